Source: an optimization exercise on an open RTL-to-GDS flow (aim: small area). Production flows keep margins and buffers that such runs may drop. RTL that was checked went through simulation tests only; none was proved equivalent to the original. Order is by start time. A run may have started before the one above it ended, and the first run may already hold edits. Some runs may be left out. An edit can pass the tests and still lose a function that they never use. Function not checked in run 1: the RTL went through the layout flow alone.

==> config.mk <==
export PLATFORM = sky130hd
export DESIGN_NAME = filter_fsm
export DESIGN_NICKNAME = filter_fsm
export VERILOG_FILES = /design/flow/design.v
export SDC_FILE = /design/flow/constraint.sdc
export NUM_CORES = 4
export LEC_CHECK = 0
export CAP_MARGIN = 20
export CORE_MARGIN = 2
export CORE_UTILIZATION = 40
export SLEW_MARGIN = 20
export SYNTH_HIERARCHICAL = 1
==> constraint.sdc <==
create_clock -name core_clock -period 13.0 [get_ports {clk_i}]
set_input_delay 2.6000 -clock core_clock [delete_from_list [all_inputs] [get_ports {clk_i}]]
set_output_delay 2.6000 -clock core_clock [all_outputs]
set_load 0.01 [all_outputs]
==> design.v <==
module grayscale_conv (
  input  logic [2:0][2:0][7:0] pixel_i,
  input  logic [107:0]         k_i,
  output logic [7:0]           pixel_o
);
  wire p1;
  wire p2;
  wire p3;
  wire p4;
  wire p5;
  wire p6;
  wire p7;
  wire p8;
  wire p9;
  wire p10;
  wire p11;
  wire p12;
  wire p13;
  wire p14;
  wire p15;
  wire p16;
  wire p17;
  wire p18;
  wire p19;
  wire p20;
  wire p21;
  wire p22;
  wire p23;
  wire p24;
  wire p25;
  wire p26;
  wire p27;
  wire p28;
  wire p29;
  wire p30;
  wire p31;
  wire p32;
  wire p33;
  wire p34;
  wire p35;
  wire p36;
  wire p37;
  wire p38;
  wire p39;
  wire p40;
  wire p41;
  wire p42;
  wire p43;
  wire p44;
  wire p45;
  wire p46;
  wire p47;
  wire p48;
  wire p49;
  wire p50;
  wire p51;
  wire p52;
  wire p53;
  wire p54;
  wire p55;
  wire p56;
  wire p57;
  wire p58;
  wire p59;
  wire p60;
  wire p61;
  wire p62;
  wire p63;
  wire p64;
  wire p65;
  wire p66;
  wire p67;
  wire p68;
  wire p69;
  wire p70;
  wire p71;
  wire p72;
  wire p73;
  wire p74;
  wire p75;
  wire p76;
  wire p77;
  wire p78;
  wire p79;
  wire p80;
  wire p81;
  wire p82;
  wire p83;
  wire p84;
  wire p85;
  wire p86;
  wire p87;
  wire p88;
  wire p89;
  wire p90;
  wire p91;
  wire p92;
  wire p93;
  wire p94;
  wire p95;
  wire p96;
  wire p97;
  wire p98;
  wire p99;
  wire p100;
  wire p101;
  wire p102;
  wire p103;
  wire p104;
  wire p105;
  wire p106;
  wire p107;
  wire p108;
  wire p109;
  wire p110;
  wire p111;
  wire p112;
  wire p113;
  wire p114;
  wire p115;
  wire p116;
  wire p117;
  wire p118;
  wire p119;
  wire p120;
  wire p121;
  wire p122;
  wire p123;
  wire p124;
  wire p125;
  wire p126;
  wire p127;
  wire p128;
  wire p129;
  wire p130;
  wire p131;
  wire p132;
  wire p133;
  wire p134;
  wire p135;
  wire p136;
  wire p137;
  wire p138;
  wire p139;
  wire p140;
  wire p141;
  wire p142;
  wire p143;
  wire p144;
  wire p145;
  wire p146;
  wire p147;
  wire p148;
  wire p149;
  wire p150;
  wire p151;
  wire p152;
  wire p153;
  wire p154;
  wire p155;
  wire p156;
  wire p157;
  wire p158;
  wire p159;
  wire p160;
  wire p161;
  wire p162;
  wire p163;
  wire p164;
  wire p165;
  wire p166;
  wire p167;
  wire p168;
  wire p169;
  wire p170;
  wire p171;
  wire p172;
  wire p173;
  wire p174;
  wire p175;
  wire p176;
  wire p177;
  wire p178;
  wire p179;
  wire p180;
  wire p181;
  wire p182;
  wire p183;
  wire p184;
  wire p185;
  wire p186;
  wire p187;
  wire p188;
  wire p189;
  wire p190;
  wire p191;
  wire p192;
  wire p193;
  wire p194;
  wire p195;
  wire p196;
  wire p197;
  wire p198;
  wire p199;
  wire p200;
  wire p201;
  wire p202;
  wire p203;
  wire p204;
  wire p205;
  wire p206;
  wire p207;
  wire p208;
  wire p209;
  wire p210;
  wire p211;
  wire p212;
  wire p213;
  wire p214;
  wire p215;
  wire p216;
  wire p217;
  wire p218;
  wire p219;
  wire p220;
  wire p221;
  wire p222;
  wire p223;
  wire p224;
  wire p225;
  wire p226;
  wire p227;
  wire p228;
  wire p229;
  wire p230;
  wire p231;
  wire p232;
  wire p233;
  wire p234;
  wire p235;
  wire p236;
  wire p237;
  wire p238;
  wire p239;
  wire p240;
  wire p241;
  wire p242;
  wire p243;
  wire p244;
  wire p245;
  wire p246;
  wire p247;
  wire p248;
  wire p249;
  wire p250;
  wire p251;
  wire p252;
  wire p253;
  wire p254;
  wire p255;
  wire p256;
  wire p257;
  wire p258;
  wire p259;
  wire p260;
  wire p261;
  wire p262;
  wire p263;
  wire p264;
  wire p265;
  wire p266;
  wire p267;
  wire p268;
  wire p269;
  wire p270;
  wire p271;
  wire p272;
  wire p273;
  wire p274;
  wire p275;
  wire p276;
  wire p277;
  wire p278;
  wire p279;
  wire p280;
  wire p281;
  wire p282;
  wire p283;
  wire p284;
  wire p285;
  wire p286;
  wire p287;
  wire p288;
  wire p289;
  wire p290;
  wire p291;
  wire p292;
  wire p293;
  wire p294;
  wire p295;
  wire p296;
  wire p297;
  wire p298;
  wire p299;
  wire p300;
  wire p301;
  wire p302;
  wire p303;
  wire p304;
  wire p305;
  wire p306;
  wire p307;
  wire p308;
  wire p309;
  wire p310;
  wire p311;
  wire p312;
  wire p313;
  wire p314;
  wire p315;
  wire p316;
  wire p317;
  wire p318;
  wire p319;
  wire p320;
  wire p321;
  wire p322;
  wire p323;
  wire p324;
  wire p325;
  wire p326;
  wire p327;
  wire p328;
  wire p329;
  wire p330;
  wire p331;
  wire p332;
  wire p333;
  wire p334;
  wire p335;
  wire p336;
  wire p337;
  wire p338;
  wire p339;
  wire p340;
  wire p341;
  wire p342;
  wire p343;
  wire p344;
  wire p345;
  wire p346;
  wire p347;
  wire p348;
  wire p349;
  wire p350;
  wire p351;
  wire p352;
  wire p353;
  wire p354;
  wire p355;
  wire p356;
  wire p357;
  wire p358;
  wire p359;
  wire p360;
  wire p361;
  wire p362;
  wire p363;
  wire p364;
  wire p365;
  wire p366;
  wire p367;
  wire p368;
  wire p369;
  wire p370;
  wire p371;
  wire p372;
  wire p373;
  wire p374;
  wire p375;
  wire p376;
  wire p377;
  wire p378;
  wire p379;
  wire p380;
  wire p381;
  wire p382;
  wire p383;
  wire p384;
  wire p385;
  wire p386;
  wire p387;
  wire p388;
  wire p389;
  wire p390;
  wire p391;
  wire p392;
  wire p393;
  wire p394;
  wire p395;
  wire p396;
  wire p397;
  wire p398;
  wire p399;
  wire p400;
  wire p401;
  wire p402;
  wire p403;
  wire p404;
  wire p405;
  wire p406;
  wire p407;
  wire p408;
  wire p409;
  wire p410;
  wire p411;
  wire p412;
  wire p413;
  wire p414;
  wire p415;
  wire p416;
  wire p417;
  wire p418;
  wire p419;
  wire p420;
  wire p421;
  wire p422;
  wire p423;
  wire p424;
  wire p425;
  wire p426;
  wire p427;
  wire p428;
  wire p429;
  wire p430;
  wire p431;
  wire p432;
  wire p433;
  wire p434;
  wire p435;
  wire p436;
  wire p437;
  wire p438;
  wire p439;
  wire p440;
  wire p441;
  wire p442;
  wire p443;
  wire p444;
  wire p445;
  wire p446;
  wire p447;
  wire p448;
  wire p449;
  wire p450;
  wire p451;
  wire p452;
  wire p453;
  wire p454;
  wire p455;
  wire p456;
  wire p457;
  wire p458;
  wire p459;
  wire p460;
  wire p461;
  wire p462;
  wire p463;
  wire p464;
  wire p465;
  wire p466;
  wire p467;
  wire p468;
  wire p469;
  wire p470;
  wire p471;
  wire p472;
  wire p473;
  wire p474;
  wire p475;
  wire p476;
  wire p477;
  wire p478;
  wire p479;
  wire p480;
  wire p481;
  wire p482;
  wire p483;
  wire p484;
  wire p485;
  wire p486;
  wire p487;
  wire p488;
  wire p489;
  wire p490;
  wire p491;
  wire p492;
  wire p493;
  wire p494;
  wire p495;
  wire p496;
  wire p497;
  wire p498;
  wire p499;
  wire p500;
  wire p501;
  wire p502;
  wire p503;
  wire p504;
  wire p505;
  wire p506;
  wire p507;
  wire p508;
  wire p509;
  wire p510;
  wire p511;
  wire p512;
  wire p513;
  wire p514;
  wire p515;
  wire p516;
  wire p517;
  wire p518;
  wire p519;
  wire p520;
  wire p521;
  wire p522;
  wire p523;
  wire p524;
  wire p525;
  wire p526;
  wire p527;
  wire p528;
  wire p529;
  wire p530;
  wire p531;
  wire p532;
  wire p533;
  wire p534;
  wire p535;
  wire p536;
  wire p537;
  wire p538;
  wire p539;
  wire p540;
  wire p541;
  wire p542;
  wire p543;
  wire p544;
  wire p545;
  wire p546;
  wire p547;
  wire p548;
  wire p549;
  wire p550;
  wire p551;
  wire p552;
  wire p553;
  wire p554;
  wire p555;
  wire p556;
  wire p557;
  wire p558;
  wire p559;
  wire p560;
  wire p561;
  wire p562;
  wire p563;
  wire p564;
  wire p565;
  wire p566;
  wire p567;
  wire p568;
  wire p569;
  wire p570;
  wire p571;
  wire p572;
  wire p573;
  wire p574;
  wire p575;
  wire p576;
  wire p577;
  wire p578;
  wire p579;
  wire p580;
  wire p581;
  wire p582;
  wire p583;
  wire p584;
  wire p585;
  wire p586;
  wire p587;
  wire p588;
  wire p589;
  wire p590;
  wire p591;
  wire p592;
  wire p593;
  wire p594;
  wire p595;
  wire p596;
  wire p597;
  wire p598;
  wire p599;
  wire p600;
  wire p601;
  wire p602;
  wire p603;
  wire p604;
  wire p605;
  wire p606;
  wire p607;
  wire p608;
  wire p609;
  wire p610;
  wire p611;
  wire p612;
  wire p613;
  wire p614;
  wire p615;
  wire p616;
  wire p617;
  wire p618;
  wire p619;
  wire p620;
  wire p621;
  wire p622;
  wire p623;
  wire p624;
  wire p625;
  wire p626;
  wire p627;
  wire p628;
  wire p629;
  wire p630;
  wire p631;
  wire p632;
  wire p633;
  wire p634;
  wire p635;
  wire p636;
  wire p637;
  wire p638;
  wire p639;
  wire p640;
  wire p641;
  wire p642;
  wire p643;
  wire p644;
  wire p645;
  wire p646;
  wire p647;
  wire p648;
  wire p649;
  wire p650;
  wire p651;
  wire p652;
  wire p653;
  wire p654;
  wire p655;
  wire p656;
  wire p657;
  wire p658;
  wire p659;
  wire p660;
  wire p661;
  wire p662;
  wire p663;
  wire p664;
  wire p665;
  wire p666;
  wire p667;
  wire p668;
  wire p669;
  wire p670;
  wire p671;
  wire p672;
  wire p673;
  wire p674;
  wire p675;
  wire p676;
  wire p677;
  wire p678;
  wire p679;
  wire p680;
  wire p681;
  wire p682;
  wire p683;
  wire p684;
  wire p685;
  wire p686;
  wire p687;
  wire p688;
  wire p689;
  wire p690;
  wire p691;
  wire p692;
  wire p693;
  wire p694;
  wire p695;
  wire p696;
  wire p697;
  wire p698;
  wire p699;
  wire p700;
  wire p701;
  wire p702;
  wire p703;
  wire p704;
  wire p705;
  wire p706;
  wire p707;
  wire p708;
  wire p709;
  wire p710;
  wire p711;
  wire p712;
  wire p713;
  wire p714;
  wire p715;
  wire p716;
  wire p717;
  wire p718;
  wire p719;
  wire p720;
  wire p721;
  wire p722;
  wire p723;
  wire p724;
  wire p725;
  wire p726;
  wire p727;
  wire p728;
  wire p729;
  wire p730;
  wire p731;
  wire p732;
  wire p733;
  wire p734;
  wire p735;
  wire p736;
  wire p737;
  wire p738;
  wire p739;
  wire p740;
  wire p741;
  wire p742;
  wire p743;
  wire p744;
  wire p745;
  wire p746;
  wire p747;
  wire p748;
  wire p749;
  wire p750;
  wire p751;
  wire p752;
  wire p753;
  wire p754;
  wire p755;
  wire p756;
  wire p757;
  wire p758;
  wire p759;
  wire p760;
  wire p761;
  wire p762;
  wire p763;
  wire p764;
  wire p765;
  wire p766;
  wire p767;
  wire p768;
  wire p769;
  wire p770;
  wire p771;
  wire p772;
  wire p773;
  wire p774;
  wire p775;
  wire p776;
  wire p777;
  wire p778;
  wire p779;
  wire p780;
  wire p781;
  wire p782;
  wire p783;
  wire p784;
  wire p785;
  wire p786;
  wire p787;
  wire p788;
  wire p789;
  wire p790;
  wire p791;
  wire p792;
  wire p793;
  wire p794;
  wire p795;
  wire p796;
  wire p797;
  wire p798;
  wire p799;
  wire p800;
  wire p801;
  wire p802;
  wire p803;
  wire p804;
  wire p805;
  wire p806;
  wire p807;
  wire p808;
  wire p809;
  wire p810;
  wire p811;
  wire p812;
  wire p813;
  wire p814;
  wire p815;
  wire p816;
  wire p817;
  wire p818;
  wire p819;
  wire p820;
  wire p821;
  wire p822;
  wire p823;
  wire p824;
  wire p825;
  wire p826;
  wire p827;
  wire p828;
  wire p829;
  wire p830;
  wire p831;
  wire p832;
  wire p833;
  wire p834;
  wire p835;
  wire p836;
  wire p837;
  wire p838;
  wire p839;
  wire p840;
  wire p841;
  wire p842;
  wire p843;
  wire p844;
  wire p845;
  wire p846;
  wire p847;
  wire p848;
  wire p849;
  wire p850;
  wire p851;
  wire p852;
  wire p853;
  wire p854;
  wire p855;
  wire p856;
  wire p857;
  wire p858;
  wire p859;
  wire p860;
  wire p861;
  wire p862;
  wire p863;
  wire p864;
  wire s865;
  wire c866;
  wire s867;
  wire c868;
  wire s869;
  wire c870;
  wire s871;
  wire c872;
  wire s873;
  wire c874;
  wire s875;
  wire c876;
  wire s877;
  wire c878;
  wire s879;
  wire c880;
  wire s881;
  wire c882;
  wire s883;
  wire c884;
  wire s885;
  wire c886;
  wire s887;
  wire c888;
  wire s889;
  wire c890;
  wire s891;
  wire c892;
  wire s893;
  wire c894;
  wire s895;
  wire c896;
  wire s897;
  wire c898;
  wire s899;
  wire c900;
  wire s901;
  wire c902;
  wire s903;
  wire c904;
  wire s905;
  wire c906;
  wire s907;
  wire c908;
  wire s909;
  wire c910;
  wire s911;
  wire c912;
  wire s913;
  wire c914;
  wire s915;
  wire c916;
  wire s917;
  wire c918;
  wire s919;
  wire c920;
  wire s921;
  wire c922;
  wire s923;
  wire c924;
  wire s925;
  wire c926;
  wire s927;
  wire c928;
  wire s929;
  wire c930;
  wire s931;
  wire c932;
  wire s933;
  wire c934;
  wire s935;
  wire c936;
  wire s937;
  wire c938;
  wire s939;
  wire c940;
  wire s941;
  wire c942;
  wire s943;
  wire c944;
  wire s945;
  wire c946;
  wire s947;
  wire c948;
  wire s949;
  wire c950;
  wire s951;
  wire c952;
  wire s953;
  wire c954;
  wire s955;
  wire c956;
  wire s957;
  wire c958;
  wire s959;
  wire c960;
  wire s961;
  wire c962;
  wire s963;
  wire c964;
  wire s965;
  wire c966;
  wire s967;
  wire c968;
  wire s969;
  wire c970;
  wire s971;
  wire c972;
  wire s973;
  wire c974;
  wire s975;
  wire c976;
  wire s977;
  wire c978;
  wire s979;
  wire c980;
  wire s981;
  wire c982;
  wire s983;
  wire c984;
  wire s985;
  wire c986;
  wire s987;
  wire c988;
  wire s989;
  wire c990;
  wire s991;
  wire c992;
  wire s993;
  wire c994;
  wire s995;
  wire c996;
  wire s997;
  wire c998;
  wire s999;
  wire c1000;
  wire s1001;
  wire c1002;
  wire s1003;
  wire c1004;
  wire s1005;
  wire c1006;
  wire s1007;
  wire c1008;
  wire s1009;
  wire c1010;
  wire s1011;
  wire c1012;
  wire s1013;
  wire c1014;
  wire s1015;
  wire c1016;
  wire s1017;
  wire c1018;
  wire s1019;
  wire c1020;
  wire s1021;
  wire c1022;
  wire s1023;
  wire c1024;
  wire s1025;
  wire c1026;
  wire s1027;
  wire c1028;
  wire s1029;
  wire c1030;
  wire s1031;
  wire c1032;
  wire s1033;
  wire c1034;
  wire s1035;
  wire c1036;
  wire s1037;
  wire c1038;
  wire s1039;
  wire c1040;
  wire s1041;
  wire c1042;
  wire s1043;
  wire c1044;
  wire s1045;
  wire c1046;
  wire s1047;
  wire c1048;
  wire s1049;
  wire c1050;
  wire s1051;
  wire c1052;
  wire s1053;
  wire c1054;
  wire s1055;
  wire c1056;
  wire s1057;
  wire c1058;
  wire s1059;
  wire c1060;
  wire s1061;
  wire c1062;
  wire s1063;
  wire c1064;
  wire s1065;
  wire c1066;
  wire s1067;
  wire c1068;
  wire s1069;
  wire c1070;
  wire s1071;
  wire c1072;
  wire s1073;
  wire c1074;
  wire s1075;
  wire c1076;
  wire s1077;
  wire c1078;
  wire s1079;
  wire c1080;
  wire s1081;
  wire c1082;
  wire s1083;
  wire c1084;
  wire s1085;
  wire c1086;
  wire s1087;
  wire c1088;
  wire s1089;
  wire c1090;
  wire s1091;
  wire c1092;
  wire s1093;
  wire c1094;
  wire s1095;
  wire c1096;
  wire s1097;
  wire c1098;
  wire s1099;
  wire c1100;
  wire s1101;
  wire c1102;
  wire s1103;
  wire c1104;
  wire s1105;
  wire c1106;
  wire s1107;
  wire c1108;
  wire s1109;
  wire c1110;
  wire s1111;
  wire c1112;
  wire s1113;
  wire c1114;
  wire s1115;
  wire c1116;
  wire s1117;
  wire c1118;
  wire s1119;
  wire c1120;
  wire s1121;
  wire c1122;
  wire s1123;
  wire c1124;
  wire s1125;
  wire c1126;
  wire s1127;
  wire c1128;
  wire s1129;
  wire c1130;
  wire s1131;
  wire c1132;
  wire s1133;
  wire c1134;
  wire s1135;
  wire c1136;
  wire s1137;
  wire c1138;
  wire s1139;
  wire c1140;
  wire s1141;
  wire c1142;
  wire s1143;
  wire c1144;
  wire s1145;
  wire c1146;
  wire s1147;
  wire c1148;
  wire s1149;
  wire c1150;
  wire s1151;
  wire c1152;
  wire s1153;
  wire c1154;
  wire s1155;
  wire c1156;
  wire s1157;
  wire c1158;
  wire s1159;
  wire c1160;
  wire s1161;
  wire c1162;
  wire s1163;
  wire c1164;
  wire s1165;
  wire c1166;
  wire s1167;
  wire c1168;
  wire s1169;
  wire c1170;
  wire s1171;
  wire c1172;
  wire s1173;
  wire c1174;
  wire s1175;
  wire c1176;
  wire s1177;
  wire c1178;
  wire s1179;
  wire c1180;
  wire s1181;
  wire c1182;
  wire s1183;
  wire c1184;
  wire s1185;
  wire c1186;
  wire s1187;
  wire c1188;
  wire s1189;
  wire c1190;
  wire s1191;
  wire c1192;
  wire s1193;
  wire c1194;
  wire s1195;
  wire c1196;
  wire s1197;
  wire c1198;
  wire s1199;
  wire c1200;
  wire s1201;
  wire c1202;
  wire s1203;
  wire c1204;
  wire s1205;
  wire c1206;
  wire s1207;
  wire c1208;
  wire s1209;
  wire c1210;
  wire s1211;
  wire c1212;
  wire s1213;
  wire c1214;
  wire s1215;
  wire c1216;
  wire s1217;
  wire c1218;
  wire s1219;
  wire c1220;
  wire s1221;
  wire c1222;
  wire s1223;
  wire c1224;
  wire s1225;
  wire c1226;
  wire s1227;
  wire c1228;
  wire s1229;
  wire c1230;
  wire s1231;
  wire c1232;
  wire s1233;
  wire c1234;
  wire s1235;
  wire c1236;
  wire s1237;
  wire c1238;
  wire s1239;
  wire c1240;
  wire s1241;
  wire c1242;
  wire s1243;
  wire c1244;
  wire s1245;
  wire c1246;
  wire s1247;
  wire c1248;
  wire s1249;
  wire c1250;
  wire s1251;
  wire c1252;
  wire s1253;
  wire c1254;
  wire s1255;
  wire c1256;
  wire s1257;
  wire c1258;
  wire s1259;
  wire c1260;
  wire s1261;
  wire c1262;
  wire s1263;
  wire c1264;
  wire s1265;
  wire c1266;
  wire s1267;
  wire c1268;
  wire s1269;
  wire c1270;
  wire s1271;
  wire c1272;
  wire s1273;
  wire c1274;
  wire s1275;
  wire c1276;
  wire s1277;
  wire c1278;
  wire s1279;
  wire c1280;
  wire s1281;
  wire c1282;
  wire s1283;
  wire c1284;
  wire s1285;
  wire c1286;
  wire s1287;
  wire c1288;
  wire s1289;
  wire c1290;
  wire s1291;
  wire c1292;
  wire s1293;
  wire c1294;
  wire s1295;
  wire c1296;
  wire s1297;
  wire c1298;
  wire s1299;
  wire c1300;
  wire s1301;
  wire c1302;
  wire s1303;
  wire c1304;
  wire s1305;
  wire c1306;
  wire s1307;
  wire c1308;
  wire s1309;
  wire c1310;
  wire s1311;
  wire c1312;
  wire s1313;
  wire c1314;
  wire s1315;
  wire c1316;
  wire s1317;
  wire c1318;
  wire s1319;
  wire c1320;
  wire s1321;
  wire c1322;
  wire s1323;
  wire c1324;
  wire s1325;
  wire c1326;
  wire s1327;
  wire c1328;
  wire s1329;
  wire c1330;
  wire s1331;
  wire c1332;
  wire s1333;
  wire c1334;
  wire s1335;
  wire c1336;
  wire s1337;
  wire c1338;
  wire s1339;
  wire c1340;
  wire s1341;
  wire c1342;
  wire s1343;
  wire c1344;
  wire s1345;
  wire c1346;
  wire s1347;
  wire c1348;
  wire s1349;
  wire c1350;
  wire s1351;
  wire c1352;
  wire s1353;
  wire c1354;
  wire s1355;
  wire c1356;
  wire s1357;
  wire c1358;
  wire s1359;
  wire c1360;
  wire s1361;
  wire c1362;
  wire s1363;
  wire c1364;
  wire s1365;
  wire c1366;
  wire s1367;
  wire c1368;
  wire s1369;
  wire c1370;
  wire s1371;
  wire c1372;
  wire s1373;
  wire c1374;
  wire s1375;
  wire c1376;
  wire s1377;
  wire c1378;
  wire s1379;
  wire c1380;
  wire s1381;
  wire c1382;
  wire s1383;
  wire c1384;
  wire s1385;
  wire c1386;
  wire s1387;
  wire c1388;
  wire s1389;
  wire c1390;
  wire s1391;
  wire c1392;
  wire s1393;
  wire c1394;
  wire s1395;
  wire c1396;
  wire s1397;
  wire c1398;
  wire s1399;
  wire c1400;
  wire s1401;
  wire c1402;
  wire s1403;
  wire c1404;
  wire s1405;
  wire c1406;
  wire s1407;
  wire c1408;
  wire s1409;
  wire c1410;
  wire s1411;
  wire c1412;
  wire s1413;
  wire c1414;
  wire s1415;
  wire c1416;
  wire s1417;
  wire c1418;
  wire s1419;
  wire c1420;
  wire s1421;
  wire c1422;
  wire s1423;
  wire c1424;
  wire s1425;
  wire c1426;
  wire s1427;
  wire c1428;
  wire s1429;
  wire c1430;
  wire s1431;
  wire c1432;
  wire s1433;
  wire c1434;
  wire s1435;
  wire c1436;
  wire s1437;
  wire c1438;
  wire s1439;
  wire c1440;
  wire s1441;
  wire c1442;
  wire s1443;
  wire c1444;
  wire s1445;
  wire c1446;
  wire s1447;
  wire c1448;
  wire s1449;
  wire c1450;
  wire s1451;
  wire c1452;
  wire s1453;
  wire c1454;
  wire s1455;
  wire c1456;
  wire s1457;
  wire c1458;
  wire s1459;
  wire c1460;
  wire s1461;
  wire c1462;
  wire s1463;
  wire c1464;
  wire s1465;
  wire c1466;
  wire s1467;
  wire c1468;
  wire s1469;
  wire c1470;
  wire s1471;
  wire c1472;
  wire s1473;
  wire c1474;
  wire s1475;
  wire c1476;
  wire s1477;
  wire c1478;
  wire s1479;
  wire c1480;
  wire s1481;
  wire c1482;
  wire s1483;
  wire c1484;
  wire s1485;
  wire c1486;
  wire s1487;
  wire c1488;
  wire s1489;
  wire c1490;
  wire s1491;
  wire c1492;
  wire s1493;
  wire c1494;
  wire s1495;
  wire c1496;
  wire s1497;
  wire c1498;
  wire s1499;
  wire c1500;
  wire s1501;
  wire c1502;
  wire s1503;
  wire c1504;
  wire s1505;
  wire c1506;
  wire s1507;
  wire c1508;
  wire s1509;
  wire c1510;
  wire s1511;
  wire c1512;
  wire s1513;
  wire c1514;
  wire s1515;
  wire c1516;
  wire s1517;
  wire c1518;
  wire s1519;
  wire c1520;
  wire s1521;
  wire c1522;
  wire s1523;
  wire c1524;
  wire s1525;
  wire c1526;
  wire s1527;
  wire c1528;
  wire s1529;
  wire c1530;
  wire s1531;
  wire c1532;
  wire s1533;
  wire c1534;
  wire s1535;
  wire c1536;
  wire s1537;
  wire c1538;
  wire s1539;
  wire c1540;
  wire s1541;
  wire c1542;
  wire s1543;
  wire c1544;
  wire s1545;
  wire c1546;
  wire s1547;
  wire c1548;
  wire s1549;
  wire c1550;
  wire s1551;
  wire c1552;
  wire s1553;
  wire c1554;
  wire s1555;
  wire c1556;
  wire s1557;
  wire c1558;
  wire s1559;
  wire c1560;
  wire s1561;
  wire c1562;
  wire s1563;
  wire c1564;
  wire s1565;
  wire c1566;
  wire s1567;
  wire c1568;
  wire s1569;
  wire c1570;
  wire s1571;
  wire c1572;
  wire s1573;
  wire c1574;
  wire s1575;
  wire c1576;
  wire s1577;
  wire c1578;
  wire s1579;
  wire c1580;
  wire s1581;
  wire c1582;
  wire s1583;
  wire c1584;
  wire s1585;
  wire c1586;
  wire s1587;
  wire c1588;
  wire s1589;
  wire c1590;
  wire s1591;
  wire c1592;
  wire s1593;
  wire c1594;
  wire s1595;
  wire c1596;
  wire s1597;
  wire c1598;
  wire s1599;
  wire c1600;
  wire s1601;
  wire c1602;
  wire s1603;
  wire c1604;
  wire s1605;
  wire c1606;
  wire s1607;
  wire c1608;
  wire s1609;
  wire c1610;
  wire s1611;
  wire c1612;
  wire s1613;
  wire c1614;
  wire s1615;
  wire c1616;
  wire s1617;
  wire c1618;
  wire s1619;
  wire c1620;
  wire s1621;
  wire c1622;
  wire s1623;
  wire c1624;
  wire s1625;
  wire c1626;
  wire s1627;
  wire c1628;
  wire s1629;
  wire c1630;
  wire s1631;
  wire c1632;
  wire s1633;
  wire c1634;
  wire s1635;
  wire c1636;
  wire s1637;
  wire c1638;
  wire s1639;
  wire c1640;
  wire s1641;
  wire c1642;
  wire s1643;
  wire c1644;
  wire s1645;
  wire c1646;
  wire s1647;
  wire c1648;
  wire s1649;
  wire c1650;
  wire s1651;
  wire c1652;
  wire s1653;
  wire c1654;
  wire s1655;
  wire c1656;
  wire s1657;
  wire c1658;
  wire s1659;
  wire c1660;
  wire s1661;
  wire c1662;
  wire s1663;
  wire c1664;
  wire s1665;
  wire c1666;
  wire s1667;
  wire c1668;
  wire s1669;
  wire c1670;
  wire s1671;
  wire c1672;
  wire s1673;
  wire c1674;
  wire s1675;
  wire c1676;
  wire s1677;
  wire c1678;
  wire s1679;
  wire c1680;
  wire s1681;
  wire c1682;
  wire s1683;
  wire c1684;
  wire s1685;
  wire c1686;
  wire s1687;
  wire c1688;
  wire s1689;
  wire c1690;
  wire s1691;
  wire c1692;
  wire s1693;
  wire c1694;
  wire s1695;
  wire c1696;
  wire s1697;
  wire c1698;
  wire s1699;
  wire c1700;
  wire s1701;
  wire c1702;
  wire s1703;
  wire c1704;
  wire s1705;
  wire c1706;
  wire s1707;
  wire c1708;
  wire s1709;
  wire c1710;
  wire s1711;
  wire c1712;
  wire s1713;
  wire c1714;
  wire s1715;
  wire c1716;
  wire s1717;
  wire c1718;
  wire s1719;
  wire c1720;
  wire s1721;
  wire c1722;
  wire s1723;
  wire c1724;
  wire s1725;
  wire c1726;
  wire s1727;
  wire c1728;
  wire s1729;
  wire c1730;
  wire s1731;
  wire c1732;
  wire s1733;
  wire c1734;
  wire s1735;
  wire c1736;
  wire s1737;
  wire c1738;
  wire s1739;
  wire c1740;
  wire s1741;
  wire c1742;
  wire s1743;
  wire c1744;
  wire s1745;
  wire c1746;
  wire s1747;
  wire c1748;
  wire s1749;
  wire c1750;
  wire s1751;
  wire c1752;
  wire s1753;
  wire c1754;
  wire s1755;
  wire c1756;
  wire s1757;
  wire c1758;
  wire s1759;
  wire c1760;
  wire s1761;
  wire c1762;
  wire s1763;
  wire c1764;
  wire s1765;
  wire c1766;
  wire s1767;
  wire c1768;
  wire s1769;
  wire c1770;
  wire s1771;
  wire c1772;
  wire s1773;
  wire c1774;
  wire s1775;
  wire c1776;
  wire s1777;
  wire c1778;
  wire s1779;
  wire c1780;
  wire s1781;
  wire c1782;
  wire s1783;
  wire c1784;
  wire s1785;
  wire c1786;
  wire s1787;
  wire c1788;
  wire s1789;
  wire c1790;
  wire s1791;
  wire c1792;
  wire s1793;
  wire c1794;
  wire s1795;
  wire c1796;
  wire s1797;
  wire c1798;
  wire s1799;
  wire c1800;
  wire s1801;
  wire c1802;
  wire s1803;
  wire c1804;
  wire s1805;
  wire c1806;
  wire s1807;
  wire c1808;
  wire s1809;
  wire c1810;
  wire s1811;
  wire c1812;
  wire s1813;
  wire c1814;
  wire s1815;
  wire c1816;
  wire s1817;
  wire c1818;
  wire s1819;
  wire c1820;
  wire s1821;
  wire c1822;
  wire s1823;
  wire c1824;
  wire s1825;
  wire c1826;
  wire s1827;
  wire c1828;
  wire s1829;
  wire c1830;
  wire s1831;
  wire c1832;
  wire s1833;
  wire c1834;
  wire s1835;
  wire c1836;
  wire s1837;
  wire c1838;
  wire s1839;
  wire c1840;
  wire s1841;
  wire c1842;
  wire s1843;
  wire c1844;
  wire s1845;
  wire c1846;
  wire s1847;
  wire c1848;
  wire s1849;
  wire c1850;
  wire s1851;
  wire c1852;
  wire s1853;
  wire c1854;
  wire s1855;
  wire c1856;
  wire s1857;
  wire c1858;
  wire s1859;
  wire c1860;
  wire s1861;
  wire c1862;
  wire s1863;
  wire c1864;
  wire s1865;
  wire c1866;
  wire s1867;
  wire c1868;
  wire s1869;
  wire c1870;
  wire s1871;
  wire c1872;
  wire s1873;
  wire c1874;
  wire s1875;
  wire c1876;
  wire s1877;
  wire c1878;
  wire s1879;
  wire c1880;
  wire s1881;
  wire c1882;
  wire s1883;
  wire c1884;
  wire s1885;
  wire c1886;
  wire s1887;
  wire c1888;
  wire s1889;
  wire c1890;
  wire s1891;
  wire c1892;
  wire s1893;
  wire c1894;
  wire s1895;
  wire c1896;
  wire s1897;
  wire c1898;
  wire s1899;
  wire c1900;
  wire s1901;
  wire c1902;
  wire s1903;
  wire c1904;
  wire s1905;
  wire c1906;
  wire s1907;
  wire c1908;
  wire s1909;
  wire c1910;
  wire s1911;
  wire c1912;
  wire s1913;
  wire c1914;
  wire s1915;
  wire c1916;
  wire s1917;
  wire c1918;
  wire s1919;
  wire c1920;
  wire s1921;
  wire c1922;
  wire s1923;
  wire c1924;
  wire s1925;
  wire c1926;
  wire s1927;
  wire c1928;
  wire s1929;
  wire c1930;
  wire s1931;
  wire c1932;
  wire s1933;
  wire c1934;
  wire s1935;
  wire c1936;
  wire s1937;
  wire c1938;
  wire s1939;
  wire c1940;
  wire s1941;
  wire c1942;
  wire s1943;
  wire c1944;
  wire s1945;
  wire c1946;
  wire s1947;
  wire c1948;
  wire s1949;
  wire c1950;
  wire s1951;
  wire c1952;
  wire s1953;
  wire c1954;
  wire s1955;
  wire c1956;
  wire s1957;
  wire c1958;
  wire s1959;
  wire c1960;
  wire s1961;
  wire c1962;
  wire s1963;
  wire c1964;
  wire s1965;
  wire c1966;
  wire s1967;
  wire c1968;
  wire s1969;
  wire c1970;
  wire s1971;
  wire c1972;
  wire s1973;
  wire c1974;
  wire s1975;
  wire c1976;
  wire s1977;
  wire c1978;
  wire s1979;
  wire c1980;
  wire s1981;
  wire c1982;
  wire s1983;
  wire c1984;
  wire s1985;
  wire c1986;
  wire s1987;
  wire c1988;
  wire s1989;
  wire c1990;
  wire s1991;
  wire c1992;
  wire s1993;
  wire c1994;
  wire s1995;
  wire c1996;
  wire s1997;
  wire c1998;
  wire s1999;
  wire c2000;
  wire s2001;
  wire c2002;
  wire s2003;
  wire c2004;
  wire s2005;
  wire c2006;
  wire s2007;
  wire c2008;
  wire s2009;
  wire c2010;
  wire s2011;
  wire c2012;
  wire s2013;
  wire c2014;
  wire s2015;
  wire c2016;
  wire s2017;
  wire c2018;
  wire s2019;
  wire c2020;
  wire s2021;
  wire c2022;
  wire s2023;
  wire c2024;
  wire s2025;
  wire c2026;
  wire s2027;
  wire c2028;
  wire s2029;
  wire c2030;
  wire s2031;
  wire c2032;
  wire s2033;
  wire c2034;
  wire s2035;
  wire c2036;
  wire s2037;
  wire c2038;
  wire s2039;
  wire c2040;
  wire s2041;
  wire c2042;
  wire s2043;
  wire c2044;
  wire s2045;
  wire c2046;
  wire s2047;
  wire c2048;
  wire s2049;
  wire c2050;
  wire s2051;
  wire c2052;
  wire s2053;
  wire c2054;
  wire s2055;
  wire c2056;
  wire s2057;
  wire c2058;
  wire s2059;
  wire c2060;
  wire s2061;
  wire c2062;
  wire s2063;
  wire c2064;
  wire s2065;
  wire c2066;
  wire s2067;
  wire c2068;
  wire s2069;
  wire c2070;
  wire s2071;
  wire c2072;
  wire s2073;
  wire c2074;
  wire s2075;
  wire c2076;
  wire s2077;
  wire c2078;
  wire s2079;
  wire c2080;
  wire s2081;
  wire c2082;
  wire s2083;
  wire c2084;
  wire s2085;
  wire c2086;
  wire s2087;
  wire c2088;
  wire s2089;
  wire c2090;
  wire s2091;
  wire c2092;
  wire s2093;
  wire c2094;
  wire s2095;
  wire c2096;
  wire s2097;
  wire c2098;
  wire s2099;
  wire c2100;
  wire s2101;
  wire c2102;
  wire s2103;
  wire c2104;
  wire s2105;
  wire c2106;
  wire s2107;
  wire c2108;
  wire s2109;
  wire c2110;
  wire s2111;
  wire c2112;
  wire s2113;
  wire c2114;
  wire s2115;
  wire c2116;
  wire s2117;
  wire c2118;
  wire s2119;
  wire c2120;
  wire s2121;
  wire c2122;
  wire s2123;
  wire c2124;
  wire s2125;
  wire c2126;
  wire s2127;
  wire c2128;
  wire s2129;
  wire c2130;
  wire s2131;
  wire c2132;
  wire s2133;
  wire c2134;
  wire s2135;
  wire c2136;
  wire s2137;
  wire c2138;
  wire s2139;
  wire c2140;
  wire s2141;
  wire c2142;
  wire s2143;
  wire c2144;
  wire s2145;
  wire c2146;
  wire s2147;
  wire c2148;
  wire s2149;
  wire c2150;
  wire s2151;
  wire c2152;
  wire s2153;
  wire c2154;
  wire s2155;
  wire c2156;
  wire s2157;
  wire c2158;
  wire s2159;
  wire c2160;
  wire s2161;
  wire c2162;
  wire s2163;
  wire c2164;
  wire s2165;
  wire c2166;
  wire s2167;
  wire c2168;
  wire s2169;
  wire c2170;
  wire s2171;
  wire c2172;
  wire s2173;
  wire c2174;
  wire s2175;
  wire c2176;
  wire s2177;
  wire c2178;
  wire s2179;
  wire c2180;
  wire s2181;
  wire c2182;
  wire s2183;
  wire c2184;
  wire s2185;
  wire c2186;
  wire s2187;
  wire c2188;
  wire s2189;
  wire c2190;
  wire s2191;
  wire c2192;
  wire s2193;
  wire c2194;
  wire s2195;
  wire c2196;
  wire s2197;
  wire c2198;
  wire s2199;
  wire c2200;
  wire s2201;
  wire c2202;
  wire s2203;
  wire c2204;
  wire s2205;
  wire c2206;
  wire s2207;
  wire c2208;
  wire s2209;
  wire c2210;
  wire s2211;
  wire c2212;
  wire s2213;
  wire c2214;
  wire s2215;
  wire c2216;
  wire s2217;
  wire c2218;
  wire s2219;
  wire c2220;
  wire s2221;
  wire c2222;
  wire s2223;
  wire c2224;
  wire s2225;
  wire c2226;
  wire s2227;
  wire c2228;
  wire s2229;
  wire c2230;
  wire s2231;
  wire c2232;
  wire s2233;
  wire c2234;
  wire s2235;
  wire c2236;
  wire s2237;
  wire c2238;
  wire s2239;
  wire c2240;
  wire s2241;
  wire c2242;
  wire s2243;
  wire c2244;
  wire s2245;
  wire c2246;
  wire s2247;
  wire c2248;
  wire s2249;
  wire c2250;
  wire s2251;
  wire c2252;
  wire s2253;
  wire c2254;
  wire s2255;
  wire c2256;
  wire s2257;
  wire c2258;
  wire s2259;
  wire c2260;
  wire s2261;
  wire c2262;
  wire s2263;
  wire c2264;
  wire s2265;
  wire c2266;
  wire s2267;
  wire c2268;
  wire s2269;
  wire c2270;
  wire s2271;
  wire c2272;
  wire s2273;
  wire c2274;
  wire s2275;
  wire c2276;
  wire s2277;
  wire c2278;
  wire s2279;
  wire c2280;
  wire s2281;
  wire c2282;
  wire s2283;
  wire c2284;
  wire s2285;
  wire c2286;
  wire s2287;
  wire c2288;
  wire s2289;
  wire c2290;
  wire s2291;
  wire c2292;
  wire s2293;
  wire c2294;
  wire s2295;
  wire c2296;
  wire s2297;
  wire c2298;
  wire s2299;
  wire c2300;
  wire s2301;
  wire c2302;
  wire s2303;
  wire c2304;
  wire s2305;
  wire c2306;
  wire s2307;
  wire c2308;
  wire s2309;
  wire c2310;
  wire s2311;
  wire c2312;
  wire s2313;
  wire c2314;
  wire s2315;
  wire c2316;
  wire s2317;
  wire c2318;
  wire s2319;
  wire c2320;
  wire s2321;
  wire c2322;
  wire s2323;
  wire c2324;
  wire s2325;
  wire c2326;
  wire s2327;
  wire c2328;
  wire s2329;
  wire c2330;
  wire s2331;
  wire c2332;
  wire s2333;
  wire c2334;
  wire s2335;
  wire c2336;
  wire s2337;
  wire c2338;
  wire s2339;
  wire c2340;
  wire s2341;
  wire c2342;
  wire s2343;
  wire c2344;
  wire s2345;
  wire c2346;
  wire s2347;
  wire c2348;
  wire s2349;
  wire c2350;
  wire s2351;
  wire c2352;
  wire s2353;
  wire c2354;
  wire s2355;
  wire c2356;
  wire s2357;
  wire c2358;
  wire s2359;
  wire c2360;
  wire s2361;
  wire c2362;
  wire s2363;
  wire c2364;
  wire s2365;
  wire c2366;
  wire s2367;
  wire c2368;
  wire s2369;
  wire c2370;
  wire s2371;
  wire c2372;
  wire s2373;
  wire c2374;
  wire s2375;
  wire c2376;
  wire s2377;
  wire c2378;
  wire s2379;
  wire c2380;
  wire s2381;
  wire c2382;
  wire s2383;
  wire c2384;
  wire s2385;
  wire c2386;
  wire s2387;
  wire c2388;
  wire s2389;
  wire c2390;
  wire s2391;
  wire c2392;
  wire s2393;
  wire c2394;
  wire s2395;
  wire c2396;
  wire s2397;
  wire c2398;
  wire s2399;
  wire c2400;
  wire s2401;
  wire c2402;
  wire s2403;
  wire c2404;
  wire s2405;
  wire c2406;
  wire s2407;
  wire c2408;
  wire s2409;
  wire c2410;
  wire s2411;
  wire c2412;
  wire s2413;
  wire c2414;
  wire s2415;
  wire c2416;
  wire s2417;
  wire c2418;
  wire s2419;
  wire c2420;
  wire s2421;
  wire c2422;
  wire s2423;
  wire c2424;
  wire s2425;
  wire c2426;
  wire s2427;
  wire c2428;
  wire s2429;
  wire c2430;
  wire s2431;
  wire c2432;
  wire s2433;
  wire c2434;
  wire s2435;
  wire c2436;
  wire s2437;
  wire c2438;
  wire s2439;
  wire c2440;
  wire s2441;
  wire c2442;
  wire s2443;
  wire c2444;
  wire s2445;
  wire c2446;
  wire s2447;
  wire c2448;
  wire s2449;
  wire c2450;
  wire s2451;
  wire c2452;
  wire s2453;
  wire c2454;
  wire s2455;
  wire c2456;
  wire s2457;
  wire c2458;
  wire s2459;
  wire c2460;
  wire s2461;
  wire c2462;
  wire s2463;
  wire c2464;
  wire s2465;
  wire c2466;
  wire s2467;
  wire c2468;
  wire s2469;
  wire c2470;
  wire s2471;
  wire c2472;
  wire s2473;
  wire c2474;
  wire s2475;
  wire c2476;
  wire s2477;
  wire c2478;
  wire s2479;
  wire c2480;
  wire s2481;
  wire c2482;
  wire s2483;
  wire c2484;
  wire s2485;
  wire c2486;
  wire s2487;
  wire c2488;
  wire s2489;
  wire c2490;
  wire s2491;
  wire c2492;
  wire s2493;
  wire c2494;
  wire s2495;
  wire c2496;
  wire s2497;
  wire c2498;
  wire s2499;
  wire c2500;
  wire s2501;
  wire c2502;
  wire s2503;
  wire c2504;
  wire s2505;
  wire c2506;
  wire s2507;
  wire c2508;
  wire s2509;
  wire c2510;
  wire s2511;
  wire c2512;
  wire s2513;
  wire c2514;
  wire s2515;
  wire c2516;
  wire s2517;
  wire c2518;
  wire s2519;
  wire c2520;
  wire s2521;
  wire c2522;
  wire s2523;
  wire c2524;
  wire s2525;
  wire c2526;
  wire s2527;
  wire c2528;
  wire s2529;
  wire c2530;
  wire s2531;
  wire c2532;
  wire s2533;
  wire c2534;
  wire s2535;
  wire c2536;
  wire s2537;
  wire c2538;
  wire s2539;
  wire c2540;
  wire s2541;
  wire c2542;
  wire s2543;
  wire c2544;
  wire s2545;
  wire c2546;
  wire s2547;
  wire c2548;
  wire s2549;
  wire c2550;
  wire s2551;
  wire c2552;
  wire s2553;
  wire c2554;
  wire s2555;
  wire c2556;
  wire s2557;
  wire c2558;
  wire s2559;
  wire c2560;
  wire s2561;
  wire c2562;
  wire s2563;
  wire c2564;
  wire s2565;
  wire c2566;
  wire s2567;
  wire c2568;
  wire s2569;
  wire c2570;
  wire s2571;
  wire c2572;
  wire s2573;
  wire c2574;
  wire s2575;
  wire c2576;
  wire s2577;
  assign p1 = ~k_i[0] | ~pixel_i[0][0][0];
  assign p2 = ~k_i[0] | ~pixel_i[0][0][1];
  assign p3 = ~k_i[0] | ~pixel_i[0][0][2];
  assign p4 = ~k_i[0] | ~pixel_i[0][0][3];
  assign p5 = ~k_i[0] | ~pixel_i[0][0][4];
  assign p6 = ~k_i[0] | ~pixel_i[0][0][5];
  assign p7 = ~k_i[0] | ~pixel_i[0][0][6];
  assign p8 = ~k_i[0] | ~pixel_i[0][0][7];
  assign p9 = ~k_i[1] | ~pixel_i[0][0][0];
  assign p10 = ~k_i[1] | ~pixel_i[0][0][1];
  assign p11 = ~k_i[1] | ~pixel_i[0][0][2];
  assign p12 = ~k_i[1] | ~pixel_i[0][0][3];
  assign p13 = ~k_i[1] | ~pixel_i[0][0][4];
  assign p14 = ~k_i[1] | ~pixel_i[0][0][5];
  assign p15 = ~k_i[1] | ~pixel_i[0][0][6];
  assign p16 = ~k_i[1] | ~pixel_i[0][0][7];
  assign p17 = ~k_i[2] | ~pixel_i[0][0][0];
  assign p18 = ~k_i[2] | ~pixel_i[0][0][1];
  assign p19 = ~k_i[2] | ~pixel_i[0][0][2];
  assign p20 = ~k_i[2] | ~pixel_i[0][0][3];
  assign p21 = ~k_i[2] | ~pixel_i[0][0][4];
  assign p22 = ~k_i[2] | ~pixel_i[0][0][5];
  assign p23 = ~k_i[2] | ~pixel_i[0][0][6];
  assign p24 = ~k_i[2] | ~pixel_i[0][0][7];
  assign p25 = ~k_i[3] | ~pixel_i[0][0][0];
  assign p26 = ~k_i[3] | ~pixel_i[0][0][1];
  assign p27 = ~k_i[3] | ~pixel_i[0][0][2];
  assign p28 = ~k_i[3] | ~pixel_i[0][0][3];
  assign p29 = ~k_i[3] | ~pixel_i[0][0][4];
  assign p30 = ~k_i[3] | ~pixel_i[0][0][5];
  assign p31 = ~k_i[3] | ~pixel_i[0][0][6];
  assign p32 = ~k_i[3] | ~pixel_i[0][0][7];
  assign p33 = ~k_i[4] | ~pixel_i[0][0][0];
  assign p34 = ~k_i[4] | ~pixel_i[0][0][1];
  assign p35 = ~k_i[4] | ~pixel_i[0][0][2];
  assign p36 = ~k_i[4] | ~pixel_i[0][0][3];
  assign p37 = ~k_i[4] | ~pixel_i[0][0][4];
  assign p38 = ~k_i[4] | ~pixel_i[0][0][5];
  assign p39 = ~k_i[4] | ~pixel_i[0][0][6];
  assign p40 = ~k_i[4] | ~pixel_i[0][0][7];
  assign p41 = ~k_i[5] | ~pixel_i[0][0][0];
  assign p42 = ~k_i[5] | ~pixel_i[0][0][1];
  assign p43 = ~k_i[5] | ~pixel_i[0][0][2];
  assign p44 = ~k_i[5] | ~pixel_i[0][0][3];
  assign p45 = ~k_i[5] | ~pixel_i[0][0][4];
  assign p46 = ~k_i[5] | ~pixel_i[0][0][5];
  assign p47 = ~k_i[5] | ~pixel_i[0][0][6];
  assign p48 = ~k_i[5] | ~pixel_i[0][0][7];
  assign p49 = ~k_i[6] | ~pixel_i[0][0][0];
  assign p50 = ~k_i[6] | ~pixel_i[0][0][1];
  assign p51 = ~k_i[6] | ~pixel_i[0][0][2];
  assign p52 = ~k_i[6] | ~pixel_i[0][0][3];
  assign p53 = ~k_i[6] | ~pixel_i[0][0][4];
  assign p54 = ~k_i[6] | ~pixel_i[0][0][5];
  assign p55 = ~k_i[6] | ~pixel_i[0][0][6];
  assign p56 = ~k_i[6] | ~pixel_i[0][0][7];
  assign p57 = ~k_i[7] | ~pixel_i[0][0][0];
  assign p58 = ~k_i[7] | ~pixel_i[0][0][1];
  assign p59 = ~k_i[7] | ~pixel_i[0][0][2];
  assign p60 = ~k_i[7] | ~pixel_i[0][0][3];
  assign p61 = ~k_i[7] | ~pixel_i[0][0][4];
  assign p62 = ~k_i[7] | ~pixel_i[0][0][5];
  assign p63 = ~k_i[7] | ~pixel_i[0][0][6];
  assign p64 = ~k_i[7] | ~pixel_i[0][0][7];
  assign p65 = ~k_i[8] | ~pixel_i[0][0][0];
  assign p66 = ~k_i[8] | ~pixel_i[0][0][1];
  assign p67 = ~k_i[8] | ~pixel_i[0][0][2];
  assign p68 = ~k_i[8] | ~pixel_i[0][0][3];
  assign p69 = ~k_i[8] | ~pixel_i[0][0][4];
  assign p70 = ~k_i[8] | ~pixel_i[0][0][5];
  assign p71 = ~k_i[8] | ~pixel_i[0][0][6];
  assign p72 = ~k_i[8] | ~pixel_i[0][0][7];
  assign p73 = ~k_i[9] | ~pixel_i[0][0][0];
  assign p74 = ~k_i[9] | ~pixel_i[0][0][1];
  assign p75 = ~k_i[9] | ~pixel_i[0][0][2];
  assign p76 = ~k_i[9] | ~pixel_i[0][0][3];
  assign p77 = ~k_i[9] | ~pixel_i[0][0][4];
  assign p78 = ~k_i[9] | ~pixel_i[0][0][5];
  assign p79 = ~k_i[9] | ~pixel_i[0][0][6];
  assign p80 = ~k_i[9] | ~pixel_i[0][0][7];
  assign p81 = ~k_i[10] | ~pixel_i[0][0][0];
  assign p82 = ~k_i[10] | ~pixel_i[0][0][1];
  assign p83 = ~k_i[10] | ~pixel_i[0][0][2];
  assign p84 = ~k_i[10] | ~pixel_i[0][0][3];
  assign p85 = ~k_i[10] | ~pixel_i[0][0][4];
  assign p86 = ~k_i[10] | ~pixel_i[0][0][5];
  assign p87 = ~k_i[10] | ~pixel_i[0][0][6];
  assign p88 = ~k_i[10] | ~pixel_i[0][0][7];
  assign p89 = k_i[11] & pixel_i[0][0][0];
  assign p90 = k_i[11] & pixel_i[0][0][1];
  assign p91 = k_i[11] & pixel_i[0][0][2];
  assign p92 = k_i[11] & pixel_i[0][0][3];
  assign p93 = k_i[11] & pixel_i[0][0][4];
  assign p94 = k_i[11] & pixel_i[0][0][5];
  assign p95 = k_i[11] & pixel_i[0][0][6];
  assign p96 = k_i[11] & pixel_i[0][0][7];
  assign p97 = ~k_i[12] | ~pixel_i[0][1][0];
  assign p98 = ~k_i[12] | ~pixel_i[0][1][1];
  assign p99 = ~k_i[12] | ~pixel_i[0][1][2];
  assign p100 = ~k_i[12] | ~pixel_i[0][1][3];
  assign p101 = ~k_i[12] | ~pixel_i[0][1][4];
  assign p102 = ~k_i[12] | ~pixel_i[0][1][5];
  assign p103 = ~k_i[12] | ~pixel_i[0][1][6];
  assign p104 = ~k_i[12] | ~pixel_i[0][1][7];
  assign p105 = ~k_i[13] | ~pixel_i[0][1][0];
  assign p106 = ~k_i[13] | ~pixel_i[0][1][1];
  assign p107 = ~k_i[13] | ~pixel_i[0][1][2];
  assign p108 = ~k_i[13] | ~pixel_i[0][1][3];
  assign p109 = ~k_i[13] | ~pixel_i[0][1][4];
  assign p110 = ~k_i[13] | ~pixel_i[0][1][5];
  assign p111 = ~k_i[13] | ~pixel_i[0][1][6];
  assign p112 = ~k_i[13] | ~pixel_i[0][1][7];
  assign p113 = ~k_i[14] | ~pixel_i[0][1][0];
  assign p114 = ~k_i[14] | ~pixel_i[0][1][1];
  assign p115 = ~k_i[14] | ~pixel_i[0][1][2];
  assign p116 = ~k_i[14] | ~pixel_i[0][1][3];
  assign p117 = ~k_i[14] | ~pixel_i[0][1][4];
  assign p118 = ~k_i[14] | ~pixel_i[0][1][5];
  assign p119 = ~k_i[14] | ~pixel_i[0][1][6];
  assign p120 = ~k_i[14] | ~pixel_i[0][1][7];
  assign p121 = ~k_i[15] | ~pixel_i[0][1][0];
  assign p122 = ~k_i[15] | ~pixel_i[0][1][1];
  assign p123 = ~k_i[15] | ~pixel_i[0][1][2];
  assign p124 = ~k_i[15] | ~pixel_i[0][1][3];
  assign p125 = ~k_i[15] | ~pixel_i[0][1][4];
  assign p126 = ~k_i[15] | ~pixel_i[0][1][5];
  assign p127 = ~k_i[15] | ~pixel_i[0][1][6];
  assign p128 = ~k_i[15] | ~pixel_i[0][1][7];
  assign p129 = ~k_i[16] | ~pixel_i[0][1][0];
  assign p130 = ~k_i[16] | ~pixel_i[0][1][1];
  assign p131 = ~k_i[16] | ~pixel_i[0][1][2];
  assign p132 = ~k_i[16] | ~pixel_i[0][1][3];
  assign p133 = ~k_i[16] | ~pixel_i[0][1][4];
  assign p134 = ~k_i[16] | ~pixel_i[0][1][5];
  assign p135 = ~k_i[16] | ~pixel_i[0][1][6];
  assign p136 = ~k_i[16] | ~pixel_i[0][1][7];
  assign p137 = ~k_i[17] | ~pixel_i[0][1][0];
  assign p138 = ~k_i[17] | ~pixel_i[0][1][1];
  assign p139 = ~k_i[17] | ~pixel_i[0][1][2];
  assign p140 = ~k_i[17] | ~pixel_i[0][1][3];
  assign p141 = ~k_i[17] | ~pixel_i[0][1][4];
  assign p142 = ~k_i[17] | ~pixel_i[0][1][5];
  assign p143 = ~k_i[17] | ~pixel_i[0][1][6];
  assign p144 = ~k_i[17] | ~pixel_i[0][1][7];
  assign p145 = ~k_i[18] | ~pixel_i[0][1][0];
  assign p146 = ~k_i[18] | ~pixel_i[0][1][1];
  assign p147 = ~k_i[18] | ~pixel_i[0][1][2];
  assign p148 = ~k_i[18] | ~pixel_i[0][1][3];
  assign p149 = ~k_i[18] | ~pixel_i[0][1][4];
  assign p150 = ~k_i[18] | ~pixel_i[0][1][5];
  assign p151 = ~k_i[18] | ~pixel_i[0][1][6];
  assign p152 = ~k_i[18] | ~pixel_i[0][1][7];
  assign p153 = ~k_i[19] | ~pixel_i[0][1][0];
  assign p154 = ~k_i[19] | ~pixel_i[0][1][1];
  assign p155 = ~k_i[19] | ~pixel_i[0][1][2];
  assign p156 = ~k_i[19] | ~pixel_i[0][1][3];
  assign p157 = ~k_i[19] | ~pixel_i[0][1][4];
  assign p158 = ~k_i[19] | ~pixel_i[0][1][5];
  assign p159 = ~k_i[19] | ~pixel_i[0][1][6];
  assign p160 = ~k_i[19] | ~pixel_i[0][1][7];
  assign p161 = ~k_i[20] | ~pixel_i[0][1][0];
  assign p162 = ~k_i[20] | ~pixel_i[0][1][1];
  assign p163 = ~k_i[20] | ~pixel_i[0][1][2];
  assign p164 = ~k_i[20] | ~pixel_i[0][1][3];
  assign p165 = ~k_i[20] | ~pixel_i[0][1][4];
  assign p166 = ~k_i[20] | ~pixel_i[0][1][5];
  assign p167 = ~k_i[20] | ~pixel_i[0][1][6];
  assign p168 = ~k_i[20] | ~pixel_i[0][1][7];
  assign p169 = ~k_i[21] | ~pixel_i[0][1][0];
  assign p170 = ~k_i[21] | ~pixel_i[0][1][1];
  assign p171 = ~k_i[21] | ~pixel_i[0][1][2];
  assign p172 = ~k_i[21] | ~pixel_i[0][1][3];
  assign p173 = ~k_i[21] | ~pixel_i[0][1][4];
  assign p174 = ~k_i[21] | ~pixel_i[0][1][5];
  assign p175 = ~k_i[21] | ~pixel_i[0][1][6];
  assign p176 = ~k_i[21] | ~pixel_i[0][1][7];
  assign p177 = ~k_i[22] | ~pixel_i[0][1][0];
  assign p178 = ~k_i[22] | ~pixel_i[0][1][1];
  assign p179 = ~k_i[22] | ~pixel_i[0][1][2];
  assign p180 = ~k_i[22] | ~pixel_i[0][1][3];
  assign p181 = ~k_i[22] | ~pixel_i[0][1][4];
  assign p182 = ~k_i[22] | ~pixel_i[0][1][5];
  assign p183 = ~k_i[22] | ~pixel_i[0][1][6];
  assign p184 = ~k_i[22] | ~pixel_i[0][1][7];
  assign p185 = k_i[23] & pixel_i[0][1][0];
  assign p186 = k_i[23] & pixel_i[0][1][1];
  assign p187 = k_i[23] & pixel_i[0][1][2];
  assign p188 = k_i[23] & pixel_i[0][1][3];
  assign p189 = k_i[23] & pixel_i[0][1][4];
  assign p190 = k_i[23] & pixel_i[0][1][5];
  assign p191 = k_i[23] & pixel_i[0][1][6];
  assign p192 = k_i[23] & pixel_i[0][1][7];
  assign p193 = ~k_i[24] | ~pixel_i[0][2][0];
  assign p194 = ~k_i[24] | ~pixel_i[0][2][1];
  assign p195 = ~k_i[24] | ~pixel_i[0][2][2];
  assign p196 = ~k_i[24] | ~pixel_i[0][2][3];
  assign p197 = ~k_i[24] | ~pixel_i[0][2][4];
  assign p198 = ~k_i[24] | ~pixel_i[0][2][5];
  assign p199 = ~k_i[24] | ~pixel_i[0][2][6];
  assign p200 = ~k_i[24] | ~pixel_i[0][2][7];
  assign p201 = ~k_i[25] | ~pixel_i[0][2][0];
  assign p202 = ~k_i[25] | ~pixel_i[0][2][1];
  assign p203 = ~k_i[25] | ~pixel_i[0][2][2];
  assign p204 = ~k_i[25] | ~pixel_i[0][2][3];
  assign p205 = ~k_i[25] | ~pixel_i[0][2][4];
  assign p206 = ~k_i[25] | ~pixel_i[0][2][5];
  assign p207 = ~k_i[25] | ~pixel_i[0][2][6];
  assign p208 = ~k_i[25] | ~pixel_i[0][2][7];
  assign p209 = ~k_i[26] | ~pixel_i[0][2][0];
  assign p210 = ~k_i[26] | ~pixel_i[0][2][1];
  assign p211 = ~k_i[26] | ~pixel_i[0][2][2];
  assign p212 = ~k_i[26] | ~pixel_i[0][2][3];
  assign p213 = ~k_i[26] | ~pixel_i[0][2][4];
  assign p214 = ~k_i[26] | ~pixel_i[0][2][5];
  assign p215 = ~k_i[26] | ~pixel_i[0][2][6];
  assign p216 = ~k_i[26] | ~pixel_i[0][2][7];
  assign p217 = ~k_i[27] | ~pixel_i[0][2][0];
  assign p218 = ~k_i[27] | ~pixel_i[0][2][1];
  assign p219 = ~k_i[27] | ~pixel_i[0][2][2];
  assign p220 = ~k_i[27] | ~pixel_i[0][2][3];
  assign p221 = ~k_i[27] | ~pixel_i[0][2][4];
  assign p222 = ~k_i[27] | ~pixel_i[0][2][5];
  assign p223 = ~k_i[27] | ~pixel_i[0][2][6];
  assign p224 = ~k_i[27] | ~pixel_i[0][2][7];
  assign p225 = ~k_i[28] | ~pixel_i[0][2][0];
  assign p226 = ~k_i[28] | ~pixel_i[0][2][1];
  assign p227 = ~k_i[28] | ~pixel_i[0][2][2];
  assign p228 = ~k_i[28] | ~pixel_i[0][2][3];
  assign p229 = ~k_i[28] | ~pixel_i[0][2][4];
  assign p230 = ~k_i[28] | ~pixel_i[0][2][5];
  assign p231 = ~k_i[28] | ~pixel_i[0][2][6];
  assign p232 = ~k_i[28] | ~pixel_i[0][2][7];
  assign p233 = ~k_i[29] | ~pixel_i[0][2][0];
  assign p234 = ~k_i[29] | ~pixel_i[0][2][1];
  assign p235 = ~k_i[29] | ~pixel_i[0][2][2];
  assign p236 = ~k_i[29] | ~pixel_i[0][2][3];
  assign p237 = ~k_i[29] | ~pixel_i[0][2][4];
  assign p238 = ~k_i[29] | ~pixel_i[0][2][5];
  assign p239 = ~k_i[29] | ~pixel_i[0][2][6];
  assign p240 = ~k_i[29] | ~pixel_i[0][2][7];
  assign p241 = ~k_i[30] | ~pixel_i[0][2][0];
  assign p242 = ~k_i[30] | ~pixel_i[0][2][1];
  assign p243 = ~k_i[30] | ~pixel_i[0][2][2];
  assign p244 = ~k_i[30] | ~pixel_i[0][2][3];
  assign p245 = ~k_i[30] | ~pixel_i[0][2][4];
  assign p246 = ~k_i[30] | ~pixel_i[0][2][5];
  assign p247 = ~k_i[30] | ~pixel_i[0][2][6];
  assign p248 = ~k_i[30] | ~pixel_i[0][2][7];
  assign p249 = ~k_i[31] | ~pixel_i[0][2][0];
  assign p250 = ~k_i[31] | ~pixel_i[0][2][1];
  assign p251 = ~k_i[31] | ~pixel_i[0][2][2];
  assign p252 = ~k_i[31] | ~pixel_i[0][2][3];
  assign p253 = ~k_i[31] | ~pixel_i[0][2][4];
  assign p254 = ~k_i[31] | ~pixel_i[0][2][5];
  assign p255 = ~k_i[31] | ~pixel_i[0][2][6];
  assign p256 = ~k_i[31] | ~pixel_i[0][2][7];
  assign p257 = ~k_i[32] | ~pixel_i[0][2][0];
  assign p258 = ~k_i[32] | ~pixel_i[0][2][1];
  assign p259 = ~k_i[32] | ~pixel_i[0][2][2];
  assign p260 = ~k_i[32] | ~pixel_i[0][2][3];
  assign p261 = ~k_i[32] | ~pixel_i[0][2][4];
  assign p262 = ~k_i[32] | ~pixel_i[0][2][5];
  assign p263 = ~k_i[32] | ~pixel_i[0][2][6];
  assign p264 = ~k_i[32] | ~pixel_i[0][2][7];
  assign p265 = ~k_i[33] | ~pixel_i[0][2][0];
  assign p266 = ~k_i[33] | ~pixel_i[0][2][1];
  assign p267 = ~k_i[33] | ~pixel_i[0][2][2];
  assign p268 = ~k_i[33] | ~pixel_i[0][2][3];
  assign p269 = ~k_i[33] | ~pixel_i[0][2][4];
  assign p270 = ~k_i[33] | ~pixel_i[0][2][5];
  assign p271 = ~k_i[33] | ~pixel_i[0][2][6];
  assign p272 = ~k_i[33] | ~pixel_i[0][2][7];
  assign p273 = ~k_i[34] | ~pixel_i[0][2][0];
  assign p274 = ~k_i[34] | ~pixel_i[0][2][1];
  assign p275 = ~k_i[34] | ~pixel_i[0][2][2];
  assign p276 = ~k_i[34] | ~pixel_i[0][2][3];
  assign p277 = ~k_i[34] | ~pixel_i[0][2][4];
  assign p278 = ~k_i[34] | ~pixel_i[0][2][5];
  assign p279 = ~k_i[34] | ~pixel_i[0][2][6];
  assign p280 = ~k_i[34] | ~pixel_i[0][2][7];
  assign p281 = k_i[35] & pixel_i[0][2][0];
  assign p282 = k_i[35] & pixel_i[0][2][1];
  assign p283 = k_i[35] & pixel_i[0][2][2];
  assign p284 = k_i[35] & pixel_i[0][2][3];
  assign p285 = k_i[35] & pixel_i[0][2][4];
  assign p286 = k_i[35] & pixel_i[0][2][5];
  assign p287 = k_i[35] & pixel_i[0][2][6];
  assign p288 = k_i[35] & pixel_i[0][2][7];
  assign p289 = ~k_i[36] | ~pixel_i[1][0][0];
  assign p290 = ~k_i[36] | ~pixel_i[1][0][1];
  assign p291 = ~k_i[36] | ~pixel_i[1][0][2];
  assign p292 = ~k_i[36] | ~pixel_i[1][0][3];
  assign p293 = ~k_i[36] | ~pixel_i[1][0][4];
  assign p294 = ~k_i[36] | ~pixel_i[1][0][5];
  assign p295 = ~k_i[36] | ~pixel_i[1][0][6];
  assign p296 = ~k_i[36] | ~pixel_i[1][0][7];
  assign p297 = ~k_i[37] | ~pixel_i[1][0][0];
  assign p298 = ~k_i[37] | ~pixel_i[1][0][1];
  assign p299 = ~k_i[37] | ~pixel_i[1][0][2];
  assign p300 = ~k_i[37] | ~pixel_i[1][0][3];
  assign p301 = ~k_i[37] | ~pixel_i[1][0][4];
  assign p302 = ~k_i[37] | ~pixel_i[1][0][5];
  assign p303 = ~k_i[37] | ~pixel_i[1][0][6];
  assign p304 = ~k_i[37] | ~pixel_i[1][0][7];
  assign p305 = ~k_i[38] | ~pixel_i[1][0][0];
  assign p306 = ~k_i[38] | ~pixel_i[1][0][1];
  assign p307 = ~k_i[38] | ~pixel_i[1][0][2];
  assign p308 = ~k_i[38] | ~pixel_i[1][0][3];
  assign p309 = ~k_i[38] | ~pixel_i[1][0][4];
  assign p310 = ~k_i[38] | ~pixel_i[1][0][5];
  assign p311 = ~k_i[38] | ~pixel_i[1][0][6];
  assign p312 = ~k_i[38] | ~pixel_i[1][0][7];
  assign p313 = ~k_i[39] | ~pixel_i[1][0][0];
  assign p314 = ~k_i[39] | ~pixel_i[1][0][1];
  assign p315 = ~k_i[39] | ~pixel_i[1][0][2];
  assign p316 = ~k_i[39] | ~pixel_i[1][0][3];
  assign p317 = ~k_i[39] | ~pixel_i[1][0][4];
  assign p318 = ~k_i[39] | ~pixel_i[1][0][5];
  assign p319 = ~k_i[39] | ~pixel_i[1][0][6];
  assign p320 = ~k_i[39] | ~pixel_i[1][0][7];
  assign p321 = ~k_i[40] | ~pixel_i[1][0][0];
  assign p322 = ~k_i[40] | ~pixel_i[1][0][1];
  assign p323 = ~k_i[40] | ~pixel_i[1][0][2];
  assign p324 = ~k_i[40] | ~pixel_i[1][0][3];
  assign p325 = ~k_i[40] | ~pixel_i[1][0][4];
  assign p326 = ~k_i[40] | ~pixel_i[1][0][5];
  assign p327 = ~k_i[40] | ~pixel_i[1][0][6];
  assign p328 = ~k_i[40] | ~pixel_i[1][0][7];
  assign p329 = ~k_i[41] | ~pixel_i[1][0][0];
  assign p330 = ~k_i[41] | ~pixel_i[1][0][1];
  assign p331 = ~k_i[41] | ~pixel_i[1][0][2];
  assign p332 = ~k_i[41] | ~pixel_i[1][0][3];
  assign p333 = ~k_i[41] | ~pixel_i[1][0][4];
  assign p334 = ~k_i[41] | ~pixel_i[1][0][5];
  assign p335 = ~k_i[41] | ~pixel_i[1][0][6];
  assign p336 = ~k_i[41] | ~pixel_i[1][0][7];
  assign p337 = ~k_i[42] | ~pixel_i[1][0][0];
  assign p338 = ~k_i[42] | ~pixel_i[1][0][1];
  assign p339 = ~k_i[42] | ~pixel_i[1][0][2];
  assign p340 = ~k_i[42] | ~pixel_i[1][0][3];
  assign p341 = ~k_i[42] | ~pixel_i[1][0][4];
  assign p342 = ~k_i[42] | ~pixel_i[1][0][5];
  assign p343 = ~k_i[42] | ~pixel_i[1][0][6];
  assign p344 = ~k_i[42] | ~pixel_i[1][0][7];
  assign p345 = ~k_i[43] | ~pixel_i[1][0][0];
  assign p346 = ~k_i[43] | ~pixel_i[1][0][1];
  assign p347 = ~k_i[43] | ~pixel_i[1][0][2];
  assign p348 = ~k_i[43] | ~pixel_i[1][0][3];
  assign p349 = ~k_i[43] | ~pixel_i[1][0][4];
  assign p350 = ~k_i[43] | ~pixel_i[1][0][5];
  assign p351 = ~k_i[43] | ~pixel_i[1][0][6];
  assign p352 = ~k_i[43] | ~pixel_i[1][0][7];
  assign p353 = ~k_i[44] | ~pixel_i[1][0][0];
  assign p354 = ~k_i[44] | ~pixel_i[1][0][1];
  assign p355 = ~k_i[44] | ~pixel_i[1][0][2];
  assign p356 = ~k_i[44] | ~pixel_i[1][0][3];
  assign p357 = ~k_i[44] | ~pixel_i[1][0][4];
  assign p358 = ~k_i[44] | ~pixel_i[1][0][5];
  assign p359 = ~k_i[44] | ~pixel_i[1][0][6];
  assign p360 = ~k_i[44] | ~pixel_i[1][0][7];
  assign p361 = ~k_i[45] | ~pixel_i[1][0][0];
  assign p362 = ~k_i[45] | ~pixel_i[1][0][1];
  assign p363 = ~k_i[45] | ~pixel_i[1][0][2];
  assign p364 = ~k_i[45] | ~pixel_i[1][0][3];
  assign p365 = ~k_i[45] | ~pixel_i[1][0][4];
  assign p366 = ~k_i[45] | ~pixel_i[1][0][5];
  assign p367 = ~k_i[45] | ~pixel_i[1][0][6];
  assign p368 = ~k_i[45] | ~pixel_i[1][0][7];
  assign p369 = ~k_i[46] | ~pixel_i[1][0][0];
  assign p370 = ~k_i[46] | ~pixel_i[1][0][1];
  assign p371 = ~k_i[46] | ~pixel_i[1][0][2];
  assign p372 = ~k_i[46] | ~pixel_i[1][0][3];
  assign p373 = ~k_i[46] | ~pixel_i[1][0][4];
  assign p374 = ~k_i[46] | ~pixel_i[1][0][5];
  assign p375 = ~k_i[46] | ~pixel_i[1][0][6];
  assign p376 = ~k_i[46] | ~pixel_i[1][0][7];
  assign p377 = k_i[47] & pixel_i[1][0][0];
  assign p378 = k_i[47] & pixel_i[1][0][1];
  assign p379 = k_i[47] & pixel_i[1][0][2];
  assign p380 = k_i[47] & pixel_i[1][0][3];
  assign p381 = k_i[47] & pixel_i[1][0][4];
  assign p382 = k_i[47] & pixel_i[1][0][5];
  assign p383 = k_i[47] & pixel_i[1][0][6];
  assign p384 = k_i[47] & pixel_i[1][0][7];
  assign p385 = ~k_i[48] | ~pixel_i[1][1][0];
  assign p386 = ~k_i[48] | ~pixel_i[1][1][1];
  assign p387 = ~k_i[48] | ~pixel_i[1][1][2];
  assign p388 = ~k_i[48] | ~pixel_i[1][1][3];
  assign p389 = ~k_i[48] | ~pixel_i[1][1][4];
  assign p390 = ~k_i[48] | ~pixel_i[1][1][5];
  assign p391 = ~k_i[48] | ~pixel_i[1][1][6];
  assign p392 = ~k_i[48] | ~pixel_i[1][1][7];
  assign p393 = ~k_i[49] | ~pixel_i[1][1][0];
  assign p394 = ~k_i[49] | ~pixel_i[1][1][1];
  assign p395 = ~k_i[49] | ~pixel_i[1][1][2];
  assign p396 = ~k_i[49] | ~pixel_i[1][1][3];
  assign p397 = ~k_i[49] | ~pixel_i[1][1][4];
  assign p398 = ~k_i[49] | ~pixel_i[1][1][5];
  assign p399 = ~k_i[49] | ~pixel_i[1][1][6];
  assign p400 = ~k_i[49] | ~pixel_i[1][1][7];
  assign p401 = ~k_i[50] | ~pixel_i[1][1][0];
  assign p402 = ~k_i[50] | ~pixel_i[1][1][1];
  assign p403 = ~k_i[50] | ~pixel_i[1][1][2];
  assign p404 = ~k_i[50] | ~pixel_i[1][1][3];
  assign p405 = ~k_i[50] | ~pixel_i[1][1][4];
  assign p406 = ~k_i[50] | ~pixel_i[1][1][5];
  assign p407 = ~k_i[50] | ~pixel_i[1][1][6];
  assign p408 = ~k_i[50] | ~pixel_i[1][1][7];
  assign p409 = ~k_i[51] | ~pixel_i[1][1][0];
  assign p410 = ~k_i[51] | ~pixel_i[1][1][1];
  assign p411 = ~k_i[51] | ~pixel_i[1][1][2];
  assign p412 = ~k_i[51] | ~pixel_i[1][1][3];
  assign p413 = ~k_i[51] | ~pixel_i[1][1][4];
  assign p414 = ~k_i[51] | ~pixel_i[1][1][5];
  assign p415 = ~k_i[51] | ~pixel_i[1][1][6];
  assign p416 = ~k_i[51] | ~pixel_i[1][1][7];
  assign p417 = ~k_i[52] | ~pixel_i[1][1][0];
  assign p418 = ~k_i[52] | ~pixel_i[1][1][1];
  assign p419 = ~k_i[52] | ~pixel_i[1][1][2];
  assign p420 = ~k_i[52] | ~pixel_i[1][1][3];
  assign p421 = ~k_i[52] | ~pixel_i[1][1][4];
  assign p422 = ~k_i[52] | ~pixel_i[1][1][5];
  assign p423 = ~k_i[52] | ~pixel_i[1][1][6];
  assign p424 = ~k_i[52] | ~pixel_i[1][1][7];
  assign p425 = ~k_i[53] | ~pixel_i[1][1][0];
  assign p426 = ~k_i[53] | ~pixel_i[1][1][1];
  assign p427 = ~k_i[53] | ~pixel_i[1][1][2];
  assign p428 = ~k_i[53] | ~pixel_i[1][1][3];
  assign p429 = ~k_i[53] | ~pixel_i[1][1][4];
  assign p430 = ~k_i[53] | ~pixel_i[1][1][5];
  assign p431 = ~k_i[53] | ~pixel_i[1][1][6];
  assign p432 = ~k_i[53] | ~pixel_i[1][1][7];
  assign p433 = ~k_i[54] | ~pixel_i[1][1][0];
  assign p434 = ~k_i[54] | ~pixel_i[1][1][1];
  assign p435 = ~k_i[54] | ~pixel_i[1][1][2];
  assign p436 = ~k_i[54] | ~pixel_i[1][1][3];
  assign p437 = ~k_i[54] | ~pixel_i[1][1][4];
  assign p438 = ~k_i[54] | ~pixel_i[1][1][5];
  assign p439 = ~k_i[54] | ~pixel_i[1][1][6];
  assign p440 = ~k_i[54] | ~pixel_i[1][1][7];
  assign p441 = ~k_i[55] | ~pixel_i[1][1][0];
  assign p442 = ~k_i[55] | ~pixel_i[1][1][1];
  assign p443 = ~k_i[55] | ~pixel_i[1][1][2];
  assign p444 = ~k_i[55] | ~pixel_i[1][1][3];
  assign p445 = ~k_i[55] | ~pixel_i[1][1][4];
  assign p446 = ~k_i[55] | ~pixel_i[1][1][5];
  assign p447 = ~k_i[55] | ~pixel_i[1][1][6];
  assign p448 = ~k_i[55] | ~pixel_i[1][1][7];
  assign p449 = ~k_i[56] | ~pixel_i[1][1][0];
  assign p450 = ~k_i[56] | ~pixel_i[1][1][1];
  assign p451 = ~k_i[56] | ~pixel_i[1][1][2];
  assign p452 = ~k_i[56] | ~pixel_i[1][1][3];
  assign p453 = ~k_i[56] | ~pixel_i[1][1][4];
  assign p454 = ~k_i[56] | ~pixel_i[1][1][5];
  assign p455 = ~k_i[56] | ~pixel_i[1][1][6];
  assign p456 = ~k_i[56] | ~pixel_i[1][1][7];
  assign p457 = ~k_i[57] | ~pixel_i[1][1][0];
  assign p458 = ~k_i[57] | ~pixel_i[1][1][1];
  assign p459 = ~k_i[57] | ~pixel_i[1][1][2];
  assign p460 = ~k_i[57] | ~pixel_i[1][1][3];
  assign p461 = ~k_i[57] | ~pixel_i[1][1][4];
  assign p462 = ~k_i[57] | ~pixel_i[1][1][5];
  assign p463 = ~k_i[57] | ~pixel_i[1][1][6];
  assign p464 = ~k_i[57] | ~pixel_i[1][1][7];
  assign p465 = ~k_i[58] | ~pixel_i[1][1][0];
  assign p466 = ~k_i[58] | ~pixel_i[1][1][1];
  assign p467 = ~k_i[58] | ~pixel_i[1][1][2];
  assign p468 = ~k_i[58] | ~pixel_i[1][1][3];
  assign p469 = ~k_i[58] | ~pixel_i[1][1][4];
  assign p470 = ~k_i[58] | ~pixel_i[1][1][5];
  assign p471 = ~k_i[58] | ~pixel_i[1][1][6];
  assign p472 = ~k_i[58] | ~pixel_i[1][1][7];
  assign p473 = k_i[59] & pixel_i[1][1][0];
  assign p474 = k_i[59] & pixel_i[1][1][1];
  assign p475 = k_i[59] & pixel_i[1][1][2];
  assign p476 = k_i[59] & pixel_i[1][1][3];
  assign p477 = k_i[59] & pixel_i[1][1][4];
  assign p478 = k_i[59] & pixel_i[1][1][5];
  assign p479 = k_i[59] & pixel_i[1][1][6];
  assign p480 = k_i[59] & pixel_i[1][1][7];
  assign p481 = ~k_i[60] | ~pixel_i[1][2][0];
  assign p482 = ~k_i[60] | ~pixel_i[1][2][1];
  assign p483 = ~k_i[60] | ~pixel_i[1][2][2];
  assign p484 = ~k_i[60] | ~pixel_i[1][2][3];
  assign p485 = ~k_i[60] | ~pixel_i[1][2][4];
  assign p486 = ~k_i[60] | ~pixel_i[1][2][5];
  assign p487 = ~k_i[60] | ~pixel_i[1][2][6];
  assign p488 = ~k_i[60] | ~pixel_i[1][2][7];
  assign p489 = ~k_i[61] | ~pixel_i[1][2][0];
  assign p490 = ~k_i[61] | ~pixel_i[1][2][1];
  assign p491 = ~k_i[61] | ~pixel_i[1][2][2];
  assign p492 = ~k_i[61] | ~pixel_i[1][2][3];
  assign p493 = ~k_i[61] | ~pixel_i[1][2][4];
  assign p494 = ~k_i[61] | ~pixel_i[1][2][5];
  assign p495 = ~k_i[61] | ~pixel_i[1][2][6];
  assign p496 = ~k_i[61] | ~pixel_i[1][2][7];
  assign p497 = ~k_i[62] | ~pixel_i[1][2][0];
  assign p498 = ~k_i[62] | ~pixel_i[1][2][1];
  assign p499 = ~k_i[62] | ~pixel_i[1][2][2];
  assign p500 = ~k_i[62] | ~pixel_i[1][2][3];
  assign p501 = ~k_i[62] | ~pixel_i[1][2][4];
  assign p502 = ~k_i[62] | ~pixel_i[1][2][5];
  assign p503 = ~k_i[62] | ~pixel_i[1][2][6];
  assign p504 = ~k_i[62] | ~pixel_i[1][2][7];
  assign p505 = ~k_i[63] | ~pixel_i[1][2][0];
  assign p506 = ~k_i[63] | ~pixel_i[1][2][1];
  assign p507 = ~k_i[63] | ~pixel_i[1][2][2];
  assign p508 = ~k_i[63] | ~pixel_i[1][2][3];
  assign p509 = ~k_i[63] | ~pixel_i[1][2][4];
  assign p510 = ~k_i[63] | ~pixel_i[1][2][5];
  assign p511 = ~k_i[63] | ~pixel_i[1][2][6];
  assign p512 = ~k_i[63] | ~pixel_i[1][2][7];
  assign p513 = ~k_i[64] | ~pixel_i[1][2][0];
  assign p514 = ~k_i[64] | ~pixel_i[1][2][1];
  assign p515 = ~k_i[64] | ~pixel_i[1][2][2];
  assign p516 = ~k_i[64] | ~pixel_i[1][2][3];
  assign p517 = ~k_i[64] | ~pixel_i[1][2][4];
  assign p518 = ~k_i[64] | ~pixel_i[1][2][5];
  assign p519 = ~k_i[64] | ~pixel_i[1][2][6];
  assign p520 = ~k_i[64] | ~pixel_i[1][2][7];
  assign p521 = ~k_i[65] | ~pixel_i[1][2][0];
  assign p522 = ~k_i[65] | ~pixel_i[1][2][1];
  assign p523 = ~k_i[65] | ~pixel_i[1][2][2];
  assign p524 = ~k_i[65] | ~pixel_i[1][2][3];
  assign p525 = ~k_i[65] | ~pixel_i[1][2][4];
  assign p526 = ~k_i[65] | ~pixel_i[1][2][5];
  assign p527 = ~k_i[65] | ~pixel_i[1][2][6];
  assign p528 = ~k_i[65] | ~pixel_i[1][2][7];
  assign p529 = ~k_i[66] | ~pixel_i[1][2][0];
  assign p530 = ~k_i[66] | ~pixel_i[1][2][1];
  assign p531 = ~k_i[66] | ~pixel_i[1][2][2];
  assign p532 = ~k_i[66] | ~pixel_i[1][2][3];
  assign p533 = ~k_i[66] | ~pixel_i[1][2][4];
  assign p534 = ~k_i[66] | ~pixel_i[1][2][5];
  assign p535 = ~k_i[66] | ~pixel_i[1][2][6];
  assign p536 = ~k_i[66] | ~pixel_i[1][2][7];
  assign p537 = ~k_i[67] | ~pixel_i[1][2][0];
  assign p538 = ~k_i[67] | ~pixel_i[1][2][1];
  assign p539 = ~k_i[67] | ~pixel_i[1][2][2];
  assign p540 = ~k_i[67] | ~pixel_i[1][2][3];
  assign p541 = ~k_i[67] | ~pixel_i[1][2][4];
  assign p542 = ~k_i[67] | ~pixel_i[1][2][5];
  assign p543 = ~k_i[67] | ~pixel_i[1][2][6];
  assign p544 = ~k_i[67] | ~pixel_i[1][2][7];
  assign p545 = ~k_i[68] | ~pixel_i[1][2][0];
  assign p546 = ~k_i[68] | ~pixel_i[1][2][1];
  assign p547 = ~k_i[68] | ~pixel_i[1][2][2];
  assign p548 = ~k_i[68] | ~pixel_i[1][2][3];
  assign p549 = ~k_i[68] | ~pixel_i[1][2][4];
  assign p550 = ~k_i[68] | ~pixel_i[1][2][5];
  assign p551 = ~k_i[68] | ~pixel_i[1][2][6];
  assign p552 = ~k_i[68] | ~pixel_i[1][2][7];
  assign p553 = ~k_i[69] | ~pixel_i[1][2][0];
  assign p554 = ~k_i[69] | ~pixel_i[1][2][1];
  assign p555 = ~k_i[69] | ~pixel_i[1][2][2];
  assign p556 = ~k_i[69] | ~pixel_i[1][2][3];
  assign p557 = ~k_i[69] | ~pixel_i[1][2][4];
  assign p558 = ~k_i[69] | ~pixel_i[1][2][5];
  assign p559 = ~k_i[69] | ~pixel_i[1][2][6];
  assign p560 = ~k_i[69] | ~pixel_i[1][2][7];
  assign p561 = ~k_i[70] | ~pixel_i[1][2][0];
  assign p562 = ~k_i[70] | ~pixel_i[1][2][1];
  assign p563 = ~k_i[70] | ~pixel_i[1][2][2];
  assign p564 = ~k_i[70] | ~pixel_i[1][2][3];
  assign p565 = ~k_i[70] | ~pixel_i[1][2][4];
  assign p566 = ~k_i[70] | ~pixel_i[1][2][5];
  assign p567 = ~k_i[70] | ~pixel_i[1][2][6];
  assign p568 = ~k_i[70] | ~pixel_i[1][2][7];
  assign p569 = k_i[71] & pixel_i[1][2][0];
  assign p570 = k_i[71] & pixel_i[1][2][1];
  assign p571 = k_i[71] & pixel_i[1][2][2];
  assign p572 = k_i[71] & pixel_i[1][2][3];
  assign p573 = k_i[71] & pixel_i[1][2][4];
  assign p574 = k_i[71] & pixel_i[1][2][5];
  assign p575 = k_i[71] & pixel_i[1][2][6];
  assign p576 = k_i[71] & pixel_i[1][2][7];
  assign p577 = ~k_i[72] | ~pixel_i[2][0][0];
  assign p578 = ~k_i[72] | ~pixel_i[2][0][1];
  assign p579 = ~k_i[72] | ~pixel_i[2][0][2];
  assign p580 = ~k_i[72] | ~pixel_i[2][0][3];
  assign p581 = ~k_i[72] | ~pixel_i[2][0][4];
  assign p582 = ~k_i[72] | ~pixel_i[2][0][5];
  assign p583 = ~k_i[72] | ~pixel_i[2][0][6];
  assign p584 = ~k_i[72] | ~pixel_i[2][0][7];
  assign p585 = ~k_i[73] | ~pixel_i[2][0][0];
  assign p586 = ~k_i[73] | ~pixel_i[2][0][1];
  assign p587 = ~k_i[73] | ~pixel_i[2][0][2];
  assign p588 = ~k_i[73] | ~pixel_i[2][0][3];
  assign p589 = ~k_i[73] | ~pixel_i[2][0][4];
  assign p590 = ~k_i[73] | ~pixel_i[2][0][5];
  assign p591 = ~k_i[73] | ~pixel_i[2][0][6];
  assign p592 = ~k_i[73] | ~pixel_i[2][0][7];
  assign p593 = ~k_i[74] | ~pixel_i[2][0][0];
  assign p594 = ~k_i[74] | ~pixel_i[2][0][1];
  assign p595 = ~k_i[74] | ~pixel_i[2][0][2];
  assign p596 = ~k_i[74] | ~pixel_i[2][0][3];
  assign p597 = ~k_i[74] | ~pixel_i[2][0][4];
  assign p598 = ~k_i[74] | ~pixel_i[2][0][5];
  assign p599 = ~k_i[74] | ~pixel_i[2][0][6];
  assign p600 = ~k_i[74] | ~pixel_i[2][0][7];
  assign p601 = ~k_i[75] | ~pixel_i[2][0][0];
  assign p602 = ~k_i[75] | ~pixel_i[2][0][1];
  assign p603 = ~k_i[75] | ~pixel_i[2][0][2];
  assign p604 = ~k_i[75] | ~pixel_i[2][0][3];
  assign p605 = ~k_i[75] | ~pixel_i[2][0][4];
  assign p606 = ~k_i[75] | ~pixel_i[2][0][5];
  assign p607 = ~k_i[75] | ~pixel_i[2][0][6];
  assign p608 = ~k_i[75] | ~pixel_i[2][0][7];
  assign p609 = ~k_i[76] | ~pixel_i[2][0][0];
  assign p610 = ~k_i[76] | ~pixel_i[2][0][1];
  assign p611 = ~k_i[76] | ~pixel_i[2][0][2];
  assign p612 = ~k_i[76] | ~pixel_i[2][0][3];
  assign p613 = ~k_i[76] | ~pixel_i[2][0][4];
  assign p614 = ~k_i[76] | ~pixel_i[2][0][5];
  assign p615 = ~k_i[76] | ~pixel_i[2][0][6];
  assign p616 = ~k_i[76] | ~pixel_i[2][0][7];
  assign p617 = ~k_i[77] | ~pixel_i[2][0][0];
  assign p618 = ~k_i[77] | ~pixel_i[2][0][1];
  assign p619 = ~k_i[77] | ~pixel_i[2][0][2];
  assign p620 = ~k_i[77] | ~pixel_i[2][0][3];
  assign p621 = ~k_i[77] | ~pixel_i[2][0][4];
  assign p622 = ~k_i[77] | ~pixel_i[2][0][5];
  assign p623 = ~k_i[77] | ~pixel_i[2][0][6];
  assign p624 = ~k_i[77] | ~pixel_i[2][0][7];
  assign p625 = ~k_i[78] | ~pixel_i[2][0][0];
  assign p626 = ~k_i[78] | ~pixel_i[2][0][1];
  assign p627 = ~k_i[78] | ~pixel_i[2][0][2];
  assign p628 = ~k_i[78] | ~pixel_i[2][0][3];
  assign p629 = ~k_i[78] | ~pixel_i[2][0][4];
  assign p630 = ~k_i[78] | ~pixel_i[2][0][5];
  assign p631 = ~k_i[78] | ~pixel_i[2][0][6];
  assign p632 = ~k_i[78] | ~pixel_i[2][0][7];
  assign p633 = ~k_i[79] | ~pixel_i[2][0][0];
  assign p634 = ~k_i[79] | ~pixel_i[2][0][1];
  assign p635 = ~k_i[79] | ~pixel_i[2][0][2];
  assign p636 = ~k_i[79] | ~pixel_i[2][0][3];
  assign p637 = ~k_i[79] | ~pixel_i[2][0][4];
  assign p638 = ~k_i[79] | ~pixel_i[2][0][5];
  assign p639 = ~k_i[79] | ~pixel_i[2][0][6];
  assign p640 = ~k_i[79] | ~pixel_i[2][0][7];
  assign p641 = ~k_i[80] | ~pixel_i[2][0][0];
  assign p642 = ~k_i[80] | ~pixel_i[2][0][1];
  assign p643 = ~k_i[80] | ~pixel_i[2][0][2];
  assign p644 = ~k_i[80] | ~pixel_i[2][0][3];
  assign p645 = ~k_i[80] | ~pixel_i[2][0][4];
  assign p646 = ~k_i[80] | ~pixel_i[2][0][5];
  assign p647 = ~k_i[80] | ~pixel_i[2][0][6];
  assign p648 = ~k_i[80] | ~pixel_i[2][0][7];
  assign p649 = ~k_i[81] | ~pixel_i[2][0][0];
  assign p650 = ~k_i[81] | ~pixel_i[2][0][1];
  assign p651 = ~k_i[81] | ~pixel_i[2][0][2];
  assign p652 = ~k_i[81] | ~pixel_i[2][0][3];
  assign p653 = ~k_i[81] | ~pixel_i[2][0][4];
  assign p654 = ~k_i[81] | ~pixel_i[2][0][5];
  assign p655 = ~k_i[81] | ~pixel_i[2][0][6];
  assign p656 = ~k_i[81] | ~pixel_i[2][0][7];
  assign p657 = ~k_i[82] | ~pixel_i[2][0][0];
  assign p658 = ~k_i[82] | ~pixel_i[2][0][1];
  assign p659 = ~k_i[82] | ~pixel_i[2][0][2];
  assign p660 = ~k_i[82] | ~pixel_i[2][0][3];
  assign p661 = ~k_i[82] | ~pixel_i[2][0][4];
  assign p662 = ~k_i[82] | ~pixel_i[2][0][5];
  assign p663 = ~k_i[82] | ~pixel_i[2][0][6];
  assign p664 = ~k_i[82] | ~pixel_i[2][0][7];
  assign p665 = k_i[83] & pixel_i[2][0][0];
  assign p666 = k_i[83] & pixel_i[2][0][1];
  assign p667 = k_i[83] & pixel_i[2][0][2];
  assign p668 = k_i[83] & pixel_i[2][0][3];
  assign p669 = k_i[83] & pixel_i[2][0][4];
  assign p670 = k_i[83] & pixel_i[2][0][5];
  assign p671 = k_i[83] & pixel_i[2][0][6];
  assign p672 = k_i[83] & pixel_i[2][0][7];
  assign p673 = ~k_i[84] | ~pixel_i[2][1][0];
  assign p674 = ~k_i[84] | ~pixel_i[2][1][1];
  assign p675 = ~k_i[84] | ~pixel_i[2][1][2];
  assign p676 = ~k_i[84] | ~pixel_i[2][1][3];
  assign p677 = ~k_i[84] | ~pixel_i[2][1][4];
  assign p678 = ~k_i[84] | ~pixel_i[2][1][5];
  assign p679 = ~k_i[84] | ~pixel_i[2][1][6];
  assign p680 = ~k_i[84] | ~pixel_i[2][1][7];
  assign p681 = ~k_i[85] | ~pixel_i[2][1][0];
  assign p682 = ~k_i[85] | ~pixel_i[2][1][1];
  assign p683 = ~k_i[85] | ~pixel_i[2][1][2];
  assign p684 = ~k_i[85] | ~pixel_i[2][1][3];
  assign p685 = ~k_i[85] | ~pixel_i[2][1][4];
  assign p686 = ~k_i[85] | ~pixel_i[2][1][5];
  assign p687 = ~k_i[85] | ~pixel_i[2][1][6];
  assign p688 = ~k_i[85] | ~pixel_i[2][1][7];
  assign p689 = ~k_i[86] | ~pixel_i[2][1][0];
  assign p690 = ~k_i[86] | ~pixel_i[2][1][1];
  assign p691 = ~k_i[86] | ~pixel_i[2][1][2];
  assign p692 = ~k_i[86] | ~pixel_i[2][1][3];
  assign p693 = ~k_i[86] | ~pixel_i[2][1][4];
  assign p694 = ~k_i[86] | ~pixel_i[2][1][5];
  assign p695 = ~k_i[86] | ~pixel_i[2][1][6];
  assign p696 = ~k_i[86] | ~pixel_i[2][1][7];
  assign p697 = ~k_i[87] | ~pixel_i[2][1][0];
  assign p698 = ~k_i[87] | ~pixel_i[2][1][1];
  assign p699 = ~k_i[87] | ~pixel_i[2][1][2];
  assign p700 = ~k_i[87] | ~pixel_i[2][1][3];
  assign p701 = ~k_i[87] | ~pixel_i[2][1][4];
  assign p702 = ~k_i[87] | ~pixel_i[2][1][5];
  assign p703 = ~k_i[87] | ~pixel_i[2][1][6];
  assign p704 = ~k_i[87] | ~pixel_i[2][1][7];
  assign p705 = ~k_i[88] | ~pixel_i[2][1][0];
  assign p706 = ~k_i[88] | ~pixel_i[2][1][1];
  assign p707 = ~k_i[88] | ~pixel_i[2][1][2];
  assign p708 = ~k_i[88] | ~pixel_i[2][1][3];
  assign p709 = ~k_i[88] | ~pixel_i[2][1][4];
  assign p710 = ~k_i[88] | ~pixel_i[2][1][5];
  assign p711 = ~k_i[88] | ~pixel_i[2][1][6];
  assign p712 = ~k_i[88] | ~pixel_i[2][1][7];
  assign p713 = ~k_i[89] | ~pixel_i[2][1][0];
  assign p714 = ~k_i[89] | ~pixel_i[2][1][1];
  assign p715 = ~k_i[89] | ~pixel_i[2][1][2];
  assign p716 = ~k_i[89] | ~pixel_i[2][1][3];
  assign p717 = ~k_i[89] | ~pixel_i[2][1][4];
  assign p718 = ~k_i[89] | ~pixel_i[2][1][5];
  assign p719 = ~k_i[89] | ~pixel_i[2][1][6];
  assign p720 = ~k_i[89] | ~pixel_i[2][1][7];
  assign p721 = ~k_i[90] | ~pixel_i[2][1][0];
  assign p722 = ~k_i[90] | ~pixel_i[2][1][1];
  assign p723 = ~k_i[90] | ~pixel_i[2][1][2];
  assign p724 = ~k_i[90] | ~pixel_i[2][1][3];
  assign p725 = ~k_i[90] | ~pixel_i[2][1][4];
  assign p726 = ~k_i[90] | ~pixel_i[2][1][5];
  assign p727 = ~k_i[90] | ~pixel_i[2][1][6];
  assign p728 = ~k_i[90] | ~pixel_i[2][1][7];
  assign p729 = ~k_i[91] | ~pixel_i[2][1][0];
  assign p730 = ~k_i[91] | ~pixel_i[2][1][1];
  assign p731 = ~k_i[91] | ~pixel_i[2][1][2];
  assign p732 = ~k_i[91] | ~pixel_i[2][1][3];
  assign p733 = ~k_i[91] | ~pixel_i[2][1][4];
  assign p734 = ~k_i[91] | ~pixel_i[2][1][5];
  assign p735 = ~k_i[91] | ~pixel_i[2][1][6];
  assign p736 = ~k_i[91] | ~pixel_i[2][1][7];
  assign p737 = ~k_i[92] | ~pixel_i[2][1][0];
  assign p738 = ~k_i[92] | ~pixel_i[2][1][1];
  assign p739 = ~k_i[92] | ~pixel_i[2][1][2];
  assign p740 = ~k_i[92] | ~pixel_i[2][1][3];
  assign p741 = ~k_i[92] | ~pixel_i[2][1][4];
  assign p742 = ~k_i[92] | ~pixel_i[2][1][5];
  assign p743 = ~k_i[92] | ~pixel_i[2][1][6];
  assign p744 = ~k_i[92] | ~pixel_i[2][1][7];
  assign p745 = ~k_i[93] | ~pixel_i[2][1][0];
  assign p746 = ~k_i[93] | ~pixel_i[2][1][1];
  assign p747 = ~k_i[93] | ~pixel_i[2][1][2];
  assign p748 = ~k_i[93] | ~pixel_i[2][1][3];
  assign p749 = ~k_i[93] | ~pixel_i[2][1][4];
  assign p750 = ~k_i[93] | ~pixel_i[2][1][5];
  assign p751 = ~k_i[93] | ~pixel_i[2][1][6];
  assign p752 = ~k_i[93] | ~pixel_i[2][1][7];
  assign p753 = ~k_i[94] | ~pixel_i[2][1][0];
  assign p754 = ~k_i[94] | ~pixel_i[2][1][1];
  assign p755 = ~k_i[94] | ~pixel_i[2][1][2];
  assign p756 = ~k_i[94] | ~pixel_i[2][1][3];
  assign p757 = ~k_i[94] | ~pixel_i[2][1][4];
  assign p758 = ~k_i[94] | ~pixel_i[2][1][5];
  assign p759 = ~k_i[94] | ~pixel_i[2][1][6];
  assign p760 = ~k_i[94] | ~pixel_i[2][1][7];
  assign p761 = k_i[95] & pixel_i[2][1][0];
  assign p762 = k_i[95] & pixel_i[2][1][1];
  assign p763 = k_i[95] & pixel_i[2][1][2];
  assign p764 = k_i[95] & pixel_i[2][1][3];
  assign p765 = k_i[95] & pixel_i[2][1][4];
  assign p766 = k_i[95] & pixel_i[2][1][5];
  assign p767 = k_i[95] & pixel_i[2][1][6];
  assign p768 = k_i[95] & pixel_i[2][1][7];
  assign p769 = ~k_i[96] | ~pixel_i[2][2][0];
  assign p770 = ~k_i[96] | ~pixel_i[2][2][1];
  assign p771 = ~k_i[96] | ~pixel_i[2][2][2];
  assign p772 = ~k_i[96] | ~pixel_i[2][2][3];
  assign p773 = ~k_i[96] | ~pixel_i[2][2][4];
  assign p774 = ~k_i[96] | ~pixel_i[2][2][5];
  assign p775 = ~k_i[96] | ~pixel_i[2][2][6];
  assign p776 = ~k_i[96] | ~pixel_i[2][2][7];
  assign p777 = ~k_i[97] | ~pixel_i[2][2][0];
  assign p778 = ~k_i[97] | ~pixel_i[2][2][1];
  assign p779 = ~k_i[97] | ~pixel_i[2][2][2];
  assign p780 = ~k_i[97] | ~pixel_i[2][2][3];
  assign p781 = ~k_i[97] | ~pixel_i[2][2][4];
  assign p782 = ~k_i[97] | ~pixel_i[2][2][5];
  assign p783 = ~k_i[97] | ~pixel_i[2][2][6];
  assign p784 = ~k_i[97] | ~pixel_i[2][2][7];
  assign p785 = ~k_i[98] | ~pixel_i[2][2][0];
  assign p786 = ~k_i[98] | ~pixel_i[2][2][1];
  assign p787 = ~k_i[98] | ~pixel_i[2][2][2];
  assign p788 = ~k_i[98] | ~pixel_i[2][2][3];
  assign p789 = ~k_i[98] | ~pixel_i[2][2][4];
  assign p790 = ~k_i[98] | ~pixel_i[2][2][5];
  assign p791 = ~k_i[98] | ~pixel_i[2][2][6];
  assign p792 = ~k_i[98] | ~pixel_i[2][2][7];
  assign p793 = ~k_i[99] | ~pixel_i[2][2][0];
  assign p794 = ~k_i[99] | ~pixel_i[2][2][1];
  assign p795 = ~k_i[99] | ~pixel_i[2][2][2];
  assign p796 = ~k_i[99] | ~pixel_i[2][2][3];
  assign p797 = ~k_i[99] | ~pixel_i[2][2][4];
  assign p798 = ~k_i[99] | ~pixel_i[2][2][5];
  assign p799 = ~k_i[99] | ~pixel_i[2][2][6];
  assign p800 = ~k_i[99] | ~pixel_i[2][2][7];
  assign p801 = ~k_i[100] | ~pixel_i[2][2][0];
  assign p802 = ~k_i[100] | ~pixel_i[2][2][1];
  assign p803 = ~k_i[100] | ~pixel_i[2][2][2];
  assign p804 = ~k_i[100] | ~pixel_i[2][2][3];
  assign p805 = ~k_i[100] | ~pixel_i[2][2][4];
  assign p806 = ~k_i[100] | ~pixel_i[2][2][5];
  assign p807 = ~k_i[100] | ~pixel_i[2][2][6];
  assign p808 = ~k_i[100] | ~pixel_i[2][2][7];
  assign p809 = ~k_i[101] | ~pixel_i[2][2][0];
  assign p810 = ~k_i[101] | ~pixel_i[2][2][1];
  assign p811 = ~k_i[101] | ~pixel_i[2][2][2];
  assign p812 = ~k_i[101] | ~pixel_i[2][2][3];
  assign p813 = ~k_i[101] | ~pixel_i[2][2][4];
  assign p814 = ~k_i[101] | ~pixel_i[2][2][5];
  assign p815 = ~k_i[101] | ~pixel_i[2][2][6];
  assign p816 = ~k_i[101] | ~pixel_i[2][2][7];
  assign p817 = ~k_i[102] | ~pixel_i[2][2][0];
  assign p818 = ~k_i[102] | ~pixel_i[2][2][1];
  assign p819 = ~k_i[102] | ~pixel_i[2][2][2];
  assign p820 = ~k_i[102] | ~pixel_i[2][2][3];
  assign p821 = ~k_i[102] | ~pixel_i[2][2][4];
  assign p822 = ~k_i[102] | ~pixel_i[2][2][5];
  assign p823 = ~k_i[102] | ~pixel_i[2][2][6];
  assign p824 = ~k_i[102] | ~pixel_i[2][2][7];
  assign p825 = ~k_i[103] | ~pixel_i[2][2][0];
  assign p826 = ~k_i[103] | ~pixel_i[2][2][1];
  assign p827 = ~k_i[103] | ~pixel_i[2][2][2];
  assign p828 = ~k_i[103] | ~pixel_i[2][2][3];
  assign p829 = ~k_i[103] | ~pixel_i[2][2][4];
  assign p830 = ~k_i[103] | ~pixel_i[2][2][5];
  assign p831 = ~k_i[103] | ~pixel_i[2][2][6];
  assign p832 = ~k_i[103] | ~pixel_i[2][2][7];
  assign p833 = ~k_i[104] | ~pixel_i[2][2][0];
  assign p834 = ~k_i[104] | ~pixel_i[2][2][1];
  assign p835 = ~k_i[104] | ~pixel_i[2][2][2];
  assign p836 = ~k_i[104] | ~pixel_i[2][2][3];
  assign p837 = ~k_i[104] | ~pixel_i[2][2][4];
  assign p838 = ~k_i[104] | ~pixel_i[2][2][5];
  assign p839 = ~k_i[104] | ~pixel_i[2][2][6];
  assign p840 = ~k_i[104] | ~pixel_i[2][2][7];
  assign p841 = ~k_i[105] | ~pixel_i[2][2][0];
  assign p842 = ~k_i[105] | ~pixel_i[2][2][1];
  assign p843 = ~k_i[105] | ~pixel_i[2][2][2];
  assign p844 = ~k_i[105] | ~pixel_i[2][2][3];
  assign p845 = ~k_i[105] | ~pixel_i[2][2][4];
  assign p846 = ~k_i[105] | ~pixel_i[2][2][5];
  assign p847 = ~k_i[105] | ~pixel_i[2][2][6];
  assign p848 = ~k_i[105] | ~pixel_i[2][2][7];
  assign p849 = ~k_i[106] | ~pixel_i[2][2][0];
  assign p850 = ~k_i[106] | ~pixel_i[2][2][1];
  assign p851 = ~k_i[106] | ~pixel_i[2][2][2];
  assign p852 = ~k_i[106] | ~pixel_i[2][2][3];
  assign p853 = ~k_i[106] | ~pixel_i[2][2][4];
  assign p854 = ~k_i[106] | ~pixel_i[2][2][5];
  assign p855 = ~k_i[106] | ~pixel_i[2][2][6];
  assign p856 = ~k_i[106] | ~pixel_i[2][2][7];
  assign p857 = k_i[107] & pixel_i[2][2][0];
  assign p858 = k_i[107] & pixel_i[2][2][1];
  assign p859 = k_i[107] & pixel_i[2][2][2];
  assign p860 = k_i[107] & pixel_i[2][2][3];
  assign p861 = k_i[107] & pixel_i[2][2][4];
  assign p862 = k_i[107] & pixel_i[2][2][5];
  assign p863 = k_i[107] & pixel_i[2][2][6];
  assign p864 = k_i[107] & pixel_i[2][2][7];
  mac_fa u866 (.a(p1), .b(p193), .c(p289), .s(s865), .co(c866));
  mac_fa u868 (.a(p385), .b(p481), .c(p577), .s(s867), .co(c868));
  mac_fa u870 (.a(p673), .b(p769), .c(p97), .s(s869), .co(c870));
  mac_fa u872 (.a(s865), .b(s867), .c(s869), .s(s871), .co(c872));
  assign s873 = ~(p105 ^ p194);
  assign c874 = p105 | p194;
  mac_fa u876 (.a(p2), .b(p201), .c(p290), .s(s875), .co(c876));
  mac_fa u878 (.a(p297), .b(p386), .c(p393), .s(s877), .co(c878));
  mac_fa u880 (.a(p482), .b(p489), .c(p578), .s(s879), .co(c880));
  mac_fa u882 (.a(p585), .b(p674), .c(p681), .s(s881), .co(c882));
  mac_fa u884 (.a(p770), .b(p777), .c(p9), .s(s883), .co(c884));
  mac_fa u886 (.a(p98), .b(c866), .c(c868), .s(s885), .co(c886));
  mac_fa u888 (.a(c870), .b(s873), .c(s875), .s(s887), .co(c888));
  mac_fa u890 (.a(s877), .b(s879), .c(s881), .s(s889), .co(c890));
  mac_fa u892 (.a(s883), .b(c872), .c(s885), .s(s891), .co(c892));
  mac_fa u894 (.a(s887), .b(s889), .c(s891), .s(s893), .co(c894));
  assign s895 = ~(p10 ^ p106);
  assign c896 = p10 | p106;
  mac_fa u898 (.a(p113), .b(p17), .c(p195), .s(s897), .co(c898));
  mac_fa u900 (.a(p202), .b(p209), .c(p291), .s(s899), .co(c900));
  mac_fa u902 (.a(p298), .b(p3), .c(p305), .s(s901), .co(c902));
  mac_fa u904 (.a(p387), .b(p394), .c(p401), .s(s903), .co(c904));
  mac_fa u906 (.a(p483), .b(p490), .c(p497), .s(s905), .co(c906));
  mac_fa u908 (.a(p579), .b(p586), .c(p593), .s(s907), .co(c908));
  mac_fa u910 (.a(p675), .b(p682), .c(p689), .s(s909), .co(c910));
  mac_fa u912 (.a(p771), .b(p778), .c(p785), .s(s911), .co(c912));
  mac_fa u914 (.a(p99), .b(c874), .c(c876), .s(s913), .co(c914));
  mac_fa u916 (.a(c878), .b(c880), .c(c882), .s(s915), .co(c916));
  mac_fa u918 (.a(c884), .b(s895), .c(s897), .s(s917), .co(c918));
  mac_fa u920 (.a(s899), .b(s901), .c(s903), .s(s919), .co(c920));
  mac_fa u922 (.a(s905), .b(s907), .c(s909), .s(s921), .co(c922));
  mac_fa u924 (.a(s911), .b(c886), .c(c888), .s(s923), .co(c924));
  mac_fa u926 (.a(c890), .b(s913), .c(s915), .s(s925), .co(c926));
  mac_fa u928 (.a(s917), .b(s919), .c(s921), .s(s927), .co(c928));
  mac_fa u930 (.a(c892), .b(s923), .c(s925), .s(s929), .co(c930));
  mac_fa u932 (.a(s927), .b(c894), .c(s929), .s(s931), .co(c932));
  mac_fa u934 (.a(p100), .b(p107), .c(p11), .s(s933), .co(c934));
  mac_fa u936 (.a(p114), .b(p121), .c(p18), .s(s935), .co(c936));
  mac_fa u938 (.a(p196), .b(p203), .c(p210), .s(s937), .co(c938));
  mac_fa u940 (.a(p217), .b(p25), .c(p292), .s(s939), .co(c940));
  mac_fa u942 (.a(p299), .b(p306), .c(p313), .s(s941), .co(c942));
  mac_fa u944 (.a(p388), .b(p395), .c(p4), .s(s943), .co(c944));
  mac_fa u946 (.a(p402), .b(p409), .c(p484), .s(s945), .co(c946));
  mac_fa u948 (.a(p491), .b(p498), .c(p505), .s(s947), .co(c948));
  mac_fa u950 (.a(p580), .b(p587), .c(p594), .s(s949), .co(c950));
  mac_fa u952 (.a(p601), .b(p676), .c(p683), .s(s951), .co(c952));
  mac_fa u954 (.a(p690), .b(p697), .c(p772), .s(s953), .co(c954));
  mac_fa u956 (.a(p779), .b(p786), .c(p793), .s(s955), .co(c956));
  mac_fa u958 (.a(c896), .b(c898), .c(c900), .s(s957), .co(c958));
  mac_fa u960 (.a(c902), .b(c904), .c(c906), .s(s959), .co(c960));
  mac_fa u962 (.a(c908), .b(c910), .c(c912), .s(s961), .co(c962));
  mac_fa u964 (.a(s933), .b(s935), .c(s937), .s(s963), .co(c964));
  mac_fa u966 (.a(s939), .b(s941), .c(s943), .s(s965), .co(c966));
  mac_fa u968 (.a(s945), .b(s947), .c(s949), .s(s967), .co(c968));
  mac_fa u970 (.a(s951), .b(s953), .c(s955), .s(s969), .co(c970));
  mac_fa u972 (.a(c914), .b(c916), .c(c918), .s(s971), .co(c972));
  mac_fa u974 (.a(c920), .b(c922), .c(s957), .s(s973), .co(c974));
  mac_fa u976 (.a(s959), .b(s961), .c(s963), .s(s975), .co(c976));
  mac_fa u978 (.a(s965), .b(s967), .c(s969), .s(s977), .co(c978));
  mac_fa u980 (.a(c924), .b(c926), .c(s971), .s(s979), .co(c980));
  mac_fa u982 (.a(s973), .b(c928), .c(s975), .s(s981), .co(c982));
  mac_fa u984 (.a(s977), .b(c930), .c(s979), .s(s983), .co(c984));
  mac_fa u986 (.a(s981), .b(c932), .c(s983), .s(s985), .co(c986));
  assign s987 = ~(p101 ^ p108);
  assign c988 = p101 | p108;
  mac_fa u990 (.a(p115), .b(p12), .c(p122), .s(s989), .co(c990));
  mac_fa u992 (.a(p129), .b(p19), .c(p197), .s(s991), .co(c992));
  mac_fa u994 (.a(p204), .b(p211), .c(p218), .s(s993), .co(c994));
  mac_fa u996 (.a(p225), .b(p26), .c(p293), .s(s995), .co(c996));
  mac_fa u998 (.a(p300), .b(p307), .c(p314), .s(s997), .co(c998));
  mac_fa u1000 (.a(p321), .b(p33), .c(p389), .s(s999), .co(c1000));
  mac_fa u1002 (.a(p396), .b(p403), .c(p410), .s(s1001), .co(c1002));
  mac_fa u1004 (.a(p417), .b(p485), .c(p492), .s(s1003), .co(c1004));
  mac_fa u1006 (.a(p499), .b(p5), .c(p506), .s(s1005), .co(c1006));
  mac_fa u1008 (.a(p513), .b(p581), .c(p588), .s(s1007), .co(c1008));
  mac_fa u1010 (.a(p595), .b(p602), .c(p609), .s(s1009), .co(c1010));
  mac_fa u1012 (.a(p677), .b(p684), .c(p691), .s(s1011), .co(c1012));
  mac_fa u1014 (.a(p698), .b(p705), .c(p773), .s(s1013), .co(c1014));
  mac_fa u1016 (.a(p780), .b(p787), .c(p794), .s(s1015), .co(c1016));
  mac_fa u1018 (.a(p801), .b(c934), .c(c936), .s(s1017), .co(c1018));
  mac_fa u1020 (.a(c938), .b(c940), .c(c942), .s(s1019), .co(c1020));
  mac_fa u1022 (.a(c944), .b(c946), .c(c948), .s(s1021), .co(c1022));
  mac_fa u1024 (.a(c950), .b(c952), .c(c954), .s(s1023), .co(c1024));
  mac_fa u1026 (.a(c956), .b(s1001), .c(s1003), .s(s1025), .co(c1026));
  mac_fa u1028 (.a(s1005), .b(s1007), .c(s1009), .s(s1027), .co(c1028));
  mac_fa u1030 (.a(s1011), .b(s1013), .c(s1015), .s(s1029), .co(c1030));
  mac_fa u1032 (.a(s987), .b(s989), .c(s991), .s(s1031), .co(c1032));
  mac_fa u1034 (.a(s993), .b(s995), .c(s997), .s(s1033), .co(c1034));
  mac_fa u1036 (.a(s999), .b(c958), .c(c960), .s(s1035), .co(c1036));
  mac_fa u1038 (.a(c962), .b(c964), .c(c966), .s(s1037), .co(c1038));
  mac_fa u1040 (.a(c968), .b(c970), .c(s1017), .s(s1039), .co(c1040));
  mac_fa u1042 (.a(s1019), .b(s1021), .c(s1023), .s(s1041), .co(c1042));
  mac_fa u1044 (.a(s1025), .b(s1027), .c(s1029), .s(s1043), .co(c1044));
  mac_fa u1046 (.a(s1031), .b(s1033), .c(c972), .s(s1045), .co(c1046));
  mac_fa u1048 (.a(c974), .b(s1035), .c(s1037), .s(s1047), .co(c1048));
  mac_fa u1050 (.a(s1039), .b(s1041), .c(c976), .s(s1049), .co(c1050));
  mac_fa u1052 (.a(c978), .b(s1043), .c(c980), .s(s1051), .co(c1052));
  mac_fa u1054 (.a(s1045), .b(s1047), .c(c982), .s(s1053), .co(c1054));
  mac_fa u1056 (.a(s1049), .b(c984), .c(s1051), .s(s1055), .co(c1056));
  mac_fa u1058 (.a(s1053), .b(c986), .c(s1055), .s(s1057), .co(c1058));
  assign s1059 = ~(p102 ^ p109);
  assign c1060 = p102 | p109;
  mac_fa u1062 (.a(p116), .b(p123), .c(p13), .s(s1061), .co(c1062));
  mac_fa u1064 (.a(p130), .b(p137), .c(p198), .s(s1063), .co(c1064));
  mac_fa u1066 (.a(p20), .b(p205), .c(p212), .s(s1065), .co(c1066));
  mac_fa u1068 (.a(p219), .b(p226), .c(p233), .s(s1067), .co(c1068));
  mac_fa u1070 (.a(p27), .b(p294), .c(p301), .s(s1069), .co(c1070));
  mac_fa u1072 (.a(p308), .b(p315), .c(p322), .s(s1071), .co(c1072));
  mac_fa u1074 (.a(p329), .b(p34), .c(p390), .s(s1073), .co(c1074));
  mac_fa u1076 (.a(p397), .b(p404), .c(p41), .s(s1075), .co(c1076));
  mac_fa u1078 (.a(p411), .b(p418), .c(p425), .s(s1077), .co(c1078));
  mac_fa u1080 (.a(p486), .b(p493), .c(p500), .s(s1079), .co(c1080));
  mac_fa u1082 (.a(p507), .b(p514), .c(p521), .s(s1081), .co(c1082));
  mac_fa u1084 (.a(p582), .b(p589), .c(p596), .s(s1083), .co(c1084));
  mac_fa u1086 (.a(p6), .b(p603), .c(p610), .s(s1085), .co(c1086));
  mac_fa u1088 (.a(p617), .b(p678), .c(p685), .s(s1087), .co(c1088));
  mac_fa u1090 (.a(p692), .b(p699), .c(p706), .s(s1089), .co(c1090));
  mac_fa u1092 (.a(p713), .b(p774), .c(p781), .s(s1091), .co(c1092));
  mac_fa u1094 (.a(p788), .b(p795), .c(p802), .s(s1093), .co(c1094));
  mac_fa u1096 (.a(p809), .b(c1000), .c(c1002), .s(s1095), .co(c1096));
  mac_fa u1098 (.a(c1004), .b(c1006), .c(c1008), .s(s1097), .co(c1098));
  mac_fa u1100 (.a(c1010), .b(c1012), .c(c1014), .s(s1099), .co(c1100));
  mac_fa u1102 (.a(c1016), .b(c988), .c(c990), .s(s1101), .co(c1102));
  mac_fa u1104 (.a(c992), .b(c994), .c(c996), .s(s1103), .co(c1104));
  mac_fa u1106 (.a(c998), .b(s1059), .c(s1061), .s(s1105), .co(c1106));
  mac_fa u1108 (.a(s1063), .b(s1065), .c(s1067), .s(s1107), .co(c1108));
  mac_fa u1110 (.a(s1069), .b(s1071), .c(s1073), .s(s1109), .co(c1110));
  mac_fa u1112 (.a(s1075), .b(s1077), .c(s1079), .s(s1111), .co(c1112));
  mac_fa u1114 (.a(s1081), .b(s1083), .c(s1085), .s(s1113), .co(c1114));
  mac_fa u1116 (.a(s1087), .b(s1089), .c(s1091), .s(s1115), .co(c1116));
  mac_fa u1118 (.a(s1093), .b(c1018), .c(c1020), .s(s1117), .co(c1118));
  mac_fa u1120 (.a(c1022), .b(c1024), .c(c1026), .s(s1119), .co(c1120));
  mac_fa u1122 (.a(c1028), .b(c1030), .c(c1032), .s(s1121), .co(c1122));
  mac_fa u1124 (.a(c1034), .b(s1095), .c(s1097), .s(s1123), .co(c1124));
  mac_fa u1126 (.a(s1099), .b(s1101), .c(s1103), .s(s1125), .co(c1126));
  mac_fa u1128 (.a(s1105), .b(s1107), .c(s1109), .s(s1127), .co(c1128));
  mac_fa u1130 (.a(s1111), .b(s1113), .c(s1115), .s(s1129), .co(c1130));
  mac_fa u1132 (.a(c1036), .b(c1038), .c(c1040), .s(s1131), .co(c1132));
  mac_fa u1134 (.a(c1042), .b(s1117), .c(s1119), .s(s1133), .co(c1134));
  mac_fa u1136 (.a(s1121), .b(s1123), .c(s1125), .s(s1135), .co(c1136));
  mac_fa u1138 (.a(c1044), .b(s1127), .c(s1129), .s(s1137), .co(c1138));
  mac_fa u1140 (.a(c1046), .b(c1048), .c(s1131), .s(s1139), .co(c1140));
  mac_fa u1142 (.a(c1050), .b(s1133), .c(s1135), .s(s1141), .co(c1142));
  mac_fa u1144 (.a(s1137), .b(c1052), .c(s1139), .s(s1143), .co(c1144));
  mac_fa u1146 (.a(c1054), .b(s1141), .c(c1056), .s(s1145), .co(c1146));
  mac_fa u1148 (.a(s1143), .b(c1058), .c(s1145), .s(s1147), .co(c1148));
  assign s1149 = ~(p103 ^ p110);
  assign c1150 = p103 | p110;
  mac_fa u1152 (.a(p117), .b(p124), .c(p131), .s(s1151), .co(c1152));
  mac_fa u1154 (.a(p138), .b(p14), .c(p145), .s(s1153), .co(c1154));
  mac_fa u1156 (.a(p199), .b(p206), .c(p21), .s(s1155), .co(c1156));
  mac_fa u1158 (.a(p213), .b(p220), .c(p227), .s(s1157), .co(c1158));
  mac_fa u1160 (.a(p234), .b(p241), .c(p28), .s(s1159), .co(c1160));
  mac_fa u1162 (.a(p295), .b(p302), .c(p309), .s(s1161), .co(c1162));
  mac_fa u1164 (.a(p316), .b(p323), .c(p330), .s(s1163), .co(c1164));
  mac_fa u1166 (.a(p337), .b(p35), .c(p391), .s(s1165), .co(c1166));
  mac_fa u1168 (.a(p398), .b(p405), .c(p412), .s(s1167), .co(c1168));
  mac_fa u1170 (.a(p419), .b(p42), .c(p426), .s(s1169), .co(c1170));
  mac_fa u1172 (.a(p433), .b(p487), .c(p49), .s(s1171), .co(c1172));
  mac_fa u1174 (.a(p494), .b(p501), .c(p508), .s(s1173), .co(c1174));
  mac_fa u1176 (.a(p515), .b(p522), .c(p529), .s(s1175), .co(c1176));
  mac_fa u1178 (.a(p583), .b(p590), .c(p597), .s(s1177), .co(c1178));
  mac_fa u1180 (.a(p604), .b(p611), .c(p618), .s(s1179), .co(c1180));
  mac_fa u1182 (.a(p625), .b(p679), .c(p686), .s(s1181), .co(c1182));
  mac_fa u1184 (.a(p693), .b(p7), .c(p700), .s(s1183), .co(c1184));
  mac_fa u1186 (.a(p707), .b(p714), .c(p721), .s(s1185), .co(c1186));
  mac_fa u1188 (.a(p775), .b(p782), .c(p789), .s(s1187), .co(c1188));
  mac_fa u1190 (.a(p796), .b(p803), .c(p810), .s(s1189), .co(c1190));
  mac_fa u1192 (.a(p817), .b(c1060), .c(c1062), .s(s1191), .co(c1192));
  mac_fa u1194 (.a(c1064), .b(c1066), .c(c1068), .s(s1193), .co(c1194));
  mac_fa u1196 (.a(c1070), .b(c1072), .c(c1074), .s(s1195), .co(c1196));
  mac_fa u1198 (.a(c1076), .b(c1078), .c(c1080), .s(s1197), .co(c1198));
  mac_fa u1200 (.a(c1082), .b(c1084), .c(c1086), .s(s1199), .co(c1200));
  mac_fa u1202 (.a(c1088), .b(c1090), .c(c1092), .s(s1201), .co(c1202));
  mac_fa u1204 (.a(c1094), .b(s1149), .c(s1151), .s(s1203), .co(c1204));
  mac_fa u1206 (.a(s1153), .b(s1155), .c(s1157), .s(s1205), .co(c1206));
  mac_fa u1208 (.a(s1159), .b(s1161), .c(s1163), .s(s1207), .co(c1208));
  mac_fa u1210 (.a(s1165), .b(s1167), .c(s1169), .s(s1209), .co(c1210));
  mac_fa u1212 (.a(s1171), .b(s1173), .c(s1175), .s(s1211), .co(c1212));
  mac_fa u1214 (.a(s1177), .b(s1179), .c(s1181), .s(s1213), .co(c1214));
  mac_fa u1216 (.a(s1183), .b(s1185), .c(s1187), .s(s1215), .co(c1216));
  mac_fa u1218 (.a(s1189), .b(c1096), .c(c1098), .s(s1217), .co(c1218));
  mac_fa u1220 (.a(c1100), .b(c1102), .c(c1104), .s(s1219), .co(c1220));
  mac_fa u1222 (.a(c1106), .b(c1108), .c(c1110), .s(s1221), .co(c1222));
  mac_fa u1224 (.a(c1112), .b(c1114), .c(c1116), .s(s1223), .co(c1224));
  mac_fa u1226 (.a(s1191), .b(s1193), .c(s1195), .s(s1225), .co(c1226));
  mac_fa u1228 (.a(s1197), .b(s1199), .c(s1201), .s(s1227), .co(c1228));
  mac_fa u1230 (.a(s1203), .b(s1205), .c(s1207), .s(s1229), .co(c1230));
  mac_fa u1232 (.a(s1209), .b(s1211), .c(s1213), .s(s1231), .co(c1232));
  mac_fa u1234 (.a(s1215), .b(c1118), .c(c1120), .s(s1233), .co(c1234));
  mac_fa u1236 (.a(c1122), .b(c1124), .c(c1126), .s(s1235), .co(c1236));
  mac_fa u1238 (.a(s1217), .b(s1219), .c(s1221), .s(s1237), .co(c1238));
  mac_fa u1240 (.a(s1223), .b(s1225), .c(s1227), .s(s1239), .co(c1240));
  mac_fa u1242 (.a(c1128), .b(c1130), .c(s1229), .s(s1241), .co(c1242));
  mac_fa u1244 (.a(s1231), .b(c1132), .c(c1134), .s(s1243), .co(c1244));
  mac_fa u1246 (.a(c1136), .b(s1233), .c(s1235), .s(s1245), .co(c1246));
  mac_fa u1248 (.a(s1237), .b(s1239), .c(c1138), .s(s1247), .co(c1248));
  mac_fa u1250 (.a(s1241), .b(c1140), .c(c1142), .s(s1249), .co(c1250));
  mac_fa u1252 (.a(s1243), .b(s1245), .c(s1247), .s(s1251), .co(c1252));
  mac_fa u1254 (.a(c1144), .b(s1249), .c(s1251), .s(s1253), .co(c1254));
  mac_fa u1256 (.a(c1146), .b(s1253), .c(c1148), .s(s1255), .co(c1256));
  assign s1257 = ~(p104 ^ p111);
  assign c1258 = p104 | p111;
  mac_fa u1260 (.a(p118), .b(p125), .c(p132), .s(s1259), .co(c1260));
  mac_fa u1262 (.a(p139), .b(p146), .c(p15), .s(s1261), .co(c1262));
  mac_fa u1264 (.a(p153), .b(p200), .c(p207), .s(s1263), .co(c1264));
  mac_fa u1266 (.a(p214), .b(p22), .c(p221), .s(s1265), .co(c1266));
  mac_fa u1268 (.a(p228), .b(p235), .c(p242), .s(s1267), .co(c1268));
  mac_fa u1270 (.a(p249), .b(p29), .c(p296), .s(s1269), .co(c1270));
  mac_fa u1272 (.a(p303), .b(p310), .c(p317), .s(s1271), .co(c1272));
  mac_fa u1274 (.a(p324), .b(p331), .c(p338), .s(s1273), .co(c1274));
  mac_fa u1276 (.a(p345), .b(p36), .c(p392), .s(s1275), .co(c1276));
  mac_fa u1278 (.a(p399), .b(p406), .c(p413), .s(s1277), .co(c1278));
  mac_fa u1280 (.a(p420), .b(p427), .c(p43), .s(s1279), .co(c1280));
  mac_fa u1282 (.a(p434), .b(p441), .c(p488), .s(s1281), .co(c1282));
  mac_fa u1284 (.a(p495), .b(p50), .c(p502), .s(s1283), .co(c1284));
  mac_fa u1286 (.a(p509), .b(p516), .c(p523), .s(s1285), .co(c1286));
  mac_fa u1288 (.a(p530), .b(p537), .c(p57), .s(s1287), .co(c1288));
  mac_fa u1290 (.a(p584), .b(p591), .c(p598), .s(s1289), .co(c1290));
  mac_fa u1292 (.a(p605), .b(p612), .c(p619), .s(s1291), .co(c1292));
  mac_fa u1294 (.a(p626), .b(p633), .c(p680), .s(s1293), .co(c1294));
  mac_fa u1296 (.a(p687), .b(p694), .c(p701), .s(s1295), .co(c1296));
  mac_fa u1298 (.a(p708), .b(p715), .c(p722), .s(s1297), .co(c1298));
  mac_fa u1300 (.a(p729), .b(p776), .c(p783), .s(s1299), .co(c1300));
  mac_fa u1302 (.a(p790), .b(p797), .c(p8), .s(s1301), .co(c1302));
  mac_fa u1304 (.a(p804), .b(p811), .c(p818), .s(s1303), .co(c1304));
  mac_fa u1306 (.a(p825), .b(c1150), .c(c1152), .s(s1305), .co(c1306));
  mac_fa u1308 (.a(c1154), .b(c1156), .c(c1158), .s(s1307), .co(c1308));
  mac_fa u1310 (.a(c1160), .b(c1162), .c(c1164), .s(s1309), .co(c1310));
  mac_fa u1312 (.a(c1166), .b(c1168), .c(c1170), .s(s1311), .co(c1312));
  mac_fa u1314 (.a(c1172), .b(c1174), .c(c1176), .s(s1313), .co(c1314));
  mac_fa u1316 (.a(c1178), .b(c1180), .c(c1182), .s(s1315), .co(c1316));
  mac_fa u1318 (.a(c1184), .b(c1186), .c(c1188), .s(s1317), .co(c1318));
  mac_fa u1320 (.a(c1190), .b(s1257), .c(s1259), .s(s1319), .co(c1320));
  mac_fa u1322 (.a(s1261), .b(s1263), .c(s1265), .s(s1321), .co(c1322));
  mac_fa u1324 (.a(s1267), .b(s1269), .c(s1271), .s(s1323), .co(c1324));
  mac_fa u1326 (.a(s1273), .b(s1275), .c(s1277), .s(s1325), .co(c1326));
  mac_fa u1328 (.a(s1279), .b(s1281), .c(s1283), .s(s1327), .co(c1328));
  mac_fa u1330 (.a(s1285), .b(s1287), .c(s1289), .s(s1329), .co(c1330));
  mac_fa u1332 (.a(s1291), .b(s1293), .c(s1295), .s(s1331), .co(c1332));
  mac_fa u1334 (.a(s1297), .b(s1299), .c(s1301), .s(s1333), .co(c1334));
  mac_fa u1336 (.a(s1303), .b(c1192), .c(c1194), .s(s1335), .co(c1336));
  mac_fa u1338 (.a(c1196), .b(c1198), .c(c1200), .s(s1337), .co(c1338));
  mac_fa u1340 (.a(c1202), .b(c1204), .c(c1206), .s(s1339), .co(c1340));
  mac_fa u1342 (.a(c1208), .b(c1210), .c(c1212), .s(s1341), .co(c1342));
  mac_fa u1344 (.a(c1214), .b(c1216), .c(s1305), .s(s1343), .co(c1344));
  mac_fa u1346 (.a(s1307), .b(s1309), .c(s1311), .s(s1345), .co(c1346));
  mac_fa u1348 (.a(s1313), .b(s1315), .c(s1317), .s(s1347), .co(c1348));
  mac_fa u1350 (.a(s1319), .b(s1321), .c(s1323), .s(s1349), .co(c1350));
  mac_fa u1352 (.a(s1325), .b(s1327), .c(s1329), .s(s1351), .co(c1352));
  mac_fa u1354 (.a(s1331), .b(s1333), .c(c1218), .s(s1353), .co(c1354));
  mac_fa u1356 (.a(c1220), .b(c1222), .c(c1224), .s(s1355), .co(c1356));
  mac_fa u1358 (.a(c1226), .b(c1228), .c(s1335), .s(s1357), .co(c1358));
  mac_fa u1360 (.a(s1337), .b(s1339), .c(s1341), .s(s1359), .co(c1360));
  mac_fa u1362 (.a(s1343), .b(s1345), .c(s1347), .s(s1361), .co(c1362));
  mac_fa u1364 (.a(c1230), .b(c1232), .c(s1349), .s(s1363), .co(c1364));
  mac_fa u1366 (.a(s1351), .b(c1234), .c(c1236), .s(s1365), .co(c1366));
  mac_fa u1368 (.a(s1353), .b(c1238), .c(c1240), .s(s1367), .co(c1368));
  mac_fa u1370 (.a(s1355), .b(s1357), .c(s1359), .s(s1369), .co(c1370));
  mac_fa u1372 (.a(s1361), .b(c1242), .c(s1363), .s(s1371), .co(c1372));
  mac_fa u1374 (.a(c1244), .b(c1246), .c(s1365), .s(s1373), .co(c1374));
  mac_fa u1376 (.a(s1367), .b(c1248), .c(s1369), .s(s1375), .co(c1376));
  mac_fa u1378 (.a(s1371), .b(c1250), .c(s1373), .s(s1377), .co(c1378));
  mac_fa u1380 (.a(c1252), .b(s1375), .c(s1377), .s(s1379), .co(c1380));
  mac_fa u1382 (.a(c1254), .b(s1379), .c(c1256), .s(s1381), .co(c1382));
  mac_fa u1384 (.a(p112), .b(p119), .c(p126), .s(s1383), .co(c1384));
  mac_fa u1386 (.a(p133), .b(p140), .c(p147), .s(s1385), .co(c1386));
  mac_fa u1388 (.a(p154), .b(p16), .c(p161), .s(s1387), .co(c1388));
  mac_fa u1390 (.a(p208), .b(p215), .c(p222), .s(s1389), .co(c1390));
  mac_fa u1392 (.a(p229), .b(p23), .c(p236), .s(s1391), .co(c1392));
  mac_fa u1394 (.a(p243), .b(p250), .c(p257), .s(s1393), .co(c1394));
  mac_fa u1396 (.a(p30), .b(p304), .c(p311), .s(s1395), .co(c1396));
  mac_fa u1398 (.a(p318), .b(p325), .c(p332), .s(s1397), .co(c1398));
  mac_fa u1400 (.a(p339), .b(p346), .c(p353), .s(s1399), .co(c1400));
  mac_fa u1402 (.a(p37), .b(p400), .c(p407), .s(s1401), .co(c1402));
  mac_fa u1404 (.a(p414), .b(p421), .c(p428), .s(s1403), .co(c1404));
  mac_fa u1406 (.a(p435), .b(p44), .c(p442), .s(s1405), .co(c1406));
  mac_fa u1408 (.a(p449), .b(p496), .c(p503), .s(s1407), .co(c1408));
  mac_fa u1410 (.a(p51), .b(p510), .c(p517), .s(s1409), .co(c1410));
  mac_fa u1412 (.a(p524), .b(p531), .c(p538), .s(s1411), .co(c1412));
  mac_fa u1414 (.a(p545), .b(p58), .c(p592), .s(s1413), .co(c1414));
  mac_fa u1416 (.a(p599), .b(p606), .c(p613), .s(s1415), .co(c1416));
  mac_fa u1418 (.a(p620), .b(p627), .c(p634), .s(s1417), .co(c1418));
  mac_fa u1420 (.a(p641), .b(p65), .c(p688), .s(s1419), .co(c1420));
  mac_fa u1422 (.a(p695), .b(p702), .c(p709), .s(s1421), .co(c1422));
  mac_fa u1424 (.a(p716), .b(p723), .c(p730), .s(s1423), .co(c1424));
  mac_fa u1426 (.a(p737), .b(p784), .c(p791), .s(s1425), .co(c1426));
  mac_fa u1428 (.a(p798), .b(p805), .c(p812), .s(s1427), .co(c1428));
  mac_fa u1430 (.a(p819), .b(p826), .c(p833), .s(s1429), .co(c1430));
  mac_fa u1432 (.a(c1258), .b(c1260), .c(c1262), .s(s1431), .co(c1432));
  mac_fa u1434 (.a(c1264), .b(c1266), .c(c1268), .s(s1433), .co(c1434));
  mac_fa u1436 (.a(c1270), .b(c1272), .c(c1274), .s(s1435), .co(c1436));
  mac_fa u1438 (.a(c1276), .b(c1278), .c(c1280), .s(s1437), .co(c1438));
  mac_fa u1440 (.a(c1282), .b(c1284), .c(c1286), .s(s1439), .co(c1440));
  mac_fa u1442 (.a(c1288), .b(c1290), .c(c1292), .s(s1441), .co(c1442));
  mac_fa u1444 (.a(c1294), .b(c1296), .c(c1298), .s(s1443), .co(c1444));
  mac_fa u1446 (.a(c1300), .b(c1302), .c(c1304), .s(s1445), .co(c1446));
  mac_fa u1448 (.a(s1383), .b(s1385), .c(s1387), .s(s1447), .co(c1448));
  mac_fa u1450 (.a(s1389), .b(s1391), .c(s1393), .s(s1449), .co(c1450));
  mac_fa u1452 (.a(s1395), .b(s1397), .c(s1399), .s(s1451), .co(c1452));
  mac_fa u1454 (.a(s1401), .b(s1403), .c(s1405), .s(s1453), .co(c1454));
  mac_fa u1456 (.a(s1407), .b(s1409), .c(s1411), .s(s1455), .co(c1456));
  mac_fa u1458 (.a(s1413), .b(s1415), .c(s1417), .s(s1457), .co(c1458));
  mac_fa u1460 (.a(s1419), .b(s1421), .c(s1423), .s(s1459), .co(c1460));
  mac_fa u1462 (.a(s1425), .b(s1427), .c(s1429), .s(s1461), .co(c1462));
  mac_fa u1464 (.a(c1306), .b(c1308), .c(c1310), .s(s1463), .co(c1464));
  mac_fa u1466 (.a(c1312), .b(c1314), .c(c1316), .s(s1465), .co(c1466));
  mac_fa u1468 (.a(c1318), .b(c1320), .c(c1322), .s(s1467), .co(c1468));
  mac_fa u1470 (.a(c1324), .b(c1326), .c(c1328), .s(s1469), .co(c1470));
  mac_fa u1472 (.a(c1330), .b(c1332), .c(c1334), .s(s1471), .co(c1472));
  mac_fa u1474 (.a(s1431), .b(s1433), .c(s1435), .s(s1473), .co(c1474));
  mac_fa u1476 (.a(s1437), .b(s1439), .c(s1441), .s(s1475), .co(c1476));
  mac_fa u1478 (.a(s1443), .b(s1445), .c(s1447), .s(s1477), .co(c1478));
  mac_fa u1480 (.a(s1449), .b(s1451), .c(s1453), .s(s1479), .co(c1480));
  mac_fa u1482 (.a(s1455), .b(s1457), .c(s1459), .s(s1481), .co(c1482));
  mac_fa u1484 (.a(s1461), .b(c1336), .c(c1338), .s(s1483), .co(c1484));
  mac_fa u1486 (.a(c1340), .b(c1342), .c(c1344), .s(s1485), .co(c1486));
  mac_fa u1488 (.a(c1346), .b(c1348), .c(s1463), .s(s1487), .co(c1488));
  mac_fa u1490 (.a(s1465), .b(s1467), .c(s1469), .s(s1489), .co(c1490));
  mac_fa u1492 (.a(s1471), .b(s1473), .c(s1475), .s(s1491), .co(c1492));
  mac_fa u1494 (.a(c1350), .b(c1352), .c(s1477), .s(s1493), .co(c1494));
  mac_fa u1496 (.a(s1479), .b(s1481), .c(c1354), .s(s1495), .co(c1496));
  mac_fa u1498 (.a(c1356), .b(c1358), .c(s1483), .s(s1497), .co(c1498));
  mac_fa u1500 (.a(c1360), .b(c1362), .c(s1485), .s(s1499), .co(c1500));
  mac_fa u1502 (.a(s1487), .b(s1489), .c(s1491), .s(s1501), .co(c1502));
  mac_fa u1504 (.a(c1364), .b(s1493), .c(c1366), .s(s1503), .co(c1504));
  mac_fa u1506 (.a(s1495), .b(c1368), .c(s1497), .s(s1505), .co(c1506));
  mac_fa u1508 (.a(c1370), .b(s1499), .c(s1501), .s(s1507), .co(c1508));
  mac_fa u1510 (.a(c1372), .b(c1374), .c(s1503), .s(s1509), .co(c1510));
  mac_fa u1512 (.a(s1505), .b(c1376), .c(s1507), .s(s1511), .co(c1512));
  mac_fa u1514 (.a(c1378), .b(s1509), .c(s1511), .s(s1513), .co(c1514));
  mac_fa u1516 (.a(c1380), .b(s1513), .c(c1382), .s(s1515), .co(c1516));
  mac_fa u1518 (.a(p120), .b(p127), .c(p134), .s(s1517), .co(c1518));
  mac_fa u1520 (.a(p141), .b(p148), .c(p155), .s(s1519), .co(c1520));
  mac_fa u1522 (.a(p162), .b(p169), .c(p216), .s(s1521), .co(c1522));
  mac_fa u1524 (.a(p223), .b(p230), .c(p237), .s(s1523), .co(c1524));
  mac_fa u1526 (.a(p24), .b(p244), .c(p251), .s(s1525), .co(c1526));
  mac_fa u1528 (.a(p258), .b(p265), .c(p31), .s(s1527), .co(c1528));
  mac_fa u1530 (.a(p312), .b(p319), .c(p326), .s(s1529), .co(c1530));
  mac_fa u1532 (.a(p333), .b(p340), .c(p347), .s(s1531), .co(c1532));
  mac_fa u1534 (.a(p354), .b(p361), .c(p38), .s(s1533), .co(c1534));
  mac_fa u1536 (.a(p408), .b(p415), .c(p422), .s(s1535), .co(c1536));
  mac_fa u1538 (.a(p429), .b(p436), .c(p443), .s(s1537), .co(c1538));
  mac_fa u1540 (.a(p45), .b(p450), .c(p457), .s(s1539), .co(c1540));
  mac_fa u1542 (.a(p504), .b(p511), .c(p518), .s(s1541), .co(c1542));
  mac_fa u1544 (.a(p52), .b(p525), .c(p532), .s(s1543), .co(c1544));
  mac_fa u1546 (.a(p539), .b(p546), .c(p553), .s(s1545), .co(c1546));
  mac_fa u1548 (.a(p59), .b(p600), .c(p607), .s(s1547), .co(c1548));
  mac_fa u1550 (.a(p614), .b(p621), .c(p628), .s(s1549), .co(c1550));
  mac_fa u1552 (.a(p635), .b(p642), .c(p649), .s(s1551), .co(c1552));
  mac_fa u1554 (.a(p66), .b(p696), .c(p703), .s(s1553), .co(c1554));
  mac_fa u1556 (.a(p710), .b(p717), .c(p724), .s(s1555), .co(c1556));
  mac_fa u1558 (.a(p73), .b(p731), .c(p738), .s(s1557), .co(c1558));
  mac_fa u1560 (.a(p745), .b(p792), .c(p799), .s(s1559), .co(c1560));
  mac_fa u1562 (.a(p806), .b(p813), .c(p820), .s(s1561), .co(c1562));
  mac_fa u1564 (.a(p827), .b(p834), .c(p841), .s(s1563), .co(c1564));
  mac_fa u1566 (.a(c1384), .b(c1386), .c(c1388), .s(s1565), .co(c1566));
  mac_fa u1568 (.a(c1390), .b(c1392), .c(c1394), .s(s1567), .co(c1568));
  mac_fa u1570 (.a(c1396), .b(c1398), .c(c1400), .s(s1569), .co(c1570));
  mac_fa u1572 (.a(c1402), .b(c1404), .c(c1406), .s(s1571), .co(c1572));
  mac_fa u1574 (.a(c1408), .b(c1410), .c(c1412), .s(s1573), .co(c1574));
  mac_fa u1576 (.a(c1414), .b(c1416), .c(c1418), .s(s1575), .co(c1576));
  mac_fa u1578 (.a(c1420), .b(c1422), .c(c1424), .s(s1577), .co(c1578));
  mac_fa u1580 (.a(c1426), .b(c1428), .c(c1430), .s(s1579), .co(c1580));
  mac_fa u1582 (.a(s1517), .b(s1519), .c(s1521), .s(s1581), .co(c1582));
  mac_fa u1584 (.a(s1523), .b(s1525), .c(s1527), .s(s1583), .co(c1584));
  mac_fa u1586 (.a(s1529), .b(s1531), .c(s1533), .s(s1585), .co(c1586));
  mac_fa u1588 (.a(s1535), .b(s1537), .c(s1539), .s(s1587), .co(c1588));
  mac_fa u1590 (.a(s1541), .b(s1543), .c(s1545), .s(s1589), .co(c1590));
  mac_fa u1592 (.a(s1547), .b(s1549), .c(s1551), .s(s1591), .co(c1592));
  mac_fa u1594 (.a(s1553), .b(s1555), .c(s1557), .s(s1593), .co(c1594));
  mac_fa u1596 (.a(s1559), .b(s1561), .c(s1563), .s(s1595), .co(c1596));
  mac_fa u1598 (.a(c1432), .b(c1434), .c(c1436), .s(s1597), .co(c1598));
  mac_fa u1600 (.a(c1438), .b(c1440), .c(c1442), .s(s1599), .co(c1600));
  mac_fa u1602 (.a(c1444), .b(c1446), .c(c1448), .s(s1601), .co(c1602));
  mac_fa u1604 (.a(c1450), .b(c1452), .c(c1454), .s(s1603), .co(c1604));
  mac_fa u1606 (.a(c1456), .b(c1458), .c(c1460), .s(s1605), .co(c1606));
  mac_fa u1608 (.a(c1462), .b(s1565), .c(s1567), .s(s1607), .co(c1608));
  mac_fa u1610 (.a(s1569), .b(s1571), .c(s1573), .s(s1609), .co(c1610));
  mac_fa u1612 (.a(s1575), .b(s1577), .c(s1579), .s(s1611), .co(c1612));
  mac_fa u1614 (.a(s1581), .b(s1583), .c(s1585), .s(s1613), .co(c1614));
  mac_fa u1616 (.a(s1587), .b(s1589), .c(s1591), .s(s1615), .co(c1616));
  mac_fa u1618 (.a(s1593), .b(s1595), .c(c1464), .s(s1617), .co(c1618));
  mac_fa u1620 (.a(c1466), .b(c1468), .c(c1470), .s(s1619), .co(c1620));
  mac_fa u1622 (.a(c1472), .b(c1474), .c(c1476), .s(s1621), .co(c1622));
  mac_fa u1624 (.a(s1597), .b(s1599), .c(s1601), .s(s1623), .co(c1624));
  mac_fa u1626 (.a(s1603), .b(s1605), .c(s1607), .s(s1625), .co(c1626));
  mac_fa u1628 (.a(s1609), .b(s1611), .c(c1478), .s(s1627), .co(c1628));
  mac_fa u1630 (.a(c1480), .b(c1482), .c(s1613), .s(s1629), .co(c1630));
  mac_fa u1632 (.a(s1615), .b(c1484), .c(c1486), .s(s1631), .co(c1632));
  mac_fa u1634 (.a(c1488), .b(s1617), .c(c1490), .s(s1633), .co(c1634));
  mac_fa u1636 (.a(c1492), .b(s1619), .c(s1621), .s(s1635), .co(c1636));
  mac_fa u1638 (.a(s1623), .b(s1625), .c(c1494), .s(s1637), .co(c1638));
  mac_fa u1640 (.a(s1627), .b(s1629), .c(c1496), .s(s1639), .co(c1640));
  mac_fa u1642 (.a(c1498), .b(c1500), .c(s1631), .s(s1641), .co(c1642));
  mac_fa u1644 (.a(c1502), .b(s1633), .c(s1635), .s(s1643), .co(c1644));
  mac_fa u1646 (.a(s1637), .b(c1504), .c(s1639), .s(s1645), .co(c1646));
  mac_fa u1648 (.a(c1506), .b(s1641), .c(c1508), .s(s1647), .co(c1648));
  mac_fa u1650 (.a(s1643), .b(c1510), .c(s1645), .s(s1649), .co(c1650));
  mac_fa u1652 (.a(c1512), .b(s1647), .c(s1649), .s(s1651), .co(c1652));
  mac_fa u1654 (.a(c1514), .b(s1651), .c(c1516), .s(s1653), .co(c1654));
  mac_fa u1656 (.a(p128), .b(p135), .c(p142), .s(s1655), .co(c1656));
  mac_fa u1658 (.a(p149), .b(p156), .c(p163), .s(s1657), .co(c1658));
  mac_fa u1660 (.a(p170), .b(p177), .c(p224), .s(s1659), .co(c1660));
  mac_fa u1662 (.a(p231), .b(p238), .c(p245), .s(s1661), .co(c1662));
  mac_fa u1664 (.a(p252), .b(p259), .c(p266), .s(s1663), .co(c1664));
  mac_fa u1666 (.a(p273), .b(p32), .c(p320), .s(s1665), .co(c1666));
  mac_fa u1668 (.a(p327), .b(p334), .c(p341), .s(s1667), .co(c1668));
  mac_fa u1670 (.a(p348), .b(p355), .c(p362), .s(s1669), .co(c1670));
  mac_fa u1672 (.a(p369), .b(p39), .c(p416), .s(s1671), .co(c1672));
  mac_fa u1674 (.a(p423), .b(p430), .c(p437), .s(s1673), .co(c1674));
  mac_fa u1676 (.a(p444), .b(p451), .c(p458), .s(s1675), .co(c1676));
  mac_fa u1678 (.a(p46), .b(p465), .c(p512), .s(s1677), .co(c1678));
  mac_fa u1680 (.a(p519), .b(p526), .c(p53), .s(s1679), .co(c1680));
  mac_fa u1682 (.a(p533), .b(p540), .c(p547), .s(s1681), .co(c1682));
  mac_fa u1684 (.a(p554), .b(p561), .c(p60), .s(s1683), .co(c1684));
  mac_fa u1686 (.a(p608), .b(p615), .c(p622), .s(s1685), .co(c1686));
  mac_fa u1688 (.a(p629), .b(p636), .c(p643), .s(s1687), .co(c1688));
  mac_fa u1690 (.a(p650), .b(p657), .c(p67), .s(s1689), .co(c1690));
  mac_fa u1692 (.a(p704), .b(p711), .c(p718), .s(s1691), .co(c1692));
  mac_fa u1694 (.a(p725), .b(p732), .c(p739), .s(s1693), .co(c1694));
  mac_fa u1696 (.a(p74), .b(p746), .c(p753), .s(s1695), .co(c1696));
  mac_fa u1698 (.a(p800), .b(p807), .c(p81), .s(s1697), .co(c1698));
  mac_fa u1700 (.a(p814), .b(p821), .c(p828), .s(s1699), .co(c1700));
  mac_fa u1702 (.a(p835), .b(p842), .c(p849), .s(s1701), .co(c1702));
  mac_fa u1704 (.a(c1518), .b(c1520), .c(c1522), .s(s1703), .co(c1704));
  mac_fa u1706 (.a(c1524), .b(c1526), .c(c1528), .s(s1705), .co(c1706));
  mac_fa u1708 (.a(c1530), .b(c1532), .c(c1534), .s(s1707), .co(c1708));
  mac_fa u1710 (.a(c1536), .b(c1538), .c(c1540), .s(s1709), .co(c1710));
  mac_fa u1712 (.a(c1542), .b(c1544), .c(c1546), .s(s1711), .co(c1712));
  mac_fa u1714 (.a(c1548), .b(c1550), .c(c1552), .s(s1713), .co(c1714));
  mac_fa u1716 (.a(c1554), .b(c1556), .c(c1558), .s(s1715), .co(c1716));
  mac_fa u1718 (.a(c1560), .b(c1562), .c(c1564), .s(s1717), .co(c1718));
  mac_fa u1720 (.a(s1655), .b(s1657), .c(s1659), .s(s1719), .co(c1720));
  mac_fa u1722 (.a(s1661), .b(s1663), .c(s1665), .s(s1721), .co(c1722));
  mac_fa u1724 (.a(s1667), .b(s1669), .c(s1671), .s(s1723), .co(c1724));
  mac_fa u1726 (.a(s1673), .b(s1675), .c(s1677), .s(s1725), .co(c1726));
  mac_fa u1728 (.a(s1679), .b(s1681), .c(s1683), .s(s1727), .co(c1728));
  mac_fa u1730 (.a(s1685), .b(s1687), .c(s1689), .s(s1729), .co(c1730));
  mac_fa u1732 (.a(s1691), .b(s1693), .c(s1695), .s(s1731), .co(c1732));
  mac_fa u1734 (.a(s1697), .b(s1699), .c(s1701), .s(s1733), .co(c1734));
  mac_fa u1736 (.a(c1566), .b(c1568), .c(c1570), .s(s1735), .co(c1736));
  mac_fa u1738 (.a(c1572), .b(c1574), .c(c1576), .s(s1737), .co(c1738));
  mac_fa u1740 (.a(c1578), .b(c1580), .c(c1582), .s(s1739), .co(c1740));
  mac_fa u1742 (.a(c1584), .b(c1586), .c(c1588), .s(s1741), .co(c1742));
  mac_fa u1744 (.a(c1590), .b(c1592), .c(c1594), .s(s1743), .co(c1744));
  mac_fa u1746 (.a(c1596), .b(s1703), .c(s1705), .s(s1745), .co(c1746));
  mac_fa u1748 (.a(s1707), .b(s1709), .c(s1711), .s(s1747), .co(c1748));
  mac_fa u1750 (.a(s1713), .b(s1715), .c(s1717), .s(s1749), .co(c1750));
  mac_fa u1752 (.a(s1719), .b(s1721), .c(s1723), .s(s1751), .co(c1752));
  mac_fa u1754 (.a(s1725), .b(s1727), .c(s1729), .s(s1753), .co(c1754));
  mac_fa u1756 (.a(s1731), .b(s1733), .c(c1598), .s(s1755), .co(c1756));
  mac_fa u1758 (.a(c1600), .b(c1602), .c(c1604), .s(s1757), .co(c1758));
  mac_fa u1760 (.a(c1606), .b(c1608), .c(c1610), .s(s1759), .co(c1760));
  mac_fa u1762 (.a(c1612), .b(s1735), .c(s1737), .s(s1761), .co(c1762));
  mac_fa u1764 (.a(s1739), .b(s1741), .c(s1743), .s(s1763), .co(c1764));
  mac_fa u1766 (.a(s1745), .b(s1747), .c(s1749), .s(s1765), .co(c1766));
  mac_fa u1768 (.a(c1614), .b(c1616), .c(s1751), .s(s1767), .co(c1768));
  mac_fa u1770 (.a(s1753), .b(c1618), .c(c1620), .s(s1769), .co(c1770));
  mac_fa u1772 (.a(c1622), .b(s1755), .c(c1624), .s(s1771), .co(c1772));
  mac_fa u1774 (.a(c1626), .b(s1757), .c(s1759), .s(s1773), .co(c1774));
  mac_fa u1776 (.a(s1761), .b(c1628), .c(s1763), .s(s1775), .co(c1776));
  mac_fa u1778 (.a(s1765), .b(c1630), .c(s1767), .s(s1777), .co(c1778));
  mac_fa u1780 (.a(c1632), .b(c1634), .c(c1636), .s(s1779), .co(c1780));
  mac_fa u1782 (.a(s1769), .b(s1771), .c(s1773), .s(s1781), .co(c1782));
  mac_fa u1784 (.a(c1638), .b(s1775), .c(s1777), .s(s1783), .co(c1784));
  mac_fa u1786 (.a(c1640), .b(c1642), .c(c1644), .s(s1785), .co(c1786));
  mac_fa u1788 (.a(s1779), .b(s1781), .c(s1783), .s(s1787), .co(c1788));
  mac_fa u1790 (.a(c1646), .b(c1648), .c(s1785), .s(s1789), .co(c1790));
  mac_fa u1792 (.a(s1787), .b(c1650), .c(s1789), .s(s1791), .co(c1792));
  mac_fa u1794 (.a(c1652), .b(s1791), .c(c1654), .s(s1793), .co(c1794));
  mac_fa u1796 (.a(p136), .b(p143), .c(p150), .s(s1795), .co(c1796));
  mac_fa u1798 (.a(p157), .b(p164), .c(p171), .s(s1797), .co(c1798));
  mac_fa u1800 (.a(p178), .b(p185), .c(p232), .s(s1799), .co(c1800));
  mac_fa u1802 (.a(p239), .b(p246), .c(p253), .s(s1801), .co(c1802));
  mac_fa u1804 (.a(p260), .b(p267), .c(p274), .s(s1803), .co(c1804));
  mac_fa u1806 (.a(p281), .b(p328), .c(p335), .s(s1805), .co(c1806));
  mac_fa u1808 (.a(p342), .b(p349), .c(p356), .s(s1807), .co(c1808));
  mac_fa u1810 (.a(p363), .b(p370), .c(p377), .s(s1809), .co(c1810));
  mac_fa u1812 (.a(p40), .b(p424), .c(p431), .s(s1811), .co(c1812));
  mac_fa u1814 (.a(p438), .b(p445), .c(p452), .s(s1813), .co(c1814));
  mac_fa u1816 (.a(p459), .b(p466), .c(p47), .s(s1815), .co(c1816));
  mac_fa u1818 (.a(p473), .b(p520), .c(p527), .s(s1817), .co(c1818));
  mac_fa u1820 (.a(p534), .b(p54), .c(p541), .s(s1819), .co(c1820));
  mac_fa u1822 (.a(p548), .b(p555), .c(p562), .s(s1821), .co(c1822));
  mac_fa u1824 (.a(p569), .b(p61), .c(p616), .s(s1823), .co(c1824));
  mac_fa u1826 (.a(p623), .b(p630), .c(p637), .s(s1825), .co(c1826));
  mac_fa u1828 (.a(p644), .b(p651), .c(p658), .s(s1827), .co(c1828));
  mac_fa u1830 (.a(p665), .b(p68), .c(p712), .s(s1829), .co(c1830));
  mac_fa u1832 (.a(p719), .b(p726), .c(p733), .s(s1831), .co(c1832));
  mac_fa u1834 (.a(p740), .b(p747), .c(p75), .s(s1833), .co(c1834));
  mac_fa u1836 (.a(p754), .b(p761), .c(p808), .s(s1835), .co(c1836));
  mac_fa u1838 (.a(p815), .b(p82), .c(p822), .s(s1837), .co(c1838));
  mac_fa u1840 (.a(p829), .b(p836), .c(p843), .s(s1839), .co(c1840));
  mac_fa u1842 (.a(p850), .b(p857), .c(p89), .s(s1841), .co(c1842));
  mac_fa u1844 (.a(c1656), .b(c1658), .c(c1660), .s(s1843), .co(c1844));
  mac_fa u1846 (.a(c1662), .b(c1664), .c(c1666), .s(s1845), .co(c1846));
  mac_fa u1848 (.a(c1668), .b(c1670), .c(c1672), .s(s1847), .co(c1848));
  mac_fa u1850 (.a(c1674), .b(c1676), .c(c1678), .s(s1849), .co(c1850));
  mac_fa u1852 (.a(c1680), .b(c1682), .c(c1684), .s(s1851), .co(c1852));
  mac_fa u1854 (.a(c1686), .b(c1688), .c(c1690), .s(s1853), .co(c1854));
  mac_fa u1856 (.a(c1692), .b(c1694), .c(c1696), .s(s1855), .co(c1856));
  mac_fa u1858 (.a(c1698), .b(c1700), .c(c1702), .s(s1857), .co(c1858));
  mac_fa u1860 (.a(s1795), .b(s1797), .c(s1799), .s(s1859), .co(c1860));
  mac_fa u1862 (.a(s1801), .b(s1803), .c(s1805), .s(s1861), .co(c1862));
  mac_fa u1864 (.a(s1807), .b(s1809), .c(s1811), .s(s1863), .co(c1864));
  mac_fa u1866 (.a(s1813), .b(s1815), .c(s1817), .s(s1865), .co(c1866));
  mac_fa u1868 (.a(s1819), .b(s1821), .c(s1823), .s(s1867), .co(c1868));
  mac_fa u1870 (.a(s1825), .b(s1827), .c(s1829), .s(s1869), .co(c1870));
  mac_fa u1872 (.a(s1831), .b(s1833), .c(s1835), .s(s1871), .co(c1872));
  mac_fa u1874 (.a(s1837), .b(s1839), .c(s1841), .s(s1873), .co(c1874));
  mac_fa u1876 (.a(c1704), .b(c1706), .c(c1708), .s(s1875), .co(c1876));
  mac_fa u1878 (.a(c1710), .b(c1712), .c(c1714), .s(s1877), .co(c1878));
  mac_fa u1880 (.a(c1716), .b(c1718), .c(c1720), .s(s1879), .co(c1880));
  mac_fa u1882 (.a(c1722), .b(c1724), .c(c1726), .s(s1881), .co(c1882));
  mac_fa u1884 (.a(c1728), .b(c1730), .c(c1732), .s(s1883), .co(c1884));
  mac_fa u1886 (.a(c1734), .b(s1843), .c(s1845), .s(s1885), .co(c1886));
  mac_fa u1888 (.a(s1847), .b(s1849), .c(s1851), .s(s1887), .co(c1888));
  mac_fa u1890 (.a(s1853), .b(s1855), .c(s1857), .s(s1889), .co(c1890));
  mac_fa u1892 (.a(s1859), .b(s1861), .c(s1863), .s(s1891), .co(c1892));
  mac_fa u1894 (.a(s1865), .b(s1867), .c(s1869), .s(s1893), .co(c1894));
  mac_fa u1896 (.a(s1871), .b(s1873), .c(c1736), .s(s1895), .co(c1896));
  mac_fa u1898 (.a(c1738), .b(c1740), .c(c1742), .s(s1897), .co(c1898));
  mac_fa u1900 (.a(c1744), .b(c1746), .c(c1748), .s(s1899), .co(c1900));
  mac_fa u1902 (.a(c1750), .b(s1875), .c(s1877), .s(s1901), .co(c1902));
  mac_fa u1904 (.a(s1879), .b(s1881), .c(s1883), .s(s1903), .co(c1904));
  mac_fa u1906 (.a(s1885), .b(s1887), .c(s1889), .s(s1905), .co(c1906));
  mac_fa u1908 (.a(c1752), .b(c1754), .c(s1891), .s(s1907), .co(c1908));
  mac_fa u1910 (.a(s1893), .b(c1756), .c(c1758), .s(s1909), .co(c1910));
  mac_fa u1912 (.a(c1760), .b(c1762), .c(s1895), .s(s1911), .co(c1912));
  mac_fa u1914 (.a(c1764), .b(c1766), .c(s1897), .s(s1913), .co(c1914));
  mac_fa u1916 (.a(s1899), .b(s1901), .c(s1903), .s(s1915), .co(c1916));
  mac_fa u1918 (.a(s1905), .b(c1768), .c(s1907), .s(s1917), .co(c1918));
  mac_fa u1920 (.a(c1770), .b(c1772), .c(c1774), .s(s1919), .co(c1920));
  mac_fa u1922 (.a(s1909), .b(s1911), .c(c1776), .s(s1921), .co(c1922));
  mac_fa u1924 (.a(s1913), .b(s1915), .c(c1778), .s(s1923), .co(c1924));
  mac_fa u1926 (.a(s1917), .b(c1780), .c(c1782), .s(s1925), .co(c1926));
  mac_fa u1928 (.a(s1919), .b(s1921), .c(c1784), .s(s1927), .co(c1928));
  mac_fa u1930 (.a(s1923), .b(c1786), .c(s1925), .s(s1929), .co(c1930));
  mac_fa u1932 (.a(c1788), .b(s1927), .c(c1790), .s(s1931), .co(c1932));
  mac_fa u1934 (.a(s1929), .b(c1792), .c(s1931), .s(s1933), .co(c1934));
  mac_ha u1936 (.a(s1933), .b(c1794), .s(s1935), .co(c1936));
  assign s1937 = ~(p144 ^ p151);
  assign c1938 = p144 | p151;
  mac_fa u1940 (.a(p158), .b(p165), .c(p172), .s(s1939), .co(c1940));
  mac_fa u1942 (.a(p179), .b(p186), .c(p240), .s(s1941), .co(c1942));
  mac_fa u1944 (.a(p247), .b(p254), .c(p261), .s(s1943), .co(c1944));
  mac_fa u1946 (.a(p268), .b(p275), .c(p282), .s(s1945), .co(c1946));
  mac_fa u1948 (.a(p336), .b(p343), .c(p350), .s(s1947), .co(c1948));
  mac_fa u1950 (.a(p357), .b(p364), .c(p371), .s(s1949), .co(c1950));
  mac_fa u1952 (.a(p378), .b(p432), .c(p439), .s(s1951), .co(c1952));
  mac_fa u1954 (.a(p446), .b(p453), .c(p460), .s(s1953), .co(c1954));
  mac_fa u1956 (.a(p467), .b(p474), .c(p48), .s(s1955), .co(c1956));
  mac_fa u1958 (.a(p528), .b(p535), .c(p542), .s(s1957), .co(c1958));
  mac_fa u1960 (.a(p549), .b(p55), .c(p556), .s(s1959), .co(c1960));
  mac_fa u1962 (.a(p563), .b(p570), .c(p62), .s(s1961), .co(c1962));
  mac_fa u1964 (.a(p624), .b(p631), .c(p638), .s(s1963), .co(c1964));
  mac_fa u1966 (.a(p645), .b(p652), .c(p659), .s(s1965), .co(c1966));
  mac_fa u1968 (.a(p666), .b(p69), .c(p720), .s(s1967), .co(c1968));
  mac_fa u1970 (.a(p727), .b(p734), .c(p741), .s(s1969), .co(c1970));
  mac_fa u1972 (.a(p748), .b(p755), .c(p76), .s(s1971), .co(c1972));
  mac_fa u1974 (.a(p762), .b(p816), .c(p823), .s(s1973), .co(c1974));
  mac_fa u1976 (.a(p83), .b(p830), .c(p837), .s(s1975), .co(c1976));
  mac_fa u1978 (.a(p844), .b(p851), .c(p858), .s(s1977), .co(c1978));
  mac_fa u1980 (.a(p90), .b(c1796), .c(c1798), .s(s1979), .co(c1980));
  mac_fa u1982 (.a(c1800), .b(c1802), .c(c1804), .s(s1981), .co(c1982));
  mac_fa u1984 (.a(c1806), .b(c1808), .c(c1810), .s(s1983), .co(c1984));
  mac_fa u1986 (.a(c1812), .b(c1814), .c(c1816), .s(s1985), .co(c1986));
  mac_fa u1988 (.a(c1818), .b(c1820), .c(c1822), .s(s1987), .co(c1988));
  mac_fa u1990 (.a(c1824), .b(c1826), .c(c1828), .s(s1989), .co(c1990));
  mac_fa u1992 (.a(c1830), .b(c1832), .c(c1834), .s(s1991), .co(c1992));
  mac_fa u1994 (.a(c1836), .b(c1838), .c(c1840), .s(s1993), .co(c1994));
  mac_fa u1996 (.a(c1842), .b(s1937), .c(s1939), .s(s1995), .co(c1996));
  mac_fa u1998 (.a(s1941), .b(s1943), .c(s1945), .s(s1997), .co(c1998));
  mac_fa u2000 (.a(s1947), .b(s1949), .c(s1951), .s(s1999), .co(c2000));
  mac_fa u2002 (.a(s1953), .b(s1955), .c(s1957), .s(s2001), .co(c2002));
  mac_fa u2004 (.a(s1959), .b(s1961), .c(s1963), .s(s2003), .co(c2004));
  mac_fa u2006 (.a(s1965), .b(s1967), .c(s1969), .s(s2005), .co(c2006));
  mac_fa u2008 (.a(s1971), .b(s1973), .c(s1975), .s(s2007), .co(c2008));
  mac_fa u2010 (.a(s1977), .b(c1844), .c(c1846), .s(s2009), .co(c2010));
  mac_fa u2012 (.a(c1848), .b(c1850), .c(c1852), .s(s2011), .co(c2012));
  mac_fa u2014 (.a(c1854), .b(c1856), .c(c1858), .s(s2013), .co(c2014));
  mac_fa u2016 (.a(c1860), .b(c1862), .c(c1864), .s(s2015), .co(c2016));
  mac_fa u2018 (.a(c1866), .b(c1868), .c(c1870), .s(s2017), .co(c2018));
  mac_fa u2020 (.a(c1872), .b(c1874), .c(s1979), .s(s2019), .co(c2020));
  mac_fa u2022 (.a(s1981), .b(s1983), .c(s1985), .s(s2021), .co(c2022));
  mac_fa u2024 (.a(s1987), .b(s1989), .c(s1991), .s(s2023), .co(c2024));
  mac_fa u2026 (.a(s1993), .b(s1995), .c(s1997), .s(s2025), .co(c2026));
  mac_fa u2028 (.a(s1999), .b(s2001), .c(s2003), .s(s2027), .co(c2028));
  mac_fa u2030 (.a(s2005), .b(s2007), .c(c1876), .s(s2029), .co(c2030));
  mac_fa u2032 (.a(c1878), .b(c1880), .c(c1882), .s(s2031), .co(c2032));
  mac_fa u2034 (.a(c1884), .b(c1886), .c(c1888), .s(s2033), .co(c2034));
  mac_fa u2036 (.a(c1890), .b(s2009), .c(s2011), .s(s2035), .co(c2036));
  mac_fa u2038 (.a(s2013), .b(s2015), .c(s2017), .s(s2037), .co(c2038));
  mac_fa u2040 (.a(s2019), .b(s2021), .c(s2023), .s(s2039), .co(c2040));
  mac_fa u2042 (.a(c1892), .b(c1894), .c(s2025), .s(s2041), .co(c2042));
  mac_fa u2044 (.a(s2027), .b(c1896), .c(c1898), .s(s2043), .co(c2044));
  mac_fa u2046 (.a(c1900), .b(c1902), .c(s2029), .s(s2045), .co(c2046));
  mac_fa u2048 (.a(c1904), .b(c1906), .c(s2031), .s(s2047), .co(c2048));
  mac_fa u2050 (.a(s2033), .b(s2035), .c(s2037), .s(s2049), .co(c2050));
  mac_fa u2052 (.a(s2039), .b(c1908), .c(s2041), .s(s2051), .co(c2052));
  mac_fa u2054 (.a(c1910), .b(c1912), .c(c1914), .s(s2053), .co(c2054));
  mac_fa u2056 (.a(s2043), .b(s2045), .c(c1916), .s(s2055), .co(c2056));
  mac_fa u2058 (.a(s2047), .b(s2049), .c(c1918), .s(s2057), .co(c2058));
  mac_fa u2060 (.a(s2051), .b(c1920), .c(c1922), .s(s2059), .co(c2060));
  mac_fa u2062 (.a(s2053), .b(s2055), .c(c1924), .s(s2061), .co(c2062));
  mac_fa u2064 (.a(s2057), .b(c1926), .c(s2059), .s(s2063), .co(c2064));
  mac_fa u2066 (.a(c1928), .b(s2061), .c(c1930), .s(s2065), .co(c2066));
  mac_fa u2068 (.a(s2063), .b(c1932), .c(s2065), .s(s2067), .co(c2068));
  mac_fa u2070 (.a(c1934), .b(s2067), .c(c1936), .s(s2069), .co(c2070));
  mac_fa u2072 (.a(p152), .b(p159), .c(p166), .s(s2071), .co(c2072));
  mac_fa u2074 (.a(p173), .b(p180), .c(p187), .s(s2073), .co(c2074));
  mac_fa u2076 (.a(p248), .b(p255), .c(p262), .s(s2075), .co(c2076));
  mac_fa u2078 (.a(p269), .b(p276), .c(p283), .s(s2077), .co(c2078));
  mac_fa u2080 (.a(p344), .b(p351), .c(p358), .s(s2079), .co(c2080));
  mac_fa u2082 (.a(p365), .b(p372), .c(p379), .s(s2081), .co(c2082));
  mac_fa u2084 (.a(p440), .b(p447), .c(p454), .s(s2083), .co(c2084));
  mac_fa u2086 (.a(p461), .b(p468), .c(p475), .s(s2085), .co(c2086));
  mac_fa u2088 (.a(p536), .b(p543), .c(p550), .s(s2087), .co(c2088));
  mac_fa u2090 (.a(p557), .b(p56), .c(p564), .s(s2089), .co(c2090));
  mac_fa u2092 (.a(p571), .b(p63), .c(p632), .s(s2091), .co(c2092));
  mac_fa u2094 (.a(p639), .b(p646), .c(p653), .s(s2093), .co(c2094));
  mac_fa u2096 (.a(p660), .b(p667), .c(p70), .s(s2095), .co(c2096));
  mac_fa u2098 (.a(p728), .b(p735), .c(p742), .s(s2097), .co(c2098));
  mac_fa u2100 (.a(p749), .b(p756), .c(p763), .s(s2099), .co(c2100));
  mac_fa u2102 (.a(p77), .b(p824), .c(p831), .s(s2101), .co(c2102));
  mac_fa u2104 (.a(p838), .b(p84), .c(p845), .s(s2103), .co(c2104));
  mac_fa u2106 (.a(p852), .b(p859), .c(p91), .s(s2105), .co(c2106));
  mac_fa u2108 (.a(c1938), .b(c1940), .c(c1942), .s(s2107), .co(c2108));
  mac_fa u2110 (.a(c1944), .b(c1946), .c(c1948), .s(s2109), .co(c2110));
  mac_fa u2112 (.a(c1950), .b(c1952), .c(c1954), .s(s2111), .co(c2112));
  mac_fa u2114 (.a(c1956), .b(c1958), .c(c1960), .s(s2113), .co(c2114));
  mac_fa u2116 (.a(c1962), .b(c1964), .c(c1966), .s(s2115), .co(c2116));
  mac_fa u2118 (.a(c1968), .b(c1970), .c(c1972), .s(s2117), .co(c2118));
  mac_fa u2120 (.a(c1974), .b(c1976), .c(c1978), .s(s2119), .co(c2120));
  mac_fa u2122 (.a(s2071), .b(s2073), .c(s2075), .s(s2121), .co(c2122));
  mac_fa u2124 (.a(s2077), .b(s2079), .c(s2081), .s(s2123), .co(c2124));
  mac_fa u2126 (.a(s2083), .b(s2085), .c(s2087), .s(s2125), .co(c2126));
  mac_fa u2128 (.a(s2089), .b(s2091), .c(s2093), .s(s2127), .co(c2128));
  mac_fa u2130 (.a(s2095), .b(s2097), .c(s2099), .s(s2129), .co(c2130));
  mac_fa u2132 (.a(s2101), .b(s2103), .c(s2105), .s(s2131), .co(c2132));
  mac_fa u2134 (.a(c1980), .b(c1982), .c(c1984), .s(s2133), .co(c2134));
  mac_fa u2136 (.a(c1986), .b(c1988), .c(c1990), .s(s2135), .co(c2136));
  mac_fa u2138 (.a(c1992), .b(c1994), .c(c1996), .s(s2137), .co(c2138));
  mac_fa u2140 (.a(c1998), .b(c2000), .c(c2002), .s(s2139), .co(c2140));
  mac_fa u2142 (.a(c2004), .b(c2006), .c(c2008), .s(s2141), .co(c2142));
  mac_fa u2144 (.a(s2107), .b(s2109), .c(s2111), .s(s2143), .co(c2144));
  mac_fa u2146 (.a(s2113), .b(s2115), .c(s2117), .s(s2145), .co(c2146));
  mac_fa u2148 (.a(s2119), .b(s2121), .c(s2123), .s(s2147), .co(c2148));
  mac_fa u2150 (.a(s2125), .b(s2127), .c(s2129), .s(s2149), .co(c2150));
  mac_fa u2152 (.a(s2131), .b(c2010), .c(c2012), .s(s2151), .co(c2152));
  mac_fa u2154 (.a(c2014), .b(c2016), .c(c2018), .s(s2153), .co(c2154));
  mac_fa u2156 (.a(c2020), .b(c2022), .c(c2024), .s(s2155), .co(c2156));
  mac_fa u2158 (.a(s2133), .b(s2135), .c(s2137), .s(s2157), .co(c2158));
  mac_fa u2160 (.a(s2139), .b(s2141), .c(s2143), .s(s2159), .co(c2160));
  mac_fa u2162 (.a(s2145), .b(c2026), .c(c2028), .s(s2161), .co(c2162));
  mac_fa u2164 (.a(s2147), .b(s2149), .c(c2030), .s(s2163), .co(c2164));
  mac_fa u2166 (.a(c2032), .b(c2034), .c(c2036), .s(s2165), .co(c2166));
  mac_fa u2168 (.a(s2151), .b(c2038), .c(c2040), .s(s2167), .co(c2168));
  mac_fa u2170 (.a(s2153), .b(s2155), .c(s2157), .s(s2169), .co(c2170));
  mac_fa u2172 (.a(s2159), .b(c2042), .c(s2161), .s(s2171), .co(c2172));
  mac_fa u2174 (.a(c2044), .b(c2046), .c(s2163), .s(s2173), .co(c2174));
  mac_fa u2176 (.a(c2048), .b(s2165), .c(c2050), .s(s2175), .co(c2176));
  mac_fa u2178 (.a(s2167), .b(s2169), .c(c2052), .s(s2177), .co(c2178));
  mac_fa u2180 (.a(s2171), .b(c2054), .c(s2173), .s(s2179), .co(c2180));
  mac_fa u2182 (.a(c2056), .b(s2175), .c(c2058), .s(s2181), .co(c2182));
  mac_fa u2184 (.a(s2177), .b(c2060), .c(s2179), .s(s2183), .co(c2184));
  mac_fa u2186 (.a(c2062), .b(s2181), .c(c2064), .s(s2185), .co(c2186));
  mac_fa u2188 (.a(s2183), .b(c2066), .c(s2185), .s(s2187), .co(c2188));
  mac_fa u2190 (.a(c2068), .b(s2187), .c(c2070), .s(s2189), .co(c2190));
  assign s2191 = ~(p160 ^ p167);
  assign c2192 = p160 | p167;
  mac_fa u2194 (.a(p174), .b(p181), .c(p188), .s(s2193), .co(c2194));
  mac_fa u2196 (.a(p256), .b(p263), .c(p270), .s(s2195), .co(c2196));
  mac_fa u2198 (.a(p277), .b(p284), .c(p352), .s(s2197), .co(c2198));
  mac_fa u2200 (.a(p359), .b(p366), .c(p373), .s(s2199), .co(c2200));
  mac_fa u2202 (.a(p380), .b(p448), .c(p455), .s(s2201), .co(c2202));
  mac_fa u2204 (.a(p462), .b(p469), .c(p476), .s(s2203), .co(c2204));
  mac_fa u2206 (.a(p544), .b(p551), .c(p558), .s(s2205), .co(c2206));
  mac_fa u2208 (.a(p565), .b(p572), .c(p64), .s(s2207), .co(c2208));
  mac_fa u2210 (.a(p640), .b(p647), .c(p654), .s(s2209), .co(c2210));
  mac_fa u2212 (.a(p661), .b(p668), .c(p71), .s(s2211), .co(c2212));
  mac_fa u2214 (.a(p736), .b(p743), .c(p750), .s(s2213), .co(c2214));
  mac_fa u2216 (.a(p757), .b(p764), .c(p78), .s(s2215), .co(c2216));
  mac_fa u2218 (.a(p832), .b(p839), .c(p846), .s(s2217), .co(c2218));
  mac_fa u2220 (.a(p85), .b(p853), .c(p860), .s(s2219), .co(c2220));
  mac_fa u2222 (.a(p92), .b(c2072), .c(c2074), .s(s2221), .co(c2222));
  mac_fa u2224 (.a(c2076), .b(c2078), .c(c2080), .s(s2223), .co(c2224));
  mac_fa u2226 (.a(c2082), .b(c2084), .c(c2086), .s(s2225), .co(c2226));
  mac_fa u2228 (.a(c2088), .b(c2090), .c(c2092), .s(s2227), .co(c2228));
  mac_fa u2230 (.a(c2094), .b(c2096), .c(c2098), .s(s2229), .co(c2230));
  mac_fa u2232 (.a(c2100), .b(c2102), .c(c2104), .s(s2231), .co(c2232));
  mac_fa u2234 (.a(c2106), .b(s2191), .c(s2193), .s(s2233), .co(c2234));
  mac_fa u2236 (.a(s2195), .b(s2197), .c(s2199), .s(s2235), .co(c2236));
  mac_fa u2238 (.a(s2201), .b(s2203), .c(s2205), .s(s2237), .co(c2238));
  mac_fa u2240 (.a(s2207), .b(s2209), .c(s2211), .s(s2239), .co(c2240));
  mac_fa u2242 (.a(s2213), .b(s2215), .c(s2217), .s(s2241), .co(c2242));
  mac_fa u2244 (.a(s2219), .b(c2108), .c(c2110), .s(s2243), .co(c2244));
  mac_fa u2246 (.a(c2112), .b(c2114), .c(c2116), .s(s2245), .co(c2246));
  mac_fa u2248 (.a(c2118), .b(c2120), .c(c2122), .s(s2247), .co(c2248));
  mac_fa u2250 (.a(c2124), .b(c2126), .c(c2128), .s(s2249), .co(c2250));
  mac_fa u2252 (.a(c2130), .b(c2132), .c(s2221), .s(s2251), .co(c2252));
  mac_fa u2254 (.a(s2223), .b(s2225), .c(s2227), .s(s2253), .co(c2254));
  mac_fa u2256 (.a(s2229), .b(s2231), .c(s2233), .s(s2255), .co(c2256));
  mac_fa u2258 (.a(s2235), .b(s2237), .c(s2239), .s(s2257), .co(c2258));
  mac_fa u2260 (.a(s2241), .b(c2134), .c(c2136), .s(s2259), .co(c2260));
  mac_fa u2262 (.a(c2138), .b(c2140), .c(c2142), .s(s2261), .co(c2262));
  mac_fa u2264 (.a(c2144), .b(c2146), .c(s2243), .s(s2263), .co(c2264));
  mac_fa u2266 (.a(s2245), .b(s2247), .c(s2249), .s(s2265), .co(c2266));
  mac_fa u2268 (.a(s2251), .b(s2253), .c(c2148), .s(s2267), .co(c2268));
  mac_fa u2270 (.a(c2150), .b(s2255), .c(s2257), .s(s2269), .co(c2270));
  mac_fa u2272 (.a(c2152), .b(c2154), .c(c2156), .s(s2271), .co(c2272));
  mac_fa u2274 (.a(s2259), .b(c2158), .c(c2160), .s(s2273), .co(c2274));
  mac_fa u2276 (.a(s2261), .b(s2263), .c(c2162), .s(s2275), .co(c2276));
  mac_fa u2278 (.a(s2265), .b(s2267), .c(s2269), .s(s2277), .co(c2278));
  mac_fa u2280 (.a(c2164), .b(c2166), .c(c2168), .s(s2279), .co(c2280));
  mac_fa u2282 (.a(s2271), .b(c2170), .c(s2273), .s(s2281), .co(c2282));
  mac_fa u2284 (.a(c2172), .b(s2275), .c(s2277), .s(s2283), .co(c2284));
  mac_fa u2286 (.a(c2174), .b(c2176), .c(s2279), .s(s2285), .co(c2286));
  mac_fa u2288 (.a(s2281), .b(c2178), .c(s2283), .s(s2287), .co(c2288));
  mac_fa u2290 (.a(c2180), .b(s2285), .c(c2182), .s(s2289), .co(c2290));
  mac_fa u2292 (.a(s2287), .b(c2184), .c(s2289), .s(s2291), .co(c2292));
  mac_fa u2294 (.a(c2186), .b(s2291), .c(c2188), .s(s2293), .co(c2294));
  mac_ha u2296 (.a(s2293), .b(c2190), .s(s2295), .co(c2296));
  mac_fa u2298 (.a(p168), .b(p175), .c(p182), .s(s2297), .co(c2298));
  mac_fa u2300 (.a(p189), .b(p264), .c(p271), .s(s2299), .co(c2300));
  mac_fa u2302 (.a(p278), .b(p285), .c(p360), .s(s2301), .co(c2302));
  mac_fa u2304 (.a(p367), .b(p374), .c(p381), .s(s2303), .co(c2304));
  mac_fa u2306 (.a(p456), .b(p463), .c(p470), .s(s2305), .co(c2306));
  mac_fa u2308 (.a(p477), .b(p552), .c(p559), .s(s2307), .co(c2308));
  mac_fa u2310 (.a(p566), .b(p573), .c(p648), .s(s2309), .co(c2310));
  mac_fa u2312 (.a(p655), .b(p662), .c(p669), .s(s2311), .co(c2312));
  mac_fa u2314 (.a(p72), .b(p744), .c(p751), .s(s2313), .co(c2314));
  mac_fa u2316 (.a(p758), .b(p765), .c(p79), .s(s2315), .co(c2316));
  mac_fa u2318 (.a(p840), .b(p847), .c(p854), .s(s2317), .co(c2318));
  mac_fa u2320 (.a(p86), .b(p861), .c(p93), .s(s2319), .co(c2320));
  mac_fa u2322 (.a(c2192), .b(c2194), .c(c2196), .s(s2321), .co(c2322));
  mac_fa u2324 (.a(c2198), .b(c2200), .c(c2202), .s(s2323), .co(c2324));
  mac_fa u2326 (.a(c2204), .b(c2206), .c(c2208), .s(s2325), .co(c2326));
  mac_fa u2328 (.a(c2210), .b(c2212), .c(c2214), .s(s2327), .co(c2328));
  mac_fa u2330 (.a(c2216), .b(c2218), .c(c2220), .s(s2329), .co(c2330));
  mac_fa u2332 (.a(s2297), .b(s2299), .c(s2301), .s(s2331), .co(c2332));
  mac_fa u2334 (.a(s2303), .b(s2305), .c(s2307), .s(s2333), .co(c2334));
  mac_fa u2336 (.a(s2309), .b(s2311), .c(s2313), .s(s2335), .co(c2336));
  mac_fa u2338 (.a(s2315), .b(s2317), .c(s2319), .s(s2337), .co(c2338));
  mac_fa u2340 (.a(c2222), .b(c2224), .c(c2226), .s(s2339), .co(c2340));
  mac_fa u2342 (.a(c2228), .b(c2230), .c(c2232), .s(s2341), .co(c2342));
  mac_fa u2344 (.a(c2234), .b(c2236), .c(c2238), .s(s2343), .co(c2344));
  mac_fa u2346 (.a(c2240), .b(c2242), .c(s2321), .s(s2345), .co(c2346));
  mac_fa u2348 (.a(s2323), .b(s2325), .c(s2327), .s(s2347), .co(c2348));
  mac_fa u2350 (.a(s2329), .b(s2331), .c(s2333), .s(s2349), .co(c2350));
  mac_fa u2352 (.a(s2335), .b(s2337), .c(c2244), .s(s2351), .co(c2352));
  mac_fa u2354 (.a(c2246), .b(c2248), .c(c2250), .s(s2353), .co(c2354));
  mac_fa u2356 (.a(c2252), .b(c2254), .c(s2339), .s(s2355), .co(c2356));
  mac_fa u2358 (.a(s2341), .b(s2343), .c(s2345), .s(s2357), .co(c2358));
  mac_fa u2360 (.a(s2347), .b(c2256), .c(c2258), .s(s2359), .co(c2360));
  mac_fa u2362 (.a(s2349), .b(c2260), .c(c2262), .s(s2361), .co(c2362));
  mac_fa u2364 (.a(c2264), .b(s2351), .c(c2266), .s(s2363), .co(c2364));
  mac_fa u2366 (.a(s2353), .b(s2355), .c(c2268), .s(s2365), .co(c2366));
  mac_fa u2368 (.a(s2357), .b(c2270), .c(s2359), .s(s2367), .co(c2368));
  mac_fa u2370 (.a(c2272), .b(c2274), .c(s2361), .s(s2369), .co(c2370));
  mac_fa u2372 (.a(c2276), .b(s2363), .c(s2365), .s(s2371), .co(c2372));
  mac_fa u2374 (.a(c2278), .b(s2367), .c(c2280), .s(s2373), .co(c2374));
  mac_fa u2376 (.a(c2282), .b(s2369), .c(s2371), .s(s2375), .co(c2376));
  mac_fa u2378 (.a(c2284), .b(c2286), .c(s2373), .s(s2377), .co(c2378));
  mac_fa u2380 (.a(s2375), .b(c2288), .c(s2377), .s(s2379), .co(c2380));
  mac_fa u2382 (.a(c2290), .b(s2379), .c(c2292), .s(s2381), .co(c2382));
  mac_fa u2384 (.a(s2381), .b(c2294), .c(c2296), .s(s2383), .co(c2384));
  mac_fa u2386 (.a(p176), .b(p183), .c(p190), .s(s2385), .co(c2386));
  mac_fa u2388 (.a(p272), .b(p279), .c(p286), .s(s2387), .co(c2388));
  mac_fa u2390 (.a(p368), .b(p375), .c(p382), .s(s2389), .co(c2390));
  mac_fa u2392 (.a(p464), .b(p471), .c(p478), .s(s2391), .co(c2392));
  mac_fa u2394 (.a(p560), .b(p567), .c(p574), .s(s2393), .co(c2394));
  mac_fa u2396 (.a(p656), .b(p663), .c(p670), .s(s2395), .co(c2396));
  mac_fa u2398 (.a(p752), .b(p759), .c(p766), .s(s2397), .co(c2398));
  mac_fa u2400 (.a(p80), .b(p848), .c(p855), .s(s2399), .co(c2400));
  mac_fa u2402 (.a(p862), .b(p87), .c(p94), .s(s2401), .co(c2402));
  mac_fa u2404 (.a(c2298), .b(c2300), .c(c2302), .s(s2403), .co(c2404));
  mac_fa u2406 (.a(c2304), .b(c2306), .c(c2308), .s(s2405), .co(c2406));
  mac_fa u2408 (.a(c2310), .b(c2312), .c(c2314), .s(s2407), .co(c2408));
  mac_fa u2410 (.a(c2316), .b(c2318), .c(c2320), .s(s2409), .co(c2410));
  mac_fa u2412 (.a(s2385), .b(s2387), .c(s2389), .s(s2411), .co(c2412));
  mac_fa u2414 (.a(s2391), .b(s2393), .c(s2395), .s(s2413), .co(c2414));
  mac_fa u2416 (.a(s2397), .b(s2399), .c(s2401), .s(s2415), .co(c2416));
  mac_fa u2418 (.a(c2322), .b(c2324), .c(c2326), .s(s2417), .co(c2418));
  mac_fa u2420 (.a(c2328), .b(c2330), .c(c2332), .s(s2419), .co(c2420));
  mac_fa u2422 (.a(c2334), .b(c2336), .c(c2338), .s(s2421), .co(c2422));
  mac_fa u2424 (.a(s2403), .b(s2405), .c(s2407), .s(s2423), .co(c2424));
  mac_fa u2426 (.a(s2409), .b(s2411), .c(s2413), .s(s2425), .co(c2426));
  mac_fa u2428 (.a(s2415), .b(c2340), .c(c2342), .s(s2427), .co(c2428));
  mac_fa u2430 (.a(c2344), .b(c2346), .c(c2348), .s(s2429), .co(c2430));
  mac_fa u2432 (.a(s2417), .b(s2419), .c(s2421), .s(s2431), .co(c2432));
  mac_fa u2434 (.a(s2423), .b(c2350), .c(s2425), .s(s2433), .co(c2434));
  mac_fa u2436 (.a(c2352), .b(c2354), .c(c2356), .s(s2435), .co(c2436));
  mac_fa u2438 (.a(s2427), .b(c2358), .c(s2429), .s(s2437), .co(c2438));
  mac_fa u2440 (.a(c2360), .b(s2431), .c(s2433), .s(s2439), .co(c2440));
  mac_fa u2442 (.a(c2362), .b(c2364), .c(s2435), .s(s2441), .co(c2442));
  mac_fa u2444 (.a(c2366), .b(s2437), .c(c2368), .s(s2443), .co(c2444));
  mac_fa u2446 (.a(s2439), .b(c2370), .c(s2441), .s(s2445), .co(c2446));
  mac_fa u2448 (.a(c2372), .b(s2443), .c(c2374), .s(s2447), .co(c2448));
  mac_fa u2450 (.a(s2445), .b(c2376), .c(c2378), .s(s2449), .co(c2450));
  mac_fa u2452 (.a(s2447), .b(c2380), .c(s2449), .s(s2451), .co(c2452));
  mac_fa u2454 (.a(s2451), .b(c2382), .c(c2384), .s(s2453), .co(c2454));
  mac_fa u2456 (.a(p184), .b(p191), .c(p280), .s(s2455), .co(c2456));
  mac_fa u2458 (.a(p287), .b(p376), .c(p383), .s(s2457), .co(c2458));
  mac_fa u2460 (.a(p472), .b(p479), .c(p568), .s(s2459), .co(c2460));
  mac_fa u2462 (.a(p575), .b(p664), .c(p671), .s(s2461), .co(c2462));
  mac_fa u2464 (.a(p760), .b(p767), .c(p856), .s(s2463), .co(c2464));
  mac_fa u2466 (.a(p863), .b(p88), .c(p95), .s(s2465), .co(c2466));
  mac_fa u2468 (.a(c2386), .b(c2388), .c(c2390), .s(s2467), .co(c2468));
  mac_fa u2470 (.a(c2392), .b(c2394), .c(c2396), .s(s2469), .co(c2470));
  mac_fa u2472 (.a(c2398), .b(c2400), .c(c2402), .s(s2471), .co(c2472));
  mac_fa u2474 (.a(s2455), .b(s2457), .c(s2459), .s(s2473), .co(c2474));
  mac_fa u2476 (.a(s2461), .b(s2463), .c(s2465), .s(s2475), .co(c2476));
  mac_fa u2478 (.a(c2404), .b(c2406), .c(c2408), .s(s2477), .co(c2478));
  mac_fa u2480 (.a(c2410), .b(c2412), .c(c2414), .s(s2479), .co(c2480));
  mac_fa u2482 (.a(c2416), .b(s2467), .c(s2469), .s(s2481), .co(c2482));
  mac_fa u2484 (.a(s2471), .b(s2473), .c(s2475), .s(s2483), .co(c2484));
  mac_fa u2486 (.a(c2418), .b(c2420), .c(c2422), .s(s2485), .co(c2486));
  mac_fa u2488 (.a(c2424), .b(s2477), .c(s2479), .s(s2487), .co(c2488));
  mac_fa u2490 (.a(s2481), .b(c2426), .c(s2483), .s(s2489), .co(c2490));
  mac_fa u2492 (.a(c2428), .b(c2430), .c(c2432), .s(s2491), .co(c2492));
  mac_fa u2494 (.a(s2485), .b(s2487), .c(c2434), .s(s2493), .co(c2494));
  mac_fa u2496 (.a(s2489), .b(c2436), .c(c2438), .s(s2495), .co(c2496));
  mac_fa u2498 (.a(s2491), .b(c2440), .c(s2493), .s(s2497), .co(c2498));
  mac_fa u2500 (.a(c2442), .b(s2495), .c(c2444), .s(s2499), .co(c2500));
  mac_fa u2502 (.a(s2497), .b(c2446), .c(s2499), .s(s2501), .co(c2502));
  mac_fa u2504 (.a(c2448), .b(s2501), .c(c2450), .s(s2503), .co(c2504));
  mac_fa u2506 (.a(c2452), .b(s2503), .c(c2454), .s(s2505), .co(c2506));
  mac_fa u2508 (.a(p192), .b(p288), .c(p384), .s(s2507), .co(c2508));
  mac_fa u2510 (.a(p480), .b(p576), .c(p672), .s(s2509), .co(c2510));
  mac_fa u2512 (.a(p768), .b(p864), .c(p96), .s(s2511), .co(c2512));
  mac_fa u2514 (.a(c2456), .b(c2458), .c(c2460), .s(s2513), .co(c2514));
  mac_fa u2516 (.a(c2462), .b(c2464), .c(c2466), .s(s2515), .co(c2516));
  mac_fa u2518 (.a(s2507), .b(s2509), .c(s2511), .s(s2517), .co(c2518));
  mac_fa u2520 (.a(c2468), .b(c2470), .c(c2472), .s(s2519), .co(c2520));
  mac_fa u2522 (.a(c2474), .b(c2476), .c(s2513), .s(s2521), .co(c2522));
  mac_fa u2524 (.a(s2515), .b(s2517), .c(c2478), .s(s2523), .co(c2524));
  mac_fa u2526 (.a(c2480), .b(c2482), .c(s2519), .s(s2525), .co(c2526));
  mac_fa u2528 (.a(s2521), .b(c2484), .c(c2486), .s(s2527), .co(c2528));
  mac_fa u2530 (.a(s2523), .b(c2488), .c(s2525), .s(s2529), .co(c2530));
  mac_fa u2532 (.a(c2490), .b(c2492), .c(s2527), .s(s2531), .co(c2532));
  mac_fa u2534 (.a(s2529), .b(c2494), .c(c2496), .s(s2533), .co(c2534));
  mac_fa u2536 (.a(s2531), .b(c2498), .c(s2533), .s(s2535), .co(c2536));
  mac_fa u2538 (.a(c2500), .b(s2535), .c(c2502), .s(s2537), .co(c2538));
  mac_fa u2540 (.a(s2537), .b(c2504), .c(c2506), .s(s2539), .co(c2540));
  assign s2541 = ~(c2508 ^ c2510);
  assign c2542 = c2508 | c2510;
  mac_fa u2544 (.a(c2512), .b(c2514), .c(c2516), .s(s2543), .co(c2544));
  mac_fa u2546 (.a(c2518), .b(s2541), .c(c2520), .s(s2545), .co(c2546));
  mac_fa u2548 (.a(c2522), .b(s2543), .c(c2524), .s(s2547), .co(c2548));
  mac_fa u2550 (.a(c2526), .b(s2545), .c(c2528), .s(s2549), .co(c2550));
  mac_fa u2552 (.a(s2547), .b(c2530), .c(c2532), .s(s2551), .co(c2552));
  mac_fa u2554 (.a(s2549), .b(c2534), .c(s2551), .s(s2553), .co(c2554));
  mac_fa u2556 (.a(c2536), .b(s2553), .c(c2538), .s(s2555), .co(c2556));
  mac_ha u2558 (.a(s2555), .b(c2540), .s(s2557), .co(c2558));
  assign s2559 = ~(c2542 ^ c2544);
  assign c2560 = c2542 | c2544;
  mac_fa u2562 (.a(c2546), .b(s2559), .c(c2548), .s(s2561), .co(c2562));
  mac_fa u2564 (.a(c2550), .b(s2561), .c(c2552), .s(s2563), .co(c2564));
  mac_fa u2566 (.a(c2554), .b(s2563), .c(c2556), .s(s2565), .co(c2566));
  mac_ha u2568 (.a(s2565), .b(c2558), .s(s2567), .co(c2568));
  assign s2569 = ~(c2560 ^ c2562);
  assign c2570 = c2560 | c2562;
  mac_fa u2572 (.a(s2569), .b(c2564), .c(c2566), .s(s2571), .co(c2572));
  mac_ha u2574 (.a(s2571), .b(c2568), .s(s2573), .co(c2574));
  mac_fa u2576 (.a(c2570), .b(c2572), .c(c2574), .s(s2575), .co(c2576));
  assign s2577 = ~c2576;
  wire [23:0] s_q;
  assign s_q = {s2577, s2575, s2573, s2567, s2557, s2539, s2505, s2453, s2383, s2295, s2189, s2069, s1935, s1793, s1653, s1515, s1381, s1255, s1147, s1057, s985, s931, s893, s871};
  assign pixel_o = s_q[23] ? ((&s_q[22:12]) ? ~s_q[11:4] : 8'hFF) : 8'h00;
endmodule
module mac_fa (input logic a, input logic b, input logic c, output logic s, output logic co);
  assign s = a ^ b ^ c;
  assign co = (a & b) | (c & (a ^ b));
endmodule
module mac_ha (input logic a, input logic b, output logic s, output logic co);
  assign s = a ^ b;
  assign co = a & b;
endmodule
module filter_fsm #(
  parameter width = 12,
  parameter input_width = 8,
  parameter im_dim = 28,
  parameter k_size = 9,  
  parameter k_dim = 3  
  )(
  input  logic                  clk_i,
  input  logic                  reset,
  input  logic [input_width-1:0] pixel_i,
  input  logic                  pix_data_valid,
  output logic           [7:0]  pixel_o,
  output logic                  conv_finished,
  output logic                  finished_image,
  output logic                  read_all_pixels,
  input  logic [107:0] k_val
);
  localparam N = 2*im_dim + 2;  
  logic [4:0] col, row;
  always_ff @(posedge clk_i or posedge reset) begin
    if (reset) begin
      col <= '0;
      row <= '0;
      conv_finished <= 1'b0;
      finished_image <= 1'b0;
    end else begin
      conv_finished  <= pix_data_valid && row >= 2 && col >= 2;
      finished_image <= pix_data_valid && row == im_dim-1 && col == im_dim-1;
      if (pix_data_valid) begin
        if (col == im_dim-1) begin
          col <= '0;
          row <= (row == im_dim-1) ? '0 : row + 1'b1;
        end else begin
          col <= col + 1'b1;
        end
      end
    end
  end
  assign read_all_pixels = 1'b0;
  logic [N*8-1:0] sr;
  always_ff @(posedge clk_i) begin
    sr <= {sr[(N-1)*8-1:0], pixel_i};
  end
  logic [2:0][2:0][7:0] win;
  always_comb begin
    for (int j = 0; j < 3; j++)
      for (int i = 0; i < 3; i++)
        if (j == 0 && i == 0) win[j][i] = pixel_i;
        else win[j][i] = sr[(im_dim*j+i-1)*8 +: 8];
  end
  logic [7:0] pix_d;
  grayscale_conv conv_layer (
    .pixel_i(win),
    .k_i(k_val),
    .pixel_o(pix_d)
  );
  always_ff @(posedge clk_i) begin
    pixel_o <= pix_d;
  end
endmodule
==> run.sh <==
#!/bin/bash
# synth_recipe.tcl (not shown) runs the flow's synth.tcl, then flattens the netlist and writes it again
# the make line also repeats each setting of config.mk as NAME=value (left out here)
make -C /OpenROAD-flow-scripts/flow DESIGN_CONFIG=/design/flow/config.mk WORK_HOME=/design/flow/orfs CLKGATE_MAP_FILE= SYNTH_SCRIPT=/design/flow/synth_recipe.tcl finish
==> impl_metrics.toml, run 1 <==
[yosys]
syn-cell-area_um2 = 31510
synth_compound_area_frac = 0.006076
ys_types = 36
synth_cells = 2463
ys_async_sr_fraction = 0.02479
synth_top_family_by_area = "adder cells"
synthAdderAreaFrac = 0.5417
yosysMostFrequentCell = "fa_1"
synth_largest_area_cell = "fa_1"
synth_edf_count = 0
synthTopCellsByCount = "fa_1, nand2_1, dfxtp_1"
synth_area_leaders = "fa_1, dfxtp_1, nand2_1"
synth_simple_gate_area_frac = 0.1153
yosys-mux-area-fraction = 0.001033
ys.flop_type = "dfxtp_1"
syn-num-nets = 3442
ys_seq_area_frac = 0.3095
syn_area_per_cell_um2 = 12.79
ys_seq_elements = 484
synthXorXnorAreaFrac = 0.0005560
synth_warnings = 7
synth_top_area_share = 0.5338

[setup_path]
cp_common_cell = "fa_1"
cpPeakStageDelay_ns = 0.62
critPathSlowestCell = "fa_1"
start_kind = "input pin"
crit_required_ns = 13.46
ff2ff_path_depth = 28
cp_max_fo = 8
worstPathArrival_ns = 13.20
endpoint_kind = "flop"
path_class = "in -> reg"

[route]
drt_iter0_drc = 2011
wl_mm = 95.96
routed_via_density = 5.225
drtPass1Iterations = 6
vias = 19350
drc_errors = 0
ant_nets = 0
wl_per_cell_um = 25.91

[clock_tree]
cts_max_level = 2
clock_insertion_delay_worst_skew_ns = 0.59
cts_setup_buffers = 0
clock_sinks = 484
cts_resized = 0
hold_buffers = 0
cts_tree = "done"
clockRootBuffer = "clkbuf_16"
clock_path_buffers = 3
path_clk_slew_ns = 0.07
cts_made_buffers = 48

[global_route]
grtUsageMet3 = 0.06260
gr-total-overflow = 0
globalRouteTotalUtil = 0.2467
use_met1 = 0.3163
grt_pass1_wl_mm = 144.2
use_met2 = 0.3922
grt_pass1_vias = 22200
grt_max_degree = 16
antenna_found_initial = 1
top_usage_layer = "met2"

[die]
die_x_um = 284.6
die_area_um2 = 81020
die-height_um = 284.6
coreArea_um2 = 77720
pin_count = 130
initial_core_util = 0.4054
rows = 102

[timing]
rsz0062_at_grt = "no"
relSlewSlack = 0.2900
finalCriticalPeriod_ns = 12.74
hold_ws_ns = 0.3131
drv_slew = 0
max_freq_ghz = 0.07851
tightest_slew_ns = 1.064
finalCritPeriodShare = 0.9797
hold_viol = 0
setup_tns_ns = 0
setup_viol = 0
fin_skew_ns = 0.01951

[status]
status = "complete, no violations"

[place]
gp_congestion = 1.036
dp_hpwl_mm = 82.87
io_buffers = 128

[layout]
seq_area_um2 = 9749
fin_util = 0.4693
multi_input_area_um2 = 20970
drive_gt1_frac = 0.09696
syn_to_final_growth_pct = 15.79
final_nets = 3603
nFillCells = 6924

[hold_path]
hold_path_class = "reg -> reg"
min_path_cells = 0

[flow_run]
maxCapViolations = 0
==> path summary, 6_finish.rpt <==
check                                endpoint             from  slack (ns)
setup / recovery           pixel_o[5]$_DFF_P_        k_val[24]        0.26
hold reg to reg               sr[215]$_DFF_P_  sr[207]$_DFF_P_        0.31
min in group asynchronous  row[1]$_DFFE_PP0P_            reset        2.32
max in group asynchronous  row[2]$_DFFE_PP0P_            reset       10.36
hold / removal                sr[215]$_DFF_P_  sr[207]$_DFF_P_        0.31
setup reg to reg           pixel_o[5]$_DFF_P_  sr[219]$_DFF_P_        1.89
==> registers in the layout, indices dropped and copies added (netlist names) <==
register / cells
sr: 464
pixel_o: 8
col: 5
row: 5
conv_finished: 1
finished_image: 1
==> cell type report <==
type / instances / share of cell area
antenna: 3 / 0.0002058
sequential: 484 / 0.2673
clock inverter: 23 / 0.008438
tap: 1040 / 0.03567
timing repair buffer: 287 / 0.07426
clock buffer: 64 / 0.03649
inverter: 28 / 0.002881
multi-input combinational: 1775 / 0.5748
==> metrics by stage <==
stage / setup WS [ns] / cells / area (um2)
2_1_floorplan: 0.4342 / 2463 / 31510
3_3_place_gp: -0.4263 / 3614 / 34790
3_5_place_dp: -0.5853 / 3614 / 34790
4_1_cts: 0.06536 / 3701 / 36420
5_1_grt: 0.03261 / 3701 / 36470
6_report: 0.2633 / 3704 / 36480
==> layer usage <==
| layer | part of all wire | up-vias |
|---|---|---|
| met5 | 0 | - |
| li1 | - | 7651 |
| met3 | 0.11 | 282 |
| met1 | 0.36 | 10130 |
| met4 | 0.058 | 0 |
| met2 | 0.47 | 1289 |
==> worst max-delay path: cells and delay by family <==
family / cells / cell delay (ns)
buf+inv: 3 / 0.83
fa+ha+maj: 24 / 9.30
compound gates: 1 / 0.11
simple gates: 2 / 0.32
==> cell usage in the layout, fill, tap and decap left out, drive strengths merged, types with 6 or more instances in the layout <==
cell / netlist / layout
buf: 29 / 159
a41oi: 8 / 8
clkbuf: 147 / 64
dlymetal6s2s: 0 / 7
dfxtp: 472 / 472
fa: 840 / 840
clkinv: 0 / 7
inv: 28 / 34
nor2: 6 / 6
and2: 88 / 88
nand2: 780 / 780
ha: 20 / 20
dfrtp: 12 / 12
clkdlybuf4s50: 0 / 121
==> Yosys stat by module (local to each module, per instance) <==
module | cells inside | copies in the design
filter_fsm | 535 | 1
mac_ha | 1 | 5
grayscale_conv | 1083 | 1
mac_fa | 1 | 840
==> cell families (layout without fill, tap and decap cells) <==
kind of cell / count (synthesis) / after routing
mux: 3 / 3
flops: 484 / 484
xor+xnor: 2 / 2
simple gates: 891 / 891
other cells: 1 / 4
compound gates: 18 / 18
buf+inv: 204 / 402
fa+ha+maj: 860 / 860
Power of run 1 is left out: the tool's default activity adds up to more than one toggle a clock period on the data nets, which glitch-free logic cannot reach.
==> run 2: too many edits to list; what changed since run 1 <==
design.v: 4386 -> 3520 lines; modules unchanged: 3
  grayscale_conv: edited, 4318 -> 3446 lines, shown in part
  mac_sel3: new, 3 lines
  mac_sel2: new, 3 lines
==> module grayscale_conv, changes in run 2, first 132 of 6804 lines <==
@@ -4,23 +4,23 @@
   output logic [7:0]           pixel_o
 );
-  wire p1;
-  wire p2;
-  wire p3;
-  wire p4;
-  wire p5;
-  wire p6;
-  wire p7;
-  wire p8;
-  wire p9;
-  wire p10;
-  wire p11;
-  wire p12;
-  wire p13;
-  wire p14;
-  wire p15;
-  wire p16;
-  wire p17;
-  wire p18;
-  wire p19;
+  wire s1;
+  wire c2;
+  wire s3;
+  wire c4;
+  wire s5;
+  wire c6;
+  wire s7;
+  wire c8;
+  wire s9;
+  wire c10;
+  wire s11;
+  wire c12;
+  wire s13;
+  wire c14;
+  wire s15;
+  wire c16;
+  wire d17;
+  wire d18;
+  wire d19;
   wire p20;
   wire p21;
@@ -33,7 +33,7 @@
   wire p28;
   wire p29;
-  wire p30;
-  wire p31;
-  wire p32;
+  wire d30;
+  wire d31;
+  wire d32;
   wire p33;
   wire p34;
@@ -46,7 +46,7 @@
   wire p41;
   wire p42;
-  wire p43;
-  wire p44;
-  wire p45;
+  wire d43;
+  wire d44;
+  wire d45;
   wire p46;
   wire p47;
@@ -59,7 +59,7 @@
   wire p54;
   wire p55;
-  wire p56;
-  wire p57;
-  wire p58;
+  wire d56;
+  wire d57;
+  wire d58;
   wire p59;
   wire p60;
@@ -72,7 +72,7 @@
   wire p67;
   wire p68;
-  wire p69;
-  wire p70;
-  wire p71;
+  wire d69;
+  wire d70;
+  wire d71;
   wire p72;
   wire p73;
@@ -101,23 +101,23 @@
   wire p96;
   wire p97;
-  wire p98;
-  wire p99;
-  wire p100;
-  wire p101;
-  wire p102;
-  wire p103;
-  wire p104;
-  wire p105;
-  wire p106;
-  wire p107;
-  wire p108;
-  wire p109;
-  wire p110;
-  wire p111;
-  wire p112;
-  wire p113;
-  wire p114;
-  wire p115;
-  wire p116;
+  wire s98;
+  wire c99;
+  wire s100;
+  wire c101;
+  wire s102;
+  wire c103;
+  wire s104;
+  wire c105;
+  wire s106;
+  wire c107;
+  wire s108;
+  wire c109;
+  wire s110;
+  wire c111;
+  wire s112;
+  wire c113;
+  wire d114;
+  wire d115;
+  wire d116;
   wire p117;
   wire p118;
@@ -130,7 +130,7 @@
   wire p125;
==> module mac_sel3 as of run 2 <==
module mac_sel3 (input logic s1, input logic a, input logic s2, input logic b, input logic s3, input logic c, output logic y);
  assign y = ~((s1 & a) | (s2 & b) | (s3 & c));
endmodule
==> module mac_sel2 as of run 2 <==
module mac_sel2 (input logic s2, input logic b, input logic s3, input logic c, output logic y);
  assign y = ~((s2 & b) | (s3 & c));
endmodule
removed: run.sh
==> flow/run.sh (new file) <==
#!/bin/bash
# The standard layout (standard.sh, the standard flow's own ORFS run), with two changes:
# - the port buffers that global placement inserts are the smallest buffer
#   cell (buf_1) instead of the delay-cell buffers buffer_ports picks itself;
# - clock tree synthesis adds no dummy loads.
# The make output goes to flow_make.log here; each ORFS step keeps its own
# log under orfs/logs/.
set -euo pipefail
export BUFFER_PORTS_ARGS="-buffer_cell sky130_fd_sc_hd__buf_1"
export CTS_ARGS="-sink_clustering_enable -repair_clock_nets -dont_use_dummy_load"
bash standard.sh > flow_make.log 2>&1
==> standard.sh (new file) <==
#!/bin/bash
# synth_recipe.tcl (not shown) runs the flow's synth.tcl, then flattens the netlist and writes it again
# the make line also repeats each setting of config.mk as NAME=value (left out here)
make -C /OpenROAD-flow-scripts/flow DESIGN_CONFIG=/design/flow/config.mk WORK_HOME=/design/flow/orfs CLKGATE_MAP_FILE= SYNTH_SCRIPT=/design/flow/synth_recipe.tcl "${@:-finish}"
--- a/config.mk
+++ b/config.mk
@@ -7,6 +7,10 @@
 export LEC_CHECK = 0
 export CAP_MARGIN = 20
+export CELL_PAD_IN_SITES_DETAIL_PLACEMENT = 1
+export CELL_PAD_IN_SITES_GLOBAL_PLACEMENT = 1
 export CORE_MARGIN = 2
 export CORE_UTILIZATION = 40
+export GPL_TIMING_DRIVEN = 0
+export PLACE_DENSITY = 0.5
 export SLEW_MARGIN = 20
 export SYNTH_HIERARCHICAL = 1
==> impl_metrics.toml, run 2 <==
[status]
status = "complete, no violations"

[clock_tree]
cts_resized = 0
cts_made_buffers = 48
clock_sinks = 484
clock_path_buffers = 3
clock_insertion_delay_worst_skew_ns = 0.59
cts_setup_buffers = 0
path_clk_slew_ns = 0.06
hold_buffers = 0
clockRootBuffer = "clkbuf_16"
cts_tree = "done"
cts_max_level = 2

[yosys]
ys_types = 42
synth_area_leaders = "fa_1, dfxtp_1, a222oi_1"
syn_area_per_cell_um2 = 14.56
syn-cell-area_um2 = 28980
synth_cells = 1990
synthTopCellsByCount = "fa_1, dfxtp_1, a222oi_1"
ys_seq_elements = 484
synth_edf_count = 0
ys.flop_type = "dfxtp_1"
syn-num-nets = 2771
synth_largest_area_cell = "fa_1"
ys_seq_area_frac = 0.3364
synth_warnings = 8
synth_top_area_share = 0.4269
yosysMostFrequentCell = "fa_1"
ys_async_sr_fraction = 0.02479

[setup_path]
endpoint_kind = "flop"
worstPathArrival_ns = 11.57
start_kind = "flop"
cp_max_fo = 15
path_class = "reg -> reg"
crit_required_ns = 13.42

[route]
wl_per_cell_um = 39.03
drtPass1Iterations = 15
drc_errors = 0
drt_iter0_drc = 4319
ant_nets = 0
vias = 20110
wl_mm = 121.4
routed_via_density = 6.465

[global_route]
grt_max_degree = 16
grt_pass1_wl_mm = 167.9
antenna_found_initial = 5
grt_pass1_vias = 21390
gr-total-overflow = 0
globalRouteTotalUtil = 0.3292

[timing]
max_freq_ghz = 0.08970
finalCriticalPeriod_ns = 11.15
setup_tns_ns = 0
hold_viol = 0
relSlewSlack = 0.1015
drv_slew = 0
fin_skew_ns = 0.04264
setup_viol = 0
rsz0062_at_grt = "no"
tightest_slew_ns = 1.348
finalCritPeriodShare = 0.8576

[place]
io_buffers = 120
gp_congestion = 1.013
dp_hpwl_mm = 100.9

[layout]
final_nets = 2943
largest_reg_flops = 464
drive_gt1_frac = 0.04907
fin_util = 0.4446
largest-register = "sr"
reg_top3 = "sr: 464 flops, pixel_o: 8 flops"
final_common_cell = "fa_1"
layout_common_cells = "fa_1, dfxtp_1, a222oi_1, nand2_1, and2_1"
syn_to_final_growth_pct = 9.847

[die]
die_x_um = 273.2
coreArea_um2 = 71610
rows = 98
die_area_um2 = 74630
die-height_um = 273.2
pin_count = 130
initial_core_util = 0.4047

[hold_path]
hold_path_class = "reg -> reg"

[flow_run]
maxCapViolations = 0
-- run 2: cell types whose count changed after synthesis, moves of 8 or more --
cell / delta
ha_1: +24
a22oi_2: +45
nand2_1: -624
inv_1: +8
buf_2: -22
nor2b_1: +90
a41oi_2: -8
and2_1: +41
a211oi_1: +8
a222oi_1: +315
clkbuf_1: -140
fa_1: -222
-- run 2: final timing paths --
| check | start | end | slack [ns] | depth (start not counted) |
|---|---|---|---|---|
| min in group asynchronous | reset | conv_finished$_DFF_PP0_ | 2.05 | 2 |
| setup reg to reg | sr[449]$_DFF_P_ | pixel_o[3]$_DFF_P_ | 1.85 | 24 |
| setup / recovery | sr[449]$_DFF_P_ | pixel_o[3]$_DFF_P_ | 1.85 | 24 |
| hold / removal | sr[328]$_DFF_P_ | sr[336]$_DFF_P_ | 0.30 | 0 |
| hold reg to reg | sr[328]$_DFF_P_ | sr[336]$_DFF_P_ | 0.30 | 0 |
| max in group asynchronous | reset | row[4]$_DFFE_PP0P_ | 10.60 | 2 |
-- run 2: worst max-delay path, stage by stage (launching register included) --
cell	delay, ns
dfxtp_1	0.58
ha_1	0.37
fa_1	0.41
fa_1	0.39
fa_1	0.39
fa_1	0.39
fa_1	0.39
fa_1	0.56
a222oi_1	1.12
fa_1	0.61
fa_1	0.50
fa_1	0.48
fa_1	0.43
fa_1	0.47
fa_1	0.52
fa_1	0.43
fa_1	0.41
fa_1	0.39
fa_1	0.39
fa_1	0.38
ha_1	0.33
nand4_2	0.18
nor4_2	0.37
a22o_2	0.34
a211oi_1	0.13
-- run 2: routing by layer --
layer / wire length, um / track usage
met1: 48010 / 0.4558
met2: 55680 / 0.5111
met3: 10870 / 0.04912
met4: 6861 / 0.1565
met5: 13 / 0
-- run 2: layout make-up --
class                      instances  area (um2)
antenna                            1       2.502
buffer                            10       42.54
clock buffer                      48        1201
fill                            7224       39770
inverter                          36       135.1
multi-input combinational       1460       19060
sequential                       484        9751
tap                              950        1189
timing repair buffer             122       460.4
-- run 2: modules after synthesis, one instance, submodules excluded --
module	flip-flops and latches	cell area (um2)
filter_fsm	484	10090
grayscale_conv	0	2587
mac_fa	0	20.02
mac_ha	0	12.51
mac_sel2	0	12.51
mac_sel3	0	10.01
-- run 2: cell families (layout without fill, tap and decap cells) --
logic type | Yosys count | in the layout | share of synthesized area
adders and majority gates | 662 | 662 | 0.4459
DFF | 484 | 484 | 0.3364
and+or+nand+nor | 403 | 403 | 0.07404
AOI/OAI and AO/OA | 384 | 384 | 0.1342
buffers and inverters | 46 | 216 | 0.006130
xor gates and xnor gates | 7 | 7 | 0.002115
muxes | 3 | 3 | 0.001122
other | 1 | 2 | 0.0001294
-- run 2: per-stage QoR --
| step | instances | cell area (um2) | setup WS, ns | hold WS (ns) |
|---|---|---|---|---|
| final | 3111 | 31840 | 1.851 | 0.2972 |
| after global routing | 3110 | 31830 | 1.667 | 0.2953 |
| after CTS | 3110 | 31830 | 2.027 | 0.3000 |
| after detailed placement | 3062 | 30630 | 1.958 | 0.3132 |
| after global placement | 3060 | 30620 | 2.068 | 0.3097 |
| after floorplan | 1990 | 28980 | 3.378 | 0.3096 |
Power of run 2 is left out for the same reason.
==> inputs of run 3 (changes only) <==
==> run.sh (new file) <==
#!/bin/bash
# synth_recipe.tcl (not shown) runs the flow's synth.tcl, then flattens the netlist and writes it again
# the make line also repeats each setting of config.mk as NAME=value (left out here)
make -C /OpenROAD-flow-scripts/flow DESIGN_CONFIG=/design/flow/config.mk WORK_HOME=/design/flow/orfs CLKGATE_MAP_FILE= SYNTH_SCRIPT=/design/flow/synth_recipe.tcl finish
==> config.mk (replaced) <==
export PLATFORM = sky130hd
export DESIGN_NAME = filter_fsm
export DESIGN_NICKNAME = filter_fsm
export VERILOG_FILES = /design/flow/design.v
export SDC_FILE = /design/flow/constraint.sdc
export NUM_CORES = 4
export LEC_CHECK = 0
export CAP_MARGIN = 20
export CORE_MARGIN = 2
export CORE_UTILIZATION = 40
export SLEW_MARGIN = 20
export SYNTH_HIERARCHICAL = 1
removed: flow/run.sh
removed: standard.sh
==> impl_metrics.toml, run 3 <==
[status]
status = "complete, no violations"

[layout]
largest-register = "sr"
final_nets = 2995
drive_gt1_frac = 0.08481
reg_top3 = "sr: 464 flops, pixel_o: 8 flops"
final_common_cell = "fa_1"
largest_reg_flops = 464
layout_common_cells = "fa_1, dfxtp_1, a222oi_1, nand2_1, and2_1"
nFillCells = 6404
syn_to_final_growth_pct = 15.52

[hold_path]
hold_path_class = "reg -> reg"
hold_start = "sr[27]$_DFF_P_"

[clock_tree]
cts_max_level = 2
clockRootBuffer = "clkbuf_16"
clock_insertion_delay_worst_skew_ns = 0.61
cts_resized = 0
clock_path_buffers = 3
cts_tree = "done"
hold_buffers = 0
cts_setup_buffers = 0
cts_made_buffers = 47
clock_sinks = 484
path_clk_slew_ns = 0.07

[yosys]
ys_types = 42
syn-num-nets = 2771
synth_warnings = 8
ys_async_sr_fraction = 0.02479
synthTopCellsByCount = "fa_1, dfxtp_1, a222oi_1"
synth_top_area_share = 0.4269
synth_cells = 1990
yosysMostFrequentCell = "fa_1"
synth_edf_count = 0
ys_seq_elements = 484
syn-cell-area_um2 = 28980
ys_seq_area_frac = 0.3364
synth_largest_area_cell = "fa_1"
ys.flop_type = "dfxtp_1"
synth_area_leaders = "fa_1, dfxtp_1, a222oi_1"
syn_area_per_cell_um2 = 14.56

[global_route]
grt_max_degree = 17
use_met2 = 0.5111
grt_pass1_vias = 20830
gr-total-overflow = 0
grtUsageMet3 = 0.06640
grt_pass1_wl_mm = 165.6
globalRouteTotalUtil = 0.3271
antenna_found_initial = 13
top_usage_layer = "met2"
use_met1 = 0.4426

[route]
routed_via_density = 6.349
ant_nets = 0
drt_iter0_drc = 5344
drtPass1Iterations = 15
drc_errors = 0
wl_mm = 120.8
vias = 20390
wl_per_cell_um = 37.61

[die]
coreArea_um2 = 71610
die_area_um2 = 74630
rows = 98
initial_core_util = 0.4047
die-height_um = 273.2
pin_count = 130
die_x_um = 273.2

[timing]
max_freq_ghz = 0.09218
finalCritPeriodShare = 0.8345
hold_viol = 0
tightest_slew_ns = 1.288
setup_tns_ns = 0
finalCriticalPeriod_ns = 10.85
relSlewSlack = 0.1416
fin_skew_ns = 0.03387
drv_slew = 0
setup_viol = 0
rsz0062_at_grt = "no"

[flow_run]
maxCapViolations = 0

[setup_path]
crit_start = "sr[9]$_DFF_P_"
worstPathArrival_ns = 11.34
path_class = "reg -> reg"
endpoint_kind = "flop"
cp_max_fo = 15
start_kind = "flop"
crit_required_ns = 13.49
rr_startpoint = "sr[9]$_DFF_P_"

[place]
gp_congestion = 1.053
io_buffers = 128
dp_hpwl_mm = 101.9
## run 3: cell counts after synthesis
Identical to the previous run, type by type.
## run 3: through the flow
stage	area, um2	std cells	worst slack [ns]	hold WS, ns	utilization
floorplan	28980	1990	3.378	0.3096	-
global placement	31790	3109	2.001	0.3095	0.4440
detailed placement	31810	3112	1.976	0.3121	0.4442
CTS	33440	3199	2.146	0.3064	0.4669
global route	33460	3202	1.797	0.3142	0.4672
finish	33480	3212	2.152	0.3016	0.4676
## run 3: logic make-up (layout without fill, tap and decap cells)
| family | count (synthesis) | count (layout) | synth area share |
|---|---|---|---|
| fa+ha+maj | 662 | 662 | 0.4459 |
| flops | 484 | 484 | 0.3364 |
| simple gates | 403 | 403 | 0.07404 |
| compound gates | 384 | 384 | 0.1342 |
| buf+inv | 46 | 308 | 0.006130 |
| xor+xnor | 7 | 7 | 0.002115 |
| mux | 3 | 3 | 0.001122 |
| other cells | 1 | 11 | 0.0001294 |
## run 3: path summary, 6_finish.rpt
path	slack, ns	endpoint	cells past startpoint
worst max-delay path	2.15	pixel_o[4]$_DFF_P_	25
worst min-delay path	0.30	sr[35]$_DFF_P_	0
worst max register to register	2.15	pixel_o[4]$_DFF_P_	25
worst min register to register	0.30	sr[35]$_DFF_P_	0
max in group asynchronous	10.35	row[1]$_DFFE_PP0P_	2
min in group asynchronous	2.31	finished_image$_DFF_PP0_	2
## run 3: cell type report
class / instances / area (um2) / area share
multi-input combinational: 1460 / 19060 / 0.5692
sequential: 484 / 9749 / 0.2912
timing repair buffer: 185 / 1702 / 0.05082
clock buffer: 61 / 1320 / 0.03943
tap: 950 / 1189 / 0.03550
clock inverter: 26 / 305.3 / 0.009118
inverter: 36 / 135.1 / 0.004036
antenna: 10 / 25.02 / 0.0007474
## run 3: per-module statistics from Yosys (local to each module, per instance)
module | flops+latches | copies in the design | area, um2 | cells inside
mac_sel2 | 0 | 45 | 12.51 | 1
mac_fa | 0 | 617 | 20.02 | 1
mac_sel3 | 0 | 315 | 10.01 | 1
mac_ha | 0 | 19 | 12.51 | 1
grayscale_conv | 0 | 1 | 2587 | 459
filter_fsm | 484 | 1 | 10090 | 535
## run 3: routing by layer
| layer | vias to the layer above | share of wire | wire length, um |
|---|---|---|---|
| met5 | - | 0.000091 | 11 |
| met4 | 2 | 0.056 | 6708 |
| met3 | 295 | 0.11 | 12710 |
| met2 | 1558 | 0.46 | 55010 |
| met1 | 10620 | 0.38 | 46350 |
| li1 | 7917 | - | - |
## run 3: worst max-delay path, cell delays in order, from the launching register on
cell	delay (ns)
dfxtp_1	0.55
ha_1	0.35
fa_1	0.38
fa_1	0.38
fa_1	0.39
fa_1	0.40
fa_1	0.39
fa_1	0.59
a222oi_1	0.69
fa_1	0.57
fa_1	0.48
fa_1	0.51
fa_1	0.45
fa_1	0.44
fa_1	0.43
fa_1	0.46
fa_1	0.39
fa_1	0.39
fa_1	0.39
fa_1	0.40
fa_1	0.39
ha_1	0.32
nand4_2	0.15
nor4_2	0.39
a22o_2	0.32
a211oi_1	0.11
Power of run 3 is left out for the same reason.
==> inputs of run 4 (changes only) <==
==> flow/run.sh (new file) <==
#!/bin/bash
# The standard layout (standard.sh, the standard flow's own ORFS run), with two changes:
# - the port buffers that global placement inserts are the smallest buffer
#   cell (buf_1) instead of the delay-cell buffers buffer_ports picks itself;
# - clock tree synthesis adds no dummy loads and clusters up to 30 sinks
#   per leaf buffer.
# The make output goes to flow_make.log here; each ORFS step keeps its own
# log under orfs/logs/.
set -euo pipefail
export BUFFER_PORTS_ARGS="-buffer_cell sky130_fd_sc_hd__buf_1"
export CTS_ARGS="-sink_clustering_enable -repair_clock_nets -dont_use_dummy_load -sink_clustering_size 30 -sink_clustering_max_diameter 120"
bash standard.sh > flow_make.log 2>&1
==> standard.sh (new file) <==
#!/bin/bash
# synth_recipe.tcl (not shown) runs the flow's synth.tcl, then flattens the netlist and writes it again
# the make line also repeats each setting of config.mk as NAME=value (left out here)
make -C /OpenROAD-flow-scripts/flow DESIGN_CONFIG=/design/flow/config.mk WORK_HOME=/design/flow/orfs CLKGATE_MAP_FILE= SYNTH_SCRIPT=/design/flow/synth_recipe.tcl "${@:-finish}"
--- a/config.mk
+++ b/config.mk
@@ -7,6 +7,10 @@
 export LEC_CHECK = 0
 export CAP_MARGIN = 20
+export CELL_PAD_IN_SITES_DETAIL_PLACEMENT = 1
+export CELL_PAD_IN_SITES_GLOBAL_PLACEMENT = 1
 export CORE_MARGIN = 2
 export CORE_UTILIZATION = 40
+export GPL_TIMING_DRIVEN = 0
+export PLACE_DENSITY = 0.5
 export SLEW_MARGIN = 20
 export SYNTH_HIERARCHICAL = 1
removed: run.sh
==> impl_metrics.toml, run 4 <==
[status]
status = "complete, no violations"

[setup_path]
r2r-end = "pixel_o[2]$_DFF_P_"
start_kind = "flop"
cp_max_fo = 15
ff2ff_setup_slack_ns = 1.83
worstPathArrival_ns = 11.58
path_class = "reg -> reg"
ff2ff_path_depth = 24
endpoint_kind = "flop"
rr_startpoint = "sr[449]$_DFF_P_"
crit_required_ns = 13.42

[die]
initial_core_util = 0.4047
rows = 98
die-height_um = 273.2
coreArea_um2 = 71610
pin_count = 130
die_area_um2 = 74630
die_x_um = 273.2

[yosys]
synth_edf_count = 0
ys_async_sr_fraction = 0.02479
syn_area_per_cell_um2 = 14.56
synth_area_leaders = "fa_1, dfxtp_1, a222oi_1"
synth_top_area_share = 0.4269
ys_seq_elements = 484
synth_cells = 1990
ys_seq_area_frac = 0.3364
yosysMostFrequentCell = "fa_1"
syn-cell-area_um2 = 28980
ys_types = 42
synth_largest_area_cell = "fa_1"
ys.flop_type = "dfxtp_1"
synthTopCellsByCount = "fa_1, dfxtp_1, a222oi_1"
syn-num-nets = 2771
synth_warnings = 8

[route]
ant_nets = 0
routed_via_density = 6.418
drt_iter0_drc = 4219
met2_length_mm = 55.24
met1Wirelength_mm = 47.73
drtPass1Iterations = 14
wl_mm = 120.1
drc_errors = 0
wl_per_cell_um = 38.90
vias = 19810
top_layer = "met5"
route.met3.wl_mm = 10.43

[layout]
largest-register = "sr"
syn_to_final_growth_pct = 7.620
layout_common_cells = "fa_1, dfxtp_1, a222oi_1, nand2_1, and2_1"
drive_gt1_frac = 0.03749
final_common_cell = "fa_1"
largest_reg_flops = 464
reg_top3 = "sr: 464 flops, pixel_o: 8 flops"
final_nets = 2917
final_area_um2 = 31190
nFillCells = 7269

[clock_tree]
clock_sinks = 484
clock_path_buffers = 3
clockRootBuffer = "clkbuf_16"
path_clk_slew_ns = 0.11
hold_buffers = 0
cts_max_level = 1
clock_insertion_delay_worst_skew_ns = 0.59
cts_setup_buffers = 0
cts_resized = 0
cts_tree = "done"
cts_made_buffers = 22

[timing]
tightest_slew_ns = 1.329
finalCritPeriodShare = 0.8589
drv_slew = 0
hold_viol = 0
max_freq_ghz = 0.08956
setup_viol = 0
relSlewSlack = 0.1143
postLayoutSetupSlackWorst_ns = 1.835
setup_tns_ns = 0
fin_skew_ns = 0.04701
finalCriticalPeriod_ns = 11.17
rsz0062_at_grt = "no"

[global_route]
grt_max_degree = 31
antenna_found_initial = 5
globalRouteTotalUtil = 0.3247
grt_pass1_vias = 21120
gr-total-overflow = 0
grt_pass1_wl_mm = 165.9

[hold_path]
holdPathEnd = "sr[185]$_DFF_P_"
hold_start = "sr[177]$_DFF_P_"
hold_path_class = "reg -> reg"
min_path_cells = 0

[place]
place_ws_ns = 1.958
io_buffers = 120
dpl_cell_area_um2 = 30630
dp_hpwl_mm = 100.9
gp_congestion = 1.013

[flow_run]
maxCapViolations = 0
==> run 4: cell counts after synthesis <==
Identical to the previous run, type by type.
==> run 4: cells by family (layout without fill, tap and decap cells) <==
logic type / Yosys count / count (layout) / share of synthesized area
flip-flops: 484 / 484 / 0.3364
multiplexers: 3 / 3 / 0.001122
XOR/XNOR: 7 / 7 / 0.002115
AND/OR/NAND/NOR: 403 / 403 / 0.07404
AO/OA/AOI/OAI: 384 / 384 / 0.1342
buffers and inverters: 46 / 190 / 0.006130
other: 1 / 4 / 0.0001294
adder cells (fa/ha/maj): 662 / 662 / 0.4459
==> run 4: how the worst max path moves through the flow <==
stage / from / to / slack, ns / cells past startpoint
after floorplan: k_val[82] / pixel_o[0]$_DFF_P_ / 3.38 / 20
after global placement: pixel_i[1] / pixel_o[2]$_DFF_P_ / 2.07 / 20
after detailed placement: pixel_i[1] / pixel_o[2]$_DFF_P_ / 1.96 / 20
after CTS: sr[449]$_DFF_P_ / pixel_o[2]$_DFF_P_ / 1.98 / 24
after global routing: sr[449]$_DFF_P_ / pixel_o[2]$_DFF_P_ / 1.62 / 24
final: sr[449]$_DFF_P_ / pixel_o[2]$_DFF_P_ / 1.83 / 24
==> run 4: worst max-delay path: stages, from the launching register on <==
cell,delay [ns]
dfxtp_1,0.61
ha_1,0.37
fa_1,0.40
fa_1,0.39
fa_1,0.40
fa_1,0.39
fa_1,0.40
fa_1,0.55
a222oi_1,1.11
fa_1,0.61
fa_1,0.50
fa_1,0.48
fa_1,0.43
fa_1,0.46
fa_1,0.52
fa_1,0.44
fa_1,0.41
fa_1,0.39
fa_1,0.39
fa_1,0.38
ha_1,0.33
nand4_2,0.18
nor4_2,0.38
a22o_2,0.34
a211oi_1,0.13
==> run 4: per-module statistics from Yosys (local to each module, per instance) <==
module,flops+latches,copies in the design,cells
mac_ha,0,19,1
mac_sel3,0,315,1
filter_fsm,484,1,535
mac_fa,0,617,1
mac_sel2,0,45,1
grayscale_conv,0,1,459
==> run 4: cell type report <==
cell class / instances / area, um2 / area share
clock buffer: 22 / 550.5 / 0.01765
inverter: 36 / 135.1 / 0.004332
sequential: 484 / 9751 / 0.3126
timing repair buffer: 122 / 460.4 / 0.01476
tap: 950 / 1189 / 0.03811
antenna: 3 / 7.507 / 0.0002407
buffer: 10 / 42.54 / 0.001364
multi-input combinational: 1460 / 19060 / 0.6109
==> run 4: routing by layer <==
layer / global-route usage / vias up
li1: - / 7693
met1: 0.4463 / 10630
met2: 0.5095 / 1258
met3: 0.05167 / 225
met4: 0.1452 / 4
met5: 0 / -
==> run 4: per-stage QoR <==
stage               hold slack (ns)  instances  utilization
global placement             0.3097       3060       0.4276
global route                 0.3274       3084       0.4355
CTS                          0.3260       3084       0.4355
detailed placement           0.3132       3062       0.4278
floorplan                    0.3096       1990            -
finish                       0.3177       3087       0.4356
Power of run 4 is left out for the same reason.

what the ideal ports hide:
How much do the figures lean on ideal ports? The routed layouts below were timed once more, with nothing changed but the port constraints.
Step 1 (the two cells are an assumption about what drives the block):
set clk [get_ports {clk_i}]
set_driving_cell -lib_cell sky130_fd_sc_hd__clkbuf_16 $clk
set_driving_cell -lib_cell sky130_fd_sc_hd__buf_2 [delete_from_list [all_inputs] $clk]
Step 2, shift: input delay + t, output delay - t, t = (earliest + latest rising clock arrival at the registers) / 2. This alone moves slack from input paths to output paths.
a / b / c = no drivers / after step 1 / after step 2; a / b = the first two.
| run | shift t [ns] | slack for setup (ns) | worst register clock-pin slew, ns |
|---|---|---|---|
| run 1 | 0.637 | 0.263 / 0.260 / -0.378 | 0.07 / 0.07 |
| run 2 | 0.635 | 1.851 / 1.851 / 1.810 | 0.06 / 0.06 |
| run 3 | 0.662 | 2.152 / 2.152 / 1.927 | 0.08 / 0.08 |
| run 4 | 0.631 | 1.835 / 1.835 / 1.756 | 0.11 / 0.11 |
Met with ideal ports but missed after step 2: setup timing in run 1. The setup slack of run 1, which loses most, moves by -0.003 ns with the drivers and by -0.641 ns with both steps.
